This is an optimization exercise on Yosys and OpenROAD, whose aim is small area and a short achievable clock period, not a production implementation.
At most, simulation tests tie the RTL to the original design; equivalence was not proved.
The runs stand in the order in which they began. Some may have run side by side, so a run need not build on the results above it, and the first need not be the original design.
Some runs may be left out. An edit can pass the tests and still lose a function that they never use.
Only the layout flow was run in runs 2 to 4 and 11; the RTL was not checked for function there.
No activity file was given, so power comes from the tool's default toggle rates.

### design/flow/design.v
module synchronous_fifo#(parameter FIFO_WIDTH = 32, NO_OF_ELEMENTS = 32, FIFO_DEPTH = $clog2(NO_OF_ELEMENTS))
(	input clk, resetn, w_en, r_en,
	input [FIFO_WIDTH-1:0] d_in,
	output [FIFO_WIDTH-1:0] d_out,
	output full, empty
	);
	reg [FIFO_WIDTH-1:0] d_out_reg;
	reg [FIFO_WIDTH-1:0] mem [NO_OF_ELEMENTS-1:0];
	reg [FIFO_DEPTH:0] w_ptr, r_ptr;
	assign full = ((w_ptr[FIFO_DEPTH] == !r_ptr[FIFO_DEPTH]) & (w_ptr[FIFO_DEPTH-1:0] == r_ptr[FIFO_DEPTH-1:0])); 
	assign empty = (w_ptr == r_ptr);
	always@(posedge clk) begin
		if(resetn && w_en && !full) begin
			mem[w_ptr[FIFO_DEPTH-1:0]] <= d_in;
		end
	end
	always@(posedge clk or negedge resetn) begin
		if(~resetn)begin
			w_ptr <= 0;
		end
		else if(w_en && !full) begin
			w_ptr <= w_ptr+1;
		end
	end
	always@(posedge clk or negedge resetn) begin
		if(~resetn)begin
			r_ptr <= 0;
			d_out_reg <= 0;
		end
		else if(r_en && !empty) begin
			d_out_reg <= mem[r_ptr[FIFO_DEPTH-1:0]];
			r_ptr <= r_ptr+1;
		end
	end
	assign d_out = d_out_reg; 
endmodule
### design/flow/run.sh
#!/bin/bash
# synth_recipe.tcl (not shown) runs the flow's synth.tcl, then flattens the netlist and writes it again
# the make line also repeats each setting of config.mk as NAME=value (left out here)
make -C /OpenROAD-flow-scripts/flow DESIGN_CONFIG=/design/flow/config.mk WORK_HOME=/design/flow/orfs CLKGATE_MAP_FILE= SYNTH_SCRIPT=/design/flow/synth_recipe.tcl finish
### design/flow/config.mk
export PLATFORM = sky130hd
export DESIGN_NAME = synchronous_fifo
export DESIGN_NICKNAME = synchronous_fifo
export VERILOG_FILES = /design/flow/design.v
export SDC_FILE = /design/flow/constraint.sdc
export NUM_CORES = 4
export LEC_CHECK = 0
export CAP_MARGIN = 20
export CORE_MARGIN = 2
export CORE_UTILIZATION = 50
export SLEW_MARGIN = 20
### design/flow/constraint.sdc
create_clock -name core_clock -period 3.3 [get_ports {clk}]
set_input_delay 0.6600 -clock core_clock [delete_from_list [all_inputs] [get_ports {clk}]]
set_output_delay 0.6600 -clock core_clock [all_outputs]
set_load 0.01 [all_outputs]
==> results of run 1 <==
per-layer routing:
metal / part of all wire / up-vias
li1: - / 8373
met1: 0.41 / 10560
met2: 0.50 / 671
met3: 0.056 / 164
met4: 0.032 / 4
met5: 0.00025 / -
where the power goes:
group	total, W	switching [W]	internal, W
combinational	0.0105	0.00579	0.00470
clock	0.0125	0.00500	0.00752
sequential	0.0160	0.000465	0.0156
total	0.0390	0.0113	0.0278
worst min path at each step:
stage / startpoint / end / slack, ns / cells after the start
5_1_grt: resetn / d_out_reg[23] / 0.16 / 2
3_5_place_dp: d_out_reg[28] / d_out_reg[28] / 0.48 / 2
6_report: resetn / d_out_reg[23] / 0.17 / 2
4_1_cts: resetn / d_out_reg[23] / 0.13 / 2
2_1_floorplan: resetn / d_out_reg[0] / 0.36 / 0
3_3_place_gp: d_out_reg[28] / d_out_reg[28] / 0.47 / 2
Yosys cell counts, drive strengths merged, types with 31 or more instances:
master | number | share of area
a22o | 31 | 0.0066
nand2 | 70 | 0.0064
nor2 | 39 | 0.0036
clkbuf | 45 | 0.0042
o2111ai | 31 | 0.0066
a22oi | 64 | 0.012
buf | 69 | 0.011
a221oi | 31 | 0.0066
mux2 | 127 | 0.035
dfrtp | 44 | 0.027
mux2i | 34 | 0.0083
mux4 | 193 | 0.11
a31oi | 32 | 0.0049
edfxtp | 1024 | 0.75
worst max-delay path, delay by kind of cell (launching register included):
| family | cells | cell delay [ns] |
|---|---|---|
| buffers and inverters | 1 | 0.55 |
| flip-flops | 1 | 0.53 |
| AND/OR/NAND/NOR | 3 | 0.51 |
| XOR/XNOR | 1 | 0.17 |
cell type report:
cell class                      count  area (µm²)
Clock buffer                      140        2945
Clock inverter                     61       715.7
Fill cell                        5788       33220
Inverter                            6       22.52
Multi-Input combinational cell    702        8692
Sequential cell                  1068       31870
Tap cell                         1060        1326
Timing Repair Buffer              206        2022
through the flow:
step | std cells | utilization
CTS | 3243 | 0.5890
finish | 3243 | 0.5889
global route | 3243 | 0.5889
detailed placement | 3042 | 0.5436
floorplan | 1890 | -
global placement | 3042 | 0.5436
kinds of logic after synthesis:
logic type               synth area share
XOR/XNOR                         0.003641
adder cells (fa/ha/maj)          0.001530
flip-flops                         0.7789
buffers and inverters             0.01557
AO/OA/AOI/OAI                     0.03714
AND/OR/NAND/NOR                   0.01368
multiplexers                       0.1496
==> impl_results.md, run 1 <==
* Setup WS post-layout at 0.2021 ns
* All-layer global routing usage at 0.2338
* Die ar. at 84090 µm²
* RR Startpoint: r_ptr[1]
* Worst stage delay on the critical path at 0.55 ns
* Area of the placeable core at 80810 µm²
* Initial core utilization at 0.5061
* Inserted Clock Buffers at 108
* GRT Max-Usage Layer: met2
* Final HPWL DP at between 50000 and 60000 µm
* Slowest stage cell, crit path: sky130_fd_sc_hd__clkdlybuf4s50_1
* Buffer levels on the longest clock path at 3
* Endpoint arrival time on the critical path at 2.44 ns
* Die height at 290.0 µm
* Number of global-route vias before repair at ~20000
* Antenna Diode Count at 0
* Post-synthesis instance area at 40890 µm²
* Overall Power at 0.03904 W
* Crit path capture: empty
* Met3 track demand over resource in global routing at 0.03661
* Drt initial violations at ~1900
* Endpoint of the most critical register-to-register path: d_out_reg[0]
* Max-cap violations at 0
* Critical Path Sink Type: output port
* GR Util met1 at 0.3199
* Average routed wire per standard cell at 30.00 µm
* Die X at between 200 and 300 µm
* Crit path cell chain: xor2_1 > nor3_2 > nand2_1 > nor2_1 > clkdlybuf4s50_1
* Count of final setup violators at 0
* Top_reg_cell synth: sky130_fd_sc_hd__edfxtp_1
* Setup Slack @ Placement at 0.4287 ns
* Actual slew at the worst max-slew pin at 1.136 ns
* Total gr overflow at 0
* Run status: timing/DRC/antenna clean
* Net Count, Synth at 1931
* Number of synthesized register bits at 1068
* Maximum clock rate at 0.3228 GHz
* Part of the Yosys area used for sequential elements at 0.7789
* Synthesis warning total at 1
* Tcrit/Tclk final at 0.9388
* Core Rows at about 100
* Depth of the worst register-to-register path at 6
* Worst min path class: in2async
* Worst clock skew at 0.01945 ns
* Clock tree from TritonCTS: done
* Setup TNS at 0 ns
* Nets at 2133
* Number of enable flip-flop cells after synthesis at 1024
* Finished Cell Area at 47590 µm²
* Routed Wire Length at 97280 µm
* Instance area at placement at 43930 µm²
* Number of iterations in the first detailed-routing pass at 7
* First element of the critical path: r_ptr[0]
* Wire length of the first global-routing pass at ~140000 µm
* CP Data Required Time at about 2.6 ns
* Top library cells by usage in the layout, fill and taps aside: sky130_fd_sc_hd__edfxtp_1 (1024), sky130_fd_sc_hd__mux4_2 (193), sky130_fd_sc_hd__mux2_2 (127), sky130_fd_sc_hd__buf_4 (112), sky130_fd_sc_hd__clkbuf_16 (110)
* Number of primary I/O pins at 70
* Number of vias per cell after detailed routing at 6.096
* Instance count of the mapped netlist at 1890
* Number of buffers added to fix hold violations after cts at 0
* Synthesis-to-finish area growth at 16.37%
* CTS root buf: sky130_fd_sc_hd__clkbuf_16
* Worst skew pair latency at around 0.67 ns
* Distinct cells, synth at 33
* Endpoints failing hold at 0
* Post-CTS setup buffer count at 0
* # port buffers at 69
* Peak supply drop at between 0.5 and 0.6 mV
* Avg Cell Area, Syn at around 22 µm²
* Min Clock Period, post-route at 3.098 ns
* Maximum number of pins on one net before global-route repair at 85
* RSZ-0062 raised after global routing: false
* Commonest non-fill, non-tap cell in the layout: sky130_fd_sc_hd__edfxtp_1
* Largest register FFs at 1024
* Resized Gates After CTS at 1
* Routed via count at 19770
* Total number of clock tree sinks at 1068
* Worst slew margin at 0.2404
* Share of synthesized flip-flops with an asynchronous set or reset at 0.04120
* CTS clk-pin slew, worst paths at around 0.06 ns
* Final worst hold slack at 0.1690 ns
* Power density over the cells at 820.3 nW/µm²
* Placer's final routability congestion estimate at just under 0.8
* Leak Pwr at ~15 nW
* Share of post-route cells with drive strength above 1 at 0.3019
* Startpoint class of the critical path: flop
* Met2 track utilization from global routing at 0.3885
* Antenna violations before repair at 5
* Reg2Reg Setup Slack at 0.56 ns
* Count of nets left with antenna violations after detail routing at 0
* Kind of critical path: reg2out
* Remaining routing DRC violations at 0
* Final Slew Violations at 0
* H-Tree Depth at 3
* Critical path peak fanout at 4
==> run 2: changes to the inputs <==
==> design/flow/design.v (replaced) <==
module synchronous_fifo#(parameter FIFO_WIDTH = 32, NO_OF_ELEMENTS = 32, FIFO_DEPTH = $clog2(NO_OF_ELEMENTS))
(	input clk, resetn, w_en, r_en,
	input [FIFO_WIDTH-1:0] d_in,
	output [FIFO_WIDTH-1:0] d_out,
	output full, empty
	);
	reg [FIFO_WIDTH-1:0] d_out_reg;
	reg [FIFO_WIDTH-1:0] mem [NO_OF_ELEMENTS-1:0];
	reg [FIFO_DEPTH-1:0] w_ptr, r_ptr;
	reg full_reg, empty_reg;
	wire wr = w_en & ~full_reg;
	wire rd = r_en & ~empty_reg;
	wire [FIFO_DEPTH-1:0] r_next = r_ptr + 1'b1;
	wire [FIFO_DEPTH-1:0] w_next = w_ptr + 1'b1;
	wire one_left  = (r_next == w_ptr);      
	wire one_free  = (w_next == r_ptr);      
	wire [NO_OF_ELEMENTS-1:0] rsel = {{(NO_OF_ELEMENTS-1){1'b0}},1'b1} << r_ptr;
	reg [FIFO_WIDTH-1:0] rdata;
	integer k;
	always @(*) begin
		rdata = 0;
		for (k = 0; k < NO_OF_ELEMENTS; k = k + 1)
			rdata = rdata | (mem[k] & {FIFO_WIDTH{rsel[k]}});
	end
	always @(posedge clk) begin
		if (resetn && wr)
			mem[w_ptr] <= d_in;
	end
	always @(posedge clk or negedge resetn) begin
		if (~resetn) begin
			w_ptr <= 0;
			r_ptr <= 0;
			full_reg <= 1'b0;
			empty_reg <= 1'b1;
			d_out_reg <= 0;
		end else begin
			if (wr) w_ptr <= w_next;
			if (rd) begin
				r_ptr <= r_next;
				d_out_reg <= rdata;
			end
			if (wr & ~rd) begin
				empty_reg <= 1'b0;
				full_reg <= one_free;
			end else if (rd & ~wr) begin
				full_reg <= 1'b0;
				empty_reg <= one_left;
			end
		end
	end
	assign d_out = d_out_reg;
	assign full = full_reg;
	assign empty = empty_reg;
endmodule
==> impl_results.md, run 2 <==
* Worst stage delay on the critical path at 0.61 ns
* Die ar. at 83130 µm²
* All-layer global routing usage at 0.3005
* Synthesis-to-finish area growth at 16.95%
* Distinct cells, synth at between 60 and 70
* Nets at 2551
* Instance count of the mapped netlist at approximately 2300
* Drt initial violations at about 3500
* Share of synthesized flip-flops with an asynchronous set or reset at 0.04120
* Number of global-route vias before repair at between 20000 and 25000
* Number of synthesized register bits at between 1000 and 1500
* Area of all sequential standard cells at 31860 µm²
* Family with the most delay on the worst path: compound AO/OA/AOI/OAI gates
* Post-synthesis instance area at 40420 µm²
* Number of vias per cell after detailed routing at around 6.6
* GRT Max-Usage Layer: met2
* Leak Pwr at between 15 and 20 nW
* Critical path peak fanout at 15
* Largest cells by area after synthesis: sky130_fd_sc_hd__edfxtp_1 (76%), sky130_fd_sc_hd__a22oi_1 (3.5%), sky130_fd_sc_hd__dfrtp_1 (2.7%)
* Number of iterations in the first detailed-routing pass at 6
* Buffer levels on the longest clock path at 3
* Max-cap violations at 0
* Clock tree from TritonCTS: done
* Synthesis warning total at 1
* Antenna violations before repair at 3
* CTS clk-pin slew, worst paths at 0.06 ns
* Antenna Diode Count at 0
* Final HPWL DP at 76670 µm
* Worst min path class: in2async
* Critical Path Sink Type: flop
* Commonest non-fill, non-tap cell in the layout: sky130_fd_sc_hd__edfxtp_1
* Initial core utilization at 0.5034
* Maximum clock rate at 0.3177 GHz
* Part of the Yosys area used for sequential elements at 0.7881
* GR Util met1 at 0.4276
* Largest register FFs at 1024
* Maximum number of pins on one net before global-route repair at 64
* RSZ-0062 raised after global routing: false
* Peak supply drop at 0.4810 mV
* Power density over the cells at 808.2 nW/µm²
* Total gr overflow at 0
* Core Util, Final at 0.5888
* Met3 track demand over resource in global routing at 0.05774
* Share of post-route cells with drive strength above 1 at 0.1821
* Slowest stage cell, crit path: sky130_fd_sc_hd__and3_1
* Number of primary I/O pins at 70
* Crit path cell chain: ha_1 > ha_2 > and3_1 > a222oi_1 > o2111ai_1 > o32a_1
* Number of buffers added to fix hold violations after cts at 0
* Area of the placeable core at 80290 µm²
* Remaining routing DRC violations at 0
* Core Rows at 104
* Setup WS post-layout at 0.1528 ns
* Actual slew at the worst max-slew pin at about 1.1 ns
* Final worst hold slack at ~0.33 ns
* Combined area of the multi-input logic cells at 8178 µm²
* Number of enable flip-flop cells after synthesis at 1024
* Placer's final routability congestion estimate at 0.9079
* Buffering stage count on the worst path with inverters included at 0
* CTS root buf: sky130_fd_sc_hd__clkbuf_16
* Die X at 288.3 µm
* Worst skew pair latency at 0.67 ns
* Post-CTS setup buffer count at 0
* Tcrit/Tclk final at 0.9537
* Endpoints failing hold at 0
* Setup Slack @ Placement at -0.1248 ns
* Average routed wire per standard cell at about 34 µm
* Run status: timing/DRC/antenna clean
* Top_reg_cell synth: sky130_fd_sc_hd__edfxtp_1
* H-Tree Depth at 3
* # port buffers at 69
* Min Clock Period, post-route at 3.147 ns
* Met2 track utilization from global routing at 0.4660
* Net Count, Synth at 2353
* Most instantiated library cell after synthesis: sky130_fd_sc_hd__edfxtp_1
* Filler instances at 5812
* Endpoint arrival time on the critical path at 3.70 ns
* Count of nets left with antenna violations after detail routing at 0
* Most common library cells after synthesis: sky130_fd_sc_hd__edfxtp_1 (1024), sky130_fd_sc_hd__a22oi_1 (191), sky130_fd_sc_hd__a22o_1 (108)
* Post-synth top area cell: sky130_fd_sc_hd__edfxtp_1
* Inserted Clock Buffers at 107
* Avg Cell Area, Syn at between 15 and 20 µm²
* Routed via count at 24310
* Die height at 288.3 µm
* Startpoint class of the critical path: flop
* Routed Wire Length at around 120000 µm
* Final Slew Violations at 0
* Wire length of the first global-routing pass at 175100 µm
* Worst clock skew at 0.02398 ns
* Top library cells by usage in the layout, fill and taps aside: sky130_fd_sc_hd__edfxtp_1 (1024), sky130_fd_sc_hd__a22oi_1 (191), sky130_fd_sc_hd__buf_4 (152), sky130_fd_sc_hd__clkbuf_16 (111), sky130_fd_sc_hd__a22o_1 (108)
* Top cell type's share of synthesized area at 0.7608
* Worst slew margin at 0.2623
* Total number of clock tree sinks at around 1100
* CP Data Required Time at 3.85 ns
* Kind of critical path: reg2reg
* Count of final setup violators at 0
==> run 2: cells by family after synthesis <==
family	synth area share
DFF	0.7881
muxes	0.02433
adders and majority gates	0.003405
and+or+nand+nor	0.04383
buffers and inverters	0.01963
AOI/OAI and AO/OA	0.1170
xor gates and xnor gates	0.003684
==> run 2: path summary, 6_finish.rpt <==
kind	slack [ns]	end	cells past startpoint	startpoint
hold / removal	0.33	d_out_reg[30]	2	resetn
min in group core_clock	0.52	mem[14][25]	1	d_in[25]
hold reg to reg	0.55	empty_reg	2	empty_reg
setup / recovery	0.15	d_out_reg[11]	6	r_ptr[0]
setup reg to reg	0.15	d_out_reg[11]	6	r_ptr[0]
max in group asynchronous	2.24	r_ptr[3]	2	resetn
==> run 2: per-layer routing <==
layer	up-vias	part of all wire
met5	-	0.00067
met4	6	0.036
met3	246	0.11
met2	1516	0.46
met1	12580	0.40
li1	9965	-
==> run 2: power by group <==
group,total [W],switching [W],internal (W)
Combinational,0.0102,0.00659,0.00357
Clock,0.0118,0.00507,0.00674
Sequential,0.0162,0.000649,0.0156
==> run 2: repair_timing <==
item | 4_1_cts | 5_1_grt
gates resized for setup | 2 | 4
endpoints found under the setup margin | 2 | 3
gates cloned | 0 | 0
pin swaps | 0 | 0
==> run 2: final cells by class <==
type,instances,share of cell area
clock buffers,136,0.06181
inverters,9,0.0007147
multi-input cells,1067,0.1730
well taps,1060,0.02806
repair buffers,251,0.05114
flip-flops and latches,1068,0.6741
clock inverters,67,0.01122
==> run 2: per-stage QoR <==
stage | cells | setup TNS, ns | power, W | instance area, µm²
after detailed placement | 3455 | -0.2388 | 0.02639 | 43810
after floorplan | 2306 | 0 | 0.02164 | 40420
final | 3658 | 0 | 0.03820 | 47270
after global routing | 3658 | 0 | 0.03927 | 47270
after global placement | 3455 | -0.1030 | 0.02628 | 43800
after CTS | 3658 | 0 | 0.03810 | 47260
==> run 3: changes to the inputs <==
==> design/flow/design.v (replaced) <==
module synchronous_fifo#(parameter FIFO_WIDTH = 32, NO_OF_ELEMENTS = 32, FIFO_DEPTH = $clog2(NO_OF_ELEMENTS))
(	input clk, resetn, w_en, r_en,
	input [FIFO_WIDTH-1:0] d_in,
	output [FIFO_WIDTH-1:0] d_out,
	output full, empty
	);
	localparam N = NO_OF_ELEMENTS;
	reg [FIFO_WIDTH-1:0] d_out_reg;
	reg [FIFO_WIDTH-1:0] mem [N-1:0];
	reg [FIFO_DEPTH-1:0] w_ptr;
	reg [N-1:0] r_sel;               
	reg [FIFO_DEPTH:0] count;        
	reg empty_reg;
	wire full_w = count[FIFO_DEPTH];
	wire wr = w_en & ~full_w;
	wire rd = r_en & ~empty_reg;
	wire one_left = (count == 1);
	wire one_free = (count == N-1);
	reg [FIFO_WIDTH-1:0] rdata;
	integer k;
	always @(*) begin
		rdata = 0;
		for (k = 0; k < N; k = k + 1)
			rdata = rdata | (mem[k] & {FIFO_WIDTH{r_sel[k]}});
	end
	always @(posedge clk) begin
		if (resetn && wr)
			mem[w_ptr] <= d_in;
	end
	always @(posedge clk or negedge resetn) begin
		if (~resetn) begin
			w_ptr <= 0;
			r_sel <= 1;
			count <= 0;
			empty_reg <= 1'b1;
			d_out_reg <= 0;
		end else begin
			if (wr) w_ptr <= w_ptr + 1'b1;
			if (rd) begin
				r_sel <= {r_sel[N-2:0], r_sel[N-1]};
				d_out_reg <= rdata;
			end
			if (wr & ~rd) begin
				count <= count + 1'b1;
				empty_reg <= 1'b0;
			end else if (rd & ~wr) begin
				count <= count - 1'b1;
				empty_reg <= one_left;
			end
		end
	end
	assign d_out = d_out_reg;
	assign full = full_w;
	assign empty = empty_reg;
endmodule
--- a/design/flow/config.mk
+++ b/design/flow/config.mk
@@ -10,2 +10,3 @@
 export CORE_UTILIZATION = 50
+export SETUP_SLACK_MARGIN = 1.0
 export SLEW_MARGIN = 20
==> impl_results.md, run 3 <==
* Instance count of the mapped netlist at between 2000 and 2500
* Tcrit/Tclk final at 0.6897
* Number of iterations in the first detailed-routing pass at 6
* Uppermost layer routed: met4
* Most common library cells after synthesis: sky130_fd_sc_hd__edfxtp_1 (1024), sky130_fd_sc_hd__a22oi_1 (448), sky130_fd_sc_hd__nand2_1 (167)
* Family with the most delay on the worst path: buffers and inverters
* Endpoints failing hold at 0
* Final HPWL DP at 71570 µm
* Nets at 2448
* Distinct cells, synth at 31
* Crit path capture: d_out[11]
* Filler instances at 5739
* CTS clk-pin slew, worst paths at ~0.060 ns
* Buffering stage count on the worst path with inverters included at 1
* Placer's final routability congestion estimate at 0.8582
* Number of enable flip-flop cells after synthesis at 1024
* CTS root buf: sky130_fd_sc_hd__clkbuf_16
* Total gr overflow at 0
* Critical path peak fanout at 2
* Synthesis warning total at 1
* Peak supply drop at about 0.4 mV
* Initial core utilization at 0.5071
* Top_reg_cell synth: sky130_fd_sc_hd__edfxtp_1
* Number of primary I/O pins at 70
* Top library cells by usage in the layout, fill and taps aside: sky130_fd_sc_hd__edfxtp_1 (1024), sky130_fd_sc_hd__a22oi_1 (448), sky130_fd_sc_hd__nand2_1 (167), sky130_fd_sc_hd__clkbuf_16 (112), sky130_fd_sc_hd__buf_4 (102)
* M1 WL at ~50000 µm
* Power density over the cells at 643.4 nW/µm²
* Synthesis-to-finish area growth at 16.59%
* RR Startpoint: r_sel[29]
* Worst stage delay on the critical path at ~0.56 ns
* Antenna violations before repair at 0
* Count of final setup violators at 0
* Die X at 284.8 µm
* Routed Wire Length at approximately 130000 µm
* Largest cells by area after synthesis: sky130_fd_sc_hd__edfxtp_1 (78%), sky130_fd_sc_hd__a22oi_1 (8.5%), sky130_fd_sc_hd__dfrtp_1 (4.7%)
* Commonest non-fill, non-tap cell in the layout: sky130_fd_sc_hd__edfxtp_1
* H-Tree Depth at 3
* Min Clock Period, post-route at between 2 and 2.5 ns
* Share of post-route cells with drive strength above 1 at 0.1465
* Endpoint arrival time on the critical path at around 1.6 ns
* Area share of fa/ha/maj cells after synthesis at 0.002540
* Combinational family with the most area after synthesis: compound AO/OA/AOI/OAI gates
* Area of all sequential standard cells at 32700 µm²
* Area share of xor/xnor cells in the synthesized design at 0.002222
* Top cell type's share of synthesized area at 0.7801
* Antenna Diode Count at 0
* Clock tree from TritonCTS: done
* Leak Pwr at 14.85 nW
* Number of synthesized register bits at between 1000 and 1500
* Reg2Reg Setup Slack at between 1 and 1.5 ns
* Number of global-route vias before repair at 23220
* Part of the Yosys area used for sequential elements at 0.8285
* Logic depth of the worst setup path including buffers at 1
* Critical Path Sink Type: output port
* Mux cell area share after synthesis at 0.0002540
* All-layer global routing usage at 0.3182
* Drt initial violations at 3700
* Slowest stage cell, crit path: sky130_fd_sc_hd__clkdlybuf4s50_1
* Endpoint of the most critical register-to-register path: d_out_reg[30]
* Overall Power at 0.02957 W
* Startpoint class of the critical path: flop
* Final Slew Violations at 0
* Post-route non-filler standard cell count at 3538
* Met2 wire length at slightly below 60000 µm
* Combined area of the multi-input logic cells at 6437 µm²
* Avg Cell Area, Syn at between 15 and 20 µm²
* Maximum number of pins on one net before global-route repair at 97
* Depth of the worst register-to-register path at 5
* Actual slew at the worst max-slew pin at 1.243 ns
* Buffer levels on the longest clock path at 3
* RSZ-0062 raised after global routing: true
* Kind of critical path: reg2out
* Share of synthesized flip-flops with an asynchronous set or reset at 0.06909
* Area of the placeable core at 77720 µm²
* Maximum clock rate at roughly 0.44 GHz
* Wire length of the first global-routing pass at about 180000 µm
* Number of instances in the placed design at 3329
* Die height at roughly 280 µm
* Inserted Clock Buffers at 110
* Worst min path class: in2async
* Routed via count at 23700
* Die ar. at 81090 µm²
* Core Rows at 102
* Largest register FFs at 1024
* Most instantiated library cell after synthesis: sky130_fd_sc_hd__edfxtp_1
* Net Count, Synth at ~2300
* Remaining routing DRC violations at 0
* Average routed wire per standard cell at 36.46 µm
* Post-synth top area cell: sky130_fd_sc_hd__edfxtp_1
* First element of the critical path: d_out_reg[11]
* Setup TNS at 0 ns
* Synthesized-area fraction occupied by ao, oa, aoi and oai cells at 0.09955
* Count of nets left with antenna violations after detail routing at 0
* Number of vias per cell after detailed routing at 6.698
* Total number of clock tree sinks at 1100
* Worst slew margin at 0.1712
* Worst clock skew at around 0.024 ns
* Met3 layer wire length in the routed design at 15970 µm
* Post-synthesis instance area at 39420 µm²
* CP Data Required Time at between 2 and 3 ns
* Core Util, Final at 0.5913
* # port buffers at 69
* Synth Area in Simple Gates at 0.05146
* Worst skew pair latency at 0.69 ns
* Run status: timing/DRC/antenna clean
* Max-cap violations at 0
* Crit path cell chain: clkdlybuf4s50_1
## run 3: cell count changes after synthesis, moves of 37 or more
cell / change
sky130_fd_sc_hd__a21oi_1: -53
sky130_fd_sc_hd__nand4_1: +43
sky130_fd_sc_hd__nand2_1: +78
sky130_fd_sc_hd__a221oi_1: -75
sky130_fd_sc_hd__a22oi_1: +257
sky130_fd_sc_hd__mux2_2: -54
sky130_fd_sc_hd__a22o_1: -108
sky130_fd_sc_hd__nand3_1: +37
sky130_fd_sc_hd__o21ai_0: -40
## run 3: metrics by stage
stage	hold WS, ns	setup WS, ns	area, µm²
finish	0.4669	1.024	45950
global route	0.4969	0.9992	45950
CTS	0.4661	0.8886	45940
detailed placement	0.4746	0.4807	42490
global placement	0.4892	0.5143	42490
floorplan	0.3644	0.8331	39670
## run 3: worst min path at each step
stage                           end  slack [ns]
final                     r_sel[15]        0.47
after global routing      r_sel[15]        0.50
after CTS                 r_sel[15]        0.47
after detailed placement  empty_reg        0.47
after global placement    empty_reg        0.49
after floorplan            count[0]        0.36
## run 3: per-layer routing
metal / up-vias / global-route usage
met3: 244 / 0.06848
met4: 0 / 0.09368
li1: 9442 / -
met5: - / 0
met2: 1797 / 0.4917
met1: 12210 / 0.4598
## run 3: repair_timing
action | 4_1_cts | 5_1_grt
setup endpoints to repair | 23 | 43
pin swaps | 0 | 1
gates resized for setup | 24 | 4
hold buffers | 1 | 0
buffers inserted | 1 | 1
gates cloned | 0 | 0
endpoints found under the hold margin | 18 | 0
## run 3: report_power, final
part,leakage (nW),switching [W],internal [W]
logic,3.01,0.00113,0.000492
clock network,1.70,0.00527,0.00675
registers,10.1,0.000254,0.0157
total,14.8,0.00665,0.0229
## run 3: cell type report
type,instances,share of cell area
timing repair buffer,202,0.04446
inverter,5,0.0004084
clock inverter,66,0.01062
clock buffer,140,0.06458
tap,1040,0.02832
sequential,1100,0.7115
multi-input combinational,985,0.1401
## run 3: cells by family (layout without fill, tap and decap cells)
logic type,count (synthesis),after routing
muxes,1,1
AOI/OAI and AO/OA,517,517
buffers and inverters,153,413
and+or+nand+nor,449,449
adders and majority gates,8,8
DFF,1100,1100
xor gates and xnor gates,10,10
==> run 4: changes to the inputs <==
--- a/design/flow/config.mk
+++ b/design/flow/config.mk
@@ -10,3 +10,3 @@
 export CORE_UTILIZATION = 50
-export SETUP_SLACK_MARGIN = 1.0
+export SETUP_SLACK_MARGIN = 1.5
 export SLEW_MARGIN = 20
==> impl_results.md, run 4 <==
* Crit path cell chain: buf_6
* Family with the most delay on the worst path: flip-flops
* Most instantiated library cell after synthesis: sky130_fd_sc_hd__edfxtp_1
* Kind of critical path: reg2out
* CTS root buf: sky130_fd_sc_hd__clkbuf_16
* Maximum number of pins on one net before global-route repair at 69
* Setup TNS at 0 ns
* Die X at 284.8 µm
* Net Count, Synth at 2282
* Run status: timing/DRC/antenna clean
* Core Util, Final at 0.6281
* Number of synthesized register bits at 1100
* Synthesis-to-finish area growth at 23.85%
* Worst skew pair latency at about 0.70 ns
* Instance area at placement at around 42000 µm²
* Buffer levels on the longest clock path at 3
* Area of the placeable core at 77720 µm²
* Largest register FFs at 1024
* Top library cells by usage in the layout, fill and taps aside: sky130_fd_sc_hd__edfxtp_1 (1024), sky130_fd_sc_hd__a22oi_1 (434), sky130_fd_sc_hd__buf_4 (169), sky130_fd_sc_hd__nand2_1 (165), sky130_fd_sc_hd__clkbuf_16 (120)
* Peak supply drop at about 0.45 mV
* Total gr overflow at 0
* H-Tree Depth at 3
* Nets at 2623
* Finished Cell Area at 48820 µm²
* Synthesis warning total at 1
* Placer's final routability congestion estimate at 0.8478
* Endpoints failing hold at 0
* Largest cells by area after synthesis: sky130_fd_sc_hd__edfxtp_1 (78%), sky130_fd_sc_hd__a22oi_1 (8.5%), sky130_fd_sc_hd__dfrtp_1 (4.7%)
* Worst min path class: in2async
* Slowest stage cell, crit path: sky130_fd_sc_hd__dfstp_2
* Startpoint class of the critical path: flop
* CP Data Required Time at 2.64 ns
* Core Rows at around 100
* Max-cap violations at 0
* Worst stage delay on the critical path at roughly 0.54 ns
* Routed Wire Length at 147400 µm
* RSZ-0062 raised after global routing: true
* Count of nets left with antenna violations after detail routing at 0
* Wire length of the first global-routing pass at 193800 µm
* Power density over the cells at 624.9 nW/µm²
* Inserted Clock Buffers at 109
* Instance count of the mapped netlist at 2238
* Part of the Yosys area used for sequential elements at 0.8285
* Leak Pwr at 16.16 nW
* Top_reg_cell synth: sky130_fd_sc_hd__edfxtp_1
* Routed via count at 25570
* CTS clk-pin slew, worst paths at about 0.060 ns
* Most common library cells after synthesis: sky130_fd_sc_hd__edfxtp_1 (1024), sky130_fd_sc_hd__a22oi_1 (448), sky130_fd_sc_hd__nand2_1 (167)
* Commonest non-fill, non-tap cell in the layout: sky130_fd_sc_hd__edfxtp_1
* Tcrit/Tclk final at 0.5989
* Share of post-route cells with drive strength above 1 at 0.2372
* # port buffers at 69
* Initial core utilization at 0.5071
* Critical Path Sink Type: output port
* Total number of clock tree sinks at 1100
* Share of synthesized flip-flops with an asynchronous set or reset at 0.06909
* Clock tree from TritonCTS: done
* Post-synthesis instance area at 39420 µm²
* Number of primary I/O pins at 70
* Distinct cells, synth at 31
* Post-synth top area cell: sky130_fd_sc_hd__edfxtp_1
* Count of final setup violators at 0
* Actual slew at the worst max-slew pin at 1.137 ns
* Number of vias per cell after detailed routing at 6.880
* Number of enable flip-flop cells after synthesis at 1024
* Drt initial violations at 5037
* All-layer global routing usage at 0.3509
* Min Clock Period, post-route at 1.976 ns
* Top cell type's share of synthesized area at 0.7801
* Buffering stage count on the worst path with inverters included at 1
* Remaining routing DRC violations at 0
* Critical path peak fanout at 2
* Average routed wire per standard cell at approximately 40 µm
* Die height at around 280 µm
* Worst slew margin at 0.2394
* Antenna violations before repair at 7
* Final Slew Violations at 0
* Maximum clock rate at 0.5060 GHz
* Avg Cell Area, Syn at 17.61 µm²
* Number of global-route vias before repair at ~24000
* Die ar. at 81090 µm²
* Number of iterations in the first detailed-routing pass at 9
* Worst clock skew at 0.02816 ns
* Final HPWL DP at 70490 µm
* Endpoint arrival time on the critical path at 1.32 ns
[run 4: area by class of cell]
cell class | count | area (µm²)
well taps | 1040 | 1301
inverters | 5 | 21.27
clock inverters | 62 | 536.8
fillers | 5406 | 28910
flip-flops and latches | 1100 | 32780
repair buffers | 378 | 4518
diodes | 4 | 10.01
clock buffers | 143 | 2988
multi-input cells | 985 | 6661
[run 4: repair_timing]
item	CTS	global route
setup endpoints to repair	1090	383
buffers inserted	117	42
gates cloned	14	10
hold buffers	1	0
endpoints found under the hold margin	8	0
resized for setup	258	59
pin swaps	17	26
[run 4: power by group]
part	internal [W]	switching (W)	total [W]	leakage (nW)
Sequential	0.0157	0.000260	0.0159	10.1
Combinational	0.000870	0.00140	0.00227	4.30
Clock	0.00705	0.00524	0.0123	1.74
Total	0.0236	0.00690	0.0305	16.2
[run 4: worst paths after layout]
path | from | end | slack (ns) | depth (start not counted)
setup / recovery | empty_reg | empty | 1.32 | 1
hold / removal | resetn | count[1] | 0.21 | 2
setup reg to reg | r_sel[31] | d_out_reg[28] | 1.43 | 5
hold reg to reg | mem[31][18] | d_out_reg[18] | 0.54 | 2
max in group asynchronous | resetn | d_out_reg[19] | 1.57 | 2
min in group core_clock | d_in[20] | mem[13][20] | 0.48 | 1
[run 4: cell families (layout without fill, tap and decap cells)]
logic type | Yosys count | after routing | synth area share
other | 0 | 4 | 0
AOI/OAI and AO/OA | 517 | 517 | 0.09955
and+or+nand+nor | 449 | 449 | 0.05146
muxes | 1 | 1 | 0.0002540
adders and majority gates | 8 | 8 | 0.002540
DFF | 1100 | 1100 | 0.8285
buffers and inverters | 153 | 588 | 0.01552
xor gates and xnor gates | 10 | 10 | 0.002222
[run 4: per-stage QoR]
| step | std cells | total power, W | setup slack (ns) | hold WS (ns) |
|---|---|---|---|---|
| finish | 3717 | 0.03050 | 1.324 | 0.2079 |
| global route | 3713 | 0.03112 | 1.289 | 0.2173 |
| CTS | 3661 | 0.03020 | 1.284 | 0.2154 |
| detailed placement | 3324 | 0.01784 | 0.4569 | 0.4768 |
| global placement | 3324 | 0.01780 | 0.4653 | 0.4811 |
| floorplan | 2238 | 0.01691 | 0.9563 | 0.3644 |
[run 4: worst register-to-register path: cells and delay by family (launching register included)]
kind            cells  cell delay (ns)
flops               1             0.68
simple gates        2             0.41
compound gates      2             0.34
buf+inv             1             0.30
[run 4: metal layers]
metal,vias to the layer above,GRT usage,share of wire
li1,9798,-,-
met1,12950,0.4858,0.34
met2,2385,0.5247,0.45
met3,435,0.09552,0.16
met4,4,0.1592,0.052
met5,-,0,0.00019
==> run 5: changes to the inputs <==
==> design/flow/design.v (replaced) <==
module synchronous_fifo#(parameter FIFO_WIDTH = 32, NO_OF_ELEMENTS = 32, FIFO_DEPTH = $clog2(NO_OF_ELEMENTS))
(	input clk, resetn, w_en, r_en,
	input [FIFO_WIDTH-1:0] d_in,
	output [FIFO_WIDTH-1:0] d_out,
	output full, empty
	);
	localparam N = NO_OF_ELEMENTS;
	reg [FIFO_WIDTH-1:0] d_out_reg;
	reg [FIFO_WIDTH-1:0] mem [N-1:0];
	reg [3:0] w_lo;                  
	reg [N/4-1:0] w_hi;              
	reg [N-1:0] r_sel;               
	reg [FIFO_DEPTH-1:0] count;      
	reg nfull_i, empty_i;            
	reg full_o, nempty_o;            
	wire wr = w_en & nfull_i;
	wire rd = r_en & ~empty_i;
	wire one_left = (count == 1);
	wire one_free = (count == N-1);
	reg [FIFO_WIDTH-1:0] rdata;
	integer k;
	always @(*) begin
		rdata = 0;
		for (k = 0; k < N; k = k + 1)
			rdata = rdata | (mem[k] & {FIFO_WIDTH{r_sel[k]}});
	end
	genvar i;
	generate
		for (i = 0; i < N; i = i + 1) begin : g_word
			always @(posedge clk)
				if (wr & w_lo[i % 4] & w_hi[i / 4])
					mem[i] <= d_in;
		end
	endgenerate
	always @(posedge clk or negedge resetn) begin
		if (~resetn) begin
			w_lo <= 1;
			w_hi <= 1;
			r_sel <= 1;
			count <= 0;
			nfull_i <= 1'b1;
			empty_i <= 1'b1;
			full_o <= 1'b0;
			nempty_o <= 1'b0;
			d_out_reg <= 0;
		end else begin
			if (wr) begin
				w_lo <= {w_lo[2:0], w_lo[3]};
				if (w_lo[3])
					w_hi <= {w_hi[N/4-2:0], w_hi[N/4-1]};
			end
			if (rd) begin
				r_sel <= {r_sel[N-2:0], r_sel[N-1]};
				d_out_reg <= rdata;
			end
			if (wr & ~rd) begin
				count <= count + 1'b1;
				empty_i <= 1'b0;
				nempty_o <= 1'b1;
				nfull_i <= ~one_free;
				full_o <= one_free;
			end else if (rd & ~wr) begin
				count <= count - 1'b1;
				nfull_i <= 1'b1;
				full_o <= 1'b0;
				empty_i <= one_left;
				nempty_o <= ~one_left;
			end
		end
	end
	assign d_out = d_out_reg;
	assign full = full_o;
	assign empty = ~nempty_o;
endmodule
--- a/design/flow/config.mk
+++ b/design/flow/config.mk
@@ -10,3 +10,3 @@
 export CORE_UTILIZATION = 50
-export SETUP_SLACK_MARGIN = 1.5
+export SETUP_SLACK_MARGIN = 1.8
 export SLEW_MARGIN = 20
==> impl_results.md, run 5 <==
* Total gr overflow at 0
* Commonest non-fill, non-tap cell in the layout: sky130_fd_sc_hd__edfxtp_1
* Endpoint arrival time on the critical path at 1.33 ns
* Placer's final routability congestion estimate at 0.8262
* Combined area of the multi-input logic cells at ~7600 µm²
* Count of final setup violators at 0
* Nets at 2936
* H-Tree Depth at 3
* Antenna violations before repair at 6
* Avg Cell Area, Syn at 17.76 µm²
* Maximum number of pins on one net before global-route repair at 45
* Worst stage delay on the critical path at around 0.48 ns
* Distinct cells, synth at 31
* Number of buffers added to fix hold violations after cts at 0
* Post-synth top area cell: sky130_fd_sc_hd__edfxtp_1
* Most common library cells after synthesis: sky130_fd_sc_hd__edfxtp_1 (1024), sky130_fd_sc_hd__a22oi_1 (450), sky130_fd_sc_hd__nand2_1 (163)
* Setup Slack @ Placement at 0.4601 ns
* Area of all sequential standard cells at 33000 µm²
* Most instantiated library cell after synthesis: sky130_fd_sc_hd__edfxtp_1
* Average routed wire per standard cell at 44.15 µm
* Startpoint class of the critical path: flop
* Total number of clock tree sinks at 1109
* Psw at 0.006287 W
* Critical path peak fanout at 2
* Share of synthesized flip-flops with an asynchronous set or reset at 0.07665
* Buffering stage count on the worst path with inverters included at 1
* Drt initial violations at between 6000 and 7000
* Family with the most delay on the worst path: flip-flops
* Synthesis warning total at 2
* Endpoints failing hold at 0
* Core Rows at between 100 and 150
* Slowest stage cell, crit path: sky130_fd_sc_hd__dfrtp_2
* Number of enable flip-flop cells after synthesis at slightly above 1000
* Wire length of the first global-routing pass at 227400 µm
* Number of iterations in the first detailed-routing pass at 8
* Net Count, Synth at 2280
* Filler instances at 4619
* Die ar. at around 82000 µm²
* Part of the total power dissipated in the clock network at 0.430
* RSZ-0062 raised after global routing: true
* Worst skew pair latency at 0.70 ns
* Crit path cell chain: buf_6
* Part of the Yosys area used for sequential elements at 0.8269
* Final Slew Violations at 0
* Number of synthesized register bits at 1109
* Share of power burned in registers at 0.532
* Final HPWL DP at 69010 µm
* Setup WS post-layout at 1.307 ns
* Number of global-route vias before repair at about 27000
* Worst slew margin at 0.2149
* Count of nets left with antenna violations after detail routing at 0
* Initial core utilization at 0.5042
* Clock tree from TritonCTS: done
* Inserted Clock Buffers at ~110
* Share of post-route cells with drive strength above 1 at 0.3763
* Die height at 286.0 µm
* Overall Power at 0.02927 W
* Remaining routing DRC violations at 0
* CP Data Required Time at 2.64 ns
* Post-synthesis instance area at 39770 µm²
* Max-cap violations at 0
* Worst clock skew at 0.03368 ns
* Switching Fraction at 0.2148
* Fraction of power consumed by combinational cells at 0.038
* Cell internal pwr at about 0.023 W
* # port buffers at slightly below 70
* Area of the placeable core at between 70000 and 80000 µm²
* Routed Wire Length at 178600 µm
* Maximum clock rate at 0.5017 GHz
* Die X at 286.0 µm
* All-layer global routing usage at 0.4159
* Routed via count at 29060
* Tcrit/Tclk final at 0.6040
* Kind of critical path: reg2out
* Top_reg_cell synth: sky130_fd_sc_hd__edfxtp_1
* Largest cells by area after synthesis: sky130_fd_sc_hd__edfxtp_1 (77%), sky130_fd_sc_hd__a22oi_1 (8.5%), sky130_fd_sc_hd__dfrtp_1 (5.0%)
* Number of primary I/O pins at 70
* CTS root buf: sky130_fd_sc_hd__clkbuf_16
* Buffer levels on the longest clock path at 3
* Top library cells by usage in the layout, fill and taps aside: sky130_fd_sc_hd__edfxtp_1 (1024), sky130_fd_sc_hd__a22oi_1 (288), sky130_fd_sc_hd__buf_12 (200), sky130_fd_sc_hd__a22oi_2 (162), sky130_fd_sc_hd__nand2_1 (158)
* Actual slew at the worst max-slew pin at 1.176 ns
* Min Clock Period, post-route at 1.993 ns
* Run status: timing/DRC/antenna clean
* Number of vias per cell after detailed routing at 7.183
* Critical Path Sink Type: output port
* Power density over the cells at 526.5 nW/µm²
* CTS clk-pin slew, worst paths at ~0.07 ns
* Reg2Reg Setup Slack at 1.31 ns
* Synthesis-to-finish area growth at 39.81%
* Instance count of the mapped netlist at 2239
* Peak supply drop at 0.4834 mV
* Leak Pwr at 19.09 nW
* Largest register FFs at slightly above 1000
* Setup TNS at 0 ns
* Worst min path class: in2async
* Top cell type's share of synthesized area at 0.7733
==> run 5: cell types whose count changed after synthesis, sizes merged, moves of 4 or more <==
cell,change
xnor2,-5
a21o,+4
and3,+4
nand3b,-4
nand3,-5
clkbuf,-62
nor2,-33
mux2,+8
dfrtp,+6
nand2,-4
and2,+32
buf,+63
==> run 5: worst paths after layout <==
| path | cells after the start | from | to |
|---|---|---|---|
| hold / removal | 1 | resetn | r_sel[28] |
| setup / recovery | 1 | d_out_reg[3] | d_out[3] |
| hold reg to reg | 1 | w_lo[0] | w_lo[0] |
| setup reg to reg | 6 | r_sel[20] | d_out_reg[24] |
| min in group core_clock | 1 | w_lo[0] | w_lo[0] |
| max in group asynchronous | 2 | resetn | w_lo[0] |
==> run 5: stage by stage <==
step	instance area, µm²	hold slack, ns	util	std cells
final	55590	0.03151	0.7049	4045
after global routing	55570	0.05816	0.7046	4037
after CTS	54060	0.06146	0.6854	3974
after detailed placement	42410	0.4802	0.5377	3310
after global placement	42350	0.4643	0.5370	3308
after floorplan	39950	0.3644	-	2239
==> run 5: worst reg2reg max path: stages, from the launching register on <==
cell and delay (ns):
sky130_fd_sc_hd__dfrtp_4 0.52, sky130_fd_sc_hd__buf_12 0.19, sky130_fd_sc_hd__buf_6 0.18, sky130_fd_sc_hd__a22oi_1 0.24, sky130_fd_sc_hd__nand4_1 0.24, sky130_fd_sc_hd__nor2_4 0.32
sky130_fd_sc_hd__a31oi_1 0.14
==> run 5: timing repair <==
item / in CTS / in global routing
pin swaps: 129 / 102
gates cloned: 76 / 14
setup endpoints to repair: 1193 / 1246
buffers inserted: 387 / 49
gates resized for setup: 597 / 167
==> run 5: cells by family after synthesis <==
logic type,share of synthesized area
and+or+nand+nor,0.05072
muxes,0.002769
adders and majority gates,0.001573
buffers and inverters,0.01731
DFF,0.8269
AOI/OAI and AO/OA,0.09984
xor gates and xnor gates,0.0008812
==> run 5: cell type report <==
cell class	instances	share of cell area
flip-flops and latches	1109	0.5936
repair buffers	678	0.1821
multi-input cells	994	0.1366
clock buffers	150	0.05381
well taps	1050	0.02363
clock inverters	51	0.009497
diodes	8	0.0003601
inverters	5	0.0003376
==> run 5: power groups by stage <==
stage | sequential [W] | clock [W] | combinational (W)
detailed placement | 0.0158 | 0 | 0.000831
global route | 0.0156 | 0.0131 | 0.00116
finish | 0.0156 | 0.0126 | 0.00111
floorplan | 0.0158 | 0 | 0.000282
CTS | 0.0155 | 0.0124 | 0.000974
global placement | 0.0158 | 0 | 0.000816
==> run 5: routing by layer <==
metal | share of wire | vias to the layer above | routed length (µm) | GRT usage
met2 | 0.41 | 3301 | 73890 | 0.5952
met3 | 0.18 | 935 | 31420 | 0.1562
met1 | 0.31 | 14320 | 55430 | 0.5260
met5 | 0.00065 | - | 116 | 0.01337
met4 | 0.099 | 8 | 17720 | 0.2869
li1 | - | 10500 | - | -
==> run 6: changes to the inputs <==
--- a/design/flow/config.mk
+++ b/design/flow/config.mk
@@ -10,3 +10,3 @@
 export CORE_UTILIZATION = 50
-export SETUP_SLACK_MARGIN = 1.8
+export SETUP_SLACK_MARGIN = 1.5
 export SLEW_MARGIN = 20
==> impl_results.md, run 6 <==
* Post-synth top area cell: sky130_fd_sc_hd__edfxtp_1
* First element of the critical path: d_out_reg[24]
* Top cell type's share of synthesized area at 0.7733
* Run status: timing/DRC/antenna clean
* Mux cell area share after synthesis at 0.002769
* Instance count of the mapped netlist at 2239
* H-Tree Depth at 3
* Depth of the worst register-to-register path at 5
* RSZ-0062 raised after global routing: true
* Most instantiated library cell after synthesis: sky130_fd_sc_hd__edfxtp_1
* Tcrit/Tclk final at 0.5983
* Number of vias per cell after detailed routing at approximately 6.8
* Number of synthesized register bits at about 1100
* Area share of xor/xnor cells in the synthesized design at 0.0008810
* Area of all sequential standard cells at 33010 µm²
* Logic depth of the worst setup path including buffers at 1
* CTS clk-pin slew, worst paths at 0.06 ns
* Buffer levels on the longest clock path at 3
* Synthesized-area fraction occupied by ao, oa, aoi and oai cells at 0.09984
* CTS root buf: sky130_fd_sc_hd__clkbuf_16
* Top_reg_cell synth: sky130_fd_sc_hd__edfxtp_1
* Area share of fa/ha/maj cells after synthesis at 0.001573
* Largest register FFs at 1024
* Net Count, Synth at ~2300
* Antenna Diode Count at 0
* Worst stage delay on the critical path at 0.48 ns
* Initial core utilization at 0.5042
* Distinct cells, synth at 31
* Crit path cell chain: buf_6
* Endpoint of the most critical register-to-register path: d_out_reg[5]
* Family with the most delay on the worst path: flip-flops
* Endpoint arrival time on the critical path at roughly 1.3 ns
* Drt initial violations at 4784
* Part of the Yosys area used for sequential elements at 0.8269
* Nets at 2629
* Kind of critical path: reg2out
* Die height at roughly 290 µm
* Avg Cell Area, Syn at 17.76 µm²
* Crit path capture: d_out[24]
* Maximum number of pins on one net before global-route repair at 97
* Count of nets left with antenna violations after detail routing at 0
* Largest cells by area after synthesis: sky130_fd_sc_hd__edfxtp_1 (77%), sky130_fd_sc_hd__a22oi_1 (8.5%), sky130_fd_sc_hd__dfrtp_1 (5.0%)
* Slowest stage cell, crit path: sky130_fd_sc_hd__dfrtp_2
* Routed Wire Length at 148000 µm
* Combinational family with the most area after synthesis: compound AO/OA/AOI/OAI gates
* CP Data Required Time at 2.64 ns
* Number of iterations in the first detailed-routing pass at 7
* Startpoint class of the critical path: flop
* Setup TNS at 0 ns
* Average routed wire per standard cell at 39.65 µm
* Total number of clock tree sinks at 1109
* Power density over the cells at about 600 nW/µm²
* Filler instances at between 5000 and 6000
* Number of enable flip-flop cells after synthesis at 1024
* Leak Pwr at 16.38 nW
* Worst skew pair latency at roughly 0.69 ns
* Actual slew at the worst max-slew pin at around 0.9 ns
* Min Clock Period, post-route at 1.974 ns
* # port buffers at 69
* Die X at 286.0 µm
* Critical Path Sink Type: output port
* Final Slew Violations at 0
* Final HPWL DP at around 70000 µm
* Antenna violations before repair at 3
* Synth Area in Simple Gates at 0.05072
* Core Rows at about 100
* Remaining routing DRC violations at 0
* Commonest non-fill, non-tap cell in the layout: sky130_fd_sc_hd__edfxtp_1
* Peak supply drop at 0.4565 mV
* Worst min path class: in2async
* Final worst hold slack at 0.4357 ns
* RR Startpoint: r_sel[18]
* Synthesis warning total at 2
* Top library cells by usage in the layout, fill and taps aside: sky130_fd_sc_hd__edfxtp_1 (1024), sky130_fd_sc_hd__a22oi_1 (442), sky130_fd_sc_hd__buf_4 (190), sky130_fd_sc_hd__nand2_1 (162), sky130_fd_sc_hd__clkbuf_16 (115)
* Routed via count at about 25000
* Number of primary I/O pins at 70
* Post-synthesis instance area at roughly 40000 µm²
* Critical path peak fanout at 2
* All-layer global routing usage at 0.3543
* Die ar. at 81800 µm²
* Count of final setup violators at 0
* Clock tree from TritonCTS: done
* Total gr overflow at 0
* Combined area of the multi-input logic cells at 6581 µm²
* Inserted Clock Buffers at 111
* Share of post-route cells with drive strength above 1 at 0.2284
* Share of synthesized flip-flops with an asynchronous set or reset at 0.07665
* Endpoints failing hold at 0
* Maximum clock rate at a little over 0.5 GHz
* Placer's final routability congestion estimate at 0.8404
* Buffering stage count on the worst path with inverters included at 1
* Number of global-route vias before repair at 24170
* Wire length of the first global-routing pass at slightly below 200000 µm
* Most common library cells after synthesis: sky130_fd_sc_hd__edfxtp_1 (1024), sky130_fd_sc_hd__a22oi_1 (450), sky130_fd_sc_hd__nand2_1 (163)
* Worst slew margin at 0.4042
* Max-cap violations at 0
* Synthesis-to-finish area growth at 22.64%
* Area of the placeable core at 78870 µm²
* Worst clock skew at 0.02637 ns
* Reg2Reg Setup Slack at 1.45 ns
==> run 6: cell counts after synthesis <==
Identical to the previous run, type by type.
==> run 6: worst min-delay path by stage <==
stage | endpoint | slack [ns] | cells after the start | from
after floorplan | count[0] | 0.36 | 0 | resetn
final | d_out_reg[17] | 0.44 | 2 | resetn
after detailed placement | w_lo[3] | 0.47 | 1 | w_lo[3]
after global routing | d_out_reg[21] | 0.44 | 2 | resetn
after CTS | d_out_reg[17] | 0.42 | 2 | resetn
after global placement | w_lo[3] | 0.46 | 1 | w_lo[3]
==> run 6: logic make-up after synthesis <==
kind of cell	after synthesis
and+or+nand+nor	433
buffers and inverters	154
muxes	10
AOI/OAI and AO/OA	524
adders and majority gates	5
DFF	1109
xor gates and xnor gates	4
==> run 6: stage by stage <==
stage	std cells	area [µm²]	utilization	setup WS, ns	power, W
3_3_place_gp	3306	42220	0.5353	0.5999	0.01665
6_report	3734	48770	0.6183	1.326	0.02903
2_1_floorplan	2239	39900	-	1.152	0.01611
4_1_cts	3691	48220	0.6113	1.308	0.02894
5_1_grt	3734	48770	0.6183	1.324	0.02966
3_5_place_dp	3306	42220	0.5354	0.5511	0.01667
==> run 6: routing by layer <==
| metal | up-vias | share of wire | GRT usage |
|---|---|---|---|
| met1 | 12980 | 0.34 | 0.4839 |
| met2 | 2316 | 0.46 | 0.5426 |
| li1 | 9826 | - | - |
| met5 | - | 0.00022 | 0 |
| met3 | 366 | 0.15 | 0.08166 |
| met4 | 4 | 0.054 | 0.1709 |
==> run 6: final cells by class <==
cell class                 count  share of cell area
clock buffer                 170             0.06548
timing repair buffer         367             0.08675
sequential                  1109              0.6769
clock inverter                39            0.008646
tap                         1050             0.02694
inverter                       5           0.0003849
multi-input combinational    994              0.1350
==> run 6: power breakdown <==
| part | switching [W] | internal (W) | leakage (nW) |
|---|---|---|---|
| registers | 0.000120 | 0.0154 | 10.2 |
| logic | 0.000565 | 0.000346 | 4.37 |
| clock network | 0.00527 | 0.00728 | 1.77 |
| total | 0.00596 | 0.0231 | 16.4 |
==> run 6: repair_timing <==
action                     in CTS  in global routing
setup endpoints to repair     942                108
resized for setup             230                 26
pin swaps                      22                  7
cloned                         18                  2
hold endpoints to repair        8                  0
hold buffers                    1                  0
setup buffers                 157                 41
==> run 7: changes to the inputs <==
--- a/design/flow/config.mk
+++ b/design/flow/config.mk
@@ -9,4 +9,4 @@
 export CORE_MARGIN = 2
-export CORE_UTILIZATION = 50
-export SETUP_SLACK_MARGIN = 1.5
+export CORE_UTILIZATION = 85
+export SETUP_SLACK_MARGIN = 1.4
 export SLEW_MARGIN = 20
==> impl_results.md, run 7 <==
* Number of buffers added to fix hold violations after cts at 0
* H-Tree Depth at 3
* CTS root buf: sky130_fd_sc_hd__clkbuf_16
* Synthesis warning total at 2
* # port buffers at 69
* Placer's final routability congestion estimate at 0.8622
* Die height at 220.3 µm
* Inserted Clock Buffers at 98
* Post-CTS setup buffer count at 81
* Die X at roughly 220 µm
* Total number of clock tree sinks at 1109
* Distinct cells, synth at 31
* Avg Cell Area, Syn at between 15 and 20 µm²
* Resized Gates After CTS at roughly 220
* Post-synth top area cell: sky130_fd_sc_hd__edfxtp_1
* Most common library cells after synthesis: sky130_fd_sc_hd__edfxtp_1 (1024), sky130_fd_sc_hd__a22oi_1 (450), sky130_fd_sc_hd__nand2_1 (163)
* Buffer levels on the longest clock path at 3
* Final HPWL DP at between 60000 and 70000 µm
* Largest cells by area after synthesis: sky130_fd_sc_hd__edfxtp_1 (77%), sky130_fd_sc_hd__a22oi_1 (8.5%), sky130_fd_sc_hd__dfrtp_1 (5.0%)
* Top_reg_cell synth: sky130_fd_sc_hd__edfxtp_1
* Number of primary I/O pins at 70
* Failed at: clock tree synthesis (4_1_cts)
* Share of synthesized flip-flops with an asynchronous set or reset at 0.07665
* Instance count of the mapped netlist at 2239
* Top cell type's share of synthesized area at 0.7733
* Number of synthesized register bits at approximately 1100
* Most instantiated library cell after synthesis: sky130_fd_sc_hd__edfxtp_1
* Core Rows at 79
* Net Count, Synth at 2280
* Number of enable flip-flop cells after synthesis at 1024
* Post-synthesis instance area at between 30000 and 40000 µm²
* Error Message: [ERROR DPL-0033] detailed placement checks failed during check placement.
* Part of the Yosys area used for sequential elements at 0.8269
* Initial core utilization at 0.8578
* Run status: did not finish
run 7: cell counts after synthesis:
No cell type changed its count.
run 7: power by group through the flow:
stage | clock network, W | logic [W] | registers, W
after floorplan | 0 | 0.000274 | 0.0158
after global placement | 0 | 0.000712 | 0.0158
after detailed placement | 0 | 0.000762 | 0.0158
run 7: how the worst max path moves through the flow:
stage	startpoint	end	slack (ns)	cells past startpoint
2_1_floorplan	r_en	count[3]	1.15	9
3_3_place_gp	w_en	mem[29][25]	0.65	4
3_5_place_dp	w_en	mem[29][19]	0.56	4
run 7: cell families after synthesis:
group,share of synthesized area
XOR/XNOR,0.0008812
flip-flops,0.8269
AO/OA/AOI/OAI,0.09984
buffers and inverters,0.01731
multiplexers,0.002769
adder cells (fa/ha/maj),0.001573
AND/OR/NAND/NOR,0.05072
run 7: metrics by stage:
stage / instance area [µm²] / setup slack [ns] / total power, W / cells
floorplan: 39850 / 1.151 / 0.01611 / 2239
global placement: 41460 / 0.6536 / 0.01655 / 2838
detailed placement: 41460 / 0.5562 / 0.01660 / 2838
==> run 8: changes to the inputs <==
--- a/design/flow/config.mk
+++ b/design/flow/config.mk
@@ -9,4 +9,4 @@
 export CORE_MARGIN = 2
-export CORE_UTILIZATION = 85
-export SETUP_SLACK_MARGIN = 1.4
+export CORE_UTILIZATION = 50
+export SETUP_SLACK_MARGIN = 1.3
 export SLEW_MARGIN = 20
==> impl_results.md, run 8 <==
* Net Count, Synth at 2280
* All-layer global routing usage at 0.3170
* Die height at 286.0 µm
* Synthesis warning total at 2
* Clock tree from TritonCTS: done
* Largest cells by area after synthesis: sky130_fd_sc_hd__edfxtp_1 (77%), sky130_fd_sc_hd__a22oi_1 (8.5%), sky130_fd_sc_hd__dfrtp_1 (5.0%)
* Synthesis-to-finish area growth at 17.04%
* Inserted Clock Buffers at between 100 and 150
* Met2 wire length at 62780 µm
* CP Data Required Time at 3.81 ns
* Total gr overflow at 0
* Part of the Yosys area used for sequential elements at 0.8269
* Total number of clock tree sinks at 1109
* Crit path cell chain: buf_4 > a222oi_1 > a31oi_1
* CTS clk-pin slew, worst paths at 0.06 ns
* Initial core utilization at 0.5042
* M1 WL at approximately 48000 µm
* Endpoint arrival time on the critical path at 2.53 ns
* Core Rows at 103
* Instance area at placement at 42480 µm²
* CTS root buf: sky130_fd_sc_hd__clkbuf_16
* Worst clock skew at 0.02894 ns
* # port buffers at 69
* Worst slew margin at 0.2163
* Count of nets left with antenna violations after detail routing at 0
* Tcrit/Tclk final at 0.6119
* Most common library cells after synthesis: sky130_fd_sc_hd__edfxtp_1 (1024), sky130_fd_sc_hd__a22oi_1 (450), sky130_fd_sc_hd__nand2_1 (163)
* Post-synthesis instance area at approximately 40000 µm²
* Instance count of the mapped netlist at 2239
* Peak supply drop at 0.5223 mV
* Endpoint of the most critical register-to-register path: d_out_reg[28]
* Worst min path class: in2async
* Reg2Reg Setup Slack at 1.28 ns
* Family with the most delay on the worst path: compound AO/OA/AOI/OAI gates
* Number of iterations in the first detailed-routing pass at 6
* Endpoints failing hold at 0
* Buffer levels on the longest clock path at 3
* Drt initial violations at 3666
* Worst stage delay on the critical path at slightly above 0.7 ns
* Wire length of the first global-routing pass at 180100 µm
* Overall Power at 0.02945 W
* Max-cap violations at 0
* Number of primary I/O pins at 70
* Post-synth top area cell: sky130_fd_sc_hd__edfxtp_1
* Nets at between 2000 and 2500
* Met3 layer wire length in the routed design at 15600 µm
* Routed Wire Length at 131500 µm
* Area of the placeable core at 78870 µm²
* Run status: timing/DRC/antenna clean
* Min Clock Period, post-route at 2.019 ns
* Distinct cells, synth at 31
* Final HPWL DP at 69510 µm
* Worst skew pair latency at 0.68 ns
* Critical Path Sink Type: flop
* Count of final setup violators at 0
* Leak Pwr at between 15 and 20 nW
* Final Slew Violations at 0
* Top library cells by usage in the layout, fill and taps aside: sky130_fd_sc_hd__edfxtp_1 (1024), sky130_fd_sc_hd__a22oi_1 (448), sky130_fd_sc_hd__nand2_1 (163), sky130_fd_sc_hd__clkbuf_16 (112), sky130_fd_sc_hd__buf_4 (87)
* Buffering stage count on the worst path with inverters included at 1
* Slowest stage cell, crit path: sky130_fd_sc_hd__dfrtp_4
* Top_reg_cell synth: sky130_fd_sc_hd__edfxtp_1
* Actual slew at the worst max-slew pin at 1.176 ns
* Routed via count at 23920
* Critical path peak fanout at 29
* Number of global-route vias before repair at approximately 23000
* Top cell type's share of synthesized area at 0.7733
* Number of synthesized register bits at 1109
* Share of synthesized flip-flops with an asynchronous set or reset at 0.07665
* RSZ-0062 raised after global routing: false
* Maximum clock rate at 0.4952 GHz
* Share of post-route cells with drive strength above 1 at 0.1707
* Setup TNS at 0 ns
* Avg Cell Area, Syn at 17.76 µm²
* Kind of critical path: reg2reg
* Most instantiated library cell after synthesis: sky130_fd_sc_hd__edfxtp_1
* Placer's final routability congestion estimate at ~0.83
* Largest register FFs at 1024
* Commonest non-fill, non-tap cell in the layout: sky130_fd_sc_hd__edfxtp_1
* Number of enable flip-flop cells after synthesis at slightly above 1000
* Startpoint class of the critical path: flop
* Die ar. at 81800 µm²
* RR Startpoint: r_sel[27]
* Finished Cell Area at 46540 µm²
* Power density over the cells at ~630 nW/µm²
* H-Tree Depth at 3
* Remaining routing DRC violations at 0
* Maximum number of pins on one net before global-route repair at between 90 and 100
* Die X at 286.0 µm
* Uppermost layer routed: met5
* Antenna violations before repair at 3
* Average routed wire per standard cell at 37.02 µm
* Number of vias per cell after detailed routing at 6.735
* Depth of the worst register-to-register path at 3
* Number of buffers added to fix hold violations after cts at 0
* Final worst hold slack at 0.1057 ns
[run 8: layout make-up]
class,instances,area (µm²)
clock inverter,60,773.2
tap,1050,1314
fill,5835,32330
antenna,1,2.502
multi-input combinational,976,6290
clock buffer,146,3050
timing repair buffer,205,2115
inverter,5,18.77
sequential,1109,32980
[run 8: through the flow]
stage | util | std cells | setup WS, ns
finish | 0.5901 | 3552 | 1.281
global route | 0.5901 | 3551 | 1.306
CTS | 0.5883 | 3533 | 1.184
detailed placement | 0.5387 | 3319 | 0.4812
global placement | 0.5387 | 3319 | 0.4668
floorplan | - | 2239 | 1.151
[run 8: worst max path at each step]
stage	from	to	slack [ns]	cells after the start
2_1_floorplan	r_en	count[3]	1.15	9
3_3_place_gp	w_en	mem[5][12]	0.47	4
3_5_place_dp	w_en	mem[5][28]	0.48	4
4_1_cts	d_out_reg[0]	d_out[0]	1.18	1
5_1_grt	r_sel[28]	d_out_reg[2]	1.31	5
6_report	r_sel[27]	d_out_reg[28]	1.28	3
[run 8: metal layers]
layer,up-vias,track usage
met3,303,0.06108
li1,9442,-
met1,12360,0.4338
met5,-,0
met4,6,0.1020
met2,1814,0.5173
[run 8: logic make-up after synthesis]
kind of cell | Yosys count | share of synthesized area
buf+inv | 154 | 0.01731
flops | 1109 | 0.8269
xor+xnor | 4 | 0.0008812
compound gates | 524 | 0.09984
fa+ha+maj | 5 | 0.001573
mux | 10 | 0.002769
simple gates | 433 | 0.05072
[run 8: what timing repair did]
item                                    in CTS  in global routing
buffers inserted                             8                 18
endpoints found under the setup margin     183                134
resized for setup                          128                 29
pin swaps                                    1                  7
[run 8: report_power, final]
group          switching (W)  internal (W)  total, W
Sequential          0.000101        0.0154    0.0155
Clock                0.00526       0.00789    0.0131
Combinational       0.000512      0.000256  0.000767
==> run 9: changes to the inputs <==
--- a/design/flow/config.mk
+++ b/design/flow/config.mk
@@ -9,4 +9,4 @@
 export CORE_MARGIN = 2
-export CORE_UTILIZATION = 50
-export SETUP_SLACK_MARGIN = 1.3
+export CORE_UTILIZATION = 70
+export SETUP_SLACK_MARGIN = 1.4
 export SLEW_MARGIN = 20
==> impl_results.md, run 9 <==
* Routed Wire Length at 121900 µm
* Die X at 242.3 µm
* Placer's final routability congestion estimate at approximately 0.84
* Number of iterations in the first detailed-routing pass at 8
* Number of enable flip-flop cells after synthesis at 1024
* Share of power burned in registers at 0.550
* Maximum number of pins on one net before global-route repair at 97
* Met3 layer wire length in the routed design at around 20000 µm
* Net Count, Synth at approximately 2300
* Cell internal pwr at 0.02255 W
* Count of final setup violators at 0
* CTS clk-pin slew, worst paths at 0.07 ns
* Remaining routing DRC violations at 0
* # port buffers at 69
* Endpoints failing hold at 0
* Crit path cell chain: buf_4 > a22oi_1 > nand4_1 > nor3_1 > a31oi_1
* Max-cap violations at 0
* Instance area at placement at 41820 µm²
* Synthesis-to-finish area growth at 14.87%
* Worst slew margin at 0.2179
* Synthesized-area fraction occupied by ao, oa, aoi and oai cells at 0.09984
* Instance count of the mapped netlist at 2239
* Slowest stage cell, crit path: sky130_fd_sc_hd__dfrtp_4
* CTS root buf: sky130_fd_sc_hd__clkbuf_16
* Initial core utilization at 0.7066
* Switching Fraction at 0.2019
* Final Slew Violations at 0
* Number of primary I/O pins at 70
* Startpoint class of the critical path: flop
* Met2 wire length at about 56000 µm
* Critical path peak fanout at 13
* CP Data Required Time at around 3.8 ns
* Count of nets left with antenna violations after detail routing at 0
* Critical Path Sink Type: flop
* Nets at 2434
* Buffering stage count on the worst path with inverters included at 1
* Total number of clock tree sinks at 1109
* Post-synthesis instance area at 39770 µm²
* Post-synth top area cell: sky130_fd_sc_hd__edfxtp_1
* Reg2Reg Setup Slack at roughly 1.4 ns
* Top_reg_cell synth: sky130_fd_sc_hd__edfxtp_1
* Leak Pwr at 15.06 nW
* Run status: timing/DRC/antenna clean
* Endpoint arrival time on the critical path at ~2.5 ns
* Number of synthesized register bits at 1109
* RSZ-0062 raised after global routing: true
* Wire length of the first global-routing pass at roughly 170000 µm
* Antenna violations before repair at 1
* Avg Cell Area, Syn at 17.76 µm²
* Setup TNS at 0 ns
* Finished Cell Area at 45680 µm²
* Worst stage delay on the critical path at 0.64 ns
* Area of all sequential standard cells at 32990 µm²
* Final HPWL DP at about 61000 µm
* Peak supply drop at 0.5784 mV
* Area of the placeable core at 56280 µm²
* Top cell type's share of synthesized area at 0.7733
* Commonest non-fill, non-tap cell in the layout: sky130_fd_sc_hd__edfxtp_1
* Area share of fa/ha/maj cells after synthesis at 0.001573
* Family with the most delay on the worst path: flip-flops
* Tcrit/Tclk final at 0.5877
* Core Util, Final at 0.8117
* Number of vias per cell after detailed routing at ~7.5
* Clock tree from TritonCTS: done
* Share of post-route cells with drive strength above 1 at 0.1634
* Setup Slack @ Placement at 0.5255 ns
* Top library cells by usage in the layout, fill and taps aside: sky130_fd_sc_hd__edfxtp_1 (1024), sky130_fd_sc_hd__a22oi_1 (449), sky130_fd_sc_hd__nand2_1 (163), sky130_fd_sc_hd__clkbuf_16 (104), sky130_fd_sc_hd__buf_4 (79)
* Largest cells by area after synthesis: sky130_fd_sc_hd__edfxtp_1 (77%), sky130_fd_sc_hd__a22oi_1 (8.5%), sky130_fd_sc_hd__dfrtp_1 (5.0%)
* Core Rows at slightly below 90
* Die height at around 240 µm
* Average routed wire per standard cell at 37.59 µm
* Number of buffers added to fix hold violations after cts at 0
* Mux cell area share after synthesis at 0.002769
* All-layer global routing usage at 0.4159
* Number of global-route vias before repair at 23990
* Most instantiated library cell after synthesis: sky130_fd_sc_hd__edfxtp_1
* Kind of critical path: reg2reg
* Share of synthesized flip-flops with an asynchronous set or reset at 0.07665
* Die ar. at 58730 µm²
* Min Clock Period, post-route at 1.939 ns
* Uppermost layer routed: met5
* Maximum clock rate at 0.5156 GHz
* Drt initial violations at 4677
* Power density over the cells at 618.5 nW/µm²
* Buffer levels on the longest clock path at 3
* Final worst hold slack at 0.08218 ns
* Part of the total power dissipated in the clock network at 0.424
* M1 WL at 40260 µm
* Worst skew pair latency at 0.68 ns
* Largest register FFs at approximately 1000
* Worst clock skew at 0.02803 ns
* Synth Area in Simple Gates at 0.05072
* Area share of xor/xnor cells in the synthesized design at 0.0008810
* Part of the Yosys area used for sequential elements at 0.8269
* Routed via count at 24180
* Worst min path class: in2async
* Most common library cells after synthesis: sky130_fd_sc_hd__edfxtp_1 (1024), sky130_fd_sc_hd__a22oi_1 (450), sky130_fd_sc_hd__nand2_1 (163)
* Inserted Clock Buffers at 104
* Psw at 0.005704 W
* Total gr overflow at 0
* Filler instances at roughly 2800
* Combinational family with the most area after synthesis: compound AO/OA/AOI/OAI gates
* Setup WS post-layout at 1.361 ns
* H-Tree Depth at 3
* Fraction of power consumed by combinational cells at 0.026
* Distinct cells, synth at 31
* Combined area of the multi-input logic cells at 6301 µm²
* Actual slew at the worst max-slew pin at ~1.2 ns
* Synthesis warning total at 2
## run 9: cell counts after synthesis
No cell type changed its count.
## run 9: worst reg2reg max path, delay by kind of cell, from the launching register on
family                 cells  cell delay, ns
DFF                        1            0.64
and+or+nand+nor            2            0.46
AOI/OAI and AO/OA          2            0.38
buffers and inverters      1            0.30
## run 9: repair_timing
item,4_1_cts,5_1_grt
endpoints found under the setup margin,584,98
gates cloned,2,0
setup buffers,24,17
resized for setup,167,18
pin swaps,7,1
## run 9: stage by stage
stage	power (W)	std cells
2_1_floorplan	0.01611	2239
3_3_place_gp	0.01655	2999
3_5_place_dp	0.01658	2999
4_1_cts	0.02823	3222
5_1_grt	0.02886	3240
6_report	0.02825	3243
## run 9: cells by family (layout without fill, tap and decap cells)
logic type | count (synthesis) | after routing
flops | 1109 | 1109
buf+inv | 154 | 397
xor+xnor | 4 | 4
fa+ha+maj | 5 | 5
other cells | 0 | 3
mux | 10 | 10
compound gates | 524 | 524
simple gates | 433 | 435
## run 9: metal layers
layer | global-route usage | vias up
li1 | - | 9411
met1 | 0.5741 | 11960
met2 | 0.6283 | 2359
met3 | 0.1144 | 444
met4 | 0.1992 | 2
met5 | 0 | -
## run 9: area by class of cell
class / count / area share
clock buffer: 131 / 0.06007
tap: 756 / 0.02071
antenna: 3 / 0.0001643
sequential: 1109 / 0.7222
inverter: 5 / 0.0004109
clock inverter: 66 / 0.01487
timing repair buffer: 195 / 0.04361
multi-input combinational: 978 / 0.1379
## run 9: worst paths after layout
kind	start	end	depth (start not counted)
worst max register to register	r_sel[25]	d_out_reg[3]	5
min in group core_clock	w_lo[1]	w_lo[1]	1
worst min register to register	w_lo[1]	w_lo[1]	1
worst min-delay path	resetn	count[2]	1
worst max-delay path	r_sel[25]	d_out_reg[3]	5
max in group asynchronous	resetn	r_sel[8]	2
## run 9: power by group through the flow
stage | Combinational [W] | Sequential [W] | Clock, W
6_report | 0.000732 | 0.0155 | 0.0120
3_5_place_dp | 0.000745 | 0.0158 | 0
3_3_place_gp | 0.000717 | 0.0158 | 0
4_1_cts | 0.000722 | 0.0155 | 0.0120
2_1_floorplan | 0.000274 | 0.0158 | 0
5_1_grt | 0.000798 | 0.0155 | 0.0125
==> run 10: changes to the inputs <==
--- a/design/flow/config.mk
+++ b/design/flow/config.mk
@@ -9,4 +9,4 @@
 export CORE_MARGIN = 2
-export CORE_UTILIZATION = 70
-export SETUP_SLACK_MARGIN = 1.4
+export CORE_UTILIZATION = 78
+export SETUP_SLACK_MARGIN = 1.45
 export SLEW_MARGIN = 20
==> impl_results.md, run 10 <==
* Post-synth top area cell: sky130_fd_sc_hd__edfxtp_1
* Maximum number of pins on one net before global-route repair at 49
* Placer's final routability congestion estimate at 0.8570
* Instance count of the mapped netlist at around 2200
* Buffer levels on the longest clock path at 3
* Avg Cell Area, Syn at 17.76 µm²
* Post-synthesis instance area at 39770 µm²
* Number of primary I/O pins at 70
* Core Rows at between 80 and 90
* Most common library cells after synthesis: sky130_fd_sc_hd__edfxtp_1 (1024), sky130_fd_sc_hd__a22oi_1 (450), sky130_fd_sc_hd__nand2_1 (163)
* Largest cells by area after synthesis: sky130_fd_sc_hd__edfxtp_1 (77%), sky130_fd_sc_hd__a22oi_1 (8.5%), sky130_fd_sc_hd__dfrtp_1 (5.0%)
* Antenna violations before repair at 26
* H-Tree Depth at 3
* Top_reg_cell synth: sky130_fd_sc_hd__edfxtp_1
* Number of synthesized register bits at 1109
* CTS root buf: sky130_fd_sc_hd__clkbuf_16
* # port buffers at slightly below 70
* Number of enable flip-flop cells after synthesis at 1024
* Run status: did not finish
* Most instantiated library cell after synthesis: sky130_fd_sc_hd__edfxtp_1
* Failed at: global routing (5_1_grt)
* Inserted Clock Buffers at 100
* Number of buffers added to fix hold violations after cts at 0
* Die height at 229.8 µm
* Share of synthesized flip-flops with an asynchronous set or reset at 0.07665
* All-layer global routing usage at 0.8716
* Instance area at placement at 41330 µm²
* Setup Slack @ Placement at 0.5748 ns
* Final HPWL DP at 58700 µm
* Distinct cells, synth at 31
* Total gr overflow at 170
* Synthesis warning total at 2
* Die X at ~230 µm
* Worst-path endpoint after global-route repair_timing: mem[9][12]$_DFFE_PP_/DE
* Total number of clock tree sinks at 1109
* Type of pin the worst path ends at: register input
* Error Message: [ERROR GRT-0232] Routing congestion too high. Check the congestion heatmap in the GUI.
* Top cell type's share of synthesized area at 0.7733
* Initial core utilization at 0.7910
* Part of the Yosys area used for sequential elements at 0.8269
* Net Count, Synth at 2280
## run 10: per-layer routing
layer,global-route usage,overflow
met2,0.9628,81
met1,0.8772,2
met5,0.5772,0
met3,0.7943,6
met4,0.8550,81
## run 10: logic make-up after synthesis
| kind of cell | synth area share |
|---|---|
| buffers and inverters | 0.01731 |
| AO/OA/AOI/OAI | 0.09984 |
| adder cells (fa/ha/maj) | 0.001573 |
| multiplexers | 0.002769 |
| AND/OR/NAND/NOR | 0.05072 |
| XOR/XNOR | 0.0008812 |
| flip-flops | 0.8269 |
## run 10: power by group through the flow
stage	combinational, W	clock [W]	sequential [W]
2_1_floorplan	0.000280	0	0.0158
3_3_place_gp	0.000746	0	0.0158
3_5_place_dp	0.000785	0	0.0158
4_1_cts	0.000845	0.0114	0.0155
## run 10: worst max path at each step
stage	startpoint	to	slack (ns)	cells after the start
CTS	d_out_reg[31]	d_out[31]	1.27	1
detailed placement	w_en	mem[15][20]	0.57	5
global placement	w_en	mem[15][20]	0.63	5
floorplan	r_en	count[3]	1.15	9
## run 10: per-stage QoR
step,total power (W),instances,util
floorplan,0.01611,2239,-
detailed placement,0.01661,2888,0.8221
global placement,0.01657,2888,0.8220
CTS,0.02776,3195,0.9215
## run 10: timing repair
item                        CTS
pin swaps                    27
setup buffers               100
setup endpoints to repair  1015
resized for setup           212
gates cloned                 20
==> run 11: changes to the inputs <==
--- a/design/flow/design.v
+++ b/design/flow/design.v
@@ -12,2 +12,3 @@
 	reg [N-1:0] r_sel;               
+	reg [N-1:0] r_sel_h;             
 	reg [FIFO_DEPTH-1:0] count;      
@@ -24,3 +25,3 @@
 		for (k = 0; k < N; k = k + 1)
-			rdata = rdata | (mem[k] & {FIFO_WIDTH{r_sel[k]}});
+			rdata = rdata | (mem[k] & {{(FIFO_WIDTH-FIFO_WIDTH/2){r_sel_h[k]}}, {(FIFO_WIDTH/2){r_sel[k]}}});
 	end
@@ -39,2 +40,3 @@
 			r_sel <= 1;
+			r_sel_h <= 1;
 			count <= 0;
@@ -53,2 +55,3 @@
 				r_sel <= {r_sel[N-2:0], r_sel[N-1]};
+				r_sel_h <= {r_sel_h[N-2:0], r_sel_h[N-1]};
 				d_out_reg <= rdata;
--- a/design/flow/config.mk
+++ b/design/flow/config.mk
@@ -9,4 +9,4 @@
 export CORE_MARGIN = 2
-export CORE_UTILIZATION = 78
-export SETUP_SLACK_MARGIN = 1.45
+export CORE_UTILIZATION = 70
+export SETUP_SLACK_MARGIN = 1.4
 export SLEW_MARGIN = 20
==> impl_results.md, run 11 <==
* Run status: timing/DRC/antenna clean
* Synthesis-to-finish area growth at 14.38%
* Reg2Reg Setup Slack at 1.29 ns
* Total gr overflow at 0
* Avg Cell Area, Syn at ~17 µm²
* Setup WS post-layout at 1.290 ns
* # port buffers at 69
* Number of iterations in the first detailed-routing pass at 7
* RSZ-0062 raised after global routing: true
* Distinct cells, synth at 36
* Die X at 246.1 µm
* Total number of clock tree sinks at 1141
* Routed Wire Length at 130500 µm
* Actual slew at the worst max-slew pin at about 1.2 ns
* Largest cells by area after synthesis: sky130_fd_sc_hd__edfxtp_1 (75%), sky130_fd_sc_hd__a22oi_1 (8.1%), sky130_fd_sc_hd__dfrtp_1 (6.8%)
* Worst clock skew at 0.02087 ns
* CTS clk-pin slew, worst paths at 0.06 ns
* Startpoint class of the critical path: flop
* Power density over the cells at approximately 630 nW/µm²
* Max-cap violations at 0
* Antenna violations before repair at 0
* Endpoint of the most critical register-to-register path: d_out_reg[6]
* Number of enable flip-flop cells after synthesis at 1024
* Number of global-route vias before repair at 25020
* Buffer levels on the longest clock path at 3
* Top_reg_cell synth: sky130_fd_sc_hd__edfxtp_1
* Post-synthesis instance area at 41030 µm²
* RR Startpoint: r_sel[24]
* Synthesis warning total at 2
* Critical path peak fanout at 10
* Kind of critical path: reg2reg
* Endpoint arrival time on the critical path at 2.51 ns
* Commonest non-fill, non-tap cell in the layout: sky130_fd_sc_hd__edfxtp_1
* Count of nets left with antenna violations after detail routing at 0
* CP Data Required Time at 3.80 ns
* Worst min path class: in2async
* Top library cells by usage in the layout, fill and taps aside: sky130_fd_sc_hd__edfxtp_1 (1024), sky130_fd_sc_hd__a22oi_1 (443), sky130_fd_sc_hd__nand2_1 (261), sky130_fd_sc_hd__clkbuf_16 (110), sky130_fd_sc_hd__buf_4 (78)
* Maximum clock rate at roughly 0.5 GHz
* Part of the Yosys area used for sequential elements at 0.8210
* Initial core utilization at 0.7098
* Worst slew margin at 0.2209
* Worst skew pair latency at 0.68 ns
* Final HPWL DP at ~66000 µm
* Clock tree from TritonCTS: done
* All-layer global routing usage at 0.4357
* Largest register FFs at approximately 1000
* Leak Pwr at ~16 nW
* Setup TNS at 0 ns
* Core Util, Final at 0.8119
* Routed via count at 25590
* CTS root buf: sky130_fd_sc_hd__clkbuf_16
* Critical Path Sink Type: flop
* Endpoints failing hold at 0
* Most instantiated library cell after synthesis: sky130_fd_sc_hd__edfxtp_1
* Number of vias per cell after detailed routing at between 7 and 8
* Average routed wire per standard cell at 38.70 µm
* Final Slew Violations at 0
* Most common library cells after synthesis: sky130_fd_sc_hd__edfxtp_1 (1024), sky130_fd_sc_hd__a22oi_1 (443), sky130_fd_sc_hd__nand2_1 (261)
* Nets at 2557
* Share of post-route cells with drive strength above 1 at 0.1580
* Instance count of the mapped netlist at 2372
* Drt initial violations at about 4600
* Die height at 246.1 µm
* Inserted Clock Buffers at 106
* Remaining routing DRC violations at 0
* H-Tree Depth at 3
* Number of primary I/O pins at 70
* Top cell type's share of synthesized area at 0.7495
* Core Rows at 88
* Peak supply drop at 0.5761 mV
* Tcrit/Tclk final at 0.6090
* Wire length of the first global-routing pass at 180700 µm
* Number of synthesized register bits at roughly 1100
* Depth of the worst register-to-register path at 3
* Share of synthesized flip-flops with an asynchronous set or reset at 0.1025
* Placer's final routability congestion estimate at between 0.8 and 0.9
* Area of the placeable core at a little under 60000 µm²
* Setup Slack @ Placement at 0.5832 ns
* Count of final setup violators at 0
* Die ar. at 60570 µm²
* Net Count, Synth at roughly 2400
* Min Clock Period, post-route at between 2 and 2.5 ns
* Maximum number of pins on one net before global-route repair at 65
* Post-synth top area cell: sky130_fd_sc_hd__edfxtp_1
==> run 11: cell types whose count changed after synthesis, moves of 2 or more <==
cell	before	now
sky130_fd_sc_hd__buf_2	88	140
sky130_fd_sc_hd__mux2_1	8	0
sky130_fd_sc_hd__buf_4	0	3
sky130_fd_sc_hd__mux2_2	0	8
sky130_fd_sc_hd__nand2_1	163	261
sky130_fd_sc_hd__a22o_1	2	4
sky130_fd_sc_hd__a22oi_1	450	443
sky130_fd_sc_hd__a221oi_1	0	3
sky130_fd_sc_hd__clkbuf_1	61	8
sky130_fd_sc_hd__dfrtp_1	80	111
sky130_fd_sc_hd__buf_1	0	3
==> run 11: worst max-delay path by stage <==
stage,from,endpoint,slack [ns],cells after the start
after detailed placement,w_en,mem[19][30],0.58,3
after global placement,w_en,mem[10][30],0.65,4
final,r_sel[24],d_out_reg[6],1.29,3
after CTS,d_out_reg[1],d_out[1],1.26,1
after floorplan,r_en,count[3],1.36,7
after global routing,d_out_reg[25],d_out[25],1.33,1
==> run 11: what timing repair did <==
item                                    CTS  global route
endpoints found under the setup margin  360           414
gates resized for setup                 172            35
hold buffers                              0             0
pin swaps                                 5             0
buffers inserted                         12             8
cloned                                    4             3
==> run 11: metrics by stage <==
step / hold WS (ns) / instances / total power [W] / instance area, µm²
6_report: 0.006706 / 3373 / 0.02951 / 46930
5_1_grt: 0.03424 / 3372 / 0.03009 / 46930
4_1_cts: 0.02819 / 3361 / 0.02940 / 46760
3_5_place_dp: 0.4689 / 3146 / 0.01705 / 43090
3_3_place_gp: 0.4581 / 3143 / 0.01701 / 43050
2_1_floorplan: 0.3644 / 2372 / 0.01652 / 41100
==> run 11: final cells by class <==
class / instances / area (µm²)
Clock buffer: 148 / 2983
Fill cell: 2916 / 10880
Timing Repair Buffer: 188 / 1929
Sequential cell: 1141 / 33740
Clock inverter: 51 / 636.9
Antenna cell: 1 / 2.502
Inverter: 5 / 18.77
Multi-Input combinational cell: 1074 / 6666
Tap cell: 765 / 957.2
==> run 11: logic make-up (layout without fill, tap and decap cells) <==
logic type	Yosys count	count (layout)	share of synthesized area
other cells	0	1	0
fa+ha+maj	5	5	0.001525
xor+xnor	4	4	0.0008540
flops	1141	1141	0.8210
simple gates	529	532	0.05800
compound gates	523	523	0.09673
mux	10	10	0.002684
buf+inv	160	392	0.01921
==> run 11: power breakdown <==
group	total [W]	internal (W)	switching, W
clock network	0.0127	0.00740	0.00528
registers	0.0159	0.0158	0.000101
logic	0.000891	0.000297	0.000594
total	0.0295	0.0235	0.00598
==> run 11: routing by layer <==
metal | up-vias | wire length [µm] | GRT usage
met4 | 0 | 9492 | 0.2417
met1 | 12570 | 41550 | 0.5901
met2 | 2664 | 58920 | 0.6654
met5 | - | 0 | 0
met3 | 569 | 20580 | 0.1027
li1 | 9785 | - | -
==> run 11: critical path: stages (launching register included) <==
cell and delay, ns:
sky130_fd_sc_hd__dfrtp_1 0.62, sky130_fd_sc_hd__buf_4 0.35, sky130_fd_sc_hd__a222oi_1 0.64, sky130_fd_sc_hd__a31oi_1 0.22
==> run 12: changes to the inputs <==
--- a/design/flow/design.v
+++ b/design/flow/design.v
@@ -12,3 +12,2 @@
 	reg [N-1:0] r_sel;               
-	reg [N-1:0] r_sel_h;             
 	reg [FIFO_DEPTH-1:0] count;      
@@ -25,3 +24,3 @@
 		for (k = 0; k < N; k = k + 1)
-			rdata = rdata | (mem[k] & {{(FIFO_WIDTH-FIFO_WIDTH/2){r_sel_h[k]}}, {(FIFO_WIDTH/2){r_sel[k]}}});
+			rdata = rdata | (mem[k] & {FIFO_WIDTH{r_sel[k]}});
 	end
@@ -40,3 +39,2 @@
 			r_sel <= 1;
-			r_sel_h <= 1;
 			count <= 0;
@@ -55,3 +53,2 @@
 				r_sel <= {r_sel[N-2:0], r_sel[N-1]};
-				r_sel_h <= {r_sel_h[N-2:0], r_sel_h[N-1]};
 				d_out_reg <= rdata;
--- a/design/flow/config.mk
+++ b/design/flow/config.mk
@@ -10,2 +10,3 @@
 export CORE_UTILIZATION = 70
+export CTS_BUF_LIST = sky130_fd_sc_hd__clkbuf_8
 export SETUP_SLACK_MARGIN = 1.4
==> impl_results.md, run 12 <==
* Run status: timing/DRC/antenna clean
* CTS clk-pin slew, worst paths at 0.06 ns
* Wire length of the first global-routing pass at 169300 µm
* Synthesis-to-finish area growth at 14.72%
* Most common library cells after synthesis: sky130_fd_sc_hd__edfxtp_1 (1024), sky130_fd_sc_hd__a22oi_1 (450), sky130_fd_sc_hd__nand2_1 (163)
* Actual slew at the worst max-slew pin at 1.137 ns
* Number of global-route vias before repair at between 20000 and 25000
* Buffer levels on the longest clock path at 3
* Number of vias per cell after detailed routing at approximately 7.3
* Min Clock Period, post-route at around 2.1 ns
* Logic depth of the worst setup path including buffers at 1
* Worst min path class: in2reg
* Top library cells by usage in the layout, fill and taps aside: sky130_fd_sc_hd__edfxtp_1 (1024), sky130_fd_sc_hd__a22oi_1 (449), sky130_fd_sc_hd__clkbuf_8 (190), sky130_fd_sc_hd__nand2_1 (163), sky130_fd_sc_hd__buf_4 (99)
* H-Tree Depth at 4
* Total number of clock tree sinks at 1109
* Total gr overflow at 0
* Initial core utilization at 0.7066
* Instance count of the mapped netlist at between 2000 and 2500
* RR Startpoint: nfull_i
* Number of enable flip-flop cells after synthesis at between 1000 and 1500
* Buffering stage count on the worst path with inverters included at 1
* Die height at 242.3 µm
* Net Count, Synth at 2280
* Tcrit/Tclk final at 0.6310
* All-layer global routing usage at 0.4163
* Crit path cell chain: buf_6
* Synthesized-area fraction occupied by ao, oa, aoi and oai cells at 0.09984
* Slowest stage cell, crit path: sky130_fd_sc_hd__dfrtp_2
* First element of the critical path: d_out_reg[0]
* Placer's final routability congestion estimate at 0.8351
* Distinct cells, synth at 31
* Part of the Yosys area used for sequential elements at 0.8269
* Maximum clock rate at 0.4802 GHz
* Filler instances at 2885
* Remaining routing DRC violations at 0
* Share of post-route cells with drive strength above 1 at 0.1825
* Clock tree from TritonCTS: done
* Number of primary I/O pins at 70
* Largest cells by area after synthesis: sky130_fd_sc_hd__edfxtp_1 (77%), sky130_fd_sc_hd__a22oi_1 (8.5%), sky130_fd_sc_hd__dfrtp_1 (5.0%)
* CP Data Required Time at approximately 2.6 ns
* Count of nets left with antenna violations after detail routing at 0
* Largest register FFs at 1024
* Endpoint of the most critical register-to-register path: mem[3][20]
* Leak Pwr at 15.41 nW
* Die ar. at 58730 µm²
* Synth Area in Simple Gates at 0.05072
* Setup Slack @ Placement at 0.5255 ns
* Post-synth top area cell: sky130_fd_sc_hd__edfxtp_1
* Core Rows at 87
* Setup TNS at 0 ns
* Commonest non-fill, non-tap cell in the layout: sky130_fd_sc_hd__edfxtp_1
* Area share of xor/xnor cells in the synthesized design at 0.0008810
* Worst skew pair latency at 0.84 ns
* Number of synthesized register bits at between 1000 and 1500
* Synthesis warning total at 2
* Worst stage delay on the critical path at 0.46 ns
* Combinational family with the most area after synthesis: compound AO/OA/AOI/OAI gates
* Family with the most delay on the worst path: flip-flops
* Endpoint arrival time on the critical path at 1.42 ns
* Post-synthesis instance area at 39770 µm²
* Top_reg_cell synth: sky130_fd_sc_hd__edfxtp_1
* Share of synthesized flip-flops with an asynchronous set or reset at 0.07665
* Peak supply drop at 0.4813 mV
* Startpoint class of the critical path: flop
* Most instantiated library cell after synthesis: sky130_fd_sc_hd__edfxtp_1
* Worst slew margin at 0.2394
* Critical Path Sink Type: output port
* Count of final setup violators at 0
* Mux cell area share after synthesis at 0.002769
* Endpoints failing hold at 0
* Routed Wire Length at roughly 120000 µm
* Number of iterations in the first detailed-routing pass at 7
* Die X at 242.3 µm
* Final Slew Violations at 0
* RSZ-0062 raised after global routing: true
* Area of the placeable core at 56280 µm²
* CTS root buf: sky130_fd_sc_hd__clkbuf_8
* Reg2Reg Setup Slack at about 1.4 ns
* Antenna violations before repair at 3
* Worst clock skew at 0.03978 ns
* # port buffers at 69
* Area share of fa/ha/maj cells after synthesis at 0.001573
* Average routed wire per standard cell at 36.43 µm
* Kind of critical path: reg2out
* Drt initial violations at between 4000 and 5000
* Setup WS post-layout at 1.218 ns
* Avg Cell Area, Syn at 17.76 µm²
* Top cell type's share of synthesized area at 0.7733
* Crit path capture: d_out[0]
* Inserted Clock Buffers at between 150 and 200
* Final HPWL DP at 60780 µm
* Depth of the worst register-to-register path at 3
* Critical path peak fanout at 2
* Routed via count at 24760
* Power density over the cells at 585.2 nW/µm²
* Maximum number of pins on one net before global-route repair at 97
* Max-cap violations at 0
* Nets at 2520
==> run 12: cell types whose count changed in the layout (fill, tap and decap cells not counted), moves of 27 or more <==
cell and change:
sky130_fd_sc_hd__clkbuf_16 -110, sky130_fd_sc_hd__clkbuf_8 +177, sky130_fd_sc_hd__nand2_1 -98, sky130_fd_sc_hd__dfrtp_4 +28, sky130_fd_sc_hd__dfrtp_2 -37, sky130_fd_sc_hd__clkbuf_1 -27
sky130_fd_sc_hd__inv_1 +84
==> run 12: metrics by stage <==
stage	utilization	instances	instance area, µm²	hold WS, ns	total power (W)
3_3_place_gp	0.7432	2999	41820	0.4572	0.01655
6_report	0.8106	3377	45620	0.3554	0.02669
4_1_cts	0.8032	3342	45200	0.4610	0.02665
2_1_floorplan	-	2239	39850	0.3644	0.01611
3_5_place_dp	0.7432	2999	41820	0.4645	0.01658
5_1_grt	0.8105	3375	45610	0.3592	0.02738
==> run 12: worst min-delay path by stage <==
stage | slack, ns | end | cells after the start | startpoint
final | 0.36 | mem[31][19] | 1 | d_in[19]
after global routing | 0.36 | mem[11][6] | 1 | d_in[6]
after CTS | 0.46 | count[3] | 2 | resetn
after detailed placement | 0.46 | w_lo[2] | 1 | w_lo[2]
after global placement | 0.46 | w_lo[1] | 1 | w_lo[1]
after floorplan | 0.36 | count[0] | 0 | resetn
==> run 12: cell type report <==
type	instances	area [µm²]	share of cell area
Sequential cell	1109	33000	0.7233
Multi-Input combinational cell	978	6299	0.1381
Clock buffer	190	2615	0.05732
Timing Repair Buffer	219	2247	0.04926
Tap cell	756	945.9	0.02074
Clock inverter	118	490.5	0.01075
Inverter	5	18.77	0.0004114
Antenna cell	2	5.005	0.0001097
==> run 12: logic make-up (layout without fill, tap and decap cells) <==
group,count (synthesis),count (layout)
xor+xnor,4,4
other cells,0,2
fa+ha+maj,5,5
simple gates,433,435
buf+inv,154,532
compound gates,524,524
mux,10,10
flops,1109,1109
==> run 12: what timing repair did <==
item / in CTS / in global routing
pin swaps: 6 / 1
setup endpoints to repair: 447 / 168
cloned: 2 / 0
endpoints found under the hold margin: 41 / 0
setup buffers: 32 / 33
hold buffers: 1 / 0
gates resized for setup: 170 / 21
==> run 12: power breakdown <==
part | internal (W) | switching, W
logic | 0.000283 | 0.000483
registers | 0.0155 | 0.0000929
clock network | 0.00524 | 0.00514
total | 0.0210 | 0.00572
==> run 12: metal layers <==
layer  track usage  share of wire  wire (µm)  up-vias
met2        0.6257           0.45      55870     2512
met5             0        0.00011         13        -
met4        0.1928          0.053       6553        2
met1        0.5809           0.32      39980    12200
met3        0.1141           0.17      20620      449
li1              -              -          -     9601
==> run 13: changes to the inputs <==
--- a/design/flow/config.mk
+++ b/design/flow/config.mk
@@ -7,2 +7,3 @@
 export LEC_CHECK = 0
+export ABC_CLOCK_PERIOD_IN_PS = 1800
 export CAP_MARGIN = 20
@@ -10,3 +11,2 @@
 export CORE_UTILIZATION = 70
-export CTS_BUF_LIST = sky130_fd_sc_hd__clkbuf_8
 export SETUP_SLACK_MARGIN = 1.4
==> impl_results.md, run 13 <==
* Placer's final routability congestion estimate at 0.8351
* Worst stage delay on the critical path at around 0.64 ns
* Distinct cells, synth at 31
* Commonest non-fill, non-tap cell in the layout: sky130_fd_sc_hd__edfxtp_1
* Buffering stage count on the worst path with inverters included at 1
* Number of synthesized register bits at 1109
* Startpoint class of the critical path: flop
* CTS clk-pin slew, worst paths at 0.07 ns
* Number of vias per cell after detailed routing at around 7.5
* Combined area of the multi-input logic cells at 6301 µm²
* Post-synth top area cell: sky130_fd_sc_hd__edfxtp_1
* Initial core utilization at 0.7066
* Power density over the cells at slightly above 600 nW/µm²
* Number of global-route vias before repair at 23990
* Drt initial violations at roughly 4700
* Buffer levels on the longest clock path at 3
* Largest register FFs at 1024
* Critical Path Sink Type: flop
* Remaining routing DRC violations at 0
* Total gr overflow at 0
* Number of primary I/O pins at 70
* Endpoints failing hold at 0
* Top library cells by usage in the layout, fill and taps aside: sky130_fd_sc_hd__edfxtp_1 (1024), sky130_fd_sc_hd__a22oi_1 (449), sky130_fd_sc_hd__nand2_1 (163), sky130_fd_sc_hd__clkbuf_16 (104), sky130_fd_sc_hd__buf_4 (79)
* Net Count, Synth at ~2300
* Instance count of the mapped netlist at around 2200
* Max-cap violations at 0
* Largest cells by area after synthesis: sky130_fd_sc_hd__edfxtp_1 (77%), sky130_fd_sc_hd__a22oi_1 (8.5%), sky130_fd_sc_hd__dfrtp_1 (5.0%)
* Kind of critical path: reg2reg
* Total number of clock tree sinks at 1109
* Run status: timing/DRC/antenna clean
* Clock tree from TritonCTS: done
* H-Tree Depth at 3
* Synthesis warning total at 2
* Filler instances at approximately 2800
* Most common library cells after synthesis: sky130_fd_sc_hd__edfxtp_1 (1024), sky130_fd_sc_hd__a22oi_1 (450), sky130_fd_sc_hd__nand2_1 (163)
* Maximum number of pins on one net before global-route repair at 97
* Avg Cell Area, Syn at 17.76 µm²
* Top_reg_cell synth: sky130_fd_sc_hd__edfxtp_1
* Leak Pwr at 15.06 nW
* Routed via count at between 20000 and 25000
* Average routed wire per standard cell at 37.59 µm
* Top cell type's share of synthesized area at 0.7733
* Crit path cell chain: buf_4 > a22oi_1 > nand4_1 > nor3_1 > a31oi_1
* Slowest stage cell, crit path: sky130_fd_sc_hd__dfrtp_4
* Setup WS post-layout at between 1 and 1.5 ns
* Core Rows at 87
* Share of post-route cells with drive strength above 1 at 0.1634
* Die height at 242.3 µm
* Critical path peak fanout at 13
* Endpoint arrival time on the critical path at 2.45 ns
* Actual slew at the worst max-slew pin at between 1 and 1.5 ns
* Family with the most delay on the worst path: flip-flops
* Die ar. at ~59000 µm²
* Final HPWL DP at 60780 µm
* Inserted Clock Buffers at 104
* Post-synthesis instance area at around 40000 µm²
* CTS root buf: sky130_fd_sc_hd__clkbuf_16
* Nets at 2434
* Number of buffers added to fix hold violations after cts at 0
* Number of iterations in the first detailed-routing pass at 8
* RSZ-0062 raised after global routing: true
* Setup Slack @ Placement at 0.5255 ns
* CP Data Required Time at 3.81 ns
* Setup TNS at 0 ns
* Final Slew Violations at 0
* Worst clock skew at around 0.028 ns
* Count of nets left with antenna violations after detail routing at 0
* Die X at 242.3 µm
* Area of all sequential standard cells at 32990 µm²
* # port buffers at 69
* Worst min path class: in2async
* Worst skew pair latency at 0.68 ns
* Tcrit/Tclk final at 0.5877
* Part of the Yosys area used for sequential elements at 0.8269
* Worst slew margin at 0.2179
* Area of the placeable core at 56280 µm²
* Number of enable flip-flop cells after synthesis at slightly above 1000
* Share of synthesized flip-flops with an asynchronous set or reset at 0.07665
* Most instantiated library cell after synthesis: sky130_fd_sc_hd__edfxtp_1
* Maximum clock rate at 0.5156 GHz
* Peak supply drop at slightly below 0.6 mV
* Antenna violations before repair at 1
* Routed Wire Length at ~120000 µm
* Min Clock Period, post-route at 1.939 ns
* All-layer global routing usage at 0.4159
* Synthesis-to-finish area growth at 14.87%
* Wire length of the first global-routing pass at 169900 µm
* Count of final setup violators at 0
## run 13: cell counts after synthesis
Identical to the previous run, type by type.
## run 13: cell type report
class / count / share of cell area
Clock inverter: 66 / 0.01487
Antenna cell: 3 / 0.0001643
Clock buffer: 131 / 0.06007
Sequential cell: 1109 / 0.7222
Multi-Input combinational cell: 978 / 0.1379
Inverter: 5 / 0.0004109
Timing Repair Buffer: 195 / 0.04361
Tap cell: 756 / 0.02071
## run 13: logic make-up (layout without fill, tap and decap cells)
group / count (synthesis) / after routing / share of synthesized area
flip-flops: 1109 / 1109 / 0.8269
adder cells (fa/ha/maj): 5 / 5 / 0.001573
multiplexers: 10 / 10 / 0.002769
AND/OR/NAND/NOR: 433 / 435 / 0.05072
other: 0 / 3 / 0
AO/OA/AOI/OAI: 524 / 524 / 0.09984
XOR/XNOR: 4 / 4 / 0.0008812
buffers and inverters: 154 / 397 / 0.01731
## run 13: worst paths after layout
check / to / cells past startpoint / start / slack [ns]
worst max register to register: d_out_reg[3] / 5 / r_sel[25] / 1.36
min in group core_clock: w_lo[1] / 1 / w_lo[1] / 0.48
worst min-delay path: count[2] / 1 / resetn / 0.08
worst min register to register: w_lo[1] / 1 / w_lo[1] / 0.48
worst max-delay path: d_out_reg[3] / 5 / r_sel[25] / 1.36
max in group asynchronous: r_sel[8] / 2 / resetn / 2.35
## run 13: what timing repair did
| action | 4_1_cts | 5_1_grt |
|---|---|---|
| setup endpoints to repair | 584 | 98 |
| gates cloned | 2 | 0 |
| setup buffers | 24 | 17 |
| pin swaps | 7 | 1 |
| gates resized for setup | 167 | 18 |
## run 13: through the flow
stage | area [µm²] | power [W] | cells | utilization | hold WS [ns]
after floorplan | 39850 | 0.01611 | 2239 | - | 0.3644
after global placement | 41820 | 0.01655 | 2999 | 0.7432 | 0.4572
after detailed placement | 41820 | 0.01658 | 2999 | 0.7432 | 0.4645
after CTS | 45440 | 0.02823 | 3222 | 0.8074 | 0.07931
after global routing | 45670 | 0.02886 | 3240 | 0.8116 | 0.1208
final | 45680 | 0.02825 | 3243 | 0.8117 | 0.08218
## run 13: metal layers
| layer | up-vias | global-route usage | wire length, µm |
|---|---|---|---|
| met2 | 2359 | 0.6283 | 55520 |
| met4 | 2 | 0.1992 | 6471 |
| li1 | 9411 | - | - |
| met1 | 11960 | 0.5741 | 40260 |
| met3 | 444 | 0.1144 | 19630 |
| met5 | - | 0 | 11 |
## run 13: where the power goes
group	internal [W]	switching (W)	total (W)
clock network	0.00685	0.00513	0.0120
logic	0.000252	0.000479	0.000732
registers	0.0154	0.0000935	0.0155
total	0.0225	0.00570	0.0283
==> run 14: changes to the inputs <==
--- a/design/flow/config.mk
+++ b/design/flow/config.mk
@@ -7,3 +7,2 @@
 export LEC_CHECK = 0
-export ABC_CLOCK_PERIOD_IN_PS = 1800
 export CAP_MARGIN = 20
@@ -11,3 +10,3 @@
 export CORE_UTILIZATION = 70
-export SETUP_SLACK_MARGIN = 1.4
+export SETUP_SLACK_MARGIN = 1.3
 export SLEW_MARGIN = 20
==> impl_results.md, run 14 <==
* Run status: timing/DRC/antenna clean
* Slowest stage cell, crit path: sky130_fd_sc_hd__dfrtp_4
* Core Util, Final at 0.8052
* # port buffers at 69
* Drt initial violations at ~4000
* Peak supply drop at 0.5781 mV
* Share of synthesized flip-flops with an asynchronous set or reset at 0.07665
* Critical path peak fanout at 27
* Instance area at placement at 41820 µm²
* M1 WL at 39550 µm
* Die X at 242.3 µm
* Met2 wire length at 54170 µm
* Core Rows at 87
* Synthesis warning total at 2
* Antenna violations before repair at 1
* Inserted Clock Buffers at 104
* Synthesis-to-finish area growth at 13.95%
* All-layer global routing usage at 0.4093
* Routed via count at 23760
* Instance count of the mapped netlist at 2239
* Clock tree from TritonCTS: done
* Depth of the worst register-to-register path at 3
* Startpoint class of the critical path: flop
* CTS clk-pin slew, worst paths at around 0.06 ns
* Actual slew at the worst max-slew pin at 1.302 ns
* Largest register FFs at 1024
* Most common library cells after synthesis: sky130_fd_sc_hd__edfxtp_1 (1024), sky130_fd_sc_hd__a22oi_1 (450), sky130_fd_sc_hd__nand2_1 (163)
* Logic depth of the worst setup path including buffers at 3
* Post-route non-filler standard cell count at 3203
* Number of buffers added to fix hold violations after cts at 0
* Finished Cell Area at 45310 µm²
* Max-cap violations at 0
* Tcrit/Tclk final at 0.6044
* Critical Path Sink Type: flop
* Number of primary I/O pins at 70
* Leak Pwr at 14.82 nW
* Avg Cell Area, Syn at ~18 µm²
* Final Slew Violations at 0
* Largest cells by area after synthesis: sky130_fd_sc_hd__edfxtp_1 (77%), sky130_fd_sc_hd__a22oi_1 (8.5%), sky130_fd_sc_hd__dfrtp_1 (5.0%)
* Remaining routing DRC violations at 0
* Endpoint arrival time on the critical path at 2.50 ns
* Number of synthesized register bits at 1109
* Setup TNS at 0 ns
* Nets at 2397
* Net Count, Synth at 2280
* Routed Wire Length at 118700 µm
* Commonest non-fill, non-tap cell in the layout: sky130_fd_sc_hd__edfxtp_1
* Crit path cell chain: buf_4 > a222oi_1 > a31oi_1
* Family with the most delay on the worst path: compound AO/OA/AOI/OAI gates
* Count of final setup violators at 0
* Uppermost layer routed: met5
* Wire length of the first global-routing pass at 167400 µm
* Worst slew margin at 0.1319
* Top library cells by usage in the layout, fill and taps aside: sky130_fd_sc_hd__edfxtp_1 (1024), sky130_fd_sc_hd__a22oi_1 (450), sky130_fd_sc_hd__nand2_1 (163), sky130_fd_sc_hd__clkbuf_16 (104), sky130_fd_sc_hd__nor2_1 (67)
* Min Clock Period, post-route at 1.995 ns
* Total number of clock tree sinks at 1109
* Buffering stage count on the worst path with inverters included at 1
* Worst stage delay on the critical path at 0.73 ns
* Maximum clock rate at 0.5014 GHz
* Most instantiated library cell after synthesis: sky130_fd_sc_hd__edfxtp_1
* Post-synth top area cell: sky130_fd_sc_hd__edfxtp_1
* Buffer levels on the longest clock path at 3
* Die height at between 200 and 250 µm
* Top_reg_cell synth: sky130_fd_sc_hd__edfxtp_1
* Distinct cells, synth at 31
* Area of the placeable core at between 50000 and 60000 µm²
* Worst skew pair latency at about 0.67 ns
* Worst min path class: in2async
* Endpoints failing hold at 0
* Setup Slack @ Placement at 0.5255 ns
* Worst clock skew at 0.02348 ns
* Number of instances in the placed design at between 2000 and 3000
* Combined area of the multi-input logic cells at 6292 µm²
* Power density over the cells at 623.0 nW/µm²
* Met3 layer wire length in the routed design at 18340 µm
* Setup WS post-layout at around 1.3 ns
* H-Tree Depth at 3
* Top cell type's share of synthesized area at 0.7733
* Antenna Diode Count at 0
* CP Data Required Time at 3.81 ns
* Part of the Yosys area used for sequential elements at 0.8269
* Kind of critical path: reg2reg
* RSZ-0062 raised after global routing: true
* Maximum number of pins on one net before global-route repair at 97
* Share of post-route cells with drive strength above 1 at 0.1418
* Number of global-route vias before repair at 23600
* Count of nets left with antenna violations after detail routing at 0
* Filler instances at between 2000 and 3000
* Average routed wire per standard cell at around 37 µm
* Area of all sequential standard cells at 32960 µm²
* Total gr overflow at 0
* Die ar. at 58730 µm²
* Placer's final routability congestion estimate at 0.8351
* Number of enable flip-flop cells after synthesis at a little over 1000
* Post-synthesis instance area at roughly 40000 µm²
* CTS root buf: sky130_fd_sc_hd__clkbuf_16
* Number of vias per cell after detailed routing at 7.418
* Number of iterations in the first detailed-routing pass at 6
* Initial core utilization at 0.7066
* Final HPWL DP at 60780 µm
-- run 14: changes by cell type in the layout (fill, tap and decap cells not counted), moves of 11 or more --
cell                              change
sky130_fd_sc_hd__dfrtp_2             +11
sky130_fd_sc_hd__buf_2               -27
sky130_fd_sc_hd__dfrtp_4             -11
sky130_fd_sc_hd__clkdlybuf4s15_1     +19
sky130_fd_sc_hd__buf_4               -23
-- run 14: path summary, 6_finish.rpt --
kind / from / to / slack [ns]
setup / recovery: r_sel[12] / d_out_reg[3] / 1.31
hold / removal: resetn / count[2] / 0.08
setup reg to reg: r_sel[12] / d_out_reg[3] / 1.31
hold reg to reg: w_lo[1] / w_lo[1] / 0.48
max in group asynchronous: resetn / r_sel[0] / 2.38
min in group core_clock: w_lo[1] / w_lo[1] / 0.48
-- run 14: stage by stage --
stage / hold slack [ns] / total power, W
6_report: 0.08169 / 0.02823
3_5_place_dp: 0.4645 / 0.01658
2_1_floorplan: 0.3644 / 0.01611
3_3_place_gp: 0.4572 / 0.01655
4_1_cts: 0.07931 / 0.02824
5_1_grt: 0.1217 / 0.02883
-- run 14: final cells by class --
type / count / share of cell area
Clock buffer: 131 / 0.06055
Clock inverter: 66 / 0.01499
Inverter: 5 / 0.0004142
Multi-Input combinational cell: 978 / 0.1389
Sequential cell: 1109 / 0.7274
Tap cell: 756 / 0.02087
Timing Repair Buffer: 158 / 0.03686
-- run 14: what timing repair did --
action | in CTS | in global routing
setup buffers | 4 | 1
resized for setup | 94 | 21
cloned | 2 | 0
setup endpoints to repair | 344 | 36
pin swaps | 3 | 0
-- run 14: layer usage --
| metal | up-vias | track usage |
|---|---|---|
| met3 | 446 | 0.1088 |
| met4 | 2 | 0.1859 |
| li1 | 9337 | - |
| met5 | - | 0 |
| met2 | 2198 | 0.6233 |
| met1 | 11780 | 0.5676 |
-- run 14: power breakdown --
| group | total (W) | internal [W] | switching, W | leakage [nW] |
|---|---|---|---|---|
| registers | 0.0155 | 0.0154 | 0.0000961 | 10.2 |
| clock network | 0.0120 | 0.00685 | 0.00512 | 1.67 |
| logic | 0.000722 | 0.000250 | 0.000472 | 2.91 |
-- run 14: kinds of logic after synthesis --
group,Yosys count,synth area share
fa+ha+maj,5,0.001573
flops,1109,0.8269
mux,10,0.002769
xor+xnor,4,0.0008812
compound gates,524,0.09984
buf+inv,154,0.01731
simple gates,433,0.05072
==> run 15: changes to the inputs <==
==> design/flow/flow/run.sh (new file) <==
#!/bin/bash
set -e
cp standard.sh standard.sh.txt
export CTS_ARGS="-sink_clustering_enable -repair_clock_nets -dont_use_dummy_load"
bash standard.sh > standard.log 2>&1
==> design/flow/standard.sh (new file) <==
#!/bin/bash
# synth_recipe.tcl (not shown) runs the flow's synth.tcl, then flattens the netlist and writes it again
# the make line also repeats each setting of config.mk as NAME=value (left out here)
make -C /OpenROAD-flow-scripts/flow DESIGN_CONFIG=/design/flow/config.mk WORK_HOME=/design/flow/orfs CLKGATE_MAP_FILE= SYNTH_SCRIPT=/design/flow/synth_recipe.tcl "${@:-finish}"
--- a/design/flow/config.mk
+++ b/design/flow/config.mk
@@ -10,3 +10,3 @@
 export CORE_UTILIZATION = 70
-export SETUP_SLACK_MARGIN = 1.3
+export SETUP_SLACK_MARGIN = 1.4
 export SLEW_MARGIN = 20
removed: design/flow/run.sh
==> impl_results.md, run 15 <==
* Clock tree from TritonCTS: done
* CTS root buf: sky130_fd_sc_hd__clkbuf_16
* Number of iterations in the first detailed-routing pass at 6
* Critical path peak fanout at 2
* RSZ-0062 raised after global routing: true
* Buffer levels on the longest clock path at 3
* Total number of clock tree sinks at around 1100
* Nets at 2437
* Worst stage delay on the critical path at 0.45 ns
* CTS clk-pin slew, worst paths at 0.06 ns
* Area of the placeable core at between 50000 and 60000 µm²
* Most common library cells after synthesis: sky130_fd_sc_hd__edfxtp_1 (1024), sky130_fd_sc_hd__a22oi_1 (450), sky130_fd_sc_hd__nand2_1 (163)
* Share of synthesized flip-flops with an asynchronous set or reset at 0.07665
* Number of global-route vias before repair at approximately 23000
* Largest cells by area after synthesis: sky130_fd_sc_hd__edfxtp_1 (77%), sky130_fd_sc_hd__a22oi_1 (8.5%), sky130_fd_sc_hd__dfrtp_1 (5.0%)
* Worst skew pair latency at 0.66 ns
* Most instantiated library cell after synthesis: sky130_fd_sc_hd__edfxtp_1
* Final Slew Violations at 0
* Drt initial violations at about 4400
* Synthesis warning total at 2
* Filler instances at a little under 3000
* All-layer global routing usage at 0.4105
* Number of vias per cell after detailed routing at about 7.7
* Tcrit/Tclk final at 0.5775
* Maximum clock rate at 0.5248 GHz
* Post-route non-filler standard cell count at 3152
* # port buffers at 69
* Avg Cell Area, Syn at 17.76 µm²
* Top_reg_cell synth: sky130_fd_sc_hd__edfxtp_1
* Distinct cells, synth at 31
* Total gr overflow at 0
* Core Rows at 87
* Run status: timing/DRC/antenna clean
* Part of the Yosys area used for sequential elements at 0.8269
* Power density over the cells at between 500 and 600 nW/µm²
* CP Data Required Time at ~2.6 ns
* Final HPWL DP at 60780 µm
* Commonest non-fill, non-tap cell in the layout: sky130_fd_sc_hd__edfxtp_1
* Endpoints failing hold at 0
* Placer's final routability congestion estimate at 0.8351
* Top cell type's share of synthesized area at 0.7733
* Die X at 242.3 µm
* Maximum number of pins on one net before global-route repair at 97
* Net Count, Synth at 2280
* Worst min path class: in2async
* Initial core utilization at 0.7066
* Kind of critical path: reg2out
* Family with the most delay on the worst path: flip-flops
* Number of synthesized register bits at 1109
* Remaining routing DRC violations at 0
* Average routed wire per standard cell at approximately 40 µm
* Routed Wire Length at 123700 µm
* Endpoint arrival time on the critical path at 1.25 ns
* Worst slew margin at 0.2282
* Number of instances in the placed design at 2999
* Post-synthesis instance area at 39770 µm²
* Leak Pwr at approximately 15 nW
* Crit path cell chain: buf_6
* Number of buffers added to fix hold violations after cts at 0
* GRT Max-Usage Layer: met2
* Peak supply drop at 0.6005 mV
* Count of nets left with antenna violations after detail routing at 0
* Post-synth top area cell: sky130_fd_sc_hd__edfxtp_1
* Actual slew at the worst max-slew pin at approximately 1.2 ns
* Min Clock Period, post-route at 1.906 ns
* Die height at 242.3 µm
* Die ar. at between 50000 and 60000 µm²
* Top library cells by usage in the layout, fill and taps aside: sky130_fd_sc_hd__edfxtp_1 (1024), sky130_fd_sc_hd__a22oi_1 (449), sky130_fd_sc_hd__nand2_1 (163), sky130_fd_sc_hd__clkbuf_16 (105), sky130_fd_sc_hd__buf_4 (79)
* Number of primary I/O pins at 70
* Routed via count at 24230
* Critical Path Sink Type: output port
* Number of enable flip-flop cells after synthesis at 1024
* Instance count of the mapped netlist at between 2000 and 2500
* Startpoint class of the critical path: flop
* Slowest stage cell, crit path: sky130_fd_sc_hd__dfrtp_2
* GR Util met1 at 0.5707
* Buffering stage count on the worst path with inverters included at 1
* Share of post-route cells with drive strength above 1 at 0.1487
* Synthesis-to-finish area growth at 12.92%
* Antenna violations before repair at 2
* Inserted Clock Buffers at 104
* H-Tree Depth at 3
* Met3 track demand over resource in global routing at 0.1126
* Setup TNS at 0 ns
* Max-cap violations at 0
* Largest register FFs at 1024
* Count of final setup violators at 0
* Worst clock skew at 0.04261 ns
* Met2 track utilization from global routing at 0.6231
* Wire length of the first global-routing pass at about 170000 µm
-- run 15: cell counts after synthesis --
No cell type changed its count.
-- run 15: cell families after synthesis --
| logic type | count (synthesis) | share of synthesized area |
|---|---|---|
| flops | 1109 | 0.8269 |
| xor+xnor | 4 | 0.0008812 |
| fa+ha+maj | 5 | 0.001573 |
| buf+inv | 154 | 0.01731 |
| simple gates | 433 | 0.05072 |
| compound gates | 524 | 0.09984 |
| mux | 10 | 0.002769 |
-- run 15: final cells by class --
type | count | area, µm² | area share
sequential | 1109 | 32990 | 0.7347
multi-input combinational | 978 | 6301 | 0.1403
clock buffer | 104 | 2603 | 0.05796
timing repair buffer | 198 | 2038 | 0.04539
tap | 756 | 945.9 | 0.02107
inverter | 5 | 18.77 | 0.0004180
antenna | 2 | 5.005 | 0.0001115
-- run 15: final timing paths --
| path | startpoint | endpoint | slack, ns | depth (start not counted) |
|---|---|---|---|---|
| worst max-delay path | d_out_reg[0] | d_out[0] | 1.39 | 1 |
| worst min-delay path | resetn | count[2] | 0.12 | 1 |
| worst max register to register | nfull_i | mem[31][16] | 1.40 | 2 |
| worst min register to register | w_lo[1] | w_lo[1] | 0.48 | 1 |
| max in group asynchronous | resetn | r_sel[14] | 2.32 | 2 |
| min in group core_clock | w_lo[1] | w_lo[1] | 0.48 | 1 |
-- run 15: where the power goes --
part	internal (W)	switching, W
clock network	0.00549	0.00457
logic	0.000255	0.000517
registers	0.0155	0.0000937
total	0.0212	0.00518
-- run 15: repair_timing --
item,4_1_cts,5_1_grt
buffers inserted,22,21
gates cloned,2,2
pin swaps,5,2
gates resized for setup,167,18
endpoints found under the setup margin,568,66
-- run 15: layer usage --
layer	share of wire	vias to the layer above	routed length [µm]
met3	0.17	439	20810
met1	0.32	11990	39950
li1	-	9322	-
met4	0.056	0	6911
met2	0.45	2474	55990
met5	0	-	0
-- run 15: metrics by stage --
| stage | power (W) | setup WS [ns] | instance area (µm²) | hold WS, ns | util |
|---|---|---|---|---|---|
| floorplan | 0.01611 | 1.151 | 39850 | 0.3644 | - |
| CTS | 0.02629 | 1.361 | 44570 | 0.1172 | 0.7919 |
| global placement | 0.01655 | 0.5895 | 41820 | 0.4572 | 0.7432 |
| detailed placement | 0.01658 | 0.5255 | 41820 | 0.4645 | 0.7432 |
| global route | 0.02693 | 1.375 | 44900 | 0.1475 | 0.7978 |
| finish | 0.02639 | 1.394 | 44900 | 0.1195 | 0.7979 |
==> run 16: changes to the inputs <==
--- a/design/flow/config.mk
+++ b/design/flow/config.mk
@@ -10,3 +10,3 @@
 export CORE_UTILIZATION = 70
-export SETUP_SLACK_MARGIN = 1.4
+export SETUP_SLACK_MARGIN = 1.5
 export SLEW_MARGIN = 20
==> impl_results.md, run 16 <==
* Number of vias per cell after detailed routing at 7.931
* Inserted Clock Buffers at roughly 100
* Buffer levels on the longest clock path at 3
* Met2 wire length at 60810 µm
* Kind of critical path: reg2out
* Routed Wire Length at approximately 140000 µm
* Worst skew pair latency at 0.70 ns
* Share of post-route cells with drive strength above 1 at 0.1940
* Die height at around 240 µm
* Worst stage delay on the critical path at 0.41 ns
* Crit path cell chain: buf_6
* Number of iterations in the first detailed-routing pass at 7
* Avg Cell Area, Syn at 17.76 µm²
* # port buffers at 69
* Power density over the cells at 570.2 nW/µm²
* Largest cells by area after synthesis: sky130_fd_sc_hd__edfxtp_1 (77%), sky130_fd_sc_hd__a22oi_1 (8.5%), sky130_fd_sc_hd__dfrtp_1 (5.0%)
* Clock tree from TritonCTS: done
* Slowest stage cell, crit path: sky130_fd_sc_hd__dfrtp_1
* Leak Pwr at about 16 nW
* Largest register FFs at 1024
* Core Rows at 87
* Placer's final routability congestion estimate at around 0.85
* Drt initial violations at 5667
* Antenna violations before repair at 8
* Synthesis-to-finish area growth at 17.48%
* Die X at ~240 µm
* Critical path peak fanout at 2
* RSZ-0062 raised after global routing: true
* Share of synthesized flip-flops with an asynchronous set or reset at 0.07665
* Die ar. at roughly 59000 µm²
* Number of primary I/O pins at 70
* Final HPWL DP at 60680 µm
* Number of instances in the placed design at 2978
* Total gr overflow at 0
* Family with the most delay on the worst path: flip-flops
* Nets at 2559
* CTS root buf: sky130_fd_sc_hd__clkbuf_16
* Maximum number of pins on one net before global-route repair at 49
* Critical Path Sink Type: output port
* Tcrit/Tclk final at 0.5745
* Number of synthesized register bits at ~1100
* Distinct cells, synth at 31
* Number of buffers added to fix hold violations after cts at 0
* Post-synthesis instance area at 39770 µm²
* Endpoints failing hold at 0
* Area of the placeable core at 56280 µm²
* Maximum clock rate at ~0.53 GHz
* First element of the critical path: d_out_reg[7]
* Startpoint class of the critical path: flop
* Run status: timing/DRC/antenna clean
* Average routed wire per standard cell at 43.01 µm
* Number of enable flip-flop cells after synthesis at 1024
* Max-cap violations at 0
* Final Slew Violations at 0
* Min Clock Period, post-route at 1.896 ns
* RR Startpoint: nfull_i
* Total number of clock tree sinks at 1109
* Number of global-route vias before repair at 24480
* Top cell type's share of synthesized area at 0.7733
* M1 WL at 41900 µm
* Wire length of the first global-routing pass at 183300 µm
* Worst min path class: in2async
* Setup TNS at 0 ns
* CTS clk-pin slew, worst paths at 0.06 ns
* Instance count of the mapped netlist at 2239
* Worst slew margin at 0.2445
* Most common library cells after synthesis: sky130_fd_sc_hd__edfxtp_1 (1024), sky130_fd_sc_hd__a22oi_1 (450), sky130_fd_sc_hd__nand2_1 (163)
* Overall Power at about 0.027 W
* Initial core utilization at 0.7066
* Uppermost layer routed: met5
* H-Tree Depth at 3
* Met3 layer wire length in the routed design at around 27000 µm
* Buffering stage count on the worst path with inverters included at 1
* Worst clock skew at between 0.05 and 0.06 ns
* Endpoint arrival time on the critical path at roughly 1.2 ns
* Count of nets left with antenna violations after detail routing at 0
* All-layer global routing usage at 0.4593
* Remaining routing DRC violations at 0
* Filler instances at around 2700
* Post-route non-filler standard cell count at 3278
* Most instantiated library cell after synthesis: sky130_fd_sc_hd__edfxtp_1
* Net Count, Synth at 2280
* Synthesis warning total at 2
* Top library cells by usage in the layout, fill and taps aside: sky130_fd_sc_hd__edfxtp_1 (1024), sky130_fd_sc_hd__a22oi_1 (446), sky130_fd_sc_hd__nand2_1 (162), sky130_fd_sc_hd__buf_4 (134), sky130_fd_sc_hd__clkbuf_16 (104)
* Part of the Yosys area used for sequential elements at 0.8269
* CP Data Required Time at 2.64 ns
* Commonest non-fill, non-tap cell in the layout: sky130_fd_sc_hd__edfxtp_1
* Top_reg_cell synth: sky130_fd_sc_hd__edfxtp_1
* Count of final setup violators at 0
* Post-synth top area cell: sky130_fd_sc_hd__edfxtp_1
* Peak supply drop at 0.5353 mV
* Routed via count at 26000
* Actual slew at the worst max-slew pin at 1.130 ns
## run 16: metrics by stage
step                  util  setup slack [ns]  hold WS (ns)  area, µm²
CTS                 0.8158             1.284       0.07410      45910
detailed placement  0.7381            0.5418        0.4688      41540
finish              0.8301             1.404       0.06485      46720
floorplan                -             1.152        0.3644      39900
global placement    0.7381            0.6024        0.4571      41540
global route        0.8299             1.362       0.08664      46700
## run 16: metal layers
metal / vias up / global-route usage
li1: 9607 / -
met4: 8 / 0.2654
met5: - / 0
met1: 12590 / 0.6105
met2: 3060 / 0.6716
met3: 733 / 0.1599
## run 16: kinds of logic (layout without fill, tap and decap cells)
group / after synthesis / after routing / share of synthesized area
flops: 1109 / 1109 / 0.8269
fa+ha+maj: 5 / 5 / 0.001573
buf+inv: 154 / 411 / 0.01731
xor+xnor: 4 / 4 / 0.0008812
other cells: 0 / 6 / 0
simple gates: 433 / 453 / 0.05072
mux: 10 / 10 / 0.002769
compound gates: 524 / 524 / 0.09984
## run 16: path summary, 6_finish.rpt
| check | depth (start not counted) | to | slack (ns) |
|---|---|---|---|
| setup / recovery | 1 | d_out[7] | 1.40 |
| hold / removal | 1 | d_out_reg[0] | 0.06 |
| min in group core_clock | 1 | w_lo[2] | 0.51 |
| hold reg to reg | 1 | w_lo[2] | 0.51 |
| setup reg to reg | 3 | mem[14][12] | 1.44 |
| max in group asynchronous | 2 | r_sel[8] | 2.34 |
## run 16: power by group
| part | leakage, nW | switching (W) | internal (W) |
|---|---|---|---|
| Clock | 1.28 | 0.00474 | 0.00550 |
| Combinational | 4.01 | 0.000539 | 0.000326 |
| Sequential | 10.2 | 0.0000940 | 0.0154 |
| Total | 15.5 | 0.00537 | 0.0213 |
## run 16: cell type report
cell class,count,area [µm²],share of cell area
Clock buffer,104,2603,0.05571
Tap cell,756,945.9,0.02025
Antenna cell,6,15.01,0.0003214
Sequential cell,1109,33000,0.7063
Timing Repair Buffer,302,3597,0.07700
Inverter,5,18.77,0.0004017
Multi-Input combinational cell,996,6541,0.1400
## run 16: what timing repair did
action                                  4_1_cts  5_1_grt
gates resized for setup                     206       21
setup buffers                               108       60
gates cloned                                 20        2
pin swaps                                    24        9
endpoints found under the setup margin      955      100
## run 16: worst reg2reg max path: stages, from the launching register on
cell and delay (ns):
sky130_fd_sc_hd__dfstp_2 0.65, sky130_fd_sc_hd__and3_4 0.37, sky130_fd_sc_hd__and2_4 0.32, sky130_fd_sc_hd__buf_12 0.23
==> run 17: changes to the inputs <==
--- a/design/flow/config.mk
+++ b/design/flow/config.mk
@@ -9,4 +9,4 @@
 export CORE_MARGIN = 2
-export CORE_UTILIZATION = 70
-export SETUP_SLACK_MARGIN = 1.5
+export CORE_UTILIZATION = 74
+export SETUP_SLACK_MARGIN = 1.4
 export SLEW_MARGIN = 20
==> impl_results.md, run 17 <==
* Run status: timing/DRC/antenna clean
* Top cell type's share of synthesized area at 0.7733
* Crit path capture: d_out_reg[6]
* Worst clock skew at 0.04491 ns
* Share of post-route cells with drive strength above 1 at 0.1587
* Routed via count at 25510
* Actual slew at the worst max-slew pin at about 1.2 ns
* Total gr overflow at 0
* Antenna violations before repair at 3
* Peak supply drop at 0.5649 mV
* Die X at 235.8 µm
* Critical Path Sink Type: flop
* Reg2Reg Setup Slack at 1.34 ns
* Initial core utilization at 0.7522
* Routed Wire Length at 132800 µm
* Post-synthesis instance area at slightly below 40000 µm²
* Filler instances at about 2300
* Startpoint class of the critical path: flop
* Remaining routing DRC violations at 0
* Met2 track utilization from global routing at 0.6843
* Nets at 2450
* Worst stage delay on the critical path at 0.70 ns
* Depth of the worst register-to-register path at 4
* Clock tree from TritonCTS: done
* Avg Cell Area, Syn at approximately 18 µm²
* Logic depth of the worst setup path including buffers at 4
* Worst skew pair latency at roughly 0.68 ns
* GR Util met1 at 0.6275
* Kind of critical path: reg2reg
* CTS root buf: sky130_fd_sc_hd__clkbuf_16
* Inserted Clock Buffers at ~100
* Share of synthesized flip-flops with an asynchronous set or reset at 0.07665
* Die ar. at approximately 56000 µm²
* Count of final setup violators at 0
* Tcrit/Tclk final at 0.5931
* Min Clock Period, post-route at a little under 2 ns
* Number of iterations in the first detailed-routing pass at 8
* H-Tree Depth at 3
* Instance area at placement at approximately 42000 µm²
* Top library cells by usage in the layout, fill and taps aside: sky130_fd_sc_hd__edfxtp_1 (1024), sky130_fd_sc_hd__a22oi_1 (449), sky130_fd_sc_hd__nand2_1 (163), sky130_fd_sc_hd__clkbuf_16 (104), sky130_fd_sc_hd__buf_4 (82)
* Distinct cells, synth at 31
* # port buffers at 69
* Part of the Yosys area used for sequential elements at 0.8269
* Met3 track demand over resource in global routing at 0.1383
* Area of the placeable core at around 53000 µm²
* Worst slew margin at 0.1949
* GRT Max-Usage Layer: met2
* Worst min path class: in2async
* Power density over the cells at ~600 nW/µm²
* Final Slew Violations at 0
* Synthesis-to-finish area growth at 13.16%
* Drt initial violations at around 5700
* Most instantiated library cell after synthesis: sky130_fd_sc_hd__edfxtp_1
* Endpoint of the most critical register-to-register path: d_out_reg[6]
* Average routed wire per standard cell at 42.81 µm
* CP Data Required Time at between 3 and 4 ns
* Wire length of the first global-routing pass at 175800 µm
* Count of nets left with antenna violations after detail routing at 0
* Commonest non-fill, non-tap cell in the layout: sky130_fd_sc_hd__edfxtp_1
* Number of synthesized register bits at 1109
* Endpoint arrival time on the critical path at 2.44 ns
* Family with the most delay on the worst path: flip-flops
* Post-synth top area cell: sky130_fd_sc_hd__edfxtp_1
* Maximum clock rate at 0.5110 GHz
* Final HPWL DP at about 65000 µm
* Number of global-route vias before repair at approximately 24000
* Number of vias per cell after detailed routing at 8.223
* Slowest stage cell, crit path: sky130_fd_sc_hd__dfrtp_4
* Net Count, Synth at roughly 2300
* Instance count of the mapped netlist at 2239
* Endpoints failing hold at 0
* Number of primary I/O pins at 70
* Buffering stage count on the worst path with inverters included at 0
* First element of the critical path: r_sel[9]
* Maximum number of pins on one net before global-route repair at 97
* Setup TNS at 0 ns
* Max-cap violations at 0
* Die height at ~240 µm
* Largest register FFs at 1024
* Critical path peak fanout at 15
* Leak Pwr at 14.79 nW
* RSZ-0062 raised after global routing: true
* All-layer global routing usage at 0.4613
* Finished Cell Area at 45000 µm²
* CTS clk-pin slew, worst paths at 0.06 ns
* Most common library cells after synthesis: sky130_fd_sc_hd__edfxtp_1 (1024), sky130_fd_sc_hd__a22oi_1 (450), sky130_fd_sc_hd__nand2_1 (163)
* Number of enable flip-flop cells after synthesis at 1024
* RR Startpoint: r_sel[9]
* Total number of clock tree sinks at 1109
* Core Rows at 84
* Top_reg_cell synth: sky130_fd_sc_hd__edfxtp_1
* Crit path cell chain: a22oi_1 > nand4_1 > nor3_1 > a31oi_1
* Overall Power at 0.02640 W
* Placer's final routability congestion estimate at 0.8755
* Buffer levels on the longest clock path at 3
* Largest cells by area after synthesis: sky130_fd_sc_hd__edfxtp_1 (77%), sky130_fd_sc_hd__a22oi_1 (8.5%), sky130_fd_sc_hd__dfrtp_1 (5.0%)
* Synthesis warning total at 2
==> run 17: final cells by class <==
cell class	count	area [µm²]	area share
Multi-Input combinational cell	980	6339	0.1409
Timing Repair Buffer	211	2231	0.04957
Antenna cell	7	17.52	0.0003893
Clock buffer	102	2552	0.05672
Tap cell	688	860.8	0.01913
Sequential cell	1109	32980	0.7329
Inverter	5	18.77	0.0004171
==> run 17: per-stage QoR <==
| step | utilization | hold slack [ns] | cells | setup WS, ns |
|---|---|---|---|---|
| 3_5_place_dp | 0.7904 | 0.4621 | 2930 | 0.5532 |
| 5_1_grt | 0.8509 | 0.07670 | 3095 | 1.362 |
| 2_1_floorplan | - | 0.3644 | 2239 | 1.151 |
| 6_report | 0.8512 | 0.05825 | 3102 | 1.343 |
| 3_3_place_gp | 0.7904 | 0.4511 | 2929 | 0.6088 |
| 4_1_cts | 0.8418 | 0.06741 | 3053 | 1.302 |
==> run 17: cell families (layout without fill, tap and decap cells) <==
logic type | count (synthesis) | after routing | synth area share
buffers and inverters | 154 | 318 | 0.01731
xor gates and xnor gates | 4 | 4 | 0.0008812
DFF | 1109 | 1109 | 0.8269
and+or+nand+nor | 433 | 437 | 0.05072
muxes | 10 | 10 | 0.002769
AOI/OAI and AO/OA | 524 | 524 | 0.09984
other | 0 | 7 | 0
adders and majority gates | 5 | 5 | 0.001573
==> run 17: layer usage <==
layer	share of wire	vias up	wire length, µm
met5	0.00025	-	33
met4	0.079	4	10490
met3	0.19	758	25520
met2	0.44	3197	57840
met1	0.29	12190	38920
li1	-	9356	-
==> run 17: timing repair <==
action,4_1_cts,5_1_grt
cloned,5,3
buffers inserted,16,39
endpoints found under the setup margin,580,305
hold buffers,0,0
gates resized for setup,172,19
endpoints found under the hold margin,0,0
pin swaps,6,0
==> run 17: how the worst min path moves through the flow <==
stage	from	endpoint	slack, ns	cells after the start
after detailed placement	w_lo[1]	w_lo[1]	0.46	1
after global placement	w_lo[2]	w_lo[2]	0.45	1
after global routing	resetn	count[1]	0.08	1
after floorplan	resetn	count[0]	0.36	0
final	resetn	count[1]	0.06	1
after CTS	resetn	full_o	0.07	1
==> run 17: power breakdown <==
group / internal, W / switching, W
registers: 0.0154 / 0.0000975
clock network: 0.00540 / 0.00467
logic: 0.000243 / 0.000543
==> run 18: changes to the inputs <==
--- a/design/flow/config.mk
+++ b/design/flow/config.mk
@@ -9,3 +9,3 @@
 export CORE_MARGIN = 2
-export CORE_UTILIZATION = 74
+export CORE_UTILIZATION = 62
 export SETUP_SLACK_MARGIN = 1.4
==> impl_results.md, run 18 <==
* Share of synthesized flip-flops with an asynchronous set or reset at 0.07665
* Area share of xor/xnor cells in the synthesized design at 0.0008810
* Number of primary I/O pins at 70
* Worst skew pair latency at approximately 0.67 ns
* Setup TNS at 0 ns
* CP Data Required Time at between 2 and 3 ns
* Top_reg_cell synth: sky130_fd_sc_hd__edfxtp_1
* Min Clock Period, post-route at 1.944 ns
* Mux cell area share after synthesis at 0.002769
* Count of nets left with antenna violations after detail routing at 0
* Die ar. at 66180 µm²
* Worst clock skew at 0.03991 ns
* Placer's final routability congestion estimate at 0.8116
* Synth Area in Simple Gates at 0.05072
* Post-route non-filler standard cell count at ~3200
* Inserted Clock Buffers at around 110
* CTS root buf: sky130_fd_sc_hd__clkbuf_16
* Run status: timing/DRC/antenna clean
* Synthesized-area fraction occupied by ao, oa, aoi and oai cells at 0.09984
* Post-synth top area cell: sky130_fd_sc_hd__edfxtp_1
* Worst slew margin at 0.2306
* Peak supply drop at 0.4791 mV
* Maximum number of pins on one net before global-route repair at 63
* Worst stage delay on the critical path at 0.46 ns
* Most common library cells after synthesis: sky130_fd_sc_hd__edfxtp_1 (1024), sky130_fd_sc_hd__a22oi_1 (450), sky130_fd_sc_hd__nand2_1 (163)
* Critical Path Sink Type: output port
* Share of post-route cells with drive strength above 1 at 0.1460
* Remaining routing DRC violations at 0
* Number of iterations in the first detailed-routing pass at 7
* Worst min path class: in2async
* Top cell type's share of synthesized area at 0.7733
* Number of vias per cell after detailed routing at between 7 and 8
* Family with the most delay on the worst path: flip-flops
* Critical path peak fanout at 2
* Nets at 2433
* Distinct cells, synth at 31
* Buffering stage count on the worst path with inverters included at 1
* Power density over the cells at 589.2 nW/µm²
* Endpoints failing hold at 0
* Antenna Diode Count at 0
* Die X at 257.3 µm
* Die height at 257.3 µm
* Most instantiated library cell after synthesis: sky130_fd_sc_hd__edfxtp_1
* Drt initial violations at 4161
* All-layer global routing usage at 0.3769
* Max-cap violations at 0
* Initial core utilization at 0.6292
* Number of instances in the placed design at 3096
* Clock tree from TritonCTS: done
* Endpoint arrival time on the critical path at 1.28 ns
* CTS clk-pin slew, worst paths at 0.06 ns
* Setup Slack @ Placement at ~0.58 ns
* Count of final setup violators at 0
* Synthesis warning total at 2
* Commonest non-fill, non-tap cell in the layout: sky130_fd_sc_hd__edfxtp_1
* Core Rows at 92
* Leak Pwr at 14.67 nW
* RSZ-0062 raised after global routing: true
* Instance count of the mapped netlist at 2239
* Number of enable flip-flop cells after synthesis at approximately 1000
* Routed via count at 23860
* H-Tree Depth at 3
* Final Slew Violations at 0
* Setup WS post-layout at about 1.4 ns
* Final HPWL DP at 62250 µm
* Avg Cell Area, Syn at roughly 18 µm²
* # port buffers at slightly below 70
* Routed Wire Length at around 130000 µm
* Post-synthesis instance area at ~40000 µm²
* Kind of critical path: reg2out
* Slowest stage cell, crit path: sky130_fd_sc_hd__dfrtp_2
* Final worst hold slack at 0.07059 ns
* Part of the Yosys area used for sequential elements at 0.8269
* Top library cells by usage in the layout, fill and taps aside: sky130_fd_sc_hd__edfxtp_1 (1024), sky130_fd_sc_hd__a22oi_1 (448), sky130_fd_sc_hd__nand2_1 (163), sky130_fd_sc_hd__clkbuf_16 (106), sky130_fd_sc_hd__buf_4 (69)
* Wire length of the first global-routing pass at approximately 170000 µm
* Crit path cell chain: clkbuf_2
* Actual slew at the worst max-slew pin at 1.151 ns
* Total number of clock tree sinks at 1109
* Largest register FFs at 1024
* Area of the placeable core at 63200 µm²
* Area share of fa/ha/maj cells after synthesis at 0.001573
* Total gr overflow at 0
* Buffer levels on the longest clock path at 3
* Core Util, Final at 0.7124
* Antenna violations before repair at 4
* Startpoint class of the critical path: flop
* Synthesis-to-finish area growth at 13.21%
* Combinational family with the most area after synthesis: compound AO/OA/AOI/OAI gates
* Average routed wire per standard cell at 38.92 µm
* Maximum clock rate at 0.5144 GHz
* Largest cells by area after synthesis: sky130_fd_sc_hd__edfxtp_1 (77%), sky130_fd_sc_hd__a22oi_1 (8.5%), sky130_fd_sc_hd__dfrtp_1 (5.0%)
* Number of synthesized register bits at about 1100
* Number of global-route vias before repair at 23150
* Tcrit/Tclk final at 0.5891
* Net Count, Synth at 2280
run 18: final cells by class:
cell class	instances	area, µm²
flip-flops and latches	1109	32990
fillers	3934	18180
multi-input cells	981	6336
clock buffers	106	2653
repair buffers	189	1963
well taps	846	1059
inverters	5	18.77
run 18: cell families (layout without fill, tap and decap cells):
logic type	after synthesis	after routing
compound gates	524	524
xor+xnor	4	4
fa+ha+maj	5	5
buf+inv	154	300
flops	1109	1109
mux	10	10
simple gates	433	438
run 18: report_power, final:
group | switching, W | leakage, nW | internal [W]
clock network | 0.00465 | 1.31 | 0.00560
logic | 0.000482 | 3.12 | 0.000250
registers | 0.0000979 | 10.2 | 0.0155
total | 0.00523 | 14.7 | 0.0213
run 18: what timing repair did:
action | CTS | global route
hold buffers | 0 | 0
resized for setup | 179 | 11
cloned | 5 | 0
pin swaps | 8 | 1
setup buffers | 19 | 10
endpoints found under the setup margin | 534 | 377
run 18: per-stage QoR:
| stage | instance area (µm²) | power, W |
|---|---|---|
| after global placement | 41930 | 0.01658 |
| after floorplan | 39850 | 0.01611 |
| after detailed placement | 41930 | 0.01661 |
| after global routing | 45020 | 0.02711 |
| after CTS | 44810 | 0.02654 |
| final | 45020 | 0.02652 |
run 18: per-layer routing:
| layer | GRT usage | wire length, µm |
|---|---|---|
| met3 | 0.07811 | 18020 |
| met1 | 0.5481 | 44960 |
| met2 | 0.5824 | 58470 |
| met5 | 0 | 27 |
| met4 | 0.1224 | 4476 |
run 18: worst paths after layout:
path / cells past startpoint / endpoint / from / slack, ns
worst max-delay path: 1 / d_out[0] / d_out_reg[0] / 1.36
worst min-delay path: 1 / d_out_reg[9] / resetn / 0.07
worst max register to register: 5 / d_out_reg[3] / r_sel[9] / 1.41
worst min register to register: 1 / w_lo[2] / w_lo[2] / 0.48
max in group asynchronous: 2 / d_out_reg[8] / resetn / 2.41
min in group core_clock: 1 / w_lo[2] / w_lo[2] / 0.48
==> run 19: changes to the inputs <==
==> design/flow/flow/run.sh (replaced) <==
#!/bin/bash
set -e
cp standard.sh standard.sh.txt
export CTS_ARGS="-sink_clustering_enable -repair_clock_nets -dont_use_dummy_load -sink_clustering_size 20 -sink_clustering_max_diameter 60"
bash standard.sh > standard.log 2>&1
--- a/design/flow/config.mk
+++ b/design/flow/config.mk
@@ -9,3 +9,3 @@
 export CORE_MARGIN = 2
-export CORE_UTILIZATION = 62
+export CORE_UTILIZATION = 70
 export SETUP_SLACK_MARGIN = 1.4
==> impl_results.md, run 19 <==
* Run status: timing/DRC/antenna clean
* Remaining routing DRC violations at 0
* Worst slew margin at 0.2241
* Number of global-route vias before repair at about 23000
* Share of post-route cells with drive strength above 1 at 0.1341
* Initial core utilization at 0.7066
* Worst min path class: in2async
* Instance count of the mapped netlist at 2239
* Instance area at placement at 41820 µm²
* Worst skew pair latency at roughly 0.64 ns
* Kind of critical path: reg2reg
* Final Slew Violations at 0
* Die height at roughly 240 µm
* Reg2Reg Setup Slack at ~1.4 ns
* Max-cap violations at 0
* Maximum number of pins on one net before global-route repair at 97
* Count of nets left with antenna violations after detail routing at 0
* Number of primary I/O pins at 70
* Setup TNS at 0 ns
* M1 WL at 39740 µm
* Number of buffers added to fix hold violations after cts at 0
* Routed Wire Length at 121500 µm
* Share of power burned in registers at 0.645
* Filler instances at 3110
* Peak supply drop at 0.5573 mV
* Finished Cell Area at 43940 µm²
* Most instantiated library cell after synthesis: sky130_fd_sc_hd__edfxtp_1
* Buffer levels on the longest clock path at 3
* Distinct cells, synth at 31
* Met3 layer wire length in the routed design at 19880 µm
* Tcrit/Tclk final at 0.5869
* RSZ-0062 raised after global routing: true
* Most common library cells after synthesis: sky130_fd_sc_hd__edfxtp_1 (1024), sky130_fd_sc_hd__a22oi_1 (450), sky130_fd_sc_hd__nand2_1 (163)
* Average routed wire per standard cell at 39.02 µm
* Part of the Yosys area used for sequential elements at 0.8269
* Number of vias per cell after detailed routing at between 7 and 8
* Total number of clock tree sinks at 1109
* CTS root buf: sky130_fd_sc_hd__clkbuf_16
* Actual slew at the worst max-slew pin at 1.160 ns
* Die ar. at 58730 µm²
* Clock tree from TritonCTS: done
* Min Clock Period, post-route at 1.937 ns
* Top_reg_cell synth: sky130_fd_sc_hd__edfxtp_1
* H-Tree Depth at 3
* Area of the placeable core at 56280 µm²
* Post-synth top area cell: sky130_fd_sc_hd__edfxtp_1
* Met2 wire length at 54670 µm
* Critical Path Sink Type: flop
* Uppermost layer routed: met5
* Top cell type's share of synthesized area at 0.7733
* Antenna violations before repair at 2
* Largest register FFs at between 1000 and 1500
* All-layer global routing usage at 0.4081
* Number of instances in the placed design at roughly 3000
* Net Count, Synth at 2280
* Core Rows at 87
* Final worst hold slack at 0.1412 ns
* CP Data Required Time at about 3.8 ns
* Synthesis-to-finish area growth at 10.49%
* Commonest non-fill, non-tap cell in the layout: sky130_fd_sc_hd__edfxtp_1
* Number of iterations in the first detailed-routing pass at 8
* Routed via count at ~24000
* Psw at 0.004784 W
* Startpoint class of the critical path: flop
* Endpoints failing hold at 0
* Final HPWL DP at 60780 µm
* Power density over the cells at 547.1 nW/µm²
* Nets at 2400
* Switching Fraction at 0.1990
* Die X at approximately 240 µm
* Top library cells by usage in the layout, fill and taps aside: sky130_fd_sc_hd__edfxtp_1 (1024), sky130_fd_sc_hd__a22oi_1 (450), sky130_fd_sc_hd__nand2_1 (163), sky130_fd_sc_hd__buf_4 (83), sky130_fd_sc_hd__clkbuf_16 (67)
* Drt initial violations at 4347
* Number of synthesized register bits at 1109
* Post-synthesis instance area at a little under 40000 µm²
* Count of final setup violators at 0
* Endpoint arrival time on the critical path at 2.41 ns
* Critical path peak fanout at 27
* First element of the critical path: r_sel[12]
* Share of synthesized flip-flops with an asynchronous set or reset at 0.07665
* Post-route non-filler standard cell count at ~3100
* Synthesis warning total at 2
* CTS clk-pin slew, worst paths at 0.08 ns
* Leak Pwr at 14.23 nW
* Inserted Clock Buffers at 66
* # port buffers at 69
* Overall Power at around 0.024 W
* Part of the total power dissipated in the clock network at 0.322
* Avg Cell Area, Syn at 17.76 µm²
* Maximum clock rate at 0.5164 GHz
* Fraction of power consumed by combinational cells at 0.032
* Number of enable flip-flop cells after synthesis at 1024
* Largest cells by area after synthesis: sky130_fd_sc_hd__edfxtp_1 (77%), sky130_fd_sc_hd__a22oi_1 (8.5%), sky130_fd_sc_hd__dfrtp_1 (5.0%)
* Worst clock skew at 0.05903 ns
* Wire length of the first global-routing pass at 166000 µm
* Total gr overflow at 0
* RR Startpoint: r_sel[12]
* Cell internal pwr at 0.01925 W
* Placer's final routability congestion estimate at between 0.8 and 0.9
[run 19: final cells by class]
type                    count  area, µm²  area share
repair buffers            199       2031     0.04622
clock buffers              66       1652     0.03759
inverters                   5      18.77   0.0004272
well taps                 756      945.9     0.02153
flip-flops and latches   1109      32990      0.7509
diodes                      1      2.502  0.00005695
multi-input cells         978       6296      0.1433
[run 19: final timing paths]
path,to,depth (start not counted)
max,d_out_reg[3],3
min in group core_clock,w_lo[2],1
min reg2reg,w_lo[2],1
max reg2reg,d_out_reg[3],3
max in group asynchronous,r_sel[1],2
min,count[2],1
[run 19: power by group through the flow]
| stage | logic [W] | registers (W) | clock network (W) |
|---|---|---|---|
| after global placement | 0.000717 | 0.0158 | 0 |
| after floorplan | 0.000274 | 0.0158 | 0 |
| after global routing | 0.000833 | 0.0155 | 0.00815 |
| after CTS | 0.000727 | 0.0155 | 0.00771 |
| after detailed placement | 0.000745 | 0.0158 | 0 |
| final | 0.000771 | 0.0155 | 0.00775 |
[run 19: logic make-up (layout without fill, tap and decap cells)]
family,after synthesis,after routing,share of synthesized area
other,0,1,0
muxes,10,10,0.002769
xor gates and xnor gates,4,4,0.0008812
AOI/OAI and AO/OA,524,524,0.09984
DFF,1109,1109,0.8269
and+or+nand+nor,433,435,0.05072
adders and majority gates,5,5,0.001573
buffers and inverters,154,270,0.01731
[run 19: metrics by stage]
stage                     utilization  setup slack [ns]
after floorplan                     -             1.151
after global placement         0.7432            0.5895
after detailed placement       0.7432            0.5255
after CTS                      0.7765             1.304
after global routing           0.7807             1.370
final                          0.7807             1.363
[run 19: what timing repair did]
item                       in CTS  in global routing
cloned                          2                  2
resized for setup             148                 27
pin swaps                       5                  1
setup endpoints to repair     461                 71
hold endpoints to repair        0                  0
buffers inserted               23                 21
[run 19: worst max-delay path, stage by stage, from the launching register on]
cell                       delay (ns)
sky130_fd_sc_hd__dfrtp_4         0.72
sky130_fd_sc_hd__buf_4           0.31
sky130_fd_sc_hd__a222oi_1        0.59
sky130_fd_sc_hd__a31oi_1         0.16
[run 19: metal layers]
layer | global-route usage | vias up
met4 | 0.1846 | 2
met1 | 0.5714 | 11890
met5 | 0 | -
li1 | - | 9231
met2 | 0.6208 | 2381
met3 | 0.1022 | 443

re-timing with driven ports:
In the flow no input, the clock included, has a driving cell. The finished layouts below were timed again as built, in two steps. Step 1 assumes that a clkbuf_16 drives the clock port and a buf_2 every other input. Step 2 also shifts input and output timing later by t, the mid clock arrival at the registers, as if the neighbouring blocks saw the same clock. Slacks: ideal ports / drivers / drivers and shift; pairs: ideal ports / drivers.
run	t (ns)	setup slack, ns	hold slack, ns	latest minus earliest clock arrival (ns)	worst slew at a driven data input, ns
run 1	0.722	0.202 / 0.140 / 0.424	0.169 / 0.130 / 0.502	0.026 / 0.026	0.19
run 2	0.728	0.153 / 0.153 / 0.140	0.334 / 0.292 / 0.553	0.027 / 0.027	0.05
run 3	0.745	1.024 / 0.958 / 0.359	0.467 / 0.420 / 0.486	0.026 / 0.026	0.04
run 4	0.747	1.324 / 1.255 / 0.788	0.208 / 0.171 / 0.538	0.035 / 0.034	0.07
run 5	0.754	1.307 / 1.236 / 0.722	0.032 / -0.013 / 0.514	0.037 / 0.037	0.14
run 6	0.742	1.326 / 1.257 / 0.857	0.436 / 0.386 / 0.491	0.030 / 0.030	0.12
run 8	0.735	1.281 / 1.259 / 0.611	0.106 / 0.064 / 0.493	0.031 / 0.032	0.10
run 9	0.724	1.361 / 1.301 / 0.726	0.082 / 0.045 / 0.484	0.031 / 0.031	0.10
run 11	0.736	1.290 / 1.280 / 0.704	0.007 / -0.019 / 0.480	0.028 / 0.028	0.04
run 12	0.878	1.218 / 1.159 / 0.689	0.355 / 0.315 / 0.477	0.040 / 0.040	0.10
run 13	0.724	1.361 / 1.301 / 0.726	0.082 / 0.045 / 0.484	0.031 / 0.031	0.10
run 14	0.724	1.305 / 1.258 / 0.658	0.082 / 0.045 / 0.484	0.026 / 0.027	0.09
run 15	0.703	1.394 / 1.334 / 0.732	0.120 / 0.085 / 0.484	0.047 / 0.047	0.10
run 16	0.732	1.404 / 1.343 / 0.995	0.065 / 0.029 / 0.508	0.060 / 0.061	0.06
run 17	0.713	1.343 / 1.322 / 0.677	0.058 / 0.022 / 0.470	0.048 / 0.048	0.16
run 18	0.718	1.356 / 1.285 / 0.757	0.071 / 0.025 / 0.485	0.042 / 0.042	0.11
run 19	0.672	1.363 / 1.355 / 0.757	0.141 / 0.106 / 0.481	0.063 / 0.063	0.10
After both steps every run listed still meets setup and hold. The setup slack of run 8, which loses most, moves by -0.022 ns with the drivers and by -0.670 ns with both steps.
